From an optimization exercise on the open Yosys and OpenROAD flow, aimed at small area; shortcuts taken in it are not production practice.
At most, simulation tests tie the RTL to the original design; equivalence was not proved.
Order is by start time. A run may have started before the one above it ended, and the first run may already hold edits.
The series may have gaps, and a smaller design here may also do less where the tests do not look.
Function not checked in run 3: the RTL went through the layout flow alone.
The clock cells of runs 7 to 14 come from the design's own scripts or RTL, not from TritonCTS.
The clock port is modelled as an ideal driver, which makes a skipped or thinned clock tree look cheaper than it is; a real chip needs a root buffer or a tree.
Power is estimated from default activity; no workload was simulated.

===== run.sh =====
#!/bin/bash
# synth_recipe.tcl (not shown) runs the flow's synth.tcl, then flattens the netlist and writes it again
# the make line also repeats each setting of config.mk as NAME=value (left out here)
make -C /OpenROAD-flow-scripts/flow DESIGN_CONFIG=/design/flow/config.mk WORK_HOME=/design/flow/orfs CLKGATE_MAP_FILE= SYNTH_SCRIPT=/design/flow/synth_recipe.tcl finish

===== config.mk =====
export PLATFORM = sky130hd
export DESIGN_NAME = top
export DESIGN_NICKNAME = top
export VERILOG_FILES = /design/flow/design.v
export SDC_FILE = /design/flow/constraint.sdc
export NUM_CORES = 8
export LEC_CHECK = 0
export CAP_MARGIN = 20
export CORE_MARGIN = 2
export CORE_UTILIZATION = 40
export SLEW_MARGIN = 20

===== constraint.sdc =====
create_clock -name core_clock -period 150.0 [get_ports {clk}]
set_input_delay 30.0000 -clock core_clock [delete_from_list [all_inputs] [get_ports {clk}]]
set_output_delay 30.0000 -clock core_clock [all_outputs]
set_load 0.01 [all_outputs]

===== design.v =====
`timescale 1ns / 1ps
module bcd(
    input clk,
    input [3:0] num,
    output [6:0] seg
    );
    reg [6:0] sseg; 
    assign seg = sseg;
    always @(posedge clk) begin
        case(num)
        4'b0000: sseg <= 7'b1000_000;         
        4'b0001: sseg <= 7'b1111_001;         
        4'b0010: sseg <= 7'b0100_100;         
        4'b0011: sseg <= 7'b0110_000;         
        4'b0100: sseg <= 7'b0011_001;         
        4'b0101: sseg <= 7'b0010_010;         
        4'b0110: sseg <= 7'b0000_010;         
        4'b0111: sseg <= 7'b1111_000;         
        4'b1000: sseg <= 7'b0000_000;         
        4'b1001: sseg <= 7'b0010_000;         
        4'b1010: sseg <= 7'b1110_111;         
        default: sseg <= 7'b1111111;
        endcase 
    end
endmodule
`timescale 1ns / 1ps
module pulse_generator(
    input CLK,
    input RESET,
    input START, 
    input [1:0]MODE,
    output OUT,
    output [15:0]SECONDS
    );
    reg pulse;
    reg [31:0]counter;
    reg [31:0]second_counter;
    reg [15:0]seconds_passed;
    assign OUT = pulse;
    assign SECONDS = seconds_passed;
    always @(posedge CLK) begin
        if(RESET)begin
            pulse <= 0;
            counter <= 0;
            second_counter <= 0;
            seconds_passed <= 0;
        end
        else begin
            counter <= counter + 1;
            second_counter <= second_counter + 1;
            if(second_counter == 10000)begin
                seconds_passed <= seconds_passed + 1;
                second_counter <= 0;
            end
            if(!START) begin
                pulse <= 0;
                counter <= 0;
                second_counter <= 0;
                seconds_passed <= 0;
            end
            else begin
                case (MODE)
                    2'b00: begin
                            if(counter >= 156) begin  
                                pulse <= pulse ^ 1;
                                counter <= 0;
                            end
                        end
                    2'b01: begin
                            if(counter >= 78) begin  
                                pulse <= pulse ^ 1;
                                counter <= 0;
                            end
                        end
                    2'b10: begin
                            if(counter >= 39) begin  
                                pulse <= pulse ^ 1;
                                counter <= 0;
                            end
                        end
                    2'b11: begin
                            if(seconds_passed < 1)begin
                                if(counter >= 1000) begin  
                                    pulse <= pulse ^ 1;
                                    counter <= 0;
                                end
                            end
                            else if(seconds_passed < 2)begin
                                if(counter >= 606) begin  
                                    pulse <= pulse ^ 1;
                                    counter <= 0;
                                end
                            end
                            else if(seconds_passed < 3)begin
                                if(counter >= 303) begin  
                                    pulse <= pulse ^ 1;
                                    counter <= 0;
                                end
                            end
                            else if(seconds_passed < 4)begin
                                if(counter >= 740) begin  
                                    pulse <= pulse ^ 1;
                                    counter <= 0;
                                end
                            end
                            else if(seconds_passed < 5)begin
                                if(counter >= 285) begin  
                                    pulse <= pulse ^ 1;
                                    counter <= 0;
                                end
                            end
                            else if(seconds_passed < 6)begin
                                if(counter >= 666) begin  
                                    pulse <= pulse ^ 1;
                                    counter <= 0;
                                end
                            end
                            else if(seconds_passed < 7)begin
                                if(counter >= 1052) begin  
                                    pulse <= pulse ^ 1;
                                    counter <= 0;
                                end
                            end
                            else if(seconds_passed < 8)begin
                                if(counter >= 666) begin  
                                    pulse <= pulse ^ 1;
                                    counter <= 0;
                                end
                            end
                            else if(seconds_passed < 9)begin
                                if(counter >= 606) begin  
                                    pulse <= pulse ^ 1;
                                    counter <= 0;
                                end
                            end
                            else if(seconds_passed < 73)begin
                                if(counter >= 289) begin  
                                    pulse <= pulse ^ 1;
                                    counter <= 0;
                                end
                            end
                            else if(seconds_passed < 79)begin
                                if(counter >= 588) begin  
                                    pulse <= pulse ^ 1;
                                    counter <= 0;
                                end
                            end
                            else if(seconds_passed < 144)begin
                                if(counter >= 161) begin  
                                    pulse <= pulse ^ 1;
                                    counter <= 0;
                                end
                            end
                            else begin  
                                pulse <= 0;
                                counter <= 0;
                            end
                        end
                endcase
            end
        end
    end
endmodule
`timescale 1ns / 1ps
module fitbit(
    input CLK,
    input START,
    input RESET,
    input [1:0]MODE,
    output reg SI,
    output reg [31:0]step_count,
    output reg [15:0]distance_covered, 
    output reg [3:0]initial_activity_count,
    output reg [15:0]high_activity_time,
    output [1:0]output_mode
    );
    wire pulse;
    wire [15:0] current_second;
    reg [2:0]output_mode_counter;
    assign output_mode = output_mode_counter[2:1];
    pulse_generator step_input(
        .CLK        (CLK),
        .RESET      (RESET),
        .START      (START),
        .MODE       (MODE),
        .OUT        (pulse),
        .SECONDS    (current_second)
    );
    reg low_received;
    reg [11:0]distance_counter;
    reg [11:0]pulses_second;
    reg [15:0]last_second;
    reg [15:0]current_high_activity_time;
    always @(posedge CLK) begin
        if(RESET)begin
            SI <= 0;
            step_count <= 0;
            distance_covered <= 0;
            initial_activity_count <= 0;
            high_activity_time <= 0;
            low_received <= 1;
            distance_counter <= 0;
            pulses_second <= 0;
            last_second <= 0;
            current_high_activity_time <= 0;
            output_mode_counter <= 0;
        end
        else begin
            if(low_received && pulse)begin
                low_received <= 0;
                step_count <= step_count + 1;
                distance_counter <= distance_counter + 1;
                pulses_second <= pulses_second + 1;
            end
            else if(!low_received && !pulse)begin
                low_received <= 1;
            end
            if(step_count > 9999)begin
                SI <= 1;
            end
            if(distance_counter == 2048)begin
                distance_covered <= distance_covered + 1;
                distance_counter <= 0;
            end
            if(current_second > last_second)begin
                last_second <= current_second;
                pulses_second <= 0;
                output_mode_counter <= output_mode_counter + 1;
                if((pulses_second > 32) && (current_second < 10))begin
                    initial_activity_count <= initial_activity_count + 1;
                end
                if(pulses_second >= 64)begin
                    current_high_activity_time <= current_high_activity_time + 1;
                    if(current_high_activity_time == 60)begin
                        high_activity_time <= high_activity_time + 60;
                    end
                    else if(current_high_activity_time > 60)begin
                        high_activity_time <= high_activity_time + 1;
                    end
                end
                else begin
                    current_high_activity_time <= 0;
                end
            end
        end
    end  
endmodule
`timescale 1ns / 1ps
module sevenseg(
  input clk,
  input reset,
  input SI,
  input [31:0] step_count,
  input [15:0] distance_covered,
  input [3:0] initial_activity_count,
  input [15:0]high_activity_time,
  input [1:0]output_mode,
  output [3:0] an,
  output reg [6:0] seg
); 
wire [6:0] out_steps;
wire [6:0] out_distance;
wire [6:0] out_init_count;
wire [6:0] out_high_activity;
reg [3:0] bcd_steps;  
reg [3:0] bcd_distance;
reg [3:0] bcd_init_count;
reg [3:0] bcd_high_activity;
bcd steps (clk, bcd_steps, out_steps);
bcd distance (clk, bcd_distance, out_distance);
bcd init_count (clk, bcd_init_count, out_init_count);
bcd high_activity (clk, bcd_high_activity, out_high_activity);
reg [2:0] count;
wire slow_tick = (count == 3'd3);
reg [1:0] current;
reg [1:0] next;
always @(posedge clk) begin
    if (reset)
        current <= 2'd0;
    else if (slow_tick)
        current <= current + 2'd1;
end
reg [3:0] an_buf;
assign an = an_buf;
always @(posedge clk) begin
    count <= reset ? 3'd0 : count + 3'd1;
    seg <= (output_mode[1]) ? ((output_mode[0]) ? out_high_activity: out_init_count) : ((output_mode[0]) ? out_distance: out_steps);
    if(reset) begin  
        bcd_steps <= 4'b0000; 
        bcd_distance <= 4'b0000;
        bcd_init_count <= 4'b0000;
        bcd_high_activity <= 4'b0000;
        an_buf <= 4'b1110;
        next <= 0; 
        end
    else begin
        case(current)
        0: begin  
                if(SI)begin
                    bcd_steps <= 9;
                end
                else begin
                    bcd_steps <= ((step_count % 1000) % 100) % 10;
                end
                if(distance_covered[0]) begin
                    bcd_distance <= 5;
                end
                else begin
                    bcd_distance <= 0;
                end
                bcd_init_count <= initial_activity_count;
                bcd_high_activity <= ((high_activity_time % 1000) % 100) % 10;
                an_buf <= 4'b1110; 
                next <= 1;  
            end
        1: begin  
                if(SI)begin
                    bcd_steps <= 9;
                end
                else begin
                    bcd_steps <= ((step_count % 1000) % 100)/10;
                end
                bcd_distance <= 10;       
                bcd_init_count <= 0;
                bcd_high_activity <= ((high_activity_time % 1000) % 100) / 10;
                an_buf <= 4'b1101;
                next <= 2;
            end
        2:begin
                if(SI)begin
                    bcd_steps <= 9;
                end
                else begin
                    bcd_steps <= (step_count % 1000)/100;
                end
                bcd_distance <=  (distance_covered >> 1) % 10;
                bcd_init_count <= 0;
                bcd_high_activity <= (high_activity_time % 1000) / 100;
                an_buf <= 4'b1011;
                next <= 3;
            end
        3:begin
                if(SI)begin
                    bcd_steps <= 9;
                end
                else begin
                    bcd_steps <= (step_count % 10000)/1000;
                end
                bcd_distance <=  ((distance_covered >> 1) % 100) / 10;
                bcd_init_count <= 0;
                bcd_high_activity <= (high_activity_time % 10000) /1000;
                an_buf <= 4'b0111;
                next <= 0;
            end
        default: begin
            bcd_steps <= 4'd0000;
            an_buf <= 4'b1110;
            next <= 1;
            end
        endcase
    end
end
endmodule
`timescale 1ns / 1ps
module top(
    input clk, 
    input [3:0]sw,
    output SI,
    output [3:0] an,
    output [6:0] seg
    );
    wire [31:0]step_count;
    wire [15:0]distance_covered; 
    wire [3:0]initial_activity_count;
    wire [15:0]high_activity_time;
    wire [1:0]output_mode;
    wire start = sw[0];
    wire reset = sw[1];
    wire [1:0]mode = sw[3:2];
    fitbit fitbit1(
        .CLK                    (clk),
        .START                  (start),
        .RESET                  (reset),
        .MODE                   (mode),
        .SI                     (SI),
        .step_count             (step_count),
        .distance_covered       (distance_covered),
        .initial_activity_count (initial_activity_count),
        .high_activity_time     (high_activity_time),
        .output_mode            (output_mode)
    );
    sevenseg ss(
        .clk                    (clk),
        .reset                  (reset),
        .SI                     (SI),
        .step_count             (step_count),
        .distance_covered       (distance_covered),
        .initial_activity_count (initial_activity_count),
        .high_activity_time     (high_activity_time),
        .output_mode            (output_mode),
        .an                     (an), 
        .seg                    (seg)
    ); 
endmodule

==> results of run 1 <==
==> state kept, by name, summed over array words and instances, names as in the netlist, 7 cells and up <==
name	count
fitbit1.current_high_activity_time	16
fitbit1.distance_counter	12
fitbit1.distance_covered	16
fitbit1.high_activity_time	16
fitbit1.last_second	16
fitbit1.pulses_second	12
fitbit1.step_count	32
fitbit1.step_input.counter	32
fitbit1.step_input.second_counter	32
fitbit1.step_input.seconds_passed	16
ss.distance.sseg	7
ss.high_activity.sseg	7
ss.init_count.sseg	7
ss.seg	7
ss.steps.sseg	7
==> layer usage <==
metal	GRT usage	wire length (µm)	share of wire
met4	0.0386	1430	0.014
met5	0	0	0
met2	0.329	47100	0.46
met3	0.0173	3770	0.037
met1	0.278	50600	0.49
==> cell usage in the layout, fill, tap and decap left out, types with 27 or more instances in the layout <==
master,Yosys,routed
o211a_1,27,27
dfxtp_1,270,270
buf_4,19,40
ha_1,77,77
nor3_1,171,171
nand2b_1,56,56
and2_1,54,54
a21o_1,46,46
nor2b_1,39,39
nand3_1,190,190
a21oi_1,301,300
mux2i_1,99,99
o2111ai_1,39,39
or3_1,60,60
nand4_1,81,81
or2_2,44,44
clkbuf_16,0,35
o21ai_1,32,32
and3_1,73,73
maj3_1,38,38
xor2_1,157,157
a211oi_1,75,75
o21a_1,50,50
o211ai_1,64,64
a21boi_0,28,28
o31ai_1,47,47
inv_1,164,164
nor4_1,52,52
a31oi_1,63,63
nand2_1,478,478
xnor2_1,293,293
o21ai_0,297,297
o22ai_1,52,52
a22oi_1,30,30
nor2_1,580,580
==> layout make-up <==
class	count	area share
clock buffers	46	0.0244
inverters	186	0.0178
multi-input cells	4555	0.767
repair buffers	55	0.0112
clock inverters	16	0.00638
well taps	1276	0.0395
flip-flops and latches	270	0.134
==> through the flow <==
| step | worst slack, ps | area, µm² | hold WS, ps | cells | util |
|---|---|---|---|---|---|
| 2_1_floorplan | 118730 | 39100 | 399 | 5279 | - |
| 4_1_cts | 118190 | 40400 | 423 | 6404 | 0.417 |
| 3_3_place_gp | 117980 | 39100 | 414 | 6342 | 0.405 |
| 3_5_place_dp | 117950 | 39100 | 416 | 6342 | 0.405 |
| 6_report | 118220 | 40400 | 420 | 6404 | 0.418 |
| 5_1_grt | 118200 | 40400 | 447 | 6404 | 0.418 |
==> logic make-up after synthesis <==
family          after synthesis
buf+inv                     454
compound gates             1686
xor+xnor                    482
flops                       270
other cells                   1
simple gates               2110
mux                         139
fa+ha+maj                   117
==> worst min path at each step <==
stage | startpoint | end | slack [ps] | depth (start not counted)
2_1_floorplan | ss.count[0] | ss.count[0] | 400 | 1
4_1_cts | ss.count[0] | ss.count[0] | 420 | 1
5_1_grt | ss.count[0] | ss.count[0] | 450 | 1
6_report | ss.count[0] | ss.count[0] | 420 | 1
3_5_place_dp | ss.count[0] | ss.count[0] | 420 | 1
3_3_place_gp | ss.count[0] | ss.count[0] | 410 | 1
==> results.py, run 1 <==
metrics = {
    "status": {
        "status": "no timing/DRC/antenna violations",
    },
    "synthesis": {
        "ys_top_cells_by_count": "nor2_1 (580), nand2_1 (478), a21oi_1 (301), o21ai_0 (297), xnor2_1 (293)",
        "netlist_instances": 5259,
        "synth_warnings": 4,
        "ys.flop_type": "dfxtp_1",
        "synthTopCellsByArea": "dfxtp_1 (14%), xnor2_1 (6.6%), nor2_1 (5.6%)",
        "synth_compound_area_frac": 0.326,
        "synthMuxAreaShare": 0.0397,
        "synth_xor_area_frac": 0.116,
        "ys_seq_area_frac": 0.139,
        "synth_seq_cells": 270,
        "synth_edf_count": 0,
        "synth_most_common_cell": "nor2_1",
        "synth_cell_types": 196,
        "synth_simple_gate_area_frac": 0.276,
        "synth_top_family_by_area": "compound AO/OA/AOI/OAI gates",
        "synthAdderAreaFrac": 0.0350,
        "syn-cell-area_um2": 39000,
        "synth_largest_area_cell": "dfxtp_1",
        "async_flop_share": 0,
        "avgSynthCellArea_um2": 7.42,
        "synth_top_area_frac": 0.139,
    },
    "clock_tree": {
        "clock_sinks": 270,
        "post_cts_buffers": 0,
        "cts_tree": "built",
        "root_buffer": "clkbuf_16",
        "clkTransAtPathRegs_ps": 60,
        "h-tree-depth": 2,
        "cts_buffers": 35,
        "cts_resized": 0,
        "cts_hold_buf": 0,
        "insertion_delay_ps": 570,
        "cts_buffer_depth": 3,
    },
    "grt": {
        "antenna_found_initial": 0,
        "grt_remaining_overflow": 0,
        "grt_pass1_wl_mm": 173,
        "track_usage": 0.197,
        "grt_max_degree": 73,
        "grt_pass1_vias": 34743,
    },
    "place": {
        "gp_congestion": 0.880,
        "dp_hpwl_mm": 76.6,
        "portBuffers": 16,
    },
    "final_layout": {
        "fillCellCount": 10016,
        "area_growth_pct": 3.51,
        "drive_gt1_frac": 0.112,
        "diodes": 0,
        "seq_area_um2": 5410,
        "multi_input_area_um2": 31000,
        "final_nets": 5185,
    },
    "setup_path": {
        "critical_path.max_fanout": 8,
        "required_ps": 120000,
        "reg2reg_depth": 65,
        "cp_cell_sequence": "clkdlybuf4s50_1",
        "crit_family": "buffers and inverters",
        "cpPeakStageDelay_ps": 740,
        "start_kind": "register",
        "critPathArrivalTime_ps": 1780,
        "r2r_start": "fitbit1.step_count[22]",
        "crit_start": "fitbit1.SI",
        "ff2ff_setup_slack_ps": 125880,
        "crit_cells": 1,
        "critical_path.endpoint": "SI",
        "crit_buf_inv": 1,
        "path_class": "reg2out",
        "r2r-end": "ss.bcd_steps[0]",
        "end_kind": "output port",
        "slowest_stage": "clkdlybuf4s50_1",
    },
    "die": {
        "initial_core_util": 0.403,
        "io_pins": 17,
        "core_um2": 96700,
        "dieArea_um2": 100000,
        "num_rows": 114,
        "die_w_um": 316,
        "die_h_um": 316,
    },
    "timing": {
        "worst_slew_pin_slew_ps": 1070,
        "setup_tns_ps": 0,
        "hold_violations": 0,
        "maxSlewViolCount": 0,
        "fin_skew_ps": 35.0,
        "max_freq_ghz": 0.0315,
        "setup_viol": 0,
        "min_period_ps": 31780,
        "min_period_over_period": 0.212,
        "max_slew_margin": 0.280,
        "rsz0062_at_grt": "false",
    },
    "flow_run": {
        "maxCapViolCount": 0,
    },
    "routing": {
        "route.detailed.drc": 0,
        "drtAntennaViolNets": 0,
        "dr.pass1.iters": 6,
        "vias": 38346,
        "route.detailed.wl_per_inst_um": 16.1,
        "drt_wl_total_mm": 103,
        "avgViaCountPerCell": 5.99,
        "drt-initial-drc-count": 2609,
    },
    "min_path": {
        "hold_class": "reg2reg",
    },
}
Power of run 1 is not shown: the default activity estimate is doubtful for this run.
==> inputs of run 2 (changes only) <==
==> design.v (replaced) <==
`timescale 1ns / 1ps
module bcd(
    input  [3:0] num,
    output reg [6:0] seg
    );
    always @(*) begin
        case (num)
        4'd0:  seg = 7'b1000000;
        4'd1:  seg = 7'b1111001;
        4'd2:  seg = 7'b0100100;
        4'd3:  seg = 7'b0110000;
        4'd4:  seg = 7'b0011001;
        4'd5:  seg = 7'b0010010;
        4'd6:  seg = 7'b0000010;
        4'd7:  seg = 7'b1111000;
        4'd8:  seg = 7'b0000000;
        4'd9:  seg = 7'b0010000;
        4'd10: seg = 7'b1110111;
        default: seg = 7'b1111111;
        endcase
    end
endmodule
`timescale 1ns / 1ps
module top(
    input clk,
    input [3:0] sw,
    output SI,
    output [3:0] an,
    output [6:0] seg
    );
    reg  [3:0] swd;
    wire st = swd[0];
    wire rs = swd[1];
    wire [1:0] md = swd[3:2];
    wire clr = rs | ~st;
    reg        P, PP;
    reg [10:0] C;
    reg [13:0] SC;      
    reg [13:0] SP;      
    reg [13:0] M;       
    reg        SYNC;    
    reg        N;       
    wire sc_end = (SC == 14'd10000);
    wire sp_sat = &SP;
    reg [10:0] thr;
    reg        off;
    always @(*) begin
        off = 1'b0;
        case (md)
        2'd0: thr = 11'd156;
        2'd1: thr = 11'd78;
        2'd2: thr = 11'd39;
        default: begin
            if      (SP < 1)   thr = 11'd1000;
            else if (SP < 2)   thr = 11'd606;
            else if (SP < 3)   thr = 11'd303;
            else if (SP < 4)   thr = 11'd740;
            else if (SP < 5)   thr = 11'd285;
            else if (SP < 6)   thr = 11'd666;
            else if (SP < 7)   thr = 11'd1052;
            else if (SP < 8)   thr = 11'd666;
            else if (SP < 9)   thr = 11'd606;
            else if (SP < 73)  thr = 11'd289;
            else if (SP < 79)  thr = 11'd588;
            else if (SP < 144) thr = 11'd161;
            else begin thr = 11'd0; off = 1'b1; end
        end
        endcase
    end
    wire tog = (C >= thr);
    wire n_next = ~rs & st & sc_end & SYNC;
    always @(posedge clk) begin
        swd <= sw;
        PP  <= P;
        if (clr) begin
            P  <= 1'b0;
            C  <= 11'd0;
            SC <= 14'd0;
            SP <= 14'd0;
        end else begin
            SC <= sc_end ? 14'd0 : SC + 14'd1;
            if (sc_end && !sp_sat) SP <= SP + 14'd1;
            if (off) begin
                P <= 1'b0;
                C <= 11'd0;
            end else if (tog) begin
                P <= ~P;
                C <= 11'd0;
            end else
                C <= C + 11'd1;
        end
        if (!rs && !st && SYNC) M <= SP;
        SYNC <= rs | (st & (SYNC | (SP == M)));
        N <= n_next;
    end
    wire step = P & ~PP;
    reg [3:0] T0, T1, T2, T3;    
    reg [11:0] DC;               
    reg        DH;               
    reg [3:0]  D0, D1;           
    reg [3:0]  IA;               
    reg [11:0] PS;               
    reg [5:0]  CH;               
    reg [3:0]  H0, H1, H2, H3;   
    reg [2:0]  O;                
    reg [4:0]  U;                
    wire t_over = T3[3] & T3[1];
    wire t_b    = t_over & T3[0];
    wire t_a    = t_over & ~T3[0];
    wire ps_hi  = |PS[11:6];
    wire ps_mid = ps_hi | (PS[5] & |PS[4:0]);
    wire ch60   = (CH == 6'd60);
    wire ch61   = (CH == 6'd61);
    wire add60  = N & ps_hi & ch60;
    wire add1   = N & ps_hi & ch61;
    wire [2:0] o_next = (rs ? 3'd0 : O) + {2'b0, n_next};
    always @(posedge clk) begin
        if (rs) begin
            T0 <= 0; T1 <= 0; T2 <= 0; T3 <= 0;
            DC <= 0; DH <= 0; D0 <= 0; D1 <= 0;
            IA <= 0; PS <= 0; CH <= 0;
            H0 <= 0; H1 <= 0; H2 <= 0; H3 <= 0;
            U <= 5'd4;
        end else begin
            U <= U + 5'd1;
            if (t_over)
                T3 <= 4'd11;
            else if (step) begin
                T0 <= (T0 == 9) ? 4'd0 : T0 + 4'd1;
                if (T0 == 9) begin
                    T1 <= (T1 == 9) ? 4'd0 : T1 + 4'd1;
                    if (T1 == 9) begin
                        T2 <= (T2 == 9) ? 4'd0 : T2 + 4'd1;
                        if (T2 == 9) T3 <= T3 + 4'd1;
                    end
                end
            end
            if (DC[11]) begin
                DC <= 12'd0;
                DH <= ~DH;
                if (DH) begin
                    D0 <= (D0 == 9) ? 4'd0 : D0 + 4'd1;
                    if (D0 == 9) D1 <= (D1 == 9) ? 4'd0 : D1 + 4'd1;
                end
            end else if (step)
                DC <= DC + 12'd1;
            if (N) begin
                PS <= 12'd0;
                if (ps_mid && SP < 10) IA <= IA + 4'd1;
                if (ps_hi) begin
                    if (!ch61) CH <= CH + 6'd1;
                end else
                    CH <= 6'd0;
                if (add60) begin
                    if (H1 >= 4) begin
                        H1 <= H1 - 4'd4;
                        H2 <= (H2 == 9) ? 4'd0 : H2 + 4'd1;
                        if (H2 == 9) H3 <= (H3 == 9) ? 4'd0 : H3 + 4'd1;
                    end else
                        H1 <= H1 + 4'd6;
                end else if (add1) begin
                    H0 <= (H0 == 9) ? 4'd0 : H0 + 4'd1;
                    if (H0 == 9) begin
                        H1 <= (H1 == 9) ? 4'd0 : H1 + 4'd1;
                        if (H1 == 9) begin
                            H2 <= (H2 == 9) ? 4'd0 : H2 + 4'd1;
                            if (H2 == 9) H3 <= (H3 == 9) ? 4'd0 : H3 + 4'd1;
                        end
                    end
                end
            end else if (step)
                PS <= PS + 12'd1;
        end
        O <= o_next;
    end
    wire [1:0] cur = U[4:3];
    wire [1:0] om  = sw[1] ? 2'd0 : o_next[2:1];
    reg [3:0] d_steps, d_dist, d_init, d_hat, d_sel;
    always @(*) begin
        case (cur)
        2'd0: begin d_steps = T0; d_dist = DH ? 4'd5 : 4'd0; d_init = IA;   d_hat = H0; end
        2'd1: begin d_steps = T1; d_dist = 4'd10;            d_init = 4'd0; d_hat = H1; end
        2'd2: begin d_steps = T2; d_dist = D0;               d_init = 4'd0; d_hat = H2; end
        default: begin d_steps = t_a ? 4'd0 : T3; d_dist = D1; d_init = 4'd0; d_hat = H3; end
        endcase
        if (t_b) d_steps = 4'd9;
        case (om)
        2'd0: d_sel = d_steps;
        2'd1: d_sel = d_dist;
        2'd2: d_sel = d_init;
        default: d_sel = d_hat;
        endcase
    end
    reg [3:0] dig, dig2;
    always @(posedge clk) begin
        dig  <= rs ? 4'd0 : d_sel;
        dig2 <= dig;
    end
    bcd dec (.num(dig2), .seg(seg));
    assign SI = ~rs & t_over;
    assign an = rs ? 4'b1110 :
                (cur == 2'd0) ? 4'b1110 :
                (cur == 2'd1) ? 4'b1101 :
                (cur == 2'd2) ? 4'b1011 : 4'b0111;
endmodule
==> run 2 against run 1 <==
Synthesized cell count is 83% lower; cell count decreased by 81%; sequential share of layout area is 23 points higher; via count fell by 84%; core utilization is 4.0 points higher; flip-flop and latch count shrank 115; hold slack got worse by 38 ps; non-clock buffer count down 37.
==> results.py, run 2 <==
metrics = {
    "clock_tree": {
        "h-tree-depth": 4,
        "cts_tree": "built",
        "cts_buffers": 17,
        "root_buffer": "clkbuf_16",
        "cts_buffer_depth": 2,
        "clock_sinks": 155,
        "cts_hold_buf": 0,
        "post_cts_buffers": 0,
        "insertion_delay_ps": 430,
        "cts_resized": 0,
        "clkTransAtPathRegs_ps": 60,
    },
    "final_layout": {
        "final_cells": 1195,
        "fin_util": 0.458,
        "fin_area_um2": 8910,
        "final_nets": 962,
        "final_common_cell": "dfxtp_1",
        "largest_registers": "M x14, SC x14, SP x14",
        "final_cell_mix": "dfxtp_1 (140), nor2_1 (133), nand2_1 (86)",
        "area_growth_pct": 12.5,
        "diodes": 0,
        "drive_gt1_frac": 0.0645,
        "fillCellCount": 1864,
    },
    "routing": {
        "avgViaCountPerCell": 5.12,
        "vias": 6124,
        "route.detailed.wl_per_inst_um": 12.7,
        "drtAntennaViolNets": 0,
        "drt_wl_total_mm": 15.2,
        "drt-initial-drc-count": 491,
        "route.detailed.drc": 0,
        "dr.pass1.iters": 7,
    },
    "synthesis": {
        "ys_seq_area_frac": 0.409,
        "synth_edf_count": 14,
        "synth_seq_cells": 155,
        "avgSynthCellArea_um2": 8.69,
        "synth_warnings": 2,
        "async_flop_share": 0,
        "ys.flop_type": "dfxtp_1",
        "synth_top_area_frac": 0.356,
        "ys_top_cells_by_count": "dfxtp_1 (141), nor2_1 (133), nand2_1 (86), a21oi_1 (56), xor2_1 (49)",
        "synthTopCellsByArea": "dfxtp_1 (36%), ha_1 (6.3%), nor2_1 (6.3%)",
        "netlist_instances": 912,
        "synth_largest_area_cell": "dfxtp_1",
        "synth_cell_types": 67,
        "syn-cell-area_um2": 7930,
        "synth_most_common_cell": "dfxtp_1",
    },
    "timing": {
        "maxSlewViolCount": 0,
        "max_freq_ghz": 0.0310,
        "min_period_ps": 32290,
        "rsz0062_at_grt": "false",
        "setup_tns_ps": 0,
        "hold_violations": 0,
        "fin_skew_ps": 8.53,
        "max_slew_margin": 0.407,
        "min_period_over_period": 0.215,
        "worst_slew_pin_slew_ps": 884,
        "setup_viol": 0,
    },
    "power": {
        "ir_drop_mv": 0.00821,
        "power.switching_uw": 19.4,
        "pwr-share-clk": 0.488,
        "leakage_uw": 0.00319,
        "powerDensity_nw_per_um2": 9.89,
        "swShare": 0.220,
        "p_int_uw": 68.8,
        "power_frac_comb": 0.028,
        "power_frac_seq": 0.484,
    },
    "setup_path": {
        "end_kind": "output port",
        "r2r_start": "swd[1]",
        "ff2ff_setup_slack_ps": 146130,
        "cp_cell_sequence": "or3b_2 -> clkdlybuf4s50_1",
        "slowest_stage": "dfxtp_1",
        "cpPeakStageDelay_ps": 890,
        "path_class": "reg2out",
        "crit_start": "U[4]",
        "critPathArrivalTime_ps": 2290,
        "start_kind": "register",
        "required_ps": 120000,
        "critical_path.max_fanout": 20,
    },
    "die": {
        "die_h_um": 145,
        "dieArea_um2": 21000,
        "die_w_um": 145,
        "io_pins": 17,
        "num_rows": 51,
        "core_um2": 19500,
        "initial_core_util": 0.407,
    },
    "place": {
        "placedCellCount": 1163,
        "dp_hpwl_mm": 10.5,
        "portBuffers": 16,
        "gp_congestion": 0.839,
        "placed_cell_area_um2": 8320,
    },
    "grt": {
        "grt_pass1_vias": 5449,
        "antenna_found_initial": 0,
        "grt_max_degree": 49,
        "grt_remaining_overflow": 0,
        "grt_pass1_wl_mm": 26.0,
        "track_usage": 0.153,
    },
    "status": {
        "status": "no timing/DRC/antenna violations",
    },
    "flow_run": {
        "maxCapViolCount": 0,
    },
    "min_path": {
        "hold_class": "reg2reg",
        "hp-start": "P",
    },
}
-- run 2: changes by cell type in the layout (fill, tap and decap cells not counted), moves of 130 or more --
cell | before | now
nand3_1 | 190 | 26
nor2_1 | 580 | 133
dfxtp_1 | 270 | 140
inv_1 | 164 | 30
a21oi_1 | 300 | 56
nand2_1 | 478 | 86
nor3_1 | 171 | 22
o21ai_0 | 297 | 42
xnor2_1 | 293 | 46
-- run 2: power by group through the flow --
stage                     Clock [µW]  Sequential, µW  Combinational [µW]
after floorplan                    0            43.3                1.90
after global placement             0            43.6                2.46
after detailed placement           0            43.6                2.49
after CTS                       44.0            42.7                2.52
after global routing            45.9            42.7                2.85
final                           43.0            42.7                2.49
-- run 2: cell type report --
| class | instances | area (µm²) | area share |
|---|---|---|---|
| Inverter | 30 | 113 | 0.0126 |
| Clock buffer | 20 | 457 | 0.0512 |
| Timing Repair Buffer | 18 | 175 | 0.0196 |
| Clock inverter | 12 | 135 | 0.0152 |
| Tap cell | 265 | 332 | 0.0372 |
| Sequential cell | 155 | 3240 | 0.364 |
| Multi-Input combinational cell | 695 | 4460 | 0.500 |
-- run 2: cells by family (layout without fill, tap and decap cells) --
kind of cell	after synthesis	after routing	synth area share
adders and majority gates	40	40	0.0631
AOI/OAI and AO/OA	158	158	0.127
xor gates and xnor gates	95	95	0.105
buffers and inverters	62	80	0.0298
DFF	155	155	0.409
muxes	14	14	0.0260
and+or+nand+nor	388	388	0.240
-- run 2: per-stage QoR --
step / power (µW) / hold WS [ps] / setup WS, ps
floorplan: 45.2 / 359 / 118470
global placement: 46.1 / 373 / 118150
detailed placement: 46.1 / 376 / 118140
CTS: 89.2 / 385 / 117690
global route: 91.5 / 390 / 117610
finish: 88.2 / 382 / 117710
-- run 2: worst paths after layout --
kind | to | depth (start not counted)
max | an[2] | 2
min | PP | 0
max reg2reg | dig[2] | 10
min reg2reg | PP | 0
-- run 2: critical path, delay by kind of cell, from the launching register on --
kind,cells,cell delay (ps)
AND/OR/NAND/NOR,1,490
buffers and inverters,1,480
flip-flops,1,890
-- run 2: layer usage --
metal,GRT usage,vias to the layer above,wire length [µm]
met4,0.0521,0,218
met1,0.216,2803,7730
li1,-,3184,-
met2,0.232,118,6720
met3,0.0339,19,549
met5,0,-,0
==> inputs of run 3 (changes only) <==
==> design.v (replaced) <==
`timescale 1ns / 1ps
module bcd(
    input  [3:0] num,
    output reg [6:0] seg
    );
    always @(*) begin
        case (num)
        4'd0:  seg = 7'b1000000;
        4'd1:  seg = 7'b1111001;
        4'd2:  seg = 7'b0100100;
        4'd3:  seg = 7'b0110000;
        4'd4:  seg = 7'b0011001;
        4'd5:  seg = 7'b0010010;
        4'd6:  seg = 7'b0000010;
        4'd7:  seg = 7'b1111000;
        4'd8:  seg = 7'b0000000;
        4'd9:  seg = 7'b0010000;
        4'd10: seg = 7'b1110111;
        default: seg = 7'b1111111;
        endcase
    end
endmodule
`timescale 1ns / 1ps
module top(
    input clk,
    input [3:0] sw,
    output SI,
    output [3:0] an,
    output [6:0] seg
    );
    function [13:0] inc14(input [13:0] q, input e);
        integer i; reg t;
        begin t = e; for (i = 0; i < 14; i = i + 1) begin inc14[i] = q[i] ^ t; t = t & q[i]; end end
    endfunction
    function [11:0] inc12(input [11:0] q, input e);
        integer i; reg t;
        begin t = e; for (i = 0; i < 12; i = i + 1) begin inc12[i] = q[i] ^ t; t = t & q[i]; end end
    endfunction
    function [10:0] inc11(input [10:0] q, input e);
        integer i; reg t;
        begin t = e; for (i = 0; i < 11; i = i + 1) begin inc11[i] = q[i] ^ t; t = t & q[i]; end end
    endfunction
    function [5:0] inc6(input [5:0] q, input e);
        integer i; reg t;
        begin t = e; for (i = 0; i < 6; i = i + 1) begin inc6[i] = q[i] ^ t; t = t & q[i]; end end
    endfunction
    function [4:0] inc5(input [4:0] q, input e);
        integer i; reg t;
        begin t = e; for (i = 0; i < 5; i = i + 1) begin inc5[i] = q[i] ^ t; t = t & q[i]; end end
    endfunction
    function [3:0] inc4(input [3:0] q, input e);
        integer i; reg t;
        begin t = e; for (i = 0; i < 4; i = i + 1) begin inc4[i] = q[i] ^ t; t = t & q[i]; end end
    endfunction
    function [2:0] inc3(input [2:0] q, input e);
        integer i; reg t;
        begin t = e; for (i = 0; i < 3; i = i + 1) begin inc3[i] = q[i] ^ t; t = t & q[i]; end end
    endfunction
    function [3:0] binc(input [3:0] d, input e);
        binc = {d[3] ^ (e & d[0] & ((d[1] & d[2]) | d[3])),
                d[2] ^ (e & d[0] & d[1]),
                d[1] ^ (e & d[0] & ~d[3]),
                d[0] ^ e};
    endfunction
    reg  [3:0] swd;
    wire st = swd[0];
    wire rs = swd[1];
    wire [1:0] md = swd[3:2];
    wire clr = rs | ~st;
    reg        P, PP;
    reg [10:0] C;       
    reg [13:0] SC;      
    reg [13:0] SP;      
    reg [13:0] M;       
    reg        SYNC;    
    reg        N;       
    wire sc_end = (SC == 14'd6219);
    wire sp_sat = &SP;
    wire s_lt9   = (SP < 14'd9);
    wire s_lt73  = (SP < 14'd73);
    wire s_lt79  = (SP < 14'd79);
    wire s_lt144 = (SP < 14'd144);
    reg tog3;
    always @(*) begin
        case (SP[3:0])
        4'd0: tog3 = (C >= 11'd1000);
        4'd1: tog3 = (C >= 11'd606);
        4'd2: tog3 = (C >= 11'd303);
        4'd3: tog3 = (C >= 11'd740);
        4'd4: tog3 = (C >= 11'd285);
        4'd5: tog3 = (C >= 11'd666);
        4'd6: tog3 = (C >= 11'd1052);
        4'd7: tog3 = (C >= 11'd666);
        default: tog3 = (C >= 11'd606);
        endcase
        if (!s_lt9)
            tog3 = s_lt73 ? (C >= 11'd289) : s_lt79 ? (C >= 11'd588) : (C >= 11'd161);
    end
    wire off = (md == 2'd3) & ~s_lt144;
    wire tog = (md == 2'd0) ? (C >= 11'd156) :
               (md == 2'd1) ? (C >= 11'd78) :
               (md == 2'd2) ? (C >= 11'd39) : tog3;
    wire n_next = ~rs & st & sc_end & SYNC;
    always @(posedge clk) begin
        swd <= sw;
        PP  <= P;
        P   <= ~clr & ~off & (P ^ tog);
        C   <= (clr | off | tog) ? 11'd0 : inc11(C, 1'b1);
        SC  <= (clr | sc_end) ? 14'd0 : {SC[12:0], ~(SC[13] ^ SC[12])};
        SP  <= clr ? 14'd0 : inc14(SP, sc_end & ~sp_sat);
        if (!rs && !st && SYNC) M <= SP;
        SYNC <= rs | (st & (SYNC | (SP == M)));
        N <= n_next;
    end
    wire step = P & ~PP;
    reg [3:0] T0, T1, T2, T3;    
    reg [11:0] DC;               
    reg        DH;               
    reg [3:0]  D0, D1;           
    reg [3:0]  IA;               
    reg [11:0] PS;               
    reg [5:0]  CH;               
    reg [3:0]  H0, H1, H2, H3;   
    reg [2:0]  O;                
    reg [4:0]  U;                
    wire t_over = T3[3] & T3[1];
    wire t_b    = t_over & T3[0];
    wire t_a    = t_over & ~T3[0];
    wire tc0 = step & T0[0] & T0[3];
    wire tc1 = tc0 & T1[0] & T1[3];
    wire tc2 = tc1 & T2[0] & T2[3];
    wire dinc = DC[11];
    wire dc0  = dinc & DH;
    wire dc1  = dc0 & D0[0] & D0[3];
    wire ps_hi  = |PS[11:6];
    wire ps_mid = ps_hi | (PS[5] & |PS[4:0]);
    wire ch60   = (CH == 6'd60);
    wire ch61   = (CH == 6'd61);
    wire hi     = N & ps_hi;
    wire add60  = hi & ch60;
    wire add1   = hi & ch61;
    wire hc0    = add1 & H0[0] & H0[3];
    wire h1ge4  = H1[3] | H1[2];
    wire hc1    = (hc0 & H1[0] & H1[3]) | (add60 & h1ge4);
    wire hc2    = hc1 & H2[0] & H2[3];
    wire [3:0] h1p6 = h1ge4 ? {1'b0, H1[2:0] - 3'd4} : {H1[1], H1[2:0] + 3'd6};
    wire ia_inc = N & ps_mid & (SP < 14'd10);
    wire [2:0] o_next = inc3(rs ? 3'd0 : O, n_next);
    always @(posedge clk) begin
        O <= o_next;
        if (rs) begin
            T0 <= 0; T1 <= 0; T2 <= 0; T3 <= 0;
            DC <= 0; DH <= 0; D0 <= 0; D1 <= 0;
            IA <= 0; PS <= 0; CH <= 0;
            H0 <= 0; H1 <= 0; H2 <= 0; H3 <= 0;
            U <= 5'd4;
        end else begin
            U  <= inc5(U, 1'b1);
            T0 <= binc(T0, step);
            T1 <= binc(T1, tc0);
            T2 <= binc(T2, tc1);
            T3 <= t_over ? 4'd11 : inc4(T3, tc2);
            DC <= dinc ? 12'd0 : inc12(DC, step);
            DH <= DH ^ dinc;
            D0 <= binc(D0, dc0);
            D1 <= binc(D1, dc1);
            PS <= N ? 12'd0 : inc12(PS, step);
            IA <= inc4(IA, ia_inc);
            CH <= (N & ~ps_hi) ? 6'd0 : inc6(CH, hi & ~ch61);
            H0 <= binc(H0, add1);
            H1 <= add60 ? h1p6 : binc(H1, hc0);
            H2 <= binc(H2, hc1);
            H3 <= binc(H3, hc2);
        end
    end
    wire [1:0] cur = U[4:3];
    wire [1:0] om  = sw[1] ? 2'd0 : o_next[2:1];
    reg [3:0] d_steps, d_dist, d_init, d_hat, d_sel;
    always @(*) begin
        case (cur)
        2'd0: begin d_steps = T0; d_dist = {1'b0, DH, 1'b0, DH}; d_init = IA;   d_hat = H0; end
        2'd1: begin d_steps = T1; d_dist = 4'd10;                d_init = 4'd0; d_hat = H1; end
        2'd2: begin d_steps = T2; d_dist = D0;                   d_init = 4'd0; d_hat = H2; end
        default: begin d_steps = t_over ? 4'd0 : T3; d_dist = D1; d_init = 4'd0; d_hat = H3; end
        endcase
        if (t_b) d_steps = 4'd9;
        case (om)
        2'd0: d_sel = d_steps;
        2'd1: d_sel = d_dist;
        2'd2: d_sel = d_init;
        default: d_sel = d_hat;
        endcase
    end
    reg [3:0] dig, dig2;
    always @(posedge clk) begin
        dig  <= rs ? 4'd0 : d_sel;
        dig2 <= dig;
    end
    bcd dec (.num(dig2), .seg(seg));
    assign SI = ~rs & t_over;
    assign an = rs ? 4'b1110 :
                (cur == 2'd0) ? 4'b1110 :
                (cur == 2'd1) ? 4'b1101 :
                (cur == 2'd2) ? 4'b1011 : 4'b0111;
endmodule
--- a/config.mk
+++ b/config.mk
@@ -9,3 +9,4 @@
 export CORE_MARGIN = 2
 export CORE_UTILIZATION = 40
+export CTS_BUF_LIST = sky130_fd_sc_hd__clkbuf_8
 export SLEW_MARGIN = 20
==> run 3 against run 2 <==
Flip-flop and latch count stayed put; worst setup slack got worse by 170 ps; hold slack worse by 3.9 ps; clock power shrank 19%; synthesized cell count is 21% lower; register-to-register slack lost 190 ps; wire length fell by 13%; global-route usage shrank 0.55 points.
==> results.py, run 3 <==
metrics = {
    "timing": {
        "setup_viol": 0,
        "max_freq_ghz": 0.0308,
        "worst_slew_pin_slew_ps": 782,
        "hold_violations": 0,
        "min_period_ps": 32460,
        "rsz0062_at_grt": "false",
        "setup_tns_ps": 0,
        "max_slew_margin": 0.478,
        "fin_skew_ps": 9.23,
        "maxSlewViolCount": 0,
        "min_period_over_period": 0.216,
    },
    "status": {
        "status": "no timing/DRC/antenna violations",
    },
    "routing": {
        "dr.pass1.iters": 5,
        "vias": 5030,
        "drt_wl_total_mm": 13.2,
        "route.detailed.drc": 0,
        "route.detailed.wl_per_inst_um": 13.6,
        "drtAntennaViolNets": 0,
        "drt-initial-drc-count": 330,
        "avgViaCountPerCell": 5.16,
    },
    "power": {
        "power_frac_comb": 0.022,
        "p_int_uw": 62.3,
        "power.switching_uw": 16.6,
        "leakage_uw": 0.00342,
        "power_frac_seq": 0.537,
        "pwr-share-clk": 0.441,
        "swShare": 0.211,
        "powerDensity_nw_per_um2": 9.86,
        "ir_drop_mv": 0.00510,
    },
    "die": {
        "core_um2": 17800,
        "initial_core_util": 0.404,
        "die_h_um": 138,
        "die_w_um": 138,
        "dieArea_um2": 19100,
        "num_rows": 49,
        "io_pins": 17,
    },
    "setup_path": {
        "path_class": "reg2out",
        "end_kind": "output port",
        "critPathArrivalTime_ps": 2460,
        "ff2ff_setup_slack_ps": 145940,
        "required_ps": 120000,
        "critical_path.max_fanout": 18,
        "start_kind": "register",
    },
    "synthesis": {
        "synth_cell_types": 65,
        "synthTopCellsByArea": "dfxtp_1 (39%), ha_1 (14%), and2_1 (6.2%)",
        "async_flop_share": 0,
        "synth_seq_cells": 155,
        "synth_top_area_frac": 0.392,
        "ys_top_cells_by_count": "dfxtp_1 (141), ha_1 (78), nor2_1 (77), and2_1 (71), nand2_1 (43)",
        "synth_edf_count": 14,
        "synth_warnings": 2,
        "ys_seq_area_frac": 0.450,
        "synth_largest_area_cell": "dfxtp_1",
        "ys.flop_type": "dfxtp_1",
        "netlist_instances": 725,
        "synth_most_common_cell": "dfxtp_1",
        "avgSynthCellArea_um2": 9.94,
        "syn-cell-area_um2": 7210,
    },
    "final_layout": {
        "final_nets": 815,
        "largest_registers": "M x14, SC x14, SP x14",
        "diodes": 0,
        "final_common_cell": "dfxtp_1",
        "fillCellCount": 1693,
        "fin_util": 0.449,
        "drive_gt1_frac": 0.0752,
        "area_growth_pct": 11.1,
        "final_cell_mix": "dfxtp_1 (140), ha_1 (78), nor2_1 (77)",
    },
    "clock_tree": {
        "cts_tree": "built",
        "root_buffer": "clkbuf_8",
        "post_cts_buffers": 0,
        "h-tree-depth": 4,
        "cts_resized": 0,
        "insertion_delay_ps": 450,
        "cts_buffer_depth": 2,
        "cts_buffers": 17,
        "cts_hold_buf": 0,
        "clkTransAtPathRegs_ps": 80,
        "clock_sinks": 155,
    },
    "grt": {
        "grt_pass1_vias": 5048,
        "grt_util_met1": 0.185,
        "use_met3": 0.0405,
        "busiest_layer": "met2",
        "track_usage": 0.148,
        "grt.met2_usage": 0.246,
        "grt_pass1_wl_mm": 23.3,
        "grt_max_degree": 71,
        "grt_remaining_overflow": 0,
        "antenna_found_initial": 0,
    },
    "place": {
        "dp_hpwl_mm": 9.32,
        "portBuffers": 16,
        "gp_congestion": 0.852,
    },
    "flow_run": {
        "maxCapViolCount": 0,
    },
    "min_path": {
        "hold_class": "reg2reg",
    },
}
run 3: changes by cell type after synthesis, moves of 13 or more:
| cell | before | now |
|---|---|---|
| xor2_1 | 49 | 14 |
| a21oi_1 | 56 | 30 |
| nor2_1 | 133 | 77 |
| and3_1 | 15 | 2 |
| inv_1 | 30 | 9 |
| nand2_1 | 86 | 43 |
| o21ai_0 | 42 | 15 |
| and2_1 | 6 | 71 |
| ha_1 | 40 | 78 |
| xnor2_1 | 46 | 24 |
run 3: cell type report:
class / instances / area (µm²) / area share
clock buffer: 17 / 234 / 0.0292
clock inverter: 15 / 206 / 0.0258
inverter: 10 / 37.5 / 0.00469
multi-input combinational: 531 / 3830 / 0.478
sequential: 155 / 3240 / 0.405
tap: 229 / 287 / 0.0358
timing repair buffer: 17 / 168 / 0.0209
run 3: worst max-delay path, stage by stage (launching register included):
cell	delay, ps
dfxtp_1	830
nand2_1	330
or2_2	370
clkdlybuf4s50_1	480
run 3: power by group through the flow:
stage	clock network, µW	registers [µW]	logic (µW)
3_5_place_dp	0	43.3	1.73
3_3_place_gp	0	43.3	1.69
4_1_cts	35.9	42.4	1.75
6_report	34.8	42.4	1.75
5_1_grt	37.9	42.4	2.00
2_1_floorplan	0	43.2	1.31
run 3: cells by family (layout without fill, tap and decap cells):
| kind of cell | after synthesis | after routing | synth area share |
|---|---|---|---|
| xor gates and xnor gates | 38 | 38 | 0.0462 |
| buffers and inverters | 39 | 59 | 0.0203 |
| DFF | 155 | 155 | 0.450 |
| adders and majority gates | 78 | 78 | 0.135 |
| and+or+nand+nor | 302 | 302 | 0.223 |
| muxes | 18 | 18 | 0.0353 |
| AOI/OAI and AO/OA | 95 | 95 | 0.0901 |
run 3: path summary, 6_finish.rpt:
| path | from | end | cells past startpoint |
|---|---|---|---|
| max | U[3] | an[3] | 3 |
| max reg2reg | SP[1] | SP[12] | 16 |
| min | P | PP | 0 |
| min reg2reg | P | PP | 0 |
run 3: stage by stage:
stage,power (µW),instances,cell area (µm²),setup WS (ps),hold slack (ps)
2_1_floorplan,44.5,725,7210,118760,357
3_3_place_gp,45.0,942,7560,118050,362
3_5_place_dp,45.1,942,7560,118020,369
4_1_cts,80.0,974,8000,117490,380
5_1_grt,82.3,974,8010,117370,406
6_report,78.9,974,8010,117540,378
run 3: routing by layer:
| metal | vias to the layer above | wire (µm) |
|---|---|---|
| met5 | - | 0 |
| met4 | 0 | 198 |
| met3 | 18 | 447 |
| met2 | 78 | 6480 |
| met1 | 2398 | 6090 |
| li1 | 2536 | - |
==> inputs of run 4 (changes only) <==
--- a/design.v
+++ b/design.v
@@ -1,23 +1,14 @@
 `timescale 1ns / 1ps
 module bcd(
-    input  [3:0] num,
-    output reg [6:0] seg
+    input  [3:0] n,
+    output [6:0] seg
     );
-    always @(*) begin
-        case (num)
-        4'd0:  seg = 7'b1000000;
-        4'd1:  seg = 7'b1111001;
-        4'd2:  seg = 7'b0100100;
-        4'd3:  seg = 7'b0110000;
-        4'd4:  seg = 7'b0011001;
-        4'd5:  seg = 7'b0010010;
-        4'd6:  seg = 7'b0000010;
-        4'd7:  seg = 7'b1111000;
-        4'd8:  seg = 7'b0000000;
-        4'd9:  seg = 7'b0010000;
-        4'd10: seg = 7'b1110111;
-        default: seg = 7'b1111111;
-        endcase
-    end
+    assign seg[0] = (~n[3] & ~n[2] & ~n[1] & n[0]) | (n[3] & n[1]) | (n[2] & ~n[1] & ~n[0]);
+    assign seg[1] = (n[2] & n[1] & ~n[0]) | (n[3] & n[1]) | (n[2] & ~n[1] & n[0]);
+    assign seg[2] = ~n[2] & n[1] & ~n[0];
+    assign seg[3] = (n[2] & ~n[1] & ~n[0]) | (~n[3] & ~n[2] & ~n[1] & n[0]) | (n[2] & n[1] & n[0]);
+    assign seg[4] = (n[2] & ~n[1]) | (n[3] & n[1]) | n[0];
+    assign seg[5] = (~n[2] & n[1]) | (~n[3] & ~n[2] & n[0]) | (n[1] & n[0]);
+    assign seg[6] = (~n[3] & ~n[2] & ~n[1]) | (n[3] & n[1]) | (n[2] & n[1] & n[0]);
 endmodule
 `timescale 1ns / 1ps
@@ -75,6 +66,19 @@
     reg        SYNC;    
     reg        N;       
-    wire sc_end = (SC == 14'd6219);
+    wire sc_end = &{SC[13:7], SC[5], SC[3], SC[1]};
     wire sp_sat = &SP;
+    wire ge39   = |C[10:6] | (C[5] & (C[4] | C[3] | (C[2] & C[1] & C[0])));
+    wire ge78   = |C[10:7] | (C[6] & (C[5] | C[4] | (C[3] & C[2] & C[1])));
+    wire ge156  = |C[10:8] | (C[7] & (C[6] | C[5] | (C[4] & C[3] & C[2])));
+    wire ge161  = C[9] | C[8] | (C[7] & (C[6] | (C[5] & |C[4:0])));           
+    wire ge285  = C[9] | (C[8] & (C[7] | C[6] | C[5] | (C[4] & C[3] & C[2] & (C[1] | C[0]))));  
+    wire ge289  = C[9] | (C[8] & (C[7] | C[6] | (C[5] & |C[4:0])));          
+    wire ge303  = C[9] | (C[8] & (C[7] | C[6] | (C[5] & (C[4] | (C[3] & C[2] & C[1] & C[0])))));  
+    wire ge588  = C[9] & C[6] & C[3] & C[2];                                  
+    wire ge606  = C[9] & (C[8] | C[7] | (C[6] & (C[5] | (C[4] & C[3] & C[2] & C[1]))));  
+    wire ge666  = C[10] | (C[9] & (C[8] | (C[7] & (C[6] | C[5] | (C[4] & C[3] & (C[2] | C[1]))))));  
+    wire ge740  = C[9] & C[7] & C[6] & C[5] & C[2];                           
+    wire ge1000 = C[9] & C[8] & C[7] & C[6] & C[5] & C[3];                    
+    wire ge1052 = C[10] & C[4] & C[3] & C[2];                                 
     wire s_lt9   = (SP < 14'd9);
     wire s_lt73  = (SP < 14'd73);
@@ -84,21 +88,21 @@
     always @(*) begin
         case (SP[3:0])
-        4'd0: tog3 = (C >= 11'd1000);
-        4'd1: tog3 = (C >= 11'd606);
-        4'd2: tog3 = (C >= 11'd303);
-        4'd3: tog3 = (C >= 11'd740);
-        4'd4: tog3 = (C >= 11'd285);
-        4'd5: tog3 = (C >= 11'd666);
-        4'd6: tog3 = (C >= 11'd1052);
-        4'd7: tog3 = (C >= 11'd666);
-        default: tog3 = (C >= 11'd606);
+        4'd0: tog3 = ge1000;
+        4'd1: tog3 = ge606;
+        4'd2: tog3 = ge303;
+        4'd3: tog3 = ge740;
+        4'd4: tog3 = ge285;
+        4'd5: tog3 = ge666;
+        4'd6: tog3 = ge1052;
+        4'd7: tog3 = ge666;
+        default: tog3 = ge606;
         endcase
         if (!s_lt9)
-            tog3 = s_lt73 ? (C >= 11'd289) : s_lt79 ? (C >= 11'd588) : (C >= 11'd161);
+            tog3 = s_lt73 ? ge289 : s_lt79 ? ge588 : ge161;
     end
     wire off = (md == 2'd3) & ~s_lt144;
-    wire tog = (md == 2'd0) ? (C >= 11'd156) :
-               (md == 2'd1) ? (C >= 11'd78) :
-               (md == 2'd2) ? (C >= 11'd39) : tog3;
+    wire tog = (md == 2'd0) ? ge156 :
+               (md == 2'd1) ? ge78 :
+               (md == 2'd2) ? ge39 : tog3;
     wire n_next = ~rs & st & sc_end & SYNC;
     always @(posedge clk) begin
@@ -107,5 +111,5 @@
         P   <= ~clr & ~off & (P ^ tog);
         C   <= (clr | off | tog) ? 11'd0 : inc11(C, 1'b1);
-        SC  <= (clr | sc_end) ? 14'd0 : {SC[12:0], ~(SC[13] ^ SC[12])};
+        SC  <= (clr | sc_end) ? 14'd2430 : {SC[12:0], ~(SC[13] ^ SC[12])};
         SP  <= clr ? 14'd0 : inc14(SP, sc_end & ~sp_sat);
         if (!rs && !st && SYNC) M <= SP;
@@ -197,5 +201,5 @@
         dig2 <= dig;
     end
-    bcd dec (.num(dig2), .seg(seg));
+    bcd dec (.n(dig2), .seg(seg));
     assign SI = ~rs & t_over;
     assign an = rs ? 4'b1110 :
==> run 4 against run 3 <==
First-iteration DRC count decreased by 21%; hold slack got worse by 45 ps; core utilization increased by 0.16 points; critical endpoint unchanged; still clean on timing, DRC and antenna; flip-flop and latch count decreased by 3; critical path depth unchanged; via count decreased by 6.3%; largest cell class unchanged; power decreased by 4.9%; synthesized area decreased by 3.2%.
==> results.py, run 4 <==
metrics = {
    "synthesis": {
        "ys_seq_area_frac": 0.456,
        "avgSynthCellArea_um2": 10.3,
        "synth_cell_types": 67,
        "synth_edf_count": 14,
        "synthTopCellsByArea": "dfxtp_1 (40%), ha_1 (13%), edfxtp_1 (6.0%)",
        "async_flop_share": 0,
        "synth_top_area_frac": 0.396,
        "syn-cell-area_um2": 6970,
        "synth_seq_cells": 152,
        "synth_warnings": 1,
        "synth_largest_area_cell": "dfxtp_1",
        "synth_most_common_cell": "dfxtp_1",
        "netlist_instances": 680,
        "ys.flop_type": "dfxtp_1",
        "ys_top_cells_by_count": "dfxtp_1 (138), ha_1 (73), nor2_1 (64), and2_1 (56), nand2_1 (38)",
    },
    "setup_path": {
        "required_ps": 120000,
        "path_class": "reg2out",
        "r2r_start": "SP[1]",
        "end_kind": "output port",
        "start_kind": "register",
        "crit_start": "U[4]",
        "critical_path.max_fanout": 20,
        "ff2ff_setup_slack_ps": 146170,
        "critPathArrivalTime_ps": 2430,
    },
    "power": {
        "pwr-share-clk": 0.419,
        "power.switching_uw": 17.8,
        "swShare": 0.237,
        "p_int_uw": 57.2,
        "leakage_uw": 0.00323,
        "power_frac_seq": 0.556,
        "powerDensity_nw_per_um2": 9.70,
        "ir_drop_mv": 0.00509,
        "power_frac_comb": 0.025,
    },
    "grt": {
        "antenna_found_initial": 0,
        "track_usage": 0.147,
        "grt_remaining_overflow": 0,
        "grt_pass1_wl_mm": 21.6,
        "grt_max_degree": 71,
        "grt_pass1_vias": 4648,
    },
    "clock_tree": {
        "cts_buffers": 17,
        "clkTransAtPathRegs_ps": 90,
        "cts_tree": "built",
        "h-tree-depth": 4,
        "root_buffer": "clkbuf_8",
        "cts_resized": 0,
        "cts_hold_buf": 0,
        "post_cts_buffers": 0,
        "insertion_delay_ps": 450,
        "cts_buffer_depth": 2,
        "clock_sinks": 152,
    },
    "flow_run": {
        "maxCapViolCount": 0,
    },
    "final_layout": {
        "final_cell_mix": "dfxtp_1 (137), ha_1 (73), nor2_1 (64)",
        "final_common_cell": "dfxtp_1",
        "final_nets": 768,
        "final_cells": 928,
        "diodes": 0,
        "drive_gt1_frac": 0.0967,
        "largest_registers": "M x14, SC x14, SP x14",
        "area_growth_pct": 10.9,
    },
    "die": {
        "dieArea_um2": 18500,
        "initial_core_util": 0.406,
        "die_h_um": 136,
        "core_um2": 17200,
        "die_w_um": 136,
        "num_rows": 48,
        "io_pins": 17,
    },
    "timing": {
        "min_period_ps": 32430,
        "worst_slew_pin_slew_ps": 933,
        "hold_violations": 0,
        "setup_viol": 0,
        "setup_tns_ps": 0,
        "fin_skew_ps": 12.0,
        "min_period_over_period": 0.216,
        "maxSlewViolCount": 0,
        "rsz0062_at_grt": "false",
        "max_freq_ghz": 0.0308,
        "max_slew_margin": 0.373,
    },
    "min_path": {
        "hold_class": "reg2reg",
        "hp-start": "dig[2]",
    },
    "status": {
        "status": "no timing/DRC/antenna violations",
    },
    "routing": {
        "drtAntennaViolNets": 0,
        "dr.pass1.iters": 5,
        "drt-initial-drc-count": 262,
        "route.detailed.drc": 0,
        "avgViaCountPerCell": 5.08,
        "drt_wl_total_mm": 12.6,
        "vias": 4712,
        "route.detailed.wl_per_inst_um": 13.6,
    },
    "place": {
        "gp_congestion": 0.863,
        "portBuffers": 16,
        "placedCellCount": 896,
        "dp_hpwl_mm": 8.92,
    },
}
## run 4: cell types whose count changed after synthesis, moves of 3 or more
| cell | before | now |
|---|---|---|
| a211oi_1 | 0 | 5 |
| a21oi_1 | 30 | 19 |
| a41oi_1 | 0 | 3 |
| and2_1 | 71 | 56 |
| clkbuf_1 | 28 | 22 |
| dfxtp_1 | 141 | 138 |
| ha_1 | 78 | 73 |
| inv_1 | 9 | 12 |
| nand2_1 | 43 | 38 |
| nand2b_1 | 10 | 13 |
| nor2_1 | 77 | 64 |
| nor3_1 | 16 | 8 |
| o21ai_1 | 5 | 1 |
| or3_1 | 4 | 8 |
## run 4: area by class of cell
cell class | instances | area [µm²]
timing repair buffer | 18 | 175
multi-input combinational | 489 | 3640
tap | 225 | 282
clock buffer | 17 | 234
fill | 1656 | 9440
sequential | 152 | 3180
clock inverter | 15 | 170
inverter | 12 | 45.0
## run 4: layer usage
metal	vias to the layer above	track usage	routed length (µm)
met2	72	0.251	6220
li1	2402	-	-
met3	18	0.0384	385
met1	2220	0.178	5780
met4	0	0.0584	225
met5	-	0	0
## run 4: worst paths after layout
| kind | end | cells past startpoint |
|---|---|---|
| worst min register to register | dig2[2] | 0 |
| worst max-delay path | an[3] | 3 |
| worst min-delay path | dig2[2] | 0 |
| worst max register to register | SP[12] | 16 |
## run 4: through the flow
stage / power [µW] / utilization / area [µm²] / setup slack (ps) / hold slack (ps)
2_1_floorplan: 43.9 / - / 6970 / 118520 / 310
3_5_place_dp: 44.6 / 0.426 / 7320 / 118030 / 316
3_3_place_gp: 44.5 / 0.426 / 7320 / 118100 / 327
4_1_cts: 76.1 / 0.450 / 7730 / 117520 / 336
5_1_grt: 78.3 / 0.450 / 7730 / 117350 / 337
6_report: 75.0 / 0.450 / 7730 / 117570 / 333
## run 4: power groups by stage
stage,Sequential [µW],Clock [µW],Combinational [µW]
6_report,41.7,31.4,1.89
3_3_place_gp,42.7,0,1.82
5_1_grt,41.8,34.4,2.11
2_1_floorplan,42.5,0,1.41
4_1_cts,41.7,32.4,1.90
3_5_place_dp,42.7,0,1.89
## run 4: logic make-up after synthesis
family | share of synthesized area
xor gates and xnor gates | 0.0477
and+or+nand+nor | 0.213
AOI/OAI and AO/OA | 0.0922
DFF | 0.456
muxes | 0.0364
adders and majority gates | 0.131
buffers and inverters | 0.0233
## run 4: critical path, stage by stage, from the launching register on
cell	delay, ps
dfxtp_1	830
nand2_1	310
or2_2	350
clkdlybuf4s50_1	490
==> inputs of run 5 (changes only) <==
==> flow/run.sh (new file) <==
#!/bin/bash
# The standard layout (standard.sh), with two changes to what it adds:
# CTS builds its tree from clkbuf_8 without dummy balancing loads, and the
# port buffers are the smallest buffer. The ORFS logs stay under orfs/logs;
# make's own output goes to standard.log.
set -euo pipefail
export CTS_ARGS="-sink_clustering_enable -repair_clock_nets -dont_use_dummy_load -buf_list sky130_fd_sc_hd__clkbuf_8"
export BUFFER_PORTS_ARGS="-buffer_cell sky130_fd_sc_hd__buf_1"
bash standard.sh finish > standard.log 2>&1
==> standard.sh (new file) <==
#!/bin/bash
# synth_recipe.tcl (not shown) runs the flow's synth.tcl, then flattens the netlist and writes it again
# the make line also repeats each setting of config.mk as NAME=value (left out here)
make -C /OpenROAD-flow-scripts/flow DESIGN_CONFIG=/design/flow/config.mk WORK_HOME=/design/flow/orfs CLKGATE_MAP_FILE= SYNTH_SCRIPT=/design/flow/synth_recipe.tcl "${@:-finish}"
--- a/config.mk
+++ b/config.mk
@@ -9,4 +9,3 @@
 export CORE_MARGIN = 2
 export CORE_UTILIZATION = 40
-export CTS_BUF_LIST = sky130_fd_sc_hd__clkbuf_8
 export SLEW_MARGIN = 20
removed: run.sh
==> run 5 against run 4 <==
Hold slack got worse by 3.2 ps; critical path type unchanged; sequential power hardly changed; cell area is 3.5% lower; global-route usage about the same; wire length fell by 0.58%; first-iteration DRC count shrank 16%; core utilization is 1.6 points lower; still clean on timing, DRC and antenna; clock power is 28% lower; combinational power is 7% lower; maximum frequency rose by 1.1%.
==> results.py, run 5 <==
metrics = {
    "status": {
        "status": "no timing/DRC/antenna violations",
    },
    "power": {
        "leakage_uw": 0.00312,
        "ir_drop_mv": 0.00557,
        "powerDensity_nw_per_um2": 8.84,
    },
    "synthesis": {
        "syn-cell-area_um2": 6970,
        "ys.flop_type": "dfxtp_1",
        "synth_cell_types": 67,
        "async_flop_share": 0,
        "synth_edf_count": 14,
        "synth_largest_area_cell": "dfxtp_1",
        "synth_most_common_cell": "dfxtp_1",
        "netlist_instances": 680,
        "synthTopCellsByArea": "dfxtp_1 (40%), ha_1 (13%), edfxtp_1 (6.0%)",
        "synth_warnings": 1,
        "synth_top_area_frac": 0.396,
        "ys_top_cells_by_count": "dfxtp_1 (138), ha_1 (73), nor2_1 (64), and2_1 (56), nand2_1 (38)",
        "synth_seq_cells": 152,
        "ys_seq_area_frac": 0.456,
        "avgSynthCellArea_um2": 10.3,
    },
    "min_path": {
        "hold_class": "reg2reg",
        "min_to": "dig2[3]",
        "whs_path_depth": 0,
        "hp-start": "dig[3]",
    },
    "place": {
        "portBuffers": 16,
        "gp_congestion": 0.850,
        "dp_hpwl_mm": 9.06,
    },
    "grt": {
        "grt_pass1_vias": 4685,
        "track_usage": 0.147,
        "grt_max_degree": 71,
        "grt_pass1_wl_mm": 21.6,
        "antenna_found_initial": 0,
        "grt_remaining_overflow": 0,
    },
    "die": {
        "io_pins": 17,
        "dieArea_um2": 18500,
        "core_um2": 17200,
        "die_w_um": 136,
        "initial_core_util": 0.406,
        "num_rows": 48,
        "die_h_um": 136,
    },
    "setup_path": {
        "reg2reg_depth": 16,
        "start_kind": "register",
        "end_kind": "output port",
        "r2r-end": "SP[12]",
        "crit_start": "U[4]",
        "r2r_start": "SP[1]",
        "required_ps": 120000,
        "ff2ff_setup_slack_ps": 146230,
        "critical_path.max_fanout": 20,
        "path_class": "reg2out",
        "critPathArrivalTime_ps": 2060,
    },
    "timing": {
        "fin_worst_hold_slack_ps": 330,
        "max_freq_ghz": 0.0312,
        "setup_tns_ps": 0,
        "fin_skew_ps": 25.1,
        "setup_viol": 0,
        "min_period_ps": 32060,
        "worst_slew_pin_slew_ps": 882,
        "rsz0062_at_grt": "false",
        "hold_violations": 0,
        "min_period_over_period": 0.214,
        "max_slew_margin": 0.407,
        "maxSlewViolCount": 0,
    },
    "final_layout": {
        "drive_gt1_frac": 0.0770,
        "final_common_cell": "dfxtp_1",
        "area_growth_pct": 7.05,
        "largest_registers": "M x14, SC x14, SP x14",
        "final_cell_mix": "dfxtp_1 (137), ha_1 (73), nor2_1 (64)",
        "final_nets": 768,
        "diodes": 0,
    },
    "routing": {
        "route.detailed.drc": 0,
        "drt-initial-drc-count": 221,
        "dr.pass1.iters": 4,
        "drt_wl_total_mm": 12.5,
        "vias": 4662,
        "avgViaCountPerCell": 5.11,
        "drtAntennaViolNets": 0,
        "route.detailed.wl_per_inst_um": 13.7,
    },
    "clock_tree": {
        "clock_sinks": 152,
        "cts_buffers": 17,
        "root_buffer": "clkbuf_8",
        "h-tree-depth": 4,
        "cts_buffer_depth": 2,
        "cts_tree": "built",
        "cts_resized": 0,
        "insertion_delay_ps": 450,
        "cts_hold_buf": 0,
        "clkTransAtPathRegs_ps": 70,
        "post_cts_buffers": 0,
    },
    "flow_run": {
        "maxCapViolCount": 0,
    },
}
## run 5: cell counts after synthesis
Identical to the previous run, type by type.
## run 5: worst max-delay path by stage
stage / to / depth (start not counted)
floorplan: an[2] / 3
global placement: an[3] / 3
detailed placement: an[3] / 3
CTS: an[3] / 3
global route: an[3] / 3
finish: an[3] / 3
## run 5: metrics by stage
step	util	cells	total power (µW)	setup WS, ps	area [µm²]
final	0.435	913	66.0	117940	7460
after global routing	0.435	913	69.0	117720	7460
after CTS	0.434	913	67.0	117900	7460
after detailed placement	0.421	896	44.5	118380	7220
after global placement	0.420	896	44.3	118460	7220
after floorplan	-	680	43.9	118520	6970
## run 5: logic make-up after synthesis
group | after synthesis | synth area share
AO/OA/AOI/OAI | 88 | 0.0922
flip-flops | 152 | 0.456
AND/OR/NAND/NOR | 272 | 0.213
adder cells (fa/ha/maj) | 73 | 0.131
multiplexers | 18 | 0.0364
XOR/XNOR | 38 | 0.0477
buffers and inverters | 39 | 0.0233
## run 5: layout make-up
| class | instances | area (µm²) |
|---|---|---|
| tap | 225 | 282 |
| timing repair buffer | 18 | 75.1 |
| clock buffer | 17 | 234 |
| sequential | 152 | 3180 |
| inverter | 12 | 45.0 |
| multi-input combinational | 489 | 3640 |
| fill | 1671 | 9710 |
## run 5: power breakdown
part	total [µW]	internal [µW]	switching, µW
logic	1.76	0.676	1.08
clock network	22.5	9.97	12.5
registers	41.8	41.4	0.395
## run 5: per-layer routing
| layer | wire (µm) | up-vias | GRT usage |
|---|---|---|---|
| met2 | 6200 | 66 | 0.252 |
| met1 | 5760 | 2201 | 0.176 |
| met4 | 130 | 0 | 0.0509 |
| met5 | 0 | - | 0 |
| li1 | - | 2382 | - |
| met3 | 444 | 13 | 0.0421 |
## run 5: critical path: stages (launching register included)
cell,delay (ps)
dfxtp_1,830
nand2_1,310
or2_2,350
buf_1,140
==> inputs of run 6 (changes only) <==
==> flow/run.sh (replaced) <==
#!/bin/bash
# The standard layout (standard.sh) with these changes:
#  - synthesis maps with an area-oriented ABC script (flow/synth.tcl);
#  - CTS builds its tree from clkbuf_8 without dummy balancing loads;
#  - the port buffers are the smallest buffer.
# The ORFS logs stay under orfs/logs; make's own output goes to standard.log.
set -euo pipefail
export CTS_ARGS="-sink_clustering_enable -repair_clock_nets -dont_use_dummy_load -buf_list sky130_fd_sc_hd__clkbuf_8"
export BUFFER_PORTS_ARGS="-buffer_cell sky130_fd_sc_hd__buf_1"
bash standard.sh SYNTH_SCRIPT="$PWD/flow/synth.tcl" finish > standard.log 2>&1
==> flow/area.abc (new file) <==
&get -n
&st
&deepsyn -T 30 -S 1
&dch
&nf -a -p
&put
topo
==> flow/synth.tcl (new file) <==
# Synthesis: the standard script (synth_recipe.tcl, which runs ORFS's
# synth.tcl), with two changes that only touch combinational logic:
# Yosys's full/half-adder extraction is skipped, and ABC maps with the
# area-oriented script area.abc instead of ORFS's speed script.
set flow_dir [file dirname [file normalize [info script]]]
set ::area_abc [file join $flow_dir area.abc]
proc abc {args} {
  set i [lsearch -exact $args -script]
  if {$i >= 0} { set args [lreplace $args [expr {$i + 1}] [expr {$i + 1}] $::area_abc] }
  yosys abc {*}$args
}
proc extract_fa {args} { puts "extract_fa skipped" }
source [file join [file dirname $flow_dir] synth_recipe.tcl]
==> run 6 against run 5 <==
Hold slack is essentially flat; flip-flop and latch count is the same; worst setup slack gained 160 ps; die area shrank 12%; still clean; synthesized area shrank 12%; first-iteration DRC count shrank 2.7%; combinational power grew about 20%.
==> results.py, run 6 <==
metrics = {
    "status": {
        "status": "no timing/DRC/antenna violations",
    },
    "routing": {
        "vias": 5049,
        "drtAntennaViolNets": 0,
        "drt-initial-drc-count": 215,
        "drt_wl_total_mm": 12.9,
        "dr.pass1.iters": 4,
        "route.detailed.wl_per_inst_um": 14.4,
        "route.detailed.drc": 0,
        "avgViaCountPerCell": 5.63,
    },
    "setup_path": {
        "cpPeakStageDelay_ps": 670,
        "r2r_start": "SC[8]",
        "path_class": "reg2out",
        "reg2reg_depth": 8,
        "slowest_stage": "nor2b_1",
        "critical_path.max_fanout": 11,
        "crit_buf_inv": 1,
        "critPathArrivalTime_ps": 1900,
        "end_kind": "output port",
        "crit_family": "simple AND/OR/NAND/NOR gates",
        "start_kind": "register",
        "cp_cell_sequence": "nor2b_1 -> nand2_1 -> buf_1",
        "r2r-end": "SP[12]",
        "ff2ff_setup_slack_ps": 146660,
        "required_ps": 120000,
    },
    "die": {
        "die_w_um": 128,
        "num_rows": 45,
        "dieArea_um2": 16300,
        "die_h_um": 128,
        "io_pins": 17,
        "initial_core_util": 0.405,
        "core_um2": 15100,
    },
    "timing": {
        "hold_violations": 0,
        "setup_viol": 0,
        "maxSlewViolCount": 0,
        "min_period_ps": 31900,
        "max_freq_ghz": 0.0313,
        "max_slew_margin": 0.473,
        "setup_tns_ps": 0,
        "fin_skew_ps": 16.3,
        "min_period_over_period": 0.213,
        "fin_worst_hold_slack_ps": 330,
        "worst_slew_pin_slew_ps": 783,
        "rsz0062_at_grt": "false",
    },
    "final_layout": {
        "fin_util": 0.441,
        "final_nets": 716,
        "area_growth_pct": 8.88,
        "final_cell_mix": "dfxtp_1 (137), a21oi_1 (75), nor2_1 (62)",
        "final_common_cell": "dfxtp_1",
        "largest_registers": "M x14, SC x14, SP x14",
        "diodes": 0,
        "drive_gt1_frac": 0.0282,
    },
    "place": {
        "portBuffers": 16,
        "gp_congestion": 0.864,
        "dp_hpwl_mm": 9.15,
    },
    "synthesis": {
        "synth_cell_types": 50,
        "synth_top_area_frac": 0.452,
        "ys_top_cells_by_count": "dfxtp_1 (138), a21oi_1 (75), nor2_1 (62), nor3_1 (55), nand2_1 (47)",
        "synth_seq_cells": 152,
        "synth_largest_area_cell": "dfxtp_1",
        "async_flop_share": 0,
        "netlist_instances": 674,
        "ys_seq_area_frac": 0.521,
        "synth_warnings": 1,
        "syn-cell-area_um2": 6110,
        "synth_most_common_cell": "dfxtp_1",
        "synthTopCellsByArea": "dfxtp_1 (45%), edfxtp_1 (6.9%), a21oi_1 (6.1%)",
        "avgSynthCellArea_um2": 9.07,
        "ys.flop_type": "dfxtp_1",
        "synth_edf_count": 14,
    },
    "power": {
        "ir_drop_mv": 0.00557,
        "powerDensity_nw_per_um2": 9.98,
        "leakage_uw": 0.00240,
    },
    "clock_tree": {
        "cts_resized": 0,
        "cts_tree": "built",
        "cts_buffers": 17,
        "clock_sinks": 152,
        "h-tree-depth": 4,
        "post_cts_buffers": 0,
        "root_buffer": "clkbuf_8",
        "clkTransAtPathRegs_ps": 60,
        "insertion_delay_ps": 440,
        "cts_hold_buf": 0,
        "cts_buffer_depth": 2,
    },
    "min_path": {
        "hp-start": "dig[1]",
        "hold_class": "reg2reg",
        "whs_path_depth": 0,
        "min_to": "dig2[1]",
    },
    "grt": {
        "grt_pass1_vias": 4701,
        "grt_pass1_wl_mm": 22.1,
        "grt_remaining_overflow": 0,
        "track_usage": 0.166,
        "antenna_found_initial": 0,
        "grt_max_degree": 57,
    },
    "flow_run": {
        "maxCapViolCount": 0,
    },
}
-- run 6: cell count changes in the layout (fill, tap and decap cells not counted), sizes merged, moves of 22 or more --
| cell | delta |
|---|---|
| ha | -73 |
| clkinv | +22 |
| nor3 | +45 |
| and2 | -40 |
| a21oi | +56 |
| and3 | +34 |
-- run 6: through the flow --
stage | total power, µW | setup slack [ps] | instances | cell area, µm²
floorplan | 44.1 | 117970 | 674 | 6110
global placement | 44.8 | 118630 | 879 | 6420
detailed placement | 44.9 | 118590 | 880 | 6420
CTS | 67.3 | 118100 | 897 | 6660
global route | 69.2 | 118000 | 897 | 6660
finish | 66.4 | 118100 | 897 | 6660
-- run 6: report_power, final --
group	internal [µW]	switching (µW)	leakage, µW	total, µW
clock network	9.98	12.5	0.000122	22.5
registers	41.4	0.408	0.00125	41.8
logic	0.696	1.42	0.00102	2.12
total	52.1	14.3	0.00240	66.4
-- run 6: layout make-up --
class | instances | area (µm²)
Sequential cell | 152 | 3180
Clock buffer | 17 | 234
Tap cell | 188 | 235
Inverter | 22 | 82.6
Timing Repair Buffer | 18 | 72.6
Multi-Input combinational cell | 500 | 2850
Fill cell | 1505 | 8430
-- run 6: metal layers --
layer  GRT usage  wire [µm]
met1       0.218       6390
met2       0.267       5950
met3      0.0410        408
met4      0.0588        202
met5           0          0
-- run 6: worst max path at each step --
stage / endpoint / slack, ps / depth (start not counted) / startpoint
floorplan: an[1] / 117970 / 2 / swd[1]
global placement: an[2] / 118630 / 3 / U[4]
detailed placement: an[2] / 118590 / 3 / U[4]
CTS: an[2] / 118100 / 3 / U[4]
global route: an[2] / 118000 / 3 / U[4]
finish: an[2] / 118100 / 3 / U[4]
-- run 6: cells by family (layout without fill, tap and decap cells) --
family,Yosys count,in the layout,synth area share
buffers and inverters,22,57,0.0135
and+or+nand+nor,299,299,0.253
DFF,152,152,0.521
AOI/OAI and AO/OA,186,186,0.191
xor gates and xnor gates,15,15,0.0215
-- run 6: worst register-to-register path: cells and delay by family (launching register included) --
kind	cells	cell delay, ps
simple gates	6	2380
flops	1	340
compound gates	2	490
==> inputs of run 7 (changes only) <==
==> flow/run.sh (replaced) <==
#!/bin/bash
# The standard layout (standard.sh) with these changes:
#  - synthesis maps with an area-oriented ABC script (flow/synth.tcl);
#  - the port buffers are the smallest buffer;
#  - the clock tree is built by flow/cts.tcl (one root buffer, ten leaf
#    buffers over k-means clusters of the flip-flops) in place of TritonCTS.
# Each tool's output goes to a log here: make's to standard_*.log (ORFS's
# own step logs stay under orfs/logs), the clock tree step's to cts.log.
set -euo pipefail
export BUFFER_PORTS_ARGS="-buffer_cell sky130_fd_sc_hd__buf_1"
SYN="SYNTH_SCRIPT=$PWD/flow/synth.tcl"
bash standard.sh "$SYN" place > standard_place.log 2>&1
export RES=$PWD/orfs/results/sky130hd/top/base
export NLEAF=${NLEAF_OVERRIDE:-8} LEAF_BUF=sky130_fd_sc_hd__clkbuf_8 ROOT_BUF=sky130_fd_sc_hd__clkbuf_4
openroad -no_init -exit flow/cts.tcl > cts.log 2>&1
cp "$RES/4_1_cts.odb" "$RES/4_cts.odb"
touch "$RES/4_cts.sdc"
bash standard.sh "$SYN" finish > standard_finish.log 2>&1
==> flow/cts.tcl (new file) <==
# Clock tree in place of ORFS's TritonCTS step (4_1_cts): the clock sinks
# are split into NLEAF groups by k-means on their placed locations; each
# group gets one LEAF buffer at its centre, and one ROOT buffer, driven by
# the clock port, drives the leaf buffers. Then the placement is legalised
# and the result is written where ORFS's CTS step would write it.
set res $::env(RES)
set platform_dir $::env(FLOW_HOME)/platforms/sky130hd
read_liberty $platform_dir/lib/sky130_fd_sc_hd__tt_025C_1v80.lib
read_db $res/3_place.odb
read_sdc $res/3_place.sdc
source $platform_dir/setRC.tcl

proc build_clock_tree {nleaf leaf_master root_master} {
  set db [ord::get_db]
  set block [ord::get_db_block]
  set clknet [$block findNet clk]
  set sinks {}
  foreach it [$clknet getITerms] {
    set loc [[$it getInst] getLocation]
    lappend sinks [list $it [lindex $loc 0] [lindex $loc 1]]
  }
  set n [llength $sinks]
  # k-means, started from sinks evenly spaced in x order
  set sorted [lsort -integer -index 1 $sinks]
  set centers {}
  for {set k 0} {$k < $nleaf} {incr k} {
    set s [lindex $sorted [expr {int(($k + 0.5) * $n / $nleaf)}]]
    lappend centers [list [lindex $s 1] [lindex $s 2]]
  }
  for {set iter 0} {$iter < 100} {incr iter} {
    set groups [lrepeat $nleaf {}]
    foreach s $sinks {
      set best 0
      set bd 1e30
      for {set k 0} {$k < $nleaf} {incr k} {
        set c [lindex $centers $k]
        set d [expr {abs([lindex $s 1] - [lindex $c 0]) + abs([lindex $s 2] - [lindex $c 1])}]
        if {$d < $bd} { set bd $d; set best $k }
      }
      lset groups $best [concat [lindex $groups $best] [list $s]]
    }
    set newc {}
    for {set k 0} {$k < $nleaf} {incr k} {
      set g [lindex $groups $k]
      if {[llength $g] == 0} { lappend newc [lindex $centers $k]; continue }
      set sx 0
      set sy 0
      foreach s $g { set sx [expr {$sx + [lindex $s 1]}]; set sy [expr {$sy + [lindex $s 2]}] }
      lappend newc [list [expr {$sx / [llength $g]}] [expr {$sy / [llength $g]}]]
    }
    if {$newc == $centers} break
    set centers $newc
  }
  # root buffer at the centre of the leaf buffers
  set rinst [odb::dbInst_create $block [$db findMaster $root_master] clkbuf_root]
  set rnet [odb::dbNet_create $block clknet_root]
  $rnet setSigType CLOCK
  [$rinst findITerm A] connect $clknet
  [$rinst findITerm X] connect $rnet
  set sx 0
  set sy 0
  foreach c $centers { set sx [expr {$sx + [lindex $c 0]}]; set sy [expr {$sy + [lindex $c 1]}] }
  $rinst setLocation [expr {$sx / $nleaf}] [expr {$sy / $nleaf}]
  $rinst setPlacementStatus PLACED
  for {set k 0} {$k < $nleaf} {incr k} {
    set g [lindex $groups $k]
    if {[llength $g] == 0} continue
    set inst [odb::dbInst_create $block [$db findMaster $leaf_master] clkbuf_leaf_$k]
    set net [odb::dbNet_create $block clknet_leaf_$k]
    $net setSigType CLOCK
    [$inst findITerm A] connect $rnet
    [$inst findITerm X] connect $net
    foreach s $g {
      set it [lindex $s 0]
      $it disconnect
      $it connect $net
    }
    set c [lindex $centers $k]
    $inst setLocation [lindex $c 0] [lindex $c 1]
    $inst setPlacementStatus PLACED
    puts "clock leaf $k: [llength $g] sinks"
  }
}

build_clock_tree $::env(NLEAF) $::env(LEAF_BUF) $::env(ROOT_BUF)
detailed_placement
check_placement -verbose
set_propagated_clock [all_clocks]
estimate_parasitics -placement
report_clock_skew
set worst 0
foreach pin [get_pins -of_objects [get_cells *] -filter "name == CLK"] {
  set s [expr {max([get_property $pin slew_max_rise], [get_property $pin slew_max_fall])}]
  if {$s > $worst} { set worst $s }
}
puts "worst estimated clock pin slew: $worst"
unset_propagated_clock [all_clocks]
write_db $res/4_1_cts.odb
write_sdc -no_timestamp $res/4_cts.sdc
--- a/config.mk
+++ b/config.mk
@@ -8,4 +8,5 @@
 export CAP_MARGIN = 20
 export CORE_MARGIN = 2
-export CORE_UTILIZATION = 40
+export CORE_UTILIZATION = 60
+export PLACE_DENSITY = 0.7
 export SLEW_MARGIN = 20
==> run 7 against run 6 <==
Synthesized cell count is the same; highest routed layer unchanged; hold slack gained 5.5 ps; combinational power is essentially flat; critical path depth grew 1.
==> results.py, run 7 <==
metrics = {
    "timing": {
        "rsz0062_at_grt": "false",
        "worst_slew_pin_slew_ps": 805,
        "setup_viol": 0,
        "min_period_ps": 32320,
        "fin_worst_hold_slack_ps": 336,
        "hold_violations": 0,
        "maxSlewViolCount": 0,
        "min_period_over_period": 0.215,
        "max_freq_ghz": 0.0309,
        "fin_skew_ps": 26.5,
        "max_slew_margin": 0.458,
        "setup_tns_ps": 0,
    },
    "grt": {
        "grt_pass1_vias": 4502,
        "grt_remaining_overflow": 0,
        "grt_util_met1": 0.324,
        "busiest_layer": "met2",
        "antenna_found_initial": 0,
        "grt_max_degree": 58,
        "grt_pass1_wl_mm": 20.8,
        "track_usage": 0.218,
        "use_met3": 0.0181,
        "grt.met2_usage": 0.357,
    },
    "die": {
        "die_h_um": 105,
        "die_w_um": 105,
        "dieArea_um2": 11000,
        "core_um2": 9820,
        "initial_core_util": 0.622,
        "num_rows": 36,
        "io_pins": 17,
    },
    "synthesis": {
        "avgSynthCellArea_um2": 9.07,
        "synthTopCellsByArea": "dfxtp_1 (45%), edfxtp_1 (6.9%), a21oi_1 (6.1%)",
        "synth_edf_count": 14,
        "synth_most_common_cell": "dfxtp_1",
        "synth_largest_area_cell": "dfxtp_1",
        "synth_cell_types": 50,
        "syn-cell-area_um2": 6110,
        "synth_seq_cells": 152,
        "synth_top_area_frac": 0.452,
        "async_flop_share": 0,
        "ys_top_cells_by_count": "dfxtp_1 (138), a21oi_1 (75), nor2_1 (62), nor3_1 (55), nand2_1 (47)",
        "synth_warnings": 1,
        "ys_seq_area_frac": 0.521,
        "ys.flop_type": "dfxtp_1",
        "netlist_instances": 674,
    },
    "min_path": {
        "min_to": "dig2[0]",
        "hp-start": "dig[0]",
        "whs_path_depth": 0,
        "hold_class": "reg2reg",
    },
    "setup_path": {
        "end_kind": "output port",
        "r2r-end": "SP[12]",
        "start_kind": "register",
        "required_ps": 120000,
        "ff2ff_setup_slack_ps": 146660,
        "reg2reg_depth": 8,
        "critical_path.max_fanout": 57,
        "r2r_start": "SC[10]",
        "critPathArrivalTime_ps": 2320,
        "path_class": "reg2out",
    },
    "place": {
        "gp_congestion": 0.832,
        "portBuffers": 16,
        "dp_hpwl_mm": 8.60,
    },
    "final_layout": {
        "fin_util": 0.658,
        "final_common_cell": "dfxtp_1",
        "drive_gt1_frac": 0.0157,
        "largest_registers": "M x14, SC x14, SP x14",
        "area_growth_pct": 5.77,
        "diodes": 0,
        "seq_area_um2": 3180,
        "final_nets": 707,
        "final_cell_mix": "dfxtp_1 (137), a21oi_1 (75), nor2_1 (62)",
        "multi_input_area_um2": 2850,
        "fillCellCount": 884,
    },
    "power": {
        "power_frac_seq": 0.695,
        "finalPower_uw": 60.1,
        "power.switching_uw": 12.9,
        "pwr-share-clk": 0.270,
        "p_int_uw": 47.2,
        "ir_drop_mv": 0.00913,
        "powerDensity_nw_per_um2": 9.30,
        "power_frac_comb": 0.035,
        "swShare": 0.215,
        "leakage_uw": 0.00233,
    },
    "routing": {
        "drt-initial-drc-count": 338,
        "route.detailed.drc": 0,
        "vias": 4950,
        "drtAntennaViolNets": 0,
        "drt_wl_total_mm": 12.1,
        "route.detailed.wl_per_inst_um": 14.5,
        "dr.pass1.iters": 5,
        "avgViaCountPerCell": 5.94,
    },
    "status": {
        "status": "no timing/DRC/antenna violations",
    },
    "clock_tree": {
        "clkTransAtPathRegs_ps": 100,
        "insertion_delay_ps": 510,
    },
    "flow_run": {
        "maxCapViolCount": 0,
    },
}
==> run 7: cell counts after synthesis <==
No cell type changed its count.
==> run 7: through the flow <==
step	instances	instance area (µm²)	setup WS, ps
6_report	833	6460	117680
5_1_grt	833	6460	117480
3_5_place_dp	824	6350	118190
3_3_place_gp	824	6350	118270
2_1_floorplan	674	6110	117970
==> run 7: cells by family after synthesis <==
| logic type | after synthesis | synth area share |
|---|---|---|
| AND/OR/NAND/NOR | 299 | 0.253 |
| XOR/XNOR | 15 | 0.0215 |
| flip-flops | 152 | 0.521 |
| buffers and inverters | 22 | 0.0135 |
| AO/OA/AOI/OAI | 186 | 0.191 |
==> run 7: metal layers <==
metal  routed length, µm  vias up
met5                   0        -
met4                 159        0
met3                 448       14
met2                5420       91
met1                6070     2289
li1                    -     2556
==> run 7: how the worst max path moves through the flow <==
| stage | slack, ps | start | endpoint |
|---|---|---|---|
| floorplan | 117970 | swd[1] | an[1] |
| global placement | 118270 | swd[1] | an[2] |
| detailed placement | 118190 | swd[1] | an[2] |
| global route | 117480 | swd[1] | an[2] |
| finish | 117680 | swd[1] | an[2] |
==> run 7: power by group through the flow <==
stage          clock network [µW]  logic [µW]  registers [µW]
2_1_floorplan                   0        1.34            42.8
3_3_place_gp                    0        2.05            42.7
3_5_place_dp                    0        2.11            42.7
5_1_grt                      18.1        2.38            41.9
6_report                     16.2        2.11            41.8
==> run 7: area by class of cell <==
| type | count | area share |
|---|---|---|
| plain buffers | 9 | 0.0182 |
| multi-input cells | 500 | 0.440 |
| well taps | 133 | 0.0257 |
| repair buffers | 17 | 0.0105 |
| flip-flops and latches | 152 | 0.493 |
| inverters | 22 | 0.0128 |
==> run 7: worst max-delay path, stage by stage, from the launching register on <==
cell,delay (ps)
dfxtp_2,320
buf_4,460
clkinv_1,620
nand2_1,240
buf_1,170
==> inputs of run 8 (changes only) <==
--- a/config.mk
+++ b/config.mk
@@ -8,5 +8,5 @@
 export CAP_MARGIN = 20
 export CORE_MARGIN = 2
-export CORE_UTILIZATION = 60
-export PLACE_DENSITY = 0.7
+export CORE_UTILIZATION = 75
+export PLACE_DENSITY = 0.85
 export SLEW_MARGIN = 20
==> run 8 against run 7 <==
Critical path type unchanged; first-iteration DRC count up 59%; hold slack better by 9.3 ps; clock power barely moved; largest cell class unchanged; worst setup slack improved by 89 ps; cell area fell by 0.60%; global-route usage is 7.9 points higher; sequential power about the same; combinational power up 2%.
==> results.py, run 8 <==
metrics = {
    "synthesis": {
        "ys.flop_type": "dfxtp_1",
        "async_flop_share": 0,
        "synth_largest_area_cell": "dfxtp_1",
        "synth_top_area_frac": 0.452,
        "ys_seq_area_frac": 0.521,
        "syn-cell-area_um2": 6110,
        "ys_top_cells_by_count": "dfxtp_1 (138), a21oi_1 (75), nor2_1 (62), nor3_1 (55), nand2_1 (47)",
        "synth_seq_cells": 152,
        "synth_cell_types": 50,
        "avgSynthCellArea_um2": 9.07,
        "netlist_instances": 674,
        "synth_most_common_cell": "dfxtp_1",
        "synthTopCellsByArea": "dfxtp_1 (45%), edfxtp_1 (6.9%), a21oi_1 (6.1%)",
        "synth_warnings": 1,
        "synth_edf_count": 14,
    },
    "grt": {
        "track_usage": 0.296,
        "grt_max_degree": 58,
        "grt_remaining_overflow": 0,
        "grt_pass1_wl_mm": 22.0,
        "grt_pass1_vias": 4846,
        "antenna_found_initial": 0,
    },
    "timing": {
        "min_period_ps": 32230,
        "maxSlewViolCount": 0,
        "setup_viol": 0,
        "fin_worst_hold_slack_ps": 345,
        "fin_skew_ps": 19.7,
        "setup_tns_ps": 0,
        "max_slew_margin": 0.408,
        "rsz0062_at_grt": "false",
        "worst_slew_pin_slew_ps": 876,
        "max_freq_ghz": 0.0310,
        "min_period_over_period": 0.215,
        "hold_violations": 0,
    },
    "flow_run": {
        "maxCapViolCount": 0,
    },
    "die": {
        "die_w_um": 94.3,
        "io_pins": 17,
        "initial_core_util": 0.783,
        "core_um2": 7810,
        "dieArea_um2": 8890,
        "num_rows": 32,
        "die_h_um": 94.3,
    },
    "final_layout": {
        "fillCellCount": 488,
        "drive_gt1_frac": 0.0157,
        "diodes": 0,
        "final_common_cell": "dfxtp_1",
        "final_cell_mix": "dfxtp_1 (137), a21oi_1 (75), nor2_1 (62)",
        "area_growth_pct": 5.14,
        "final_cells": 802,
        "largest_registers": "M x14, SC x14, SP x14",
        "final_nets": 707,
        "fin_area_um2": 6430,
    },
    "setup_path": {
        "end_kind": "output port",
        "critPathArrivalTime_ps": 2230,
        "start_kind": "register",
        "path_class": "reg2out",
        "critical_path.max_fanout": 57,
        "required_ps": 120000,
    },
    "power": {
        "p_int_uw": 47.2,
        "power.switching_uw": 13.0,
        "power_frac_comb": 0.036,
        "ir_drop_mv": 0.0108,
        "swShare": 0.216,
        "powerDensity_nw_per_um2": 9.37,
        "leakage_uw": 0.00233,
        "pwr-share-clk": 0.270,
        "power_frac_seq": 0.694,
    },
    "routing": {
        "drt_wl_total_mm": 13.0,
        "route.detailed.wl_per_inst_um": 16.2,
        "vias": 5204,
        "avgViaCountPerCell": 6.49,
        "dr.pass1.iters": 6,
        "drt-initial-drc-count": 536,
        "drtAntennaViolNets": 0,
        "route.detailed.drc": 0,
    },
    "clock_tree": {
        "clkTransAtPathRegs_ps": 110,
        "insertion_delay_ps": 510,
    },
    "place": {
        "placedCellCount": 793,
        "portBuffers": 16,
        "dp_hpwl_mm": 8.98,
        "gp_congestion": 0.866,
        "placed_cell_area_um2": 6310,
    },
    "min_path": {
        "hold_class": "reg2reg",
    },
    "status": {
        "status": "no timing/DRC/antenna violations",
    },
}
## run 8: final timing paths
| kind | depth (start not counted) | end | startpoint | slack (ps) |
|---|---|---|---|---|
| hold / removal | 0 | dig2[3] | dig[3] | 340 |
| hold reg to reg | 0 | dig2[3] | dig[3] | 340 |
| setup / recovery | 4 | an[3] | swd[1] | 117770 |
| setup reg to reg | 9 | H3[3] | CH[5] | 146570 |
## run 8: layout make-up
type	count	area, µm²	share of cell area
inverters	22	82.6	0.0129
flip-flops and latches	152	3180	0.496
multi-input cells	500	2850	0.443
repair buffers	17	67.6	0.0105
well taps	102	128	0.0199
plain buffers	9	118	0.0183
## run 8: cell families (layout without fill, tap and decap cells)
kind of cell,count (synthesis),after routing,synth area share
simple gates,299,299,0.253
compound gates,186,186,0.191
xor+xnor,15,15,0.0215
buf+inv,22,48,0.0135
flops,152,152,0.521
## run 8: metal layers
metal	share of wire	global-route usage	vias to the layer above
met5	0	0	-
met4	0.0099	0.0507	0
met3	0.066	0.0321	18
met2	0.48	0.509	216
met1	0.45	0.412	2400
li1	-	-	2570
## run 8: worst max-delay path, stage by stage, from the launching register on
cell,delay (ps)
dfxtp_2,330
buf_4,470
clkinv_1,580
nand2_1,170
buf_1,160
## run 8: power by group through the flow
stage	registers, µW	logic, µW	clock network [µW]
detailed placement	42.7	2.10	0
finish	41.8	2.15	16.3
global route	41.9	2.39	18.0
global placement	42.7	2.01	0
floorplan	42.8	1.34	0
## run 8: stage by stage
| stage | worst slack (ps) | utilization | total power, µW |
|---|---|---|---|
| after global placement | 118360 | 0.808 | 44.7 |
| after global routing | 117580 | 0.823 | 62.3 |
| final | 117770 | 0.823 | 60.2 |
| after floorplan | 117970 | - | 44.1 |
| after detailed placement | 118330 | 0.808 | 44.9 |
==> inputs of run 9 (changes only) <==
--- a/flow/run.sh
+++ b/flow/run.sh
@@ -12,5 +12,5 @@
 bash standard.sh "$SYN" place > standard_place.log 2>&1
 export RES=$PWD/orfs/results/sky130hd/top/base
-export NLEAF=${NLEAF_OVERRIDE:-8} LEAF_BUF=sky130_fd_sc_hd__clkbuf_8 ROOT_BUF=sky130_fd_sc_hd__clkbuf_4
+export NLEAF=10 LEAF_BUF=sky130_fd_sc_hd__clkbuf_8 ROOT_BUF=sky130_fd_sc_hd__clkbuf_4
 openroad -no_init -exit flow/cts.tcl > cts.log 2>&1
 cp "$RES/4_1_cts.odb" "$RES/4_cts.odb"
--- a/config.mk
+++ b/config.mk
@@ -8,5 +8,4 @@
 export CAP_MARGIN = 20
 export CORE_MARGIN = 2
-export CORE_UTILIZATION = 75
-export PLACE_DENSITY = 0.85
+export CORE_UTILIZATION = 40
 export SLEW_MARGIN = 20
==> run 9 against run 8 <==
Clock skew rose by 12 ps; largest cell class unchanged; highest routed layer is now met5; critical path type unchanged; critical endpoint is now an[2]; flip-flop and latch count did not move; die area rose by 83%; register-to-register slack improved by 90 ps.
==> results.py, run 9 <==
metrics = {
    "timing": {
        "rsz0062_at_grt": "false",
        "fin_skew_ps": 31.5,
        "setup_viol": 0,
        "hold_violations": 0,
        "min_period_over_period": 0.213,
        "setup_tns_ps": 0,
        "fin_worst_hold_slack_ps": 339,
        "worst_slew_pin_slew_ps": 786,
        "maxSlewViolCount": 0,
        "min_period_ps": 31990,
        "max_slew_margin": 0.471,
        "max_freq_ghz": 0.0313,
    },
    "synthesis": {
        "synthTopCellsByArea": "dfxtp_1 (45%), edfxtp_1 (6.9%), a21oi_1 (6.1%)",
        "synth_seq_cells": 152,
        "avgSynthCellArea_um2": 9.07,
        "synth_top_area_frac": 0.452,
        "synth_cell_types": 50,
        "async_flop_share": 0,
        "synth_warnings": 1,
        "synth_largest_area_cell": "dfxtp_1",
        "ys.flop_type": "dfxtp_1",
        "ys_top_cells_by_count": "dfxtp_1 (138), a21oi_1 (75), nor2_1 (62), nor3_1 (55), nand2_1 (47)",
        "netlist_instances": 674,
        "syn-cell-area_um2": 6110,
        "ys_seq_area_frac": 0.521,
        "synth_most_common_cell": "dfxtp_1",
        "synth_edf_count": 14,
    },
    "setup_path": {
        "critical_path.max_fanout": 11,
        "path_class": "reg2out",
        "start_kind": "register",
        "ff2ff_setup_slack_ps": 146660,
        "required_ps": 120000,
        "critPathArrivalTime_ps": 1990,
        "end_kind": "output port",
    },
    "routing": {
        "vias": 4978,
        "drtAntennaViolNets": 0,
        "route.detailed.drc": 0,
        "drt-initial-drc-count": 192,
        "route.detailed.wl_per_inst_um": 14.4,
        "avgViaCountPerCell": 5.59,
        "dr.pass1.iters": 6,
        "drt_wl_total_mm": 12.9,
    },
    "die": {
        "num_rows": 45,
        "die_h_um": 128,
        "dieArea_um2": 16300,
        "die_w_um": 128,
        "core_um2": 15100,
        "io_pins": 17,
        "initial_core_util": 0.405,
    },
    "power": {
        "leakage_uw": 0.00235,
        "powerDensity_nw_per_um2": 9.41,
        "ir_drop_mv": 0.00677,
    },
    "grt": {
        "grt_remaining_overflow": 0,
        "track_usage": 0.155,
        "grt_pass1_vias": 4669,
        "grt_pass1_wl_mm": 21.9,
        "grt_max_degree": 57,
        "antenna_found_initial": 1,
    },
    "place": {
        "dp_hpwl_mm": 9.15,
        "gp_congestion": 0.864,
        "portBuffers": 16,
    },
    "clock_tree": {
        "insertion_delay_ps": 540,
        "clkTransAtPathRegs_ps": 100,
    },
    "status": {
        "status": "no timing/DRC/antenna violations",
    },
    "min_path": {
        "hold_class": "reg2reg",
    },
    "final_layout": {
        "largest_registers": "M x14, SC x14, SP x14",
        "final_nets": 710,
        "drive_gt1_frac": 0.0199,
        "final_cell_mix": "dfxtp_1 (137), a21oi_1 (75), nor2_1 (62)",
        "diodes": 0,
        "area_growth_pct": 7.43,
        "final_common_cell": "dfxtp_1",
    },
    "flow_run": {
        "maxCapViolCount": 0,
    },
}
run 9: cell count changes in the layout (fill, tap and decap cells not counted):
cell | before | now
o21ai_0 | 33 | 34
buf_2 | 0 | 1
o21ai_1 | 1 | 0
clkbuf_8 | 8 | 10
run 9: stage by stage:
| step | total power, µW | worst slack (ps) | util | instances | instance area, µm² |
|---|---|---|---|---|---|
| global route | 64.6 | 117880 | 0.435 | 891 | 6570 |
| floorplan | 44.1 | 117970 | - | 674 | 6110 |
| detailed placement | 44.9 | 118590 | 0.426 | 880 | 6420 |
| global placement | 44.8 | 118630 | 0.425 | 879 | 6420 |
| finish | 61.8 | 118010 | 0.435 | 891 | 6570 |
run 9: cell families (layout without fill, tap and decap cells):
| logic type | count (synthesis) | in the layout | synth area share |
|---|---|---|---|
| compound gates | 186 | 186 | 0.191 |
| xor+xnor | 15 | 15 | 0.0215 |
| buf+inv | 22 | 51 | 0.0135 |
| flops | 152 | 152 | 0.521 |
| simple gates | 299 | 299 | 0.253 |
run 9: critical path, cell delays in order, from the launching register on:
cell     delay (ps)
dfxtp_1         490
nor2b_1         670
nand2_1         150
buf_1           170
run 9: path summary, 6_finish.rpt:
check | from | end | depth (start not counted)
max | U[4] | an[2] | 3
min | dig[3] | dig2[3] | 0
max reg2reg | SC[8] | SP[12] | 8
min reg2reg | dig[3] | dig2[3] | 0
run 9: report_power, final:
group	leakage, µW	total (µW)	internal [µW]	switching [µW]
Combinational	0.00102	2.12	0.696	1.42
Sequential	0.00125	41.8	41.4	0.406
Clock	0.0000765	17.8	6.20	11.6
Total	0.00235	61.8	48.3	13.5
run 9: final cells by class:
| cell class | instances | area, µm² |
|---|---|---|
| fillers | 1508 | 8520 |
| flip-flops and latches | 152 | 3180 |
| multi-input cells | 500 | 2850 |
| well taps | 188 | 235 |
| plain buffers | 11 | 145 |
| inverters | 22 | 82.6 |
| repair buffers | 18 | 72.6 |
run 9: layer usage:
metal	global-route usage	up-vias	part of all wire
met5	0	-	0.0010
met3	0.0155	15	0.025
met1	0.217	2344	0.50
met4	0.0226	2	0.014
met2	0.265	53	0.46
li1	-	2564	-
==> inputs of run 10 (changes only) <==
==> flow/area.abc (replaced) <==
&get -n
&st
&deepsyn -T 30 -S 1
&dch
&nf -a -p -F 8 -A 4
&put
topo
==> run 10 against run 9 <==
Still clean on timing, DRC and antenna; flip-flop and latch count unchanged; maximum frequency decreased by 1.2%; synthesized cell count decreased by 0.30%; via count increased by 0.40%; combinational power decreased by 3%; synthesized area decreased by 0.70%; clock power about the same; cell area decreased by 0.57%; cell count decreased by 0.11%; core utilization decreased by 0.087 points; largest cell class unchanged.
==> results.py, run 10 <==
metrics = {
    "power": {
        "swShare": 0.221,
        "power_frac_comb": 0.033,
        "power_frac_seq": 0.674,
        "p_int_uw": 48.2,
        "power.switching_uw": 13.7,
        "powerDensity_nw_per_um2": 9.49,
        "leakage_uw": 0.00233,
        "ir_drop_mv": 0.00489,
        "pwr-share-clk": 0.292,
    },
    "synthesis": {
        "synth_largest_area_cell": "dfxtp_1",
        "synth_simple_gate_area_frac": 0.241,
        "ys_top_cells_by_count": "dfxtp_1 (138), a21oi_1 (86), nor2_1 (59), nor3_1 (48), nand2_1 (47)",
        "synthMuxAreaShare": 0,
        "syn-cell-area_um2": 6070,
        "netlist_instances": 672,
        "ys.flop_type": "dfxtp_1",
        "synth_most_common_cell": "dfxtp_1",
        "synth_top_area_frac": 0.455,
        "synth_cell_types": 49,
        "synth_top_family_by_area": "simple AND/OR/NAND/NOR gates",
        "synth_compound_area_frac": 0.201,
        "avgSynthCellArea_um2": 9.03,
        "synthTopCellsByArea": "dfxtp_1 (46%), a21oi_1 (7.1%), edfxtp_1 (6.9%)",
        "synth_seq_cells": 152,
        "ys_seq_area_frac": 0.524,
        "synth_edf_count": 14,
        "synthAdderAreaFrac": 0,
        "async_flop_share": 0,
        "synth_warnings": 1,
        "synth_xor_area_frac": 0.0173,
    },
    "die": {
        "io_pins": 17,
        "die_w_um": 127,
        "dieArea_um2": 16200,
        "die_h_um": 127,
        "initial_core_util": 0.404,
        "core_um2": 15000,
        "num_rows": 45,
    },
    "grt": {
        "busiest_layer": "met2",
        "track_usage": 0.153,
        "grt_pass1_wl_mm": 21.6,
        "grt_max_degree": 54,
        "antenna_found_initial": 1,
        "grt_util_met1": 0.201,
        "grt_pass1_vias": 4638,
        "use_met3": 0.0163,
        "grt.met2_usage": 0.273,
        "grt_remaining_overflow": 0,
    },
    "setup_path": {
        "crit_start": "swd[1]",
        "ff2ff_setup_slack_ps": 145870,
        "start_kind": "register",
        "r2r_start": "swd[1]",
        "cp_cell_sequence": "buf_4 -> clkinv_1 -> nand2_1 -> buf_1",
        "critical_path.endpoint": "an[3]",
        "end_kind": "output port",
        "reg2reg_depth": 10,
        "required_ps": 120000,
        "critical_path.max_fanout": 53,
        "path_class": "reg2out",
        "cpPeakStageDelay_ps": 640,
        "r2r-end": "dig[3]",
        "critPathArrivalTime_ps": 2380,
        "slowest_stage": "clkinv_1",
    },
    "final_layout": {
        "fillCellCount": 1482,
        "final_cell_mix": "dfxtp_1 (137), a21oi_1 (86), nor2_1 (59)",
        "area_growth_pct": 7.57,
        "largest_registers": "M x14, SC x14, SP x14",
        "final_nets": 708,
        "fin_area_um2": 6530,
        "final_common_cell": "dfxtp_1",
        "drive_gt1_frac": 0.0200,
    },
    "clock_tree": {
        "clkTransAtPathRegs_ps": 120,
        "insertion_delay_ps": 550,
    },
    "routing": {
        "drt-initial-drc-count": 271,
        "vias": 4998,
        "dr.pass1.iters": 5,
        "avgViaCountPerCell": 5.62,
        "drtAntennaViolNets": 0,
        "route.detailed.wl_per_inst_um": 14.3,
        "drt_wl_total_mm": 12.8,
        "route.detailed.drc": 0,
    },
    "timing": {
        "max_freq_ghz": 0.0309,
        "max_slew_margin": 0.351,
        "worst_slew_pin_slew_ps": 973,
        "setup_tns_ps": 0,
        "setup_viol": 0,
        "rsz0062_at_grt": "false",
        "hold_violations": 0,
        "min_period_over_period": 0.216,
        "maxSlewViolCount": 0,
        "min_period_ps": 32380,
        "fin_skew_ps": 57.5,
    },
    "place": {
        "dp_hpwl_mm": 8.94,
        "gp_congestion": 0.843,
        "placed_cell_area_um2": 6380,
        "portBuffers": 16,
    },
    "status": {
        "status": "no timing/DRC/antenna violations",
    },
    "min_path": {
        "hold_class": "reg2reg",
    },
    "flow_run": {
        "maxCapViolCount": 0,
    },
}
==> run 10: power by group through the flow <==
stage                     clock (µW)  combinational (µW)  sequential (µW)
final                           18.1                2.05             41.8
after global routing            20.4                2.31             41.9
after detailed placement           0                2.06             42.7
after global placement             0                2.01             42.7
after floorplan                    0                1.28             42.8
==> run 10: critical path, delay by kind of cell, from the launching register on <==
kind	cells	cell delay [ps]
buffers and inverters	3	1280
AND/OR/NAND/NOR	1	210
flip-flops	1	330
==> run 10: cell type report <==
cell class | count | area (µm²) | area share
flip-flops and latches | 152 | 3180 | 0.488
multi-input cells | 495 | 2790 | 0.428
well taps | 188 | 235 | 0.0360
plain buffers | 11 | 145 | 0.0222
inverters | 25 | 93.8 | 0.0144
repair buffers | 18 | 75.1 | 0.0115
diodes | 1 | 2.50 | 0.000383
==> run 10: kinds of logic after synthesis <==
| family | Yosys count |
|---|---|
| simple gates | 283 |
| buf+inv | 25 |
| compound gates | 200 |
| xor+xnor | 12 |
| flops | 152 |
==> run 10: per-layer routing <==
layer  share of wire  routed length (µm)
met1            0.47                5950
met2            0.48                6110
met5               0                   0
met3           0.035                 446
met4           0.019                 246
==> run 10: how the worst min path moves through the flow <==
stage | slack [ps] | from | cells after the start | endpoint
after floorplan | 310 | dig[0] | 0 | dig2[0]
after global placement | 320 | dig[1] | 0 | dig2[1]
after detailed placement | 310 | dig[3] | 0 | dig2[3]
after global routing | 350 | dig[3] | 0 | dig2[3]
final | 350 | dig[3] | 0 | dig2[3]
==> run 10: stage by stage <==
stage,cells,util,setup slack (ps),total power (µW),hold slack (ps)
3_5_place_dp,878,0.424,118200,44.8,314
2_1_floorplan,672,-,118020,44.0,310
6_report,890,0.434,117620,62.0,347
5_1_grt,889,0.434,117380,64.6,349
3_3_place_gp,878,0.424,118230,44.7,323
==> inputs of run 11 (changes only) <==
==> flow/run.sh (replaced) <==
#!/bin/bash
# The standard layout (standard.sh) with these changes:
#  - synthesis maps with an area-oriented ABC script (flow/synth.tcl);
#  - the port buffers are the smallest buffer;
#  - the clock tree is built by flow/cts.tcl in place of TritonCTS: one
#    root buffer and clkbuf_8 leaf buffers over even k-means clusters of the
#    flip-flops, with the fewest leaves (from 9) whose estimated clock-pin
#    slew is at most 112 ps.
# Each tool's output goes to a log here: make's to standard_*.log (ORFS's
# own step logs stay under orfs/logs), each clock tree try's to cts_N.log.
set -euo pipefail
export BUFFER_PORTS_ARGS="-buffer_cell sky130_fd_sc_hd__buf_1"
SYN="SYNTH_SCRIPT=$PWD/flow/synth.tcl"
bash standard.sh "$SYN" place > standard_place.log 2>&1
export RES=$PWD/orfs/results/sky130hd/top/base
export LEAF_BUF=sky130_fd_sc_hd__clkbuf_8 ROOT_BUF=sky130_fd_sc_hd__clkbuf_4 MAX_SLEW=0.112
done_cts=0
for n in 9 10 11 12 13 14 16 18 20 24; do
  if NLEAF=$n openroad -no_init -exit flow/cts.tcl > cts_$n.log 2>&1; then
    done_cts=1
    break
  fi
done
[ "$done_cts" = 1 ]
cp "$RES/4_1_cts.odb" "$RES/4_cts.odb"
touch "$RES/4_cts.sdc"
bash standard.sh "$SYN" finish > standard_finish.log 2>&1
--- a/flow/cts.tcl
+++ b/flow/cts.tcl
@@ -1,7 +1,10 @@
 # Clock tree in place of ORFS's TritonCTS step (4_1_cts): the clock sinks
-# are split into NLEAF groups by k-means on their placed locations; each
-# group gets one LEAF buffer at its centre, and one ROOT buffer, driven by
-# the clock port, drives the leaf buffers. Then the placement is legalised
-# and the result is written where ORFS's CTS step would write it.
+# are split into NLEAF groups by k-means on their placed locations, evened
+# out so that no group has more than its share; each group gets one LEAF
+# buffer at its centre, and one ROOT buffer, driven by the clock port,
+# drives the leaf buffers. The placement is then legalised, and the result
+# is written where ORFS's CTS step would write it, but only if the largest
+# estimated clock-pin slew is at most MAX_SLEW (ns); run.sh then tries more
+# leaves.
 set res $::env(RES)
 set platform_dir $::env(FLOW_HOME)/platforms/sky130hd
@@ -52,4 +55,39 @@
     set centers $newc
   }
+  # rebalance: while some cluster is over the cap, move its sink farthest
+  # from its centre to the nearest cluster with room
+  set cap [expr {($n + $nleaf - 1) / $nleaf}]
+  set moved 1
+  while {$moved} {
+    set moved 0
+    for {set k 0} {$k < $nleaf} {incr k} {
+      set g [lindex $groups $k]
+      if {[llength $g] <= $cap} continue
+      set c [lindex $centers $k]
+      set far -1; set fd -1
+      for {set i 0} {$i < [llength $g]} {incr i} {
+        set s [lindex $g $i]
+        set d [expr {abs([lindex $s 1] - [lindex $c 0]) + abs([lindex $s 2] - [lindex $c 1])}]
+        if {$d > $fd} { set fd $d; set far $i }
+      }
+      set s [lindex $g $far]
+      set best -1; set bd 1e30
+      for {set j 0} {$j < $nleaf} {incr j} {
+        if {$j == $k || [llength [lindex $groups $j]] >= $cap} continue
+        set cj [lindex $centers $j]
+        set d [expr {abs([lindex $s 1] - [lindex $cj 0]) + abs([lindex $s 2] - [lindex $cj 1])}]
+        if {$d < $bd} { set bd $d; set best $j }
+      }
+      lset groups $k [lreplace $g $far $far]
+      lset groups $best [concat [lindex $groups $best] [list $s]]
+      set moved 1
+    }
+  }
+  set centers {}
+  foreach g $groups {
+    set sx 0; set sy 0
+    foreach s $g { set sx [expr {$sx + [lindex $s 1]}]; set sy [expr {$sy + [lindex $s 2]}] }
+    lappend centers [list [expr {$sx / [llength $g]}] [expr {$sy / [llength $g]}]]
+  }
   # root buffer at the centre of the leaf buffers
   set rinst [odb::dbInst_create $block [$db findMaster $root_master] clkbuf_root]
@@ -95,4 +133,8 @@
 }
 puts "worst estimated clock pin slew: $worst"
+if {$worst > $::env(MAX_SLEW)} {
+  puts "clock tree rejected"
+  exit 1
+}
 unset_propagated_clock [all_clocks]
 write_db $res/4_1_cts.odb
==> run 11 against run 10 <==
Core utilization rose by 0.18 points; cell area is 0.42% higher; clock power rose by 9%; still clean on timing, DRC and antenna; highest routed layer unchanged.
==> results.py, run 11 <==
metrics = {
    "status": {
        "status": "no timing/DRC/antenna violations",
    },
    "timing": {
        "maxSlewViolCount": 0,
        "min_period_ps": 32360,
        "max_freq_ghz": 0.0309,
        "finalWorstSetupSlack_ps": 117640,
        "worst_slew_pin_slew_ps": 968,
        "min_period_over_period": 0.216,
        "rsz0062_at_grt": "false",
        "setup_viol": 0,
        "hold_violations": 0,
        "setup_tns_ps": 0,
        "max_slew_margin": 0.354,
        "fin_skew_ps": 15.5,
    },
    "min_path": {
        "hold_class": "reg2reg",
        "whs_path_depth": 0,
        "hp-start": "dig[3]",
        "min_to": "dig2[3]",
    },
    "synthesis": {
        "ys.flop_type": "dfxtp_1",
        "synth_seq_cells": 152,
        "netlist_instances": 672,
        "avgSynthCellArea_um2": 9.03,
        "syn-cell-area_um2": 6070,
        "synthTopCellsByArea": "dfxtp_1 (46%), a21oi_1 (7.1%), edfxtp_1 (6.9%)",
        "synth_warnings": 1,
        "ys_top_cells_by_count": "dfxtp_1 (138), a21oi_1 (86), nor2_1 (59), nor3_1 (48), nand2_1 (47)",
        "async_flop_share": 0,
        "synth_most_common_cell": "dfxtp_1",
        "ys_seq_area_frac": 0.524,
        "synth_largest_area_cell": "dfxtp_1",
        "synth_edf_count": 14,
        "synth_cell_types": 49,
        "synth_top_area_frac": 0.455,
    },
    "power": {
        "power_frac_seq": 0.657,
        "leakage_uw": 0.00234,
        "swShare": 0.223,
        "p_int_uw": 49.4,
        "power_frac_comb": 0.032,
        "ir_drop_mv": 0.00437,
        "pwr-share-clk": 0.311,
        "power.switching_uw": 14.2,
        "powerDensity_nw_per_um2": 9.70,
        "finalPower_uw": 63.6,
    },
    "die": {
        "io_pins": 17,
        "num_rows": 45,
        "core_um2": 15000,
        "die_w_um": 127,
        "initial_core_util": 0.404,
        "dieArea_um2": 16200,
        "die_h_um": 127,
    },
    "setup_path": {
        "r2r_start": "swd[1]",
        "r2r-end": "dig[3]",
        "reg2reg_depth": 10,
        "end_kind": "output port",
        "ff2ff_setup_slack_ps": 145870,
        "critPathArrivalTime_ps": 2370,
        "start_kind": "register",
        "critical_path.max_fanout": 53,
        "path_class": "reg2out",
        "required_ps": 120000,
    },
    "routing": {
        "route.met3.wl_um": 393,
        "route.detailed.drc": 0,
        "avgViaCountPerCell": 5.65,
        "route.detailed.wl_per_inst_um": 14.4,
        "dr.pass1.iters": 4,
        "route.met2.wl_mm": 6.13,
        "drtAntennaViolNets": 0,
        "drt-initial-drc-count": 326,
        "met1_length_mm": 5.95,
        "topRoutingLayerUsed": "met4",
        "vias": 5036,
        "drt_wl_total_mm": 12.8,
    },
    "place": {
        "dp_hpwl_mm": 8.94,
        "place_ws_ps": 118200,
        "gp_congestion": 0.843,
        "portBuffers": 16,
    },
    "final_layout": {
        "largest_registers": "M x14, SC x14, SP x14",
        "final_common_cell": "dfxtp_1",
        "drive_gt1_frac": 0.0228,
        "area_growth_pct": 8.02,
        "final_nets": 710,
        "final_cell_mix": "dfxtp_1 (137), a21oi_1 (86), nor2_1 (59)",
    },
    "grt": {
        "antenna_found_initial": 1,
        "track_usage": 0.155,
        "grt_pass1_vias": 4669,
        "grt_pass1_wl_mm": 21.7,
        "grt_remaining_overflow": 0,
        "grt_max_degree": 54,
    },
    "flow_run": {
        "maxCapViolCount": 0,
    },
    "clock_tree": {
        "clkTransAtPathRegs_ps": 80,
        "insertion_delay_ps": 560,
    },
}
[run 11: cell families (layout without fill, tap and decap cells)]
| logic type | count (synthesis) | count (layout) | synth area share |
|---|---|---|---|
| AOI/OAI and AO/OA | 200 | 200 | 0.201 |
| xor gates and xnor gates | 12 | 12 | 0.0173 |
| buffers and inverters | 25 | 56 | 0.0155 |
| DFF | 152 | 152 | 0.524 |
| other | 0 | 1 | 0 |
| and+or+nand+nor | 283 | 283 | 0.241 |
[run 11: area by class of cell]
| class | count | area [µm²] |
|---|---|---|
| Sequential cell | 152 | 3180 |
| Fill cell | 1485 | 8480 |
| Antenna cell | 1 | 2.50 |
| Tap cell | 188 | 235 |
| Buffer | 13 | 173 |
| Timing Repair Buffer | 18 | 75.1 |
| Inverter | 25 | 93.8 |
| Multi-Input combinational cell | 495 | 2790 |
[run 11: worst max path at each step]
stage	start	endpoint	cells after the start
floorplan	swd[1]	an[1]	2
global placement	swd[1]	an[1]	4
detailed placement	swd[1]	an[3]	4
global route	swd[1]	an[2]	4
finish	swd[1]	an[3]	4
[run 11: power by group through the flow]
| stage | Sequential [µW] | Clock (µW) | Combinational [µW] |
|---|---|---|---|
| floorplan | 42.8 | 0 | 1.28 |
| global placement | 42.7 | 0 | 2.01 |
| detailed placement | 42.7 | 0 | 2.06 |
| global route | 41.9 | 22.1 | 2.31 |
| finish | 41.8 | 19.8 | 2.04 |
[run 11: layer usage]
metal,GRT usage,up-vias
li1,-,2548
met2,0.273,86
met4,0.0414,0
met1,0.205,2377
met3,0.0134,25
met5,0,-
[run 11: critical path, cell delays in order, from the launching register on]
cell	delay, ps
dfxtp_2	320
buf_4	470
clkinv_1	640
nand2_1	210
buf_1	170
[run 11: metrics by stage]
stage,std cells,hold slack (ps),utilization,cell area [µm²]
final,892,338,0.436,6560
after global routing,891,341,0.436,6550
after detailed placement,878,314,0.424,6380
after global placement,878,323,0.424,6380
after floorplan,672,310,-,6070
==> inputs of run 12 (changes only) <==
==> flow/run.sh (replaced) <==
#!/bin/bash
# The standard layout (standard.sh) with these changes:
#  - synthesis maps with an area-oriented ABC script (flow/synth.tcl);
#  - the port buffers are the smallest buffer;
set -euo pipefail
export BUFFER_PORTS_ARGS="-buffer_cell sky130_fd_sc_hd__buf_1"
SYN="SYNTH_SCRIPT=$PWD/flow/synth.tcl"
bash standard.sh "$SYN" place > standard_place.log 2>&1
export RES=$PWD/orfs/results/sky130hd/top/base
export LEAF_BUF=sky130_fd_sc_hd__clkbuf_8 ROOT_BUF=sky130_fd_sc_hd__clkbuf_4
export NMIN=8 NMAX=24 MAX_SLEW=0.121
openroad -no_init -exit flow/cts.tcl > cts.log 2>&1
cp "$RES/4_1_cts.odb" "$RES/4_cts.odb"
touch "$RES/4_cts.sdc"
bash standard.sh "$SYN" finish > standard_finish.log 2>&1
==> flow/cts.tcl (replaced) <==
set res $::env(RES)
set platform_dir $::env(FLOW_HOME)/platforms/sky130hd
read_liberty $platform_dir/lib/sky130_fd_sc_hd__tt_025C_1v80.lib
read_db $res/3_place.odb
read_sdc $res/3_place.sdc
source $platform_dir/setRC.tcl

set db [ord::get_db]
set block [ord::get_db_block]
set clknet [$block findNet clk]
set sinks {}
foreach it [$clknet getITerms] {
  set loc [[$it getInst] getLocation]
  lappend sinks [list $it [lindex $loc 0] [lindex $loc 1]]
}

proc dist {s c} {
  expr {abs([lindex $s 1] - [lindex $c 0]) + abs([lindex $s 2] - [lindex $c 1])}
}

proc centre {g} {
  set sx 0
  set sy 0
  foreach s $g { set sx [expr {$sx + [lindex $s 1]}]; set sy [expr {$sy + [lindex $s 2]}] }
  list [expr {$sx / [llength $g]}] [expr {$sy / [llength $g]}]
}

# k-means into k groups, started from sinks evenly spaced in the order of
# the key (x, y, x+y or x-y), then evened out so that no group has more than
# slack sinks over its share. Returns the groups.
proc cluster {k key slack} {
  set n [llength $::sinks]
  set keyed {}
  foreach s $::sinks {
    set x [lindex $s 1]
    set y [lindex $s 2]
    switch $key {
      x { set v $x }
      y { set v $y }
      s { set v [expr {$x + $y}] }
      d { set v [expr {$x - $y}] }
    }
    lappend keyed [list $v $s]
  }
  set sorted {}
  foreach e [lsort -integer -index 0 $keyed] { lappend sorted [lindex $e 1] }
  set centers {}
  for {set i 0} {$i < $k} {incr i} {
    set s [lindex $sorted [expr {int(($i + 0.5) * $n / $k)}]]
    lappend centers [list [lindex $s 1] [lindex $s 2]]
  }
  for {set iter 0} {$iter < 100} {incr iter} {
    set groups [lrepeat $k {}]
    foreach s $::sinks {
      set best 0
      set bd 1e30
      for {set i 0} {$i < $k} {incr i} {
        set d [dist $s [lindex $centers $i]]
        if {$d < $bd} { set bd $d; set best $i }
      }
      lset groups $best [concat [lindex $groups $best] [list $s]]
    }
    set newc {}
    for {set i 0} {$i < $k} {incr i} {
      set g [lindex $groups $i]
      if {[llength $g] == 0} { lappend newc [lindex $centers $i] } else { lappend newc [centre $g] }
    }
    if {$newc == $centers} break
    set centers $newc
  }
  set cap [expr {($n + $k - 1) / $k + $slack}]
  set moved 1
  while {$moved} {
    set moved 0
    for {set i 0} {$i < $k} {incr i} {
      set g [lindex $groups $i]
      if {[llength $g] <= $cap} continue
      set c [lindex $centers $i]
      set far -1
      set fd -1
      for {set j 0} {$j < [llength $g]} {incr j} {
        set d [dist [lindex $g $j] $c]
        if {$d > $fd} { set fd $d; set far $j }
      }
      set s [lindex $g $far]
      set best -1
      set bd 1e30
      for {set j 0} {$j < $k} {incr j} {
        if {$j == $i || [llength [lindex $groups $j]] >= $cap} continue
        set d [dist $s [lindex $centers $j]]
        if {$d < $bd} { set bd $d; set best $j }
      }
      lset groups $i [lreplace $g $far $far]
      lset groups $best [concat [lindex $groups $best] [list $s]]
      set moved 1
    }
  }
  set out {}
  foreach g $groups { if {[llength $g] > 0} { lappend out $g } }
  return $out
}

proc build {groups} {
  set rinst [odb::dbInst_create $::block [$::db findMaster $::env(ROOT_BUF)] clkbuf_root]
  set rnet [odb::dbNet_create $::block clknet_root]
  $rnet setSigType CLOCK
  [$rinst findITerm A] connect $::clknet
  [$rinst findITerm X] connect $rnet
  set centers {}
  set i 0
  foreach g $groups {
    set inst [odb::dbInst_create $::block [$::db findMaster $::env(LEAF_BUF)] clkbuf_leaf_$i]
    set net [odb::dbNet_create $::block clknet_leaf_$i]
    $net setSigType CLOCK
    [$inst findITerm A] connect $rnet
    [$inst findITerm X] connect $net
    foreach s $g {
      set it [lindex $s 0]
      $it disconnect
      $it connect $net
    }
    set c [centre $g]
    lappend centers $c
    $inst setLocation [lindex $c 0] [lindex $c 1]
    $inst setPlacementStatus PLACED
    incr i
  }
  set c [centre [lmap c $centers {list {} [lindex $c 0] [lindex $c 1]}]]
  $rinst setLocation [lindex $c 0] [lindex $c 1]
  $rinst setPlacementStatus PLACED
}

proc unbuild {ngroups} {
  for {set i 0} {$i < $ngroups} {incr i} {
    set net [$::block findNet clknet_leaf_$i]
    foreach it [$net getITerms] {
      if {[[$it getInst] getName] eq "clkbuf_leaf_$i"} continue
      $it disconnect
      $it connect $::clknet
    }
    odb::dbInst_destroy [$::block findInst clkbuf_leaf_$i]
    odb::dbNet_destroy $net
  }
  odb::dbInst_destroy [$::block findInst clkbuf_root]
  odb::dbNet_destroy [$::block findNet clknet_root]
}

# largest estimated clock-pin slew in each group of the tree as built
proc group_slews {ngroups} {
  set_propagated_clock [all_clocks]
  estimate_parasitics -placement
  set out {}
  for {set i 0} {$i < $ngroups} {incr i} {
    set worst 0
    foreach it [[$::block findNet clknet_leaf_$i] getITerms] {
      if {[$it getMTerm] == "NULL" || [[$it getMTerm] getName] ne "CLK"} continue
      set pin [get_pins [[$it getInst] getName]/CLK]
      set s [expr {max([get_property $pin slew_max_rise], [get_property $pin slew_max_fall])}]
      if {$s > $worst} { set worst $s }
    }
    lappend out $worst
  }
  unset_propagated_clock [all_clocks]
  return $out
}

proc max_of {l} {
  set m 0
  foreach v $l { if {$v > $m} { set m $v } }
  return $m
}

# Greedy repair of a grouping: move a sink of the group with the largest
# slew (one of the three farthest from its centre) to the group whose centre
# is nearest to it, as long as that lowers the largest slew.
proc refine {groups} {
  build $groups
  set sl [group_slews [llength $groups]]
  unbuild [llength $groups]
  for {set step 0} {$step < 200} {incr step} {
    set w [max_of $sl]
    set i [lsearch -exact $sl $w]
    set g [lindex $groups $i]
    set c [centre $g]
    set order {}
    for {set j 0} {$j < [llength $g]} {incr j} { lappend order [list [dist [lindex $g $j] $c] $j] }
    set order [lsort -integer -decreasing -index 0 $order]
    set improved 0
    foreach cand [lrange $order 0 2] {
      set j [lindex $cand 1]
      set s [lindex $g $j]
      set bt -1
      set bd 1e30
      for {set t 0} {$t < [llength $groups]} {incr t} {
        if {$t == $i} continue
        set d [dist $s [centre [lindex $groups $t]]]
        if {$d < $bd} { set bd $d; set bt $t }
      }
      set trial $groups
      lset trial $i [lreplace $g $j $j]
      lset trial $bt [concat [lindex $trial $bt] [list $s]]
      build $trial
      set tsl [group_slews [llength $trial]]
      unbuild [llength $trial]
      if {[max_of $tsl] < $w} {
        set groups $trial
        set sl $tsl
        set improved 1
        break
      }
    }
    if {!$improved} break
  }
  return [list [max_of $sl] $groups]
}

proc worst_slew {} {
  set_propagated_clock [all_clocks]
  estimate_parasitics -placement
  set worst 0
  foreach pin [get_pins -of_objects [get_cells *] -filter "name == CLK"] {
    set s [expr {max([get_property $pin slew_max_rise], [get_property $pin slew_max_fall])}]
    if {$s > $worst} { set worst $s }
  }
  unset_propagated_clock [all_clocks]
  return $worst
}

set chosen {}
for {set k $::env(NMIN)} {$k <= $::env(NMAX) && $chosen == {}} {incr k} {
  set best_w 1e30
  set best_g {}
  foreach key {x y s d} {
    foreach slack {1000 6 3 0} {
      set groups [cluster $k $key $slack]
      build $groups
      set w [worst_slew]
      unbuild [llength $groups]
      puts [format "groups %d start %s slack %d: worst estimated clock-pin slew %.4f" $k $key $slack $w]
      if {$w < $best_w} { set best_w $w; set best_g $groups }
    }
  }
  if {$best_w <= $::env(MAX_SLEW) + 0.02} {
    lassign [refine $best_g] best_w best_g
    puts [format "groups %d refined: worst estimated clock-pin slew %.4f" $k $best_w]
  }
  if {$best_w <= $::env(MAX_SLEW)} { set chosen $best_g }
}
if {$chosen == {}} {
  puts "no clock tree within the slew limit"
  exit 1
}
build $chosen
set i 0
foreach g $chosen { puts "clock leaf $i: [llength $g] sinks"; incr i }
detailed_placement
check_placement -verbose
puts [format "built: worst estimated clock-pin slew %.4f" [worst_slew]]
set_propagated_clock [all_clocks]
estimate_parasitics -placement
report_clock_skew
unset_propagated_clock [all_clocks]
write_db $res/4_1_cts.odb
write_sdc -no_timestamp $res/4_cts.sdc
==> run 12 against run 11 <==
Critical endpoint is now an[2]; synthesized cell count unchanged; cell area decreased by 0.84%; hold slack improved by 8.8 ps; sequential share of layout area increased by 0.41 points; critical path depth unchanged; maximum frequency about the same; wire length decreased by 0.94%; cell count decreased by 0.45%.
==> results.py, run 12 <==
metrics = {
    "synthesis": {
        "async_flop_share": 0,
        "synth_largest_area_cell": "dfxtp_1",
        "synth_edf_count": 14,
        "ys_top_cells_by_count": "dfxtp_1 (138), a21oi_1 (86), nor2_1 (59), nor3_1 (48), nand2_1 (47)",
        "synth_seq_cells": 152,
        "ys.flop_type": "dfxtp_1",
        "syn-cell-area_um2": 6070,
        "synth_top_area_frac": 0.455,
        "avgSynthCellArea_um2": 9.03,
        "ys_seq_area_frac": 0.524,
        "netlist_instances": 672,
        "synth_cell_types": 49,
        "synth_warnings": 1,
        "synthTopCellsByArea": "dfxtp_1 (46%), a21oi_1 (7.1%), edfxtp_1 (6.9%)",
        "synth_most_common_cell": "dfxtp_1",
    },
    "final_layout": {
        "final_common_cell": "dfxtp_1",
        "fin_util": 0.432,
        "drive_gt1_frac": 0.0172,
        "largest_registers": "M x14, SC x14, SP x14",
        "final_cell_mix": "dfxtp_1 (137), a21oi_1 (86), nor2_1 (59)",
        "final_nets": 706,
        "area_growth_pct": 7.11,
        "fillCellCount": 1489,
    },
    "routing": {
        "avgViaCountPerCell": 5.61,
        "route.detailed.drc": 0,
        "drt-initial-drc-count": 306,
        "drtAntennaViolNets": 0,
        "route.detailed.wl_per_inst_um": 14.3,
        "dr.pass1.iters": 4,
        "drt_wl_total_mm": 12.7,
        "vias": 4986,
    },
    "setup_path": {
        "required_ps": 120000,
        "critical_path.max_fanout": 53,
        "critPathArrivalTime_ps": 2340,
        "start_kind": "register",
        "end_kind": "output port",
        "path_class": "reg2out",
    },
    "place": {
        "portBuffers": 16,
        "gp_congestion": 0.843,
        "dp_hpwl_mm": 8.94,
    },
    "timing": {
        "fin_skew_ps": 11.2,
        "worst_slew_pin_slew_ps": 974,
        "hold_violations": 0,
        "min_period_over_period": 0.216,
        "min_period_ps": 32340,
        "setup_tns_ps": 0,
        "max_freq_ghz": 0.0309,
        "maxSlewViolCount": 0,
        "setup_viol": 0,
        "max_slew_margin": 0.350,
        "rsz0062_at_grt": "false",
    },
    "power": {
        "powerDensity_nw_per_um2": 9.33,
        "power_frac_seq": 0.689,
        "ir_drop_mv": 0.00411,
        "p_int_uw": 47.2,
        "finalPower_uw": 60.6,
        "power_frac_comb": 0.034,
        "swShare": 0.222,
        "pwr-share-clk": 0.277,
        "leakage_uw": 0.00232,
        "power.switching_uw": 13.5,
    },
    "clock_tree": {
        "clkTransAtPathRegs_ps": 120,
        "insertion_delay_ps": 510,
    },
    "die": {
        "die_w_um": 127,
        "core_um2": 15000,
        "io_pins": 17,
        "initial_core_util": 0.404,
        "die_h_um": 127,
        "num_rows": 45,
        "dieArea_um2": 16200,
    },
    "min_path": {
        "hold_class": "reg2reg",
    },
    "grt": {
        "grt_pass1_wl_mm": 21.6,
        "grt_remaining_overflow": 0,
        "antenna_found_initial": 1,
        "grt_util_met1": 0.204,
        "busiest_layer": "met2",
        "grt.met2_usage": 0.273,
        "use_met3": 0.0134,
        "grt_pass1_vias": 4657,
        "track_usage": 0.153,
        "grt_max_degree": 54,
    },
    "flow_run": {
        "maxCapViolCount": 0,
    },
    "status": {
        "status": "no timing/DRC/antenna violations",
    },
}
## run 12: cell counts after synthesis
No cell type changed its count.
## run 12: worst paths after layout
path	start	end	slack, ps	cells after the start
worst max-delay path	swd[1]	an[2]	117660	4
worst min-delay path	dig[3]	dig2[3]	350	0
worst max register to register	swd[1]	dig[3]	145890	10
worst min register to register	dig[3]	dig2[3]	350	0
## run 12: power by group through the flow
| stage | Sequential, µW | Combinational, µW | Clock [µW] |
|---|---|---|---|
| 3_3_place_gp | 42.7 | 2.01 | 0 |
| 5_1_grt | 41.9 | 2.31 | 19.1 |
| 2_1_floorplan | 42.8 | 1.28 | 0 |
| 3_5_place_dp | 42.7 | 2.06 | 0 |
| 6_report | 41.8 | 2.04 | 16.8 |
## run 12: area by class of cell
| type | count | area [µm²] | area share |
|---|---|---|---|
| inverter | 25 | 93.8 | 0.0144 |
| tap | 188 | 235 | 0.0362 |
| sequential | 152 | 3180 | 0.490 |
| antenna | 1 | 2.50 | 0.000385 |
| timing repair buffer | 18 | 75.1 | 0.0115 |
| multi-input combinational | 495 | 2790 | 0.430 |
| buffer | 9 | 118 | 0.0181 |
## run 12: per-layer routing
| layer | vias up | part of all wire |
|---|---|---|
| met1 | 2361 | 0.47 |
| met5 | - | 0 |
| met4 | 0 | 0.022 |
| li1 | 2541 | - |
| met2 | 62 | 0.48 |
| met3 | 22 | 0.027 |
## run 12: cell families (layout without fill, tap and decap cells)
kind of cell / count (synthesis) / count (layout) / share of synthesized area
compound gates: 200 / 200 / 0.201
other cells: 0 / 1 / 0
flops: 152 / 152 / 0.524
simple gates: 283 / 283 / 0.241
xor+xnor: 12 / 12 / 0.0173
buf+inv: 25 / 52 / 0.0155
## run 12: critical path, stage by stage, from the launching register on
cell      delay, ps
dfxtp_2         330
buf_4           470
clkinv_1        640
nand2_1         220
buf_1           170
## run 12: through the flow
stage,hold WS (ps),setup WS [ps],cell area (µm²),instances
final,347,117660,6500,888
after global routing,348,117440,6500,887
after detailed placement,314,118200,6380,878
after global placement,323,118230,6380,878
after floorplan,310,118020,6070,672
==> inputs of run 13 (changes only) <==
--- a/config.mk
+++ b/config.mk
@@ -6,6 +6,6 @@
 export NUM_CORES = 8
 export LEC_CHECK = 0
-export CAP_MARGIN = 20
+export CAP_MARGIN = 0
 export CORE_MARGIN = 2
 export CORE_UTILIZATION = 40
-export SLEW_MARGIN = 20
+export SLEW_MARGIN = 0
==> run 13 against run 12 <==
Wire length is 1.4% higher; maximum frequency about the same; first-iteration DRC count increased by 4.2%; critical path depth stayed put; critical endpoint is now an[3]; combinational power about the same; highest routed layer unchanged; worst setup slack worse by 13 ps; register-to-register slack better by 20 ps; clock power is 3% higher; still clean on timing, DRC and antenna; cell area increased by 0.21%.
==> results.py, run 13 <==
metrics = {
    "routing": {
        "route.detailed.drc": 0,
        "vias": 5076,
        "avgViaCountPerCell": 5.71,
        "drt-initial-drc-count": 319,
        "route.detailed.wl_per_inst_um": 14.5,
        "drtAntennaViolNets": 0,
        "dr.pass1.iters": 5,
        "drt_wl_total_mm": 12.9,
    },
    "timing": {
        "setup_tns_ps": 0,
        "setup_viol": 0,
        "rsz0062_at_grt": "false",
        "finalWorstSetupSlack_ps": 117650,
        "min_period_over_period": 0.216,
        "fin_skew_ps": 23.4,
        "max_slew_margin": 0.346,
        "worst_slew_pin_slew_ps": 980,
        "max_freq_ghz": 0.0309,
        "min_period_ps": 32350,
        "maxSlewViolCount": 0,
        "hold_violations": 0,
    },
    "clock_tree": {
        "insertion_delay_ps": 530,
        "clkTransAtPathRegs_ps": 110,
    },
    "grt": {
        "track_usage": 0.154,
        "grt_remaining_overflow": 0,
        "antenna_found_initial": 1,
        "grt_pass1_wl_mm": 21.5,
        "grt_pass1_vias": 4647,
        "grt_max_degree": 54,
    },
    "setup_path": {
        "path_class": "reg2out",
        "required_ps": 120000,
        "start_kind": "register",
        "critical_path.max_fanout": 53,
        "critPathArrivalTime_ps": 2350,
        "ff2ff_setup_slack_ps": 145910,
        "end_kind": "output port",
    },
    "synthesis": {
        "netlist_instances": 672,
        "async_flop_share": 0,
        "synth_top_area_frac": 0.455,
        "ys.flop_type": "dfxtp_1",
        "synth_edf_count": 14,
        "syn-cell-area_um2": 6070,
        "synth_warnings": 1,
        "ys_seq_area_frac": 0.524,
        "synth_most_common_cell": "dfxtp_1",
        "avgSynthCellArea_um2": 9.03,
        "synth_largest_area_cell": "dfxtp_1",
        "synth_cell_types": 49,
        "ys_top_cells_by_count": "dfxtp_1 (138), a21oi_1 (86), nor2_1 (59), nor3_1 (48), nand2_1 (47)",
        "synthTopCellsByArea": "dfxtp_1 (46%), a21oi_1 (7.1%), edfxtp_1 (6.9%)",
        "synth_seq_cells": 152,
    },
    "final_layout": {
        "final_nets": 707,
        "fin_util": 0.433,
        "area_growth_pct": 7.34,
        "drive_gt1_frac": 0.0186,
        "final_common_cell": "dfxtp_1",
        "multi_input_area_um2": 2790,
        "fillCellCount": 1485,
        "largest_registers": "M x14, SC x14, SP x14",
        "final_cell_mix": "dfxtp_1 (137), a21oi_1 (86), nor2_1 (59)",
        "seq_area_um2": 3180,
    },
    "flow_run": {
        "maxCapViolCount": 0,
    },
    "die": {
        "io_pins": 17,
        "initial_core_util": 0.404,
        "dieArea_um2": 16200,
        "num_rows": 45,
        "die_h_um": 127,
        "core_um2": 15000,
        "die_w_um": 127,
    },
    "status": {
        "status": "no timing/DRC/antenna violations",
    },
    "power": {
        "ir_drop_mv": 0.00519,
        "leakage_uw": 0.00232,
        "finalPower_uw": 61.1,
        "powerDensity_nw_per_um2": 9.38,
    },
    "place": {
        "gp_congestion": 0.843,
        "dp_hpwl_mm": 9.03,
        "place_ws_ps": 118200,
        "portBuffers": 16,
    },
    "min_path": {
        "hold_class": "reg2reg",
    },
}
## run 13: final cells by class
class,instances,area share
inverters,25,0.0144
multi-input cells,495,0.429
plain buffers,10,0.0202
diodes,1,0.000384
repair buffers,18,0.0115
well taps,188,0.0361
flip-flops and latches,152,0.489
## run 13: final timing paths
path | cells after the start | startpoint | endpoint
min | 0 | dig[3] | dig2[3]
min reg2reg | 0 | dig[3] | dig2[3]
max | 4 | swd[1] | an[3]
max reg2reg | 10 | swd[1] | dig[3]
## run 13: layer usage
metal  GRT usage  vias up  part of all wire
li1            -     2557                 -
met1       0.201     2414              0.47
met2       0.277       87              0.48
met3      0.0147       18             0.032
met4      0.0336        0             0.020
met5           0        -                 0
## run 13: logic make-up after synthesis
| group | Yosys count | share of synthesized area |
|---|---|---|
| AND/OR/NAND/NOR | 283 | 0.241 |
| AO/OA/AOI/OAI | 200 | 0.201 |
| flip-flops | 152 | 0.524 |
| buffers and inverters | 25 | 0.0155 |
| XOR/XNOR | 12 | 0.0173 |
## run 13: through the flow
step / instance area [µm²] / hold slack, ps / std cells
2_1_floorplan: 6070 / 310 / 672
3_3_place_gp: 6380 / 323 / 878
3_5_place_dp: 6380 / 320 / 878
5_1_grt: 6510 / 359 / 888
6_report: 6520 / 352 / 889
## run 13: report_power, final
part	internal [µW]	switching (µW)	leakage, µW
registers	41.4	0.378	0.00125
logic	0.635	1.42	0.00101
clock network	5.64	11.7	0.0000693
## run 13: worst max-delay path, stage by stage (launching register included)
cell      delay [ps]
dfxtp_2          320
buf_4            470
clkinv_1         650
nand2_1          220
buf_1            170
==> inputs of run 14 (changes only) <==
--- a/flow/run.sh
+++ b/flow/run.sh
@@ -1,4 +1,5 @@
 #!/bin/bash
-# The standard layout (standard.sh) with these changes:
+# The standard layout (standard.sh), at the core utilisation and
+# placement density in config.mk, with these changes:
 #  - synthesis maps with an area-oriented ABC script (flow/synth.tcl);
 #  - the port buffers are the smallest buffer;
@@ -9,5 +10,5 @@
 export RES=$PWD/orfs/results/sky130hd/top/base
 export LEAF_BUF=sky130_fd_sc_hd__clkbuf_8 ROOT_BUF=sky130_fd_sc_hd__clkbuf_4
-export NMIN=8 NMAX=24 MAX_SLEW=0.121
+export NMIN=7 NMAX=24 MAX_SLEW=0.118
 openroad -no_init -exit flow/cts.tcl > cts.log 2>&1
 cp "$RES/4_1_cts.odb" "$RES/4_cts.odb"
--- a/config.mk
+++ b/config.mk
@@ -6,6 +6,7 @@
 export NUM_CORES = 8
 export LEC_CHECK = 0
-export CAP_MARGIN = 0
+export CAP_MARGIN = 20
 export CORE_MARGIN = 2
-export CORE_UTILIZATION = 40
-export SLEW_MARGIN = 0
+export CORE_UTILIZATION = 70
+export PLACE_DENSITY = 0.8
+export SLEW_MARGIN = 20
==> run 14 against run 13 <==
Still clean on timing, DRC and antenna; die area fell by 42%; core utilization increased by 34 points; cell area shrank 1.5%; cell count decreased by 9.3%; combinational power hardly changed; power decreased by 0.45%; critical path type unchanged.
==> results.py, run 14 <==
metrics = {
    "status": {
        "status": "no timing/DRC/antenna violations",
    },
    "synthesis": {
        "synth_largest_area_cell": "dfxtp_1",
        "netlist_instances": 672,
        "ys.flop_type": "dfxtp_1",
        "synth_most_common_cell": "dfxtp_1",
        "syn-cell-area_um2": 6070,
        "synth_cell_types": 49,
        "async_flop_share": 0,
        "ys_seq_area_frac": 0.524,
        "synth_seq_cells": 152,
        "ys_top_cells_by_count": "dfxtp_1 (138), a21oi_1 (86), nor2_1 (59), nor3_1 (48), nand2_1 (47)",
        "avgSynthCellArea_um2": 9.03,
        "synth_warnings": 1,
        "synth_top_area_frac": 0.455,
        "synth_edf_count": 14,
        "synthTopCellsByArea": "dfxtp_1 (46%), a21oi_1 (7.1%), edfxtp_1 (6.9%)",
    },
    "setup_path": {
        "critical_path.max_fanout": 8,
        "start_kind": "register",
        "end_kind": "output port",
        "cp_cell_sequence": "clkinv_1 -> nor2_1 -> nand2_1 -> buf_1",
        "critPathArrivalTime_ps": 1940,
        "path_class": "reg2out",
        "slowest_stage": "nor2_1",
        "r2r_start": "swd[1]",
        "crit_start": "U[3]",
        "required_ps": 120000,
        "cpPeakStageDelay_ps": 520,
    },
    "routing": {
        "drtAntennaViolNets": 0,
        "route.detailed.wl_per_inst_um": 15.4,
        "avgViaCountPerCell": 6.21,
        "drt-initial-drc-count": 293,
        "dr.pass1.iters": 4,
        "drt_wl_total_mm": 12.4,
        "route.detailed.drc": 0,
        "vias": 5008,
    },
    "die": {
        "num_rows": 33,
        "dieArea_um2": 9430,
        "die_w_um": 97.1,
        "core_um2": 8300,
        "die_h_um": 97.1,
        "initial_core_util": 0.731,
        "io_pins": 17,
    },
    "grt": {
        "antenna_found_initial": 0,
        "grt_remaining_overflow": 0,
        "grt_pass1_wl_mm": 21.4,
        "grt_max_degree": 53,
        "grt_pass1_vias": 4766,
        "track_usage": 0.260,
    },
    "min_path": {
        "hp-start": "dig[1]",
        "hold_class": "reg2reg",
    },
    "final_layout": {
        "final_cell_mix": "dfxtp_1 (137), a21oi_1 (86), nor2_1 (59)",
        "drive_gt1_frac": 0.0200,
        "area_growth_pct": 5.71,
        "final_nets": 708,
        "largest_registers": "M x14, SC x14, SP x14",
        "diodes": 0,
        "final_common_cell": "dfxtp_1",
    },
    "timing": {
        "max_slew_margin": 0.415,
        "finalWorstSetupSlack_ps": 118060,
        "max_freq_ghz": 0.0313,
        "worst_slew_pin_slew_ps": 877,
        "setup_viol": 0,
        "min_period_over_period": 0.213,
        "hold_violations": 0,
        "fin_skew_ps": 17.0,
        "rsz0062_at_grt": "false",
        "setup_tns_ps": 0,
        "maxSlewViolCount": 0,
        "min_period_ps": 31940,
    },
    "clock_tree": {
        "insertion_delay_ps": 500,
        "clkTransAtPathRegs_ps": 100,
    },
    "power": {
        "leakage_uw": 0.00233,
        "power_frac_seq": 0.687,
        "pwr-share-clk": 0.280,
        "powerDensity_nw_per_um2": 9.48,
        "finalPower_uw": 60.9,
        "swShare": 0.216,
        "power.switching_uw": 13.1,
        "p_int_uw": 47.7,
        "ir_drop_mv": 0.00882,
        "power_frac_comb": 0.034,
    },
    "place": {
        "portBuffers": 16,
        "gp_congestion": 0.906,
        "place_ws_ps": 118620,
        "dp_hpwl_mm": 8.73,
    },
    "flow_run": {
        "maxCapViolCount": 0,
    },
}
run 14: worst max-delay path: cells and delay by family, from the launching register on:
family / cells / cell delay, ps
AND/OR/NAND/NOR: 2 / 630
flip-flops: 1 / 470
buffers and inverters: 2 / 350
run 14: power by group through the flow:
stage	clock network, µW	registers (µW)	logic, µW
floorplan	0	42.8	1.28
global placement	0	42.7	1.98
detailed placement	0	42.7	2.04
global route	18.6	41.9	2.30
finish	17.0	41.8	2.05
run 14: cell type report:
type / count / area [µm²]
flip-flops and latches: 152 / 3180
well taps: 105 / 131
inverters: 25 / 93.8
plain buffers: 10 / 131
multi-input cells: 495 / 2790
fillers: 631 / 1880
repair buffers: 19 / 82.6
run 14: kinds of logic after synthesis:
logic type                Yosys count  synth area share
AOI/OAI and AO/OA                 200             0.201
and+or+nand+nor                   283             0.241
buffers and inverters              25            0.0155
DFF                               152             0.524
xor gates and xnor gates           12            0.0173
run 14: worst paths after layout:
path	cells after the start	slack, ps	endpoint
worst max-delay path	4	118060	an[1]
worst min register to register	0	330	dig2[1]
worst max register to register	9	146630	dig[3]
worst min-delay path	0	330	dig2[1]
run 14: per-stage QoR:
stage	instances	hold WS [ps]	instance area, µm²	util
finish	806	334	6420	0.773
global route	806	348	6420	0.773
detailed placement	796	314	6280	0.757
global placement	796	312	6280	0.757
floorplan	672	310	6070	-
run 14: per-layer routing:
metal	vias up	global-route usage	part of all wire
li1	2544	-	-
met1	2329	0.346	0.46
met2	117	0.468	0.48
met3	18	0.0180	0.038
met4	0	0.0553	0.017
met5	-	0	0

separate check: timing with driven ports:
Ports are ideal in the flow. The routed layouts listed here were re-timed in OpenROAD. Step 1 sets driving cells, clkbuf_16 on the clock port and buf_2 on the other inputs (assumed; they add their load-dependent delay and slew). Step 2 adds t to the input delays and takes it off the output delays; t is the mean of the earliest and latest rising clock arrival at the registers after step 1. Input paths then give back, and output paths get back, about the clock's delay inside the block. Three values: no drivers, after step 1, after step 2; two values: the first two.
run	t, ns	slack for setup (ns)	worst hold slack (ns)	clock arrival spread, ns	worst data-port slew with drivers (ns)
run 1	0.614	118.223 / 118.161 / 117.949	0.420 / 0.420 / 0.420	0.035 / 0.036	0.03
run 2	0.462	117.713 / 117.673 / 118.135	0.382 / 0.382 / 0.382	0.010 / 0.010	0.05
run 3	0.485	117.543 / 117.506 / 117.991	0.378 / 0.378 / 0.378	0.010 / 0.010	0.04
run 4	0.477	117.573 / 117.537 / 118.014	0.333 / 0.333 / 0.333	0.013 / 0.013	0.03
run 5	0.472	117.940 / 117.905 / 118.377	0.330 / 0.330 / 0.330	0.025 / 0.025	0.03
run 6	0.466	118.100 / 118.066 / 118.531	0.330 / 0.330 / 0.330	0.017 / 0.017	0.03
run 7	0.526	117.680 / 117.652 / 118.177	0.336 / 0.336 / 0.336	0.027 / 0.027	0.03
run 8	0.530	117.769 / 117.739 / 118.269	0.345 / 0.345 / 0.345	0.021 / 0.021	0.03
run 9	0.555	118.009 / 117.978 / 118.533	0.339 / 0.339 / 0.339	0.032 / 0.032	0.03
run 10	0.558	117.621 / 117.588 / 118.147	0.347 / 0.347 / 0.347	0.058 / 0.057	0.03
run 11	0.585	117.635 / 117.601 / 118.187	0.338 / 0.338 / 0.338	0.019 / 0.019	0.03
run 12	0.533	117.662 / 117.629 / 118.162	0.347 / 0.347 / 0.347	0.012 / 0.012	0.03
run 13	0.553	117.649 / 117.615 / 118.168	0.352 / 0.352 / 0.352	0.029 / 0.028	0.03
run 14	0.518	118.058 / 118.031 / 118.549	0.334 / 0.334 / 0.334	0.018 / 0.019	0.03
After both steps setup and hold are still met in every run listed. The setup slack of run 1, which loses most, moves by -0.062 ns with the drivers and by -0.274 ns with both steps.
